This design comes from an exercise in tuning for small area, a short achievable clock period and few clock cycles on the open sky130 flow, not from production work. In this exercise RTL edits were held to simulation tests only and were not proved equivalent to the original. Order is by start time. A run may have started before the one above it ended, and the first run may already hold edits. The series may have gaps, and a smaller design here may also do less where the tests do not look.

[design/flow/design.v]
`timescale 1ns / 1ps
module xxh32_mul(
input  wire        clk,
input  wire        sclr,
input  wire [31:0] a,
input  wire [31:0] b,
output reg  [63:0] p
);
always @(posedge clk)
begin
	if(sclr)
		p <= 64'b0;
	else
		p <= a * b;
end
endmodule
module fifo_16x32b(
input  wire        clk,
input  wire        rst,
input  wire [31:0] din,
input  wire        wr_en,
input  wire        rd_en,
output wire [31:0] dout,
output wire        full,
output wire        empty,
output wire        valid,
output wire [3:0]  data_count
);
reg [31:0] mem [0:15];
reg [3:0]  wp, rp;
reg [4:0]  cnt;
wire do_rd = rd_en && (cnt != 5'd0);
wire do_wr = wr_en && (cnt != 5'd16);
always @(posedge clk)
begin
	if(rst)
	begin
		wp  <= 4'd0;
		rp  <= 4'd0;
		cnt <= 5'd0;
	end
	else
	begin
		if(do_wr) wp <= wp + 4'd1;
		if(do_rd) rp <= rp + 4'd1;
		cnt <= cnt + {4'd0,do_wr} - {4'd0,do_rd};
	end
end
always @(posedge clk)
	if(do_wr) mem[wp] <= din;
assign dout       = mem[rp];
assign empty      = (cnt == 5'd0);
assign full       = (cnt == 5'd16);
assign valid      = !empty;
assign data_count = cnt[3:0];
endmodule
`timescale 1ns / 1ps
module xxh32_calc_v2(
input	wire				clk,
input wire				rstN,
input wire				compress_start,
input wire				compress_done,
input wire	[31:0]	length,
input wire				length_valid,
input wire	[31:0]	data,
input wire				data_valid,
output reg	[31:0]	digest,
output reg				digest_valid
);
parameter		PRIME32_1  = 32'd2654435761;
parameter		PRIME32_2  = 32'd2246822519;
parameter		PRIME32_3  = 32'd3266489917;
parameter		PRIME32_4  = 32'd668265263;
parameter		PRIME32_5  = 32'd374761393;
parameter		IDLE					=	4'h0	;
parameter		XXH32_RESET			=	4'h1	;
parameter		XXH32_UPDATE_WAIT	=	4'h2	;
parameter		XXH32_UPDATE		=	4'h3	;
parameter		XXH32_UPDATE_END	=	4'h4	;
parameter		XXH32_DIGEST_WAIT	=	4'h5	;
parameter		XXH32_DIGEST_INIT	=	4'h6	;
parameter		XXH32_DIGEST_DW	=	4'h7	;
parameter		XXH32_DIGEST_BYTE	=	4'h8	;
parameter		XXH32_DIGEST_END1	=	4'h9	;
parameter		XXH32_DIGEST_END2	=	4'hA	;
parameter		XXH32_DONE			=	4'hB	;
parameter		XXH32_DIGEST_LAST	=	4'hC	;
reg	[3:0]		current_state,next_state;
reg	[31:0]	state_v1,state_v2,state_v3,state_v4;
reg	[31:0]	temp_v1,temp_v2,temp_v3,temp_v4;
reg				v1_valid,v2_valid,v3_valid,v4_valid;
wire	[31:0]	mul_vi;
reg	[31:0]	digest_temp;
wire	[63:0]	mul_vi_temp,mul_digest,update_vi_temp;
reg	[31:0]	update_coe1;
wire	[31:0]	update_coe2;
reg	[31:0]	digest_coe;
reg	[31:0]	update_temp;
wire	[31:0]	update_vi;
reg	[31:0]	mul_data;
reg				update_wait;
reg	[31:0]	data_reg;
reg				compress_start_d1;
reg	[31:0]	proc_cnt;
reg	[1:0]		vi_cnt,vi_cnt_d1;
reg				vi_updating;
reg	[31:0]	h32,h32_reg;
reg				h32_valid;
reg	[31:0]	length_reg;
reg	[3:0]		remain;
reg	[3:0]		remain_next;
reg	[1:0]		byte_idx;
reg				s2_valid,s2_byte;
reg				issue_valid,issue_byte;
reg				h_first,h_first_next;
wire	[31:0]	h_cur;
reg	[31:0]	data_d1;
reg				data_valid_d1,data_valid_d2;
wire				fifo_valid,fifo_empty;
reg				fifo_wr,fifo_rd;
wire	[31:0]	fifo_data;
wire	[3:0]		data_count;
function	[31:0] ROTL32_13;
	input	[31:0] data_in;
	ROTL32_13	=	(data_in << 13) | (data_in >> 19);
endfunction
function	[31:0] ROTL32_1;
	input	[31:0] data_in;
	ROTL32_1	=	(data_in << 1) | (data_in >> 31);
endfunction
function	[31:0] ROTL32_7;
	input	[31:0] data_in;
	ROTL32_7	=	(data_in << 7) | (data_in >> 25);
endfunction
function	[31:0] ROTL32_12;
	input	[31:0] data_in;
	ROTL32_12	=	(data_in << 12) | (data_in >> 20);
endfunction
function	[31:0] ROTL32_18;
	input	[31:0] data_in;
	ROTL32_18	=	(data_in << 18) | (data_in >> 14);
endfunction
function	[31:0] ROTL32_17;
	input	[31:0] data_in;
	ROTL32_17	=	(data_in << 17) | (data_in >> 15);
endfunction
function	[31:0] ROTL32_11;
	input	[31:0] data_in;
	ROTL32_11	=	(data_in << 11) | (data_in >> 21);
endfunction
function	[31:0] COMPLEMENT32;
	input	[31:0] data_in;
	COMPLEMENT32	=	(~data_in) + 32'h1;
endfunction
assign		update_coe2	=	(vi_updating || update_wait) ? PRIME32_1 : 32'b0;
assign		mul_vi	=	mul_vi_temp[31:0];
assign		update_vi=	update_vi_temp[31:0];
assign		h_cur		=	h_first ? h32_reg : mul_digest[31:0];
assign		fifo_empty	=	(data_count>4'b0) ? 1'b0 : 1'b1;
always @ (posedge clk or negedge rstN)
begin
	if(!rstN)
	begin
		current_state	<=	IDLE;
	end
	else
	begin
		current_state	<=	next_state;
	end
end
always @ (posedge clk or negedge rstN)
begin
	if(!rstN)
	begin
		compress_start_d1	<=	1'b0;
	end
	else
	begin
		compress_start_d1	<=	compress_start;
	end
end
always @ (posedge clk or negedge rstN)
begin
	if(!rstN)
	begin
		state_v1	<=	32'b0;
		state_v2	<=	32'b0;
		state_v3	<=	32'b0;
		state_v4	<=	32'b0;
	end
	else
	begin
		if(v1_valid)
			state_v1	<=	temp_v1;
		if(v2_valid)
			state_v2	<=	temp_v2;
		if(v3_valid)
			state_v3	<=	temp_v3;
		if(v4_valid)
			state_v4	<=	temp_v4;
	end
end
always @ (posedge clk or negedge rstN)
begin
	if(!rstN)
	begin
		proc_cnt		<=	32'b0;
		length_reg	<=	32'b0;
	end
	else
	begin
		if(length_valid)
		begin
			proc_cnt		<=	32'b0;
			length_reg	<=	length;
		end
		else if(vi_updating)
		begin
			proc_cnt		<=	proc_cnt + 32'd4;
		end
	end
end
always @ (posedge clk or negedge rstN)
begin
	if(!rstN)
	begin
		vi_cnt	<=	2'b0;
		vi_cnt_d1<=	2'b0;
	end
	else
	begin
		if(vi_updating)
		begin
			vi_cnt_d1	<=	vi_cnt;
			vi_cnt		<=	vi_cnt + 1'b1;
		end
	end
end
always @ (posedge clk or negedge rstN)
begin
	if(!rstN)
	begin
		h32_reg	<=	32'b0;
	end
	else
	begin
		if(h32_valid)
			h32_reg	<=	h32;
	end
end
always @ (posedge clk or negedge rstN)
begin
	if(!rstN)
	begin
		data_d1			<=	32'b0;
		data_valid_d2	<=	1'b0;
		data_valid_d1	<=	1'b0;
	end
	else
	begin
		data_valid_d2	<=	data_valid_d1;
		data_valid_d1	<=	data_valid;
		if(data_valid)
			data_d1	<=	data;
	end
end
always @ (posedge clk or negedge rstN)
begin
	if(!rstN)
	begin
		data_reg	<=	32'b0;
	end
	else
	begin
		if(data_valid)
			data_reg	<=	data;
	end
end
always @ (posedge clk or negedge rstN)
begin
	if(!rstN)
	begin
		remain	<=	4'b0;
		byte_idx	<=	2'b0;
		s2_valid	<=	1'b0;
		s2_byte	<=	1'b0;
		h_first	<=	1'b1;
	end
	else
	begin
		remain	<=	remain_next;
		s2_valid	<=	issue_valid;
		s2_byte	<=	issue_byte;
		h_first	<=	h_first_next;
		if(current_state == XXH32_DIGEST_BYTE)
			byte_idx	<=	byte_idx + 1'b1;
		else
			byte_idx	<=	2'b0;
	end
end
always@ (*)
begin
	case(current_state)
	IDLE					:	begin
									if({compress_start_d1,compress_start}==2'b01)
										next_state	=	XXH32_RESET;
									else
										next_state	=	IDLE;
								end
	XXH32_RESET			:	begin
									if(data_valid)
										next_state	=	XXH32_UPDATE;
									else
										next_state	=	XXH32_UPDATE_WAIT;
								end
	XXH32_UPDATE_WAIT	:	begin
									if(data_valid)
										next_state	=	XXH32_UPDATE;
									else
										next_state	=	XXH32_UPDATE_WAIT;
								end
	XXH32_UPDATE		:	begin
									if(((proc_cnt + 32'd20) > length_reg)&&(vi_cnt==2'b11))
										next_state	=	XXH32_UPDATE_END;
									else if(data_valid)
										next_state	=	XXH32_UPDATE;
									else
										next_state	=	XXH32_UPDATE_WAIT;
								end
	XXH32_UPDATE_END	:	begin
									next_state	=	XXH32_DIGEST_WAIT;
								end
	XXH32_DIGEST_WAIT	:	begin
									if((proc_cnt+{26'b0,data_count,2'b0}) < length_reg)
										next_state	=	XXH32_DIGEST_WAIT;
									else
										next_state	=	XXH32_DIGEST_INIT;
								end
	XXH32_DIGEST_INIT	:	begin
									if(remain >= 4'h4)
										next_state	=	XXH32_DIGEST_DW;
									else if(remain != 4'h0)
										next_state	=	XXH32_DIGEST_BYTE;
									else
										next_state	=	XXH32_DIGEST_END1;
								end
	XXH32_DIGEST_DW	:	begin
									if(remain >= 4'h8)
										next_state	=	XXH32_DIGEST_DW;
									else if(remain != 4'h4)
										next_state	=	XXH32_DIGEST_BYTE;
									else
										next_state	=	XXH32_DIGEST_LAST;
								end
	XXH32_DIGEST_BYTE	:	begin
									if(remain != 4'h1)
										next_state	=	XXH32_DIGEST_BYTE;
									else
										next_state	=	XXH32_DIGEST_LAST;
								end
	XXH32_DIGEST_LAST	:	begin
									next_state	=	XXH32_DIGEST_END1;
								end
	XXH32_DIGEST_END1	:	begin
									next_state	=	XXH32_DIGEST_END2;
								end
	XXH32_DIGEST_END2	:	begin
									next_state	=	XXH32_DONE;
								end
	XXH32_DONE			:	begin
									next_state	=	IDLE;
								end
	default				:	begin
									next_state	=	IDLE;
								end
	endcase
end
always@ (*)
begin
	case(vi_cnt)
	2'b00		:	update_temp	=	ROTL32_13(mul_vi + state_v1);
	2'b01		:	update_temp	=	ROTL32_13(mul_vi + state_v2);
	2'b10		:	update_temp	=	ROTL32_13(mul_vi + state_v3);
	default	:	update_temp	=	ROTL32_13(mul_vi + state_v4);
	endcase
end
always@ (*)
begin
	fifo_wr		=	1'b0;
	fifo_rd		=	1'b0;
	temp_v1		=	32'b0;
	temp_v2		=	32'b0;
	temp_v3		=	32'b0;
	temp_v4		=	32'b0;
	v1_valid		=	1'b0;
	v2_valid		=	1'b0;
	v3_valid		=	1'b0;
	v4_valid		=	1'b0;
	vi_updating	=	1'b0;
	update_wait	=	1'b0;
	h32			=	32'b0;
	h32_valid	=	1'b0;
	digest_temp	=	32'b0;
	digest_coe	=	PRIME32_4;
	update_coe1	=	PRIME32_2;
	mul_data		=	data_valid ? data : data_reg;
	digest		=	32'b0;
	digest_valid=	1'b0;
	remain_next	=	remain;
	issue_valid	=	1'b0;
	issue_byte	=	1'b0;
	h_first_next=	h_first;
	if(((current_state == XXH32_UPDATE_WAIT) || (current_state == XXH32_UPDATE)) ? data_valid_d2 : (current_state == XXH32_UPDATE_END))
	begin
		case(vi_cnt_d1)
		2'b00		:	begin
							temp_v1	=	update_vi;
							v1_valid	=	1'b1;
						end
		2'b01		:	begin
							temp_v2	=	update_vi;
							v2_valid	=	1'b1;
						end
		2'b10		:	begin
							temp_v3	=	update_vi;
							v3_valid	=	1'b1;
						end
		default	:	begin
							temp_v4	=	update_vi;
							v4_valid	=	1'b1;
						end
		endcase
	end
	if(s2_valid)
	begin
		if(s2_byte)
		begin
			digest_temp	=	ROTL32_11(h_cur + mul_vi);
			digest_coe	=	PRIME32_1;
		end
		else
		begin
			digest_temp	=	ROTL32_17(h_cur + mul_vi);
			digest_coe	=	PRIME32_4;
		end
		h_first_next	=	1'b0;
	end
	case(current_state)
	XXH32_RESET			:	begin
									temp_v1		=	PRIME32_1 + PRIME32_2;
									temp_v2		=	PRIME32_2;
									temp_v3		=	32'b0;
									temp_v4		=	COMPLEMENT32(PRIME32_1);
									v1_valid		=	1'b1;
									v2_valid		=	1'b1;
									v3_valid		=	1'b1;
									v4_valid		=	1'b1;
								end
	XXH32_UPDATE_WAIT	:	begin
									update_wait	=	1'b1;
								end
	XXH32_UPDATE		:	begin
									vi_updating	=	1'b1;
									if(!data_valid)
										update_wait	=	1'b1;
								end
	XXH32_UPDATE_END	:	begin
									if(data_valid_d1)
										fifo_wr		=	1'b1;
								end
	XXH32_DIGEST_WAIT	:	begin
									if(data_valid_d1)
										fifo_wr		=	1'b1;
									remain_next	=	length_reg[3:0] - proc_cnt[3:0];
								end
	XXH32_DIGEST_INIT	:	begin
									h32			=	ROTL32_1(state_v1) + ROTL32_7(state_v2)
													 + ROTL32_12(state_v3) + ROTL32_18(state_v4)
													 + length_reg;
									h32_valid	=	1'b1;
									h_first_next=	1'b1;
								end
	XXH32_DIGEST_DW	:	begin
									fifo_rd		=	1'b1;
									mul_data		=	fifo_data;
									update_coe1	=	PRIME32_3;
									issue_valid	=	1'b1;
									remain_next	=	remain - 4'h4;
								end
	XXH32_DIGEST_BYTE	:	begin
									case(byte_idx)
									2'b00		:	mul_data	=	{fifo_data[31:24],24'b0};
									2'b01		:	mul_data	=	{fifo_data[23:16],24'b0};
									2'b10		:	mul_data	=	{fifo_data[15:8],24'b0};
									default	:	mul_data	=	{fifo_data[7:0],24'b0};
									endcase
									if(remain == 4'h1)
										fifo_rd	=	1'b1;
									update_coe1	=	PRIME32_5;
									issue_valid	=	1'b1;
									issue_byte	=	1'b1;
									remain_next	=	remain - 4'h1;
								end
	XXH32_DIGEST_END1	:	begin
									h32			=	h_cur ^ (h_cur >> 15);
									digest_temp	=	h32;
									digest_coe	=	PRIME32_2;
								end
	XXH32_DIGEST_END2	:	begin
									h32			=	mul_digest[31:0] ^ (mul_digest[31:0]>>13);
									digest_temp	=	h32;
									digest_coe	=	PRIME32_3;
								end
	XXH32_DONE			:	begin
									digest		=	mul_digest[31:0] ^ (mul_digest[31:0]>>16);
									digest_valid=	1'b1;
								end
	default				:	begin
								end
	endcase
end
xxh32_mul vi_mul1
(
  .clk		(clk),
  .sclr		(~rstN),
  .a			(update_coe1),
  .b			({mul_data[7:0],mul_data[15:8],mul_data[23:16],mul_data[31:24]}),
  .p			(mul_vi_temp)
);
xxh32_mul vi_mul2
(
  .clk		(clk),
  .sclr		(~rstN),
  .a			(update_coe2),
  .b			(update_temp),
  .p			(update_vi_temp)
);
xxh32_mul digest_mul
(
  .clk		(clk),
  .sclr		(~rstN),
  .a			(digest_coe),
  .b			(digest_temp),
  .p			(mul_digest)
);
fifo_16x32b	U_digest_fifo
(
  .clk			(clk),
  .rst			(~rstN),
  .din			(data_d1),
  .wr_en			(fifo_wr),
  .rd_en			(fifo_rd),
  .dout			(fifo_data),
  .full			(),
  .empty			(),
  .valid			(fifo_valid),
  .data_count	(data_count)
);
endmodule
[design/flow/run.sh]
#!/bin/bash
# synth_recipe.tcl (not shown) runs the flow's synth.tcl, then flattens the netlist and writes it again
# the make line also repeats each setting of config.mk as NAME=value (left out here)
make -C /OpenROAD-flow-scripts/flow DESIGN_CONFIG=/design/flow/config.mk WORK_HOME=/design/flow/orfs CLKGATE_MAP_FILE= SYNTH_SCRIPT=/design/flow/synth_recipe.tcl finish
[design/flow/config.mk]
export PLATFORM = sky130hd
export DESIGN_NAME = xxh32_calc_v2
export DESIGN_NICKNAME = xxh32_calc_v2
export VERILOG_FILES = /design/flow/design.v
export SDC_FILE = /design/flow/constraint.sdc
export NUM_CORES = 4
export LEC_CHECK = 0
export CAP_MARGIN = 20
export CORE_MARGIN = 2
export CORE_UTILIZATION = 40
export PLACE_DENSITY = 0.6
export SLEW_MARGIN = 20
[design/flow/constraint.sdc]
create_clock -name core_clock -period 13.0 [get_ports {clk}]
set_input_delay 2.6000 -clock core_clock [delete_from_list [all_inputs] [get_ports {clk}]]
set_output_delay 2.6000 -clock core_clock [all_outputs]
set_load 0.01 [all_outputs]
==> results of run 1 <==
[metrics by stage]
| step | util [%] | instances | setup slack [ps] | instance area (sq um) |
|---|---|---|---|---|
| detailed placement | 42.81 | 10908 | 411.5 | 90880 |
| floorplan | - | 8036 | 711.3 | 85660 |
| global placement | 42.80 | 10907 | 473.2 | 90870 |
| CTS | 44.40 | 11088 | 375.2 | 94270 |
| global route | 44.44 | 11090 | 11.33 | 94340 |
| finish | 44.44 | 11090 | 608.6 | 94340 |
[worst max-delay path by stage]
stage,from,to,slack [ps],cells after the start
3_5_place_dp,h_first$_DFFE_PN1P_,digest_mul.p[31]$_SDFF_PN0_,410,42
2_1_floorplan,h_first$_DFFE_PN1P_,digest_mul.p[31]$_SDFF_PN0_,710,48
4_1_cts,h_first$_DFFE_PN1P_,digest_mul.p[31]$_SDFF_PN0_,380,42
3_3_place_gp,h_first$_DFFE_PN1P_,digest_mul.p[31]$_SDFF_PN0_,470,42
6_report,h_first$_DFFE_PN1P_,digest_mul.p[31]$_SDFF_PN0_,610,48
5_1_grt,h_first$_DFFE_PN1P_,digest_mul.p[31]$_SDFF_PN0_,10,52
[logic make-up after synthesis]
logic type               Yosys count
AO/OA/AOI/OAI                   1096
XOR/XNOR                         501
adder cells (fa/ha/maj)         1801
buffers and inverters           1771
flip-flops                       931
multiplexers                     222
other                              2
AND/OR/NAND/NOR                 1676
[worst max-delay path: cells and delay by family (launching register included)]
family	cells	cell delay, ps
AOI/OAI and AO/OA	17	3770
xor gates and xnor gates	2	690
adders and majority gates	11	4410
buffers and inverters	9	1200
DFF	1	680
muxes	1	290
and+or+nand+nor	8	1230
[layer usage]
metal,track usage (%),vias up
li1,-,26408
met1,36.17,30636
met2,42.28,2148
met3,4.072,442
met4,9.410,8
met5,0,-
[cell usage in the layout (no fill, tap or decap), types with 160 or more instances in the layout]
cell type     n
a21oi_1     387
buf_4       162
dfrtp_1     305
edfxtp_1    512
fa_1       1069
ha_1        731
inv_1      1548
mux4_2      160
nand2_1     740
nor2_1      401
o21ai_0     271
xnor2_1     328
[layout make-up]
class                   count  area, sq um
fillers                 20180       118000
multi-input cells        5334        53900
flip-flops and latches    931        25310
inverters                1553         5831
well taps                2821         3530
clock buffers             130         2653
repair buffers            271         2384
clock inverters            50        729.5
==> impl_metrics.csv, run 1 <==
group,metric,value,unit
clocking,clock_latency,750,ps
critical_path,reg2reg_from,"h_first$_DFFE_PN1P_",
sta,tns,0,ps
grt,antenna_found_initial,7,
sta,period_minus_slack,12390,ps
grt,grt_pass1_wl,419.1,mm
grt,grt_max_degree,120,
clocking,cts_resized,0,
clocking,clk_pin_slew_worst_paths,70,ps
hold_path,holdPathEnd,"data_valid_d2$_DFF_PN0_",
floorplanning,fp-row-count,169,
grt,grt_overflow_total,0,
route,dr.max_layer_used,"met5",
grt,grt_pass1_vias,61967,
floorplanning,io_pins,103,
critical_path,cp.arrival,13020,ps
sta,finalClockSkew,50.97,ps
sta,hold_viol_final,0,
critical_path,rrSetupSlack,610,ps
critical_path,crit_top_cell,"fa_1",
route,ant_nets,0,
route,totalWireLength,283.3,mm
floorplanning,coreArea,212300,sq um
sta,whs,374.0,ps
route,drt_first_pass_iters,7,
route,drt_iter0_drc,5474,
placement,finalWeightedCongestion,1.001,
logic_synthesis,synth_area_leaders,"fa_1, edfxtp_1, ha_1",
critical_path,worst-setup-path-type,"reg2reg",
clocking,holdBufCountCts,0,
run,maxCapViolCount,0,
sta,rsz0062_at_grt,"false",
logic_synthesis,synthTopCellsByCount,"inv_1, fa_1, nand2_1",
critical_path,ff2ff_path_depth,48,
layout,antenna_cells,0,
logic_synthesis,synthesis.area,85520,sq um
logic_synthesis,yosys.area.top_type,"fa_1",
floorplanning,die_h,466.4,microns
route,vias,59642,
critical_path,crit_path_max_incr_delay,680,ps
floorplanning,dieWidth,466.4,microns
critical_path,end_kind,"register",
logic_synthesis,synthMuxAreaShare,4.968,%
sta,maxSlewViolCount,0,
logic_synthesis,syn_avg_cell_area,10.69,sq um
clocking,cts_htree_levels,3,
logic_synthesis,synth_cell_type_count,93,
route,dr_wl_met2,131.0,mm
clocking,cts_setup_buffers,0,
placement,io_buffers,101,
clocking,cts_buffers,96,
clocking,cts-root-buf,"clkbuf_16",
critical_path,critPathLaunchType,"register",
logic_synthesis,synthXorXnorAreaFrac,5.318,%
route,avgRoutedWirePerCell,25.55,microns
sta,max_freq,0.08070,GHz
critical_path,r2r_end,"digest_mul.p[31]$_SDFF_PN0_",
logic_synthesis,synth-compound-area-share,7.871,%
route,drc,0,
sta,setup_viol,0,
logic_synthesis,synth_top_area_share,25.02,%
logic_synthesis,synth_cells,8000,
clocking,cts_tree,"built",
hold_path,hp-start,"data_valid_d1$_DFF_PN0_",
floorplanning,dieArea,217500,sq um
logic_synthesis,synth.most_common_cell,"inv_1",
layout,layout-drive-gt1-share,7.208,%
logic_synthesis,synthSimpleGateAreaFrac,8.706,%
layout,area_delta_synth_final,10.31,%
status,status,"finished clean",
hold_path,hp-class,"reg2reg",
critical_path,cp_data_required_time,13630,ps
logic_synthesis,ys_seq_area_share,29.58,%
clocking,cts.path.max_buffers,3,
logic_synthesis,synth_ff_type,"edfxtp_1",
logic_synthesis,yosys_warnings,3,
floorplanning,start_util,40.28,%
sta,period_share,95.32,%
route,vias_per_cell,5.378,
sta,tightestPinTransition,1155,ps
sta,relSlewSlack,23.02,%
logic_synthesis,ys_ff_latch,931,
critical_path,crit_slowest_cell,"dfstp_2",
route,wl_met3,19.45,mm
placement,dpl.hpwl,229.0,mm
hold_path,hold_depth,0,
grt,track_usage,26.33,%
logic_synthesis,synth_top_family_by_area,"adder cells",
logic_synthesis,async_reset_ff_share,32.87,%
critical_path,cp_max_fo,9,
logic_synthesis,yosys.area_share.adder,35.73,%
clocking,cts_sinks,931,
layout,top_register,"U_digest_fifo.mem",
layout,largest_reg_flops,512,
route,wl_met1,120.8,mm
logic_synthesis,synth_edf_count,512,
layout,finalNetCount,10058,
Testbench counts, summed over its fixed seeds: cycles 40,435.
Power of run 1 is not shown: default switching activity piles up to over one toggle a cycle in this logic, so the estimate is an artifact.
==> run 2: too many edits to list; what changed since run 1 <==
design/flow/design.v: 559 -> 950 lines; modules unchanged: 0
  xxh32_tp1: new, 141 lines
  xxh32_tp2: new, 147 lines, not shown
  xxh32_tp3: new, 180 lines, shown in part
  xxh32_tp4: new, 166 lines, not shown
  xxh32_tp5b: new, 64 lines
  xxh32_calc_v2: edited, 502 -> 250 lines
  removed: xxh32_mul, fifo_16x32b
==> module xxh32_tp1 as of run 2 <==
module xxh32_tp1(input wire [31:0] x, output wire [31:0] s, output wire [31:0] c);
wire n_1 = x[25] ^ ~x[21]; wire n_2 = x[25] & ~x[21];
wire n_3 = x[26] ^ ~x[22]; wire n_4 = x[26] & ~x[22];
wire n_5 = x[27] ^ ~x[23]; wire n_6 = x[27] & ~x[23];
wire n_7 = x[28] ^ ~x[24]; wire n_8 = x[28] & ~x[24];
wire n_9 = x[29] ^ ~x[25] ^ ~x[23]; wire n_10 = (x[29] & ~x[25]) | (x[29] & ~x[23]) | (~x[25] & ~x[23]);
wire n_11 = x[30] ^ ~x[26] ^ ~x[24]; wire n_12 = (x[30] & ~x[26]) | (x[30] & ~x[24]) | (~x[26] & ~x[24]);
wire n_13 = x[31] ^ ~x[27] ^ ~x[25]; wire n_14 = (x[31] & ~x[27]) | (x[31] & ~x[25]) | (~x[27] & ~x[25]);
wire n_15 = x[22] ^ ~x[20]; wire n_16 = x[22] & ~x[20];
wire n_17 = x[15] ^ ~x[11]; wire n_18 = x[15] & ~x[11];
wire n_19 = x[16] ^ ~x[12]; wire n_20 = x[16] & ~x[12];
wire n_21 = x[17] ^ ~x[13]; wire n_22 = x[17] & ~x[13];
wire n_23 = x[18] ^ ~x[14]; wire n_24 = x[18] & ~x[14];
wire n_25 = x[19] ^ ~x[15] ^ ~x[13]; wire n_26 = (x[19] & ~x[15]) | (x[19] & ~x[13]) | (~x[15] & ~x[13]);
wire n_27 = x[10] ^ ~x[8]; wire n_28 = x[10] & ~x[8];
wire n_29 = x[20] ^ ~x[16] ^ ~x[14]; wire n_30 = (x[20] & ~x[16]) | (x[20] & ~x[14]) | (~x[16] & ~x[14]);
wire n_31 = x[11] ^ ~x[9]; wire n_32 = x[11] & ~x[9];
wire n_33 = x[21] ^ ~x[17] ^ ~x[15]; wire n_34 = (x[21] & ~x[17]) | (x[21] & ~x[15]) | (~x[17] & ~x[15]);
wire n_35 = x[12] ^ ~x[10]; wire n_36 = x[12] & ~x[10];
wire n_37 = x[22] ^ ~x[18] ^ ~x[16]; wire n_38 = (x[22] & ~x[18]) | (x[22] & ~x[16]) | (~x[18] & ~x[16]);
wire n_39 = x[13] ^ ~x[11] ^ ~x[7]; wire n_40 = (x[13] & ~x[11]) | (x[13] & ~x[7]) | (~x[11] & ~x[7]);
wire n_41 = x[23] ^ ~x[19] ^ ~x[17]; wire n_42 = (x[23] & ~x[19]) | (x[23] & ~x[17]) | (~x[19] & ~x[17]);
wire n_43 = x[14] ^ ~x[12] ^ ~x[8]; wire n_44 = (x[14] & ~x[12]) | (x[14] & ~x[8]) | (~x[12] & ~x[8]);
wire n_45 = x[24] ^ ~x[20] ^ ~x[18]; wire n_46 = (x[24] & ~x[20]) | (x[24] & ~x[18]) | (~x[20] & ~x[18]);
wire n_47 = x[15] ^ ~x[13] ^ ~x[9]; wire n_48 = (x[15] & ~x[13]) | (x[15] & ~x[9]) | (~x[13] & ~x[9]);
wire n_49 = n_1 ^ ~x[19] ^ x[16]; wire n_50 = (n_1 & ~x[19]) | (n_1 & x[16]) | (~x[19] & x[16]);
wire n_51 = ~x[14] ^ ~x[10] ^ ~x[6]; wire n_52 = (~x[14] & ~x[10]) | (~x[14] & ~x[6]) | (~x[10] & ~x[6]);
wire n_53 = x[3] ^ ~x[0]; wire n_54 = x[3] & ~x[0];
wire n_55 = n_3 ^ ~x[20] ^ x[17]; wire n_56 = (n_3 & ~x[20]) | (n_3 & x[17]) | (~x[20] & x[17]);
wire n_57 = ~x[15] ^ ~x[11] ^ ~x[7]; wire n_58 = (~x[15] & ~x[11]) | (~x[15] & ~x[7]) | (~x[11] & ~x[7]);
wire n_59 = x[4] ^ ~x[1] ^ n_2; wire n_60 = (x[4] & ~x[1]) | (x[4] & n_2) | (~x[1] & n_2);
wire n_61 = n_5 ^ ~x[21] ^ x[18]; wire n_62 = (n_5 & ~x[21]) | (n_5 & x[18]) | (~x[21] & x[18]);
wire n_63 = ~x[16] ^ ~x[12] ^ ~x[8]; wire n_64 = (~x[16] & ~x[12]) | (~x[16] & ~x[8]) | (~x[12] & ~x[8]);
wire n_65 = x[5] ^ ~x[2] ^ n_4; wire n_66 = (x[5] & ~x[2]) | (x[5] & n_4) | (~x[2] & n_4);
wire n_67 = n_7 ^ ~x[22] ^ x[19]; wire n_68 = (n_7 & ~x[22]) | (n_7 & x[19]) | (~x[22] & x[19]);
wire n_69 = ~x[17] ^ ~x[13] ^ ~x[9]; wire n_70 = (~x[17] & ~x[13]) | (~x[17] & ~x[9]) | (~x[13] & ~x[9]);
wire n_71 = x[6] ^ ~x[3] ^ n_6; wire n_72 = (x[6] & ~x[3]) | (x[6] & n_6) | (~x[3] & n_6);
wire n_73 = n_9 ^ x[20] ^ ~x[18]; wire n_74 = (n_9 & x[20]) | (n_9 & ~x[18]) | (x[20] & ~x[18]);
wire n_75 = ~x[14] ^ ~x[10] ^ x[7]; wire n_76 = (~x[14] & ~x[10]) | (~x[14] & x[7]) | (~x[10] & x[7]);
wire n_77 = ~x[4] ^ x[0] ^ n_8; wire n_78 = (~x[4] & x[0]) | (~x[4] & n_8) | (x[0] & n_8);
wire n_79 = n_11 ^ x[21] ^ ~x[19]; wire n_80 = (n_11 & x[21]) | (n_11 & ~x[19]) | (x[21] & ~x[19]);
wire n_81 = ~x[15] ^ ~x[11] ^ x[8]; wire n_82 = (~x[15] & ~x[11]) | (~x[15] & x[8]) | (~x[11] & x[8]);
wire n_83 = ~x[5] ^ x[1] ^ n_10; wire n_84 = (~x[5] & x[1]) | (~x[5] & n_10) | (x[1] & n_10);
wire n_85 = n_13 ^ n_15 ^ ~x[16]; wire n_86 = (n_13 & n_15) | (n_13 & ~x[16]) | (n_15 & ~x[16]);
wire n_87 = ~x[12] ^ x[9] ^ ~x[6]; wire n_88 = (~x[12] & x[9]) | (~x[12] & ~x[6]) | (x[9] & ~x[6]);
wire n_89 = x[2] ^ x[0] ^ n_12; wire n_90 = (x[2] & x[0]) | (x[2] & n_12) | (x[0] & n_12);
wire n_91 = x[11] ^ ~x[7] ^ ~x[5]; wire n_92 = (x[11] & ~x[7]) | (x[11] & ~x[5]) | (~x[7] & ~x[5]);
wire n_93 = x[12] ^ ~x[8] ^ ~x[6]; wire n_94 = (x[12] & ~x[8]) | (x[12] & ~x[6]) | (~x[8] & ~x[6]);
wire n_95 = x[13] ^ ~x[9] ^ ~x[7]; wire n_96 = (x[13] & ~x[9]) | (x[13] & ~x[7]) | (~x[9] & ~x[7]);
wire n_97 = x[14] ^ ~x[10] ^ ~x[8]; wire n_98 = (x[14] & ~x[10]) | (x[14] & ~x[8]) | (~x[10] & ~x[8]);
wire n_99 = n_17 ^ ~x[9] ^ x[6]; wire n_100 = (n_17 & ~x[9]) | (n_17 & x[6]) | (~x[9] & x[6]);
wire n_101 = ~x[4] ^ ~x[0]; wire n_102 = ~x[4] & ~x[0];
wire n_103 = n_19 ^ ~x[10] ^ x[7]; wire n_104 = (n_19 & ~x[10]) | (n_19 & x[7]) | (~x[10] & x[7]);
wire n_105 = ~x[5] ^ ~x[1] ^ n_18; wire n_106 = (~x[5] & ~x[1]) | (~x[5] & n_18) | (~x[1] & n_18);
wire n_107 = n_21 ^ ~x[11] ^ x[8]; wire n_108 = (n_21 & ~x[11]) | (n_21 & x[8]) | (~x[11] & x[8]);
wire n_109 = ~x[6] ^ ~x[2] ^ n_20; wire n_110 = (~x[6] & ~x[2]) | (~x[6] & n_20) | (~x[2] & n_20);
wire n_111 = n_23 ^ ~x[12] ^ x[9]; wire n_112 = (n_23 & ~x[12]) | (n_23 & x[9]) | (~x[12] & x[9]);
wire n_113 = ~x[7] ^ ~x[3] ^ n_22; wire n_114 = (~x[7] & ~x[3]) | (~x[7] & n_22) | (~x[3] & n_22);
wire n_115 = n_25 ^ n_27 ^ ~x[4]; wire n_116 = (n_25 & n_27) | (n_25 & ~x[4]) | (n_27 & ~x[4]);
wire n_117 = ~(~x[0] ^ n_24); wire n_118 = ~x[0] | n_24;
wire n_119 = n_29 ^ n_31 ^ ~x[5]; wire n_120 = (n_29 & n_31) | (n_29 & ~x[5]) | (n_31 & ~x[5]);
wire n_121 = ~x[1] ^ n_26 ^ n_28; wire n_122 = (~x[1] & n_26) | (~x[1] & n_28) | (n_26 & n_28);
wire n_123 = n_33 ^ n_35 ^ ~x[6]; wire n_124 = (n_33 & n_35) | (n_33 & ~x[6]) | (n_35 & ~x[6]);
wire n_125 = ~x[2] ^ n_30 ^ n_32; wire n_126 = (~x[2] & n_30) | (~x[2] & n_32) | (n_30 & n_32);
wire n_127 = n_37 ^ n_39 ^ ~x[3]; wire n_128 = (n_37 & n_39) | (n_37 & ~x[3]) | (n_39 & ~x[3]);
wire n_129 = x[0] ^ n_34 ^ n_36; wire n_130 = (x[0] & n_34) | (x[0] & n_36) | (n_34 & n_36);
wire n_131 = n_41 ^ n_43 ^ ~x[4]; wire n_132 = (n_41 & n_43) | (n_41 & ~x[4]) | (n_43 & ~x[4]);
wire n_133 = x[1] ^ n_38 ^ n_40; wire n_134 = (x[1] & n_38) | (x[1] & n_40) | (n_38 & n_40);
wire n_135 = n_45 ^ n_47 ^ ~x[5]; wire n_136 = (n_45 & n_47) | (n_45 & ~x[5]) | (n_47 & ~x[5]);
wire n_137 = x[2] ^ n_42 ^ n_44; wire n_138 = (x[2] & n_42) | (x[2] & n_44) | (n_42 & n_44);
wire n_139 = n_49 ^ n_51 ^ n_53; wire n_140 = (n_49 & n_51) | (n_49 & n_53) | (n_51 & n_53);
wire n_141 = ~(n_46 ^ n_48); wire n_142 = n_46 | n_48;
wire n_143 = n_55 ^ n_57 ^ n_59; wire n_144 = (n_55 & n_57) | (n_55 & n_59) | (n_57 & n_59);
wire n_145 = n_50 ^ n_52 ^ n_54; wire n_146 = (n_50 & n_52) | (n_50 & n_54) | (n_52 & n_54);
wire n_147 = n_61 ^ n_63 ^ n_65; wire n_148 = (n_61 & n_63) | (n_61 & n_65) | (n_63 & n_65);
wire n_149 = n_56 ^ n_58 ^ n_60; wire n_150 = (n_56 & n_58) | (n_56 & n_60) | (n_58 & n_60);
wire n_151 = n_67 ^ n_69 ^ n_71; wire n_152 = (n_67 & n_69) | (n_67 & n_71) | (n_69 & n_71);
wire n_153 = n_62 ^ n_64 ^ n_66; wire n_154 = (n_62 & n_64) | (n_62 & n_66) | (n_64 & n_66);
wire n_155 = n_73 ^ n_75 ^ n_77; wire n_156 = (n_73 & n_75) | (n_73 & n_77) | (n_75 & n_77);
wire n_157 = n_68 ^ n_70 ^ n_72; wire n_158 = (n_68 & n_70) | (n_68 & n_72) | (n_70 & n_72);
wire n_159 = n_79 ^ n_81 ^ n_83; wire n_160 = (n_79 & n_81) | (n_79 & n_83) | (n_81 & n_83);
wire n_161 = n_74 ^ n_76 ^ n_78; wire n_162 = (n_74 & n_76) | (n_74 & n_78) | (n_76 & n_78);
wire n_163 = n_85 ^ n_87 ^ n_89; wire n_164 = (n_85 & n_87) | (n_85 & n_89) | (n_87 & n_89);
wire n_165 = n_80 ^ n_82 ^ n_84; wire n_166 = (n_80 & n_82) | (n_80 & n_84) | (n_82 & n_84);
wire n_167 = x[6] ^ ~x[2]; wire n_168 = x[6] & ~x[2];
wire n_169 = x[7] ^ ~x[3]; wire n_170 = x[7] & ~x[3];
wire n_171 = x[8] ^ ~x[4]; wire n_172 = x[8] & ~x[4];
wire n_173 = x[9] ^ ~x[5] ^ ~x[3]; wire n_174 = (x[9] & ~x[5]) | (x[9] & ~x[3]) | (~x[5] & ~x[3]);
wire n_175 = x[10] ^ ~x[6] ^ ~x[4]; wire n_176 = (x[10] & ~x[6]) | (x[10] & ~x[4]) | (~x[6] & ~x[4]);
wire n_177 = n_91 ^ x[2] ^ ~x[0]; wire n_178 = (n_91 & x[2]) | (n_91 & ~x[0]) | (x[2] & ~x[0]);
wire n_179 = n_93 ^ x[3] ^ ~x[1]; wire n_180 = (n_93 & x[3]) | (n_93 & ~x[1]) | (x[3] & ~x[1]);
wire n_181 = n_95 ^ x[4] ^ ~x[2]; wire n_182 = (n_95 & x[4]) | (n_95 & ~x[2]) | (x[4] & ~x[2]);
wire n_183 = n_97 ^ x[5] ^ ~x[3]; wire n_184 = (n_97 & x[5]) | (n_97 & ~x[3]) | (x[5] & ~x[3]);
wire n_185 = n_99 ^ n_101 ^ n_98; wire n_186 = (n_99 & n_101) | (n_99 & n_98) | (n_101 & n_98);
wire n_187 = n_103 ^ n_105 ^ n_100; wire n_188 = (n_103 & n_105) | (n_103 & n_100) | (n_105 & n_100);
wire n_189 = n_107 ^ n_109 ^ n_104; wire n_190 = (n_107 & n_109) | (n_107 & n_104) | (n_109 & n_104);
wire n_191 = n_111 ^ n_113 ^ n_108; wire n_192 = (n_111 & n_113) | (n_111 & n_108) | (n_113 & n_108);
wire n_193 = n_115 ^ n_117 ^ n_112; wire n_194 = (n_115 & n_117) | (n_115 & n_112) | (n_117 & n_112);
wire n_195 = n_119 ^ n_121 ^ n_116; wire n_196 = (n_119 & n_121) | (n_119 & n_116) | (n_121 & n_116);
wire n_197 = n_123 ^ n_125 ^ n_120; wire n_198 = (n_123 & n_125) | (n_123 & n_120) | (n_125 & n_120);
wire n_199 = n_127 ^ n_129 ^ n_124; wire n_200 = (n_127 & n_129) | (n_127 & n_124) | (n_129 & n_124);
wire n_201 = n_131 ^ n_133 ^ n_128; wire n_202 = (n_131 & n_133) | (n_131 & n_128) | (n_133 & n_128);
wire n_203 = n_135 ^ n_137 ^ n_132; wire n_204 = (n_135 & n_137) | (n_135 & n_132) | (n_137 & n_132);
wire n_205 = n_139 ^ n_141 ^ n_136; wire n_206 = (n_139 & n_141) | (n_139 & n_136) | (n_141 & n_136);
wire n_207 = n_143 ^ n_145 ^ n_140; wire n_208 = (n_143 & n_145) | (n_143 & n_140) | (n_145 & n_140);
wire n_209 = n_147 ^ n_149 ^ n_144; wire n_210 = (n_147 & n_149) | (n_147 & n_144) | (n_149 & n_144);
wire n_211 = n_151 ^ n_153 ^ n_148; wire n_212 = (n_151 & n_153) | (n_151 & n_148) | (n_153 & n_148);
wire n_213 = n_155 ^ n_157 ^ n_152; wire n_214 = (n_155 & n_157) | (n_155 & n_152) | (n_157 & n_152);
wire n_215 = n_159 ^ n_161 ^ n_156; wire n_216 = (n_159 & n_161) | (n_159 & n_156) | (n_161 & n_156);
wire n_217 = n_163 ^ n_165 ^ n_160; wire n_218 = (n_163 & n_165) | (n_163 & n_160) | (n_165 & n_160);
wire n_219 = x[4] ^ ~x[0]; wire n_220 = x[4] & ~x[0];
wire n_221 = x[5] ^ ~x[1]; wire n_222 = x[5] & ~x[1];
wire n_223 = ~(n_167 ^ ~x[0]); wire n_224 = n_167 | ~x[0];
wire n_225 = n_169 ^ ~x[1] ^ n_168; wire n_226 = (n_169 & ~x[1]) | (n_169 & n_168) | (~x[1] & n_168);
wire n_227 = n_171 ^ ~x[2] ^ n_170; wire n_228 = (n_171 & ~x[2]) | (n_171 & n_170) | (~x[2] & n_170);
wire n_229 = n_173 ^ x[0] ^ n_172; wire n_230 = (n_173 & x[0]) | (n_173 & n_172) | (x[0] & n_172);
wire n_231 = n_175 ^ x[1] ^ n_174; wire n_232 = (n_175 & x[1]) | (n_175 & n_174) | (x[1] & n_174);
wire n_233 = ~(n_177 ^ n_176); wire n_234 = n_177 | n_176;
wire n_235 = n_179 ^ n_92 ^ n_178; wire n_236 = (n_179 & n_92) | (n_179 & n_178) | (n_92 & n_178);
wire n_237 = n_181 ^ n_94 ^ n_180; wire n_238 = (n_181 & n_94) | (n_181 & n_180) | (n_94 & n_180);
wire n_239 = n_183 ^ n_96 ^ n_182; wire n_240 = (n_183 & n_96) | (n_183 & n_182) | (n_96 & n_182);
wire n_241 = ~(n_185 ^ n_184); wire n_242 = n_185 | n_184;
wire n_243 = n_187 ^ n_102 ^ n_186; wire n_244 = (n_187 & n_102) | (n_187 & n_186) | (n_102 & n_186);
wire n_245 = n_189 ^ n_106 ^ n_188; wire n_246 = (n_189 & n_106) | (n_189 & n_188) | (n_106 & n_188);
wire n_247 = n_191 ^ n_110 ^ n_190; wire n_248 = (n_191 & n_110) | (n_191 & n_190) | (n_110 & n_190);
wire n_249 = n_193 ^ n_114 ^ n_192; wire n_250 = (n_193 & n_114) | (n_193 & n_192) | (n_114 & n_192);
wire n_251 = n_195 ^ n_118 ^ n_194; wire n_252 = (n_195 & n_118) | (n_195 & n_194) | (n_118 & n_194);
wire n_253 = n_197 ^ n_122 ^ n_196; wire n_254 = (n_197 & n_122) | (n_197 & n_196) | (n_122 & n_196);
wire n_255 = n_199 ^ n_126 ^ n_198; wire n_256 = (n_199 & n_126) | (n_199 & n_198) | (n_126 & n_198);
wire n_257 = n_201 ^ n_130 ^ n_200; wire n_258 = (n_201 & n_130) | (n_201 & n_200) | (n_130 & n_200);
wire n_259 = n_203 ^ n_134 ^ n_202; wire n_260 = (n_203 & n_134) | (n_203 & n_202) | (n_134 & n_202);
wire n_261 = n_205 ^ n_138 ^ n_204; wire n_262 = (n_205 & n_138) | (n_205 & n_204) | (n_138 & n_204);
wire n_263 = n_207 ^ n_142 ^ n_206; wire n_264 = (n_207 & n_142) | (n_207 & n_206) | (n_142 & n_206);
wire n_265 = n_209 ^ n_146 ^ n_208; wire n_266 = (n_209 & n_146) | (n_209 & n_208) | (n_146 & n_208);
wire n_267 = n_211 ^ n_150 ^ n_210; wire n_268 = (n_211 & n_150) | (n_211 & n_210) | (n_150 & n_210);
wire n_269 = n_213 ^ n_154 ^ n_212; wire n_270 = (n_213 & n_154) | (n_213 & n_212) | (n_154 & n_212);
wire n_271 = n_215 ^ n_158 ^ n_214; wire n_272 = (n_215 & n_158) | (n_215 & n_214) | (n_158 & n_214);
wire n_273 = n_217 ^ n_162 ^ n_216; wire n_274 = (n_217 & n_162) | (n_217 & n_216) | (n_162 & n_216);
assign s = {n_273, n_271, n_269, n_267, n_265, n_263, n_261, n_259, n_257, n_255, n_253, n_251, n_249, n_247, n_245, n_243, n_241, n_239, n_237, n_235, n_233, n_231, n_229, n_227, n_225, n_223, n_221, n_219, x[3], x[2], x[1], x[0]};
assign c = {n_272, n_270, n_268, n_266, n_264, n_262, n_260, n_258, n_256, n_254, n_252, n_250, n_248, n_246, n_244, n_242, n_240, n_238, n_236, n_234, n_232, n_230, n_228, n_226, n_224, n_222, n_220, 1'b1, 1'b0, 1'b0, 1'b0, 1'b0};
endmodule
==> module xxh32_tp3 as of run 2, first 21 of 180 lines <==
module xxh32_tp3(input wire [31:0] x, output wire [31:0] s, output wire [31:0] c);
wire n_1 = x[30] ^ ~x[28]; wire n_2 = x[30] & ~x[28];
wire n_3 = x[31] ^ ~x[29]; wire n_4 = x[31] & ~x[29];
wire n_5 = x[20] ^ ~x[18]; wire n_6 = x[20] & ~x[18];
wire n_7 = x[21] ^ ~x[19]; wire n_8 = x[21] & ~x[19];
wire n_9 = x[22] ^ ~x[20] ^ x[16]; wire n_10 = (x[22] & ~x[20]) | (x[22] & x[16]) | (~x[20] & x[16]);
wire n_11 = ~x[13] ^ ~x[10]; wire n_12 = ~x[13] & ~x[10];
wire n_13 = x[23] ^ ~x[21] ^ x[17]; wire n_14 = (x[23] & ~x[21]) | (x[23] & x[17]) | (~x[21] & x[17]);
wire n_15 = ~x[14] ^ ~x[11]; wire n_16 = ~x[14] & ~x[11];
wire n_17 = x[24] ^ ~x[22] ^ x[18]; wire n_18 = (x[24] & ~x[22]) | (x[24] & x[18]) | (~x[22] & x[18]);
wire n_19 = ~x[15] ^ ~x[12] ^ ~x[10]; wire n_20 = (~x[15] & ~x[12]) | (~x[15] & ~x[10]) | (~x[12] & ~x[10]);
wire n_21 = ~x[8] ^ x[6]; wire n_22 = ~x[8] & x[6];
wire n_23 = x[25] ^ ~x[23] ^ x[19]; wire n_24 = (x[25] & ~x[23]) | (x[25] & x[19]) | (~x[23] & x[19]);
wire n_25 = ~x[16] ^ ~x[13] ^ ~x[11]; wire n_26 = (~x[16] & ~x[13]) | (~x[16] & ~x[11]) | (~x[13] & ~x[11]);
wire n_27 = ~x[9] ^ x[7]; wire n_28 = ~x[9] & x[7];
wire n_29 = x[26] ^ ~x[24] ^ x[20]; wire n_30 = (x[26] & ~x[24]) | (x[26] & x[20]) | (~x[24] & x[20]);
wire n_31 = ~x[17] ^ ~x[14] ^ ~x[12]; wire n_32 = (~x[17] & ~x[14]) | (~x[17] & ~x[12]) | (~x[14] & ~x[12]);
wire n_33 = ~x[10] ^ x[8] ^ ~x[6]; wire n_34 = (~x[10] & x[8]) | (~x[10] & ~x[6]) | (x[8] & ~x[6]);
wire n_35 = x[27] ^ ~x[25] ^ x[21]; wire n_36 = (x[27] & ~x[25]) | (x[27] & x[21]) | (~x[25] & x[21]);
wire n_37 = ~x[18] ^ ~x[15] ^ ~x[13]; wire n_38 = (~x[18] & ~x[15]) | (~x[18] & ~x[13]) | (~x[15] & ~x[13]);
wire n_39 = ~x[11] ^ x[9] ^ ~x[7]; wire n_40 = (~x[11] & x[9]) | (~x[11] & ~x[7]) | (x[9] & ~x[7]);
==> module xxh32_tp5b as of run 2 <==
module xxh32_tp5b(input wire [7:0] x, output wire [31:0] s, output wire [31:0] c);
wire n_1 = ~x[6] ^ x[4]; wire n_2 = ~x[6] & x[4];
wire n_3 = ~x[7] ^ x[5]; wire n_4 = ~x[7] & x[5];
wire n_5 = x[6] ^ ~x[4]; wire n_6 = x[6] & ~x[4];
wire n_7 = x[7] ^ ~x[5]; wire n_8 = x[7] & ~x[5];
wire n_9 = ~x[6] ^ ~x[4]; wire n_10 = ~x[6] & ~x[4];
wire n_11 = ~x[7] ^ ~x[5]; wire n_12 = ~x[7] & ~x[5];
wire n_13 = ~x[6] ^ ~x[4]; wire n_14 = ~x[6] & ~x[4];
wire n_15 = ~x[7] ^ ~x[5]; wire n_16 = ~x[7] & ~x[5];
wire n_17 = ~x[6] ^ x[4]; wire n_18 = ~x[6] & x[4];
wire n_19 = ~x[7] ^ x[5]; wire n_20 = ~x[7] & x[5];
wire n_21 = x[6] ^ ~x[4] ^ ~x[2]; wire n_22 = (x[6] & ~x[4]) | (x[6] & ~x[2]) | (~x[4] & ~x[2]);
wire n_23 = x[7] ^ ~x[5] ^ ~x[3]; wire n_24 = (x[7] & ~x[5]) | (x[7] & ~x[3]) | (~x[5] & ~x[3]);
wire n_25 = ~x[6] ^ ~x[4]; wire n_26 = ~x[6] & ~x[4];
wire n_27 = x[6] ^ ~x[2]; wire n_28 = x[6] & ~x[2];
wire n_29 = x[7] ^ ~x[3]; wire n_30 = x[7] & ~x[3];
wire n_31 = x[4] ^ ~x[2]; wire n_32 = x[4] & ~x[2];
wire n_33 = x[5] ^ ~x[3] ^ x[1]; wire n_34 = (x[5] & ~x[3]) | (x[5] & x[1]) | (~x[3] & x[1]);
wire n_35 = x[6] ^ ~x[4] ^ x[2]; wire n_36 = (x[6] & ~x[4]) | (x[6] & x[2]) | (~x[4] & x[2]);
wire n_37 = x[7] ^ ~x[5] ^ x[3]; wire n_38 = (x[7] & ~x[5]) | (x[7] & x[3]) | (~x[5] & x[3]);
wire n_39 = n_1 ^ ~x[2] ^ ~x[0]; wire n_40 = (n_1 & ~x[2]) | (n_1 & ~x[0]) | (~x[2] & ~x[0]);
wire n_41 = n_3 ^ ~x[3] ^ ~x[1]; wire n_42 = (n_3 & ~x[3]) | (n_3 & ~x[1]) | (~x[3] & ~x[1]);
wire n_43 = n_5 ^ ~x[2] ^ ~x[0]; wire n_44 = (n_5 & ~x[2]) | (n_5 & ~x[0]) | (~x[2] & ~x[0]);
wire n_45 = n_7 ^ ~x[3] ^ ~x[1]; wire n_46 = (n_7 & ~x[3]) | (n_7 & ~x[1]) | (~x[3] & ~x[1]);
wire n_47 = n_9 ^ ~x[2] ^ x[0]; wire n_48 = (n_9 & ~x[2]) | (n_9 & x[0]) | (~x[2] & x[0]);
wire n_49 = n_11 ^ ~x[3] ^ x[1]; wire n_50 = (n_11 & ~x[3]) | (n_11 & x[1]) | (~x[3] & x[1]);
wire n_51 = n_13 ^ x[2] ^ ~x[0]; wire n_52 = (n_13 & x[2]) | (n_13 & ~x[0]) | (x[2] & ~x[0]);
wire n_53 = n_15 ^ x[3] ^ ~x[1]; wire n_54 = (n_15 & x[3]) | (n_15 & ~x[1]) | (x[3] & ~x[1]);
wire n_55 = n_17 ^ ~x[2] ^ ~x[0]; wire n_56 = (n_17 & ~x[2]) | (n_17 & ~x[0]) | (~x[2] & ~x[0]);
wire n_57 = n_19 ^ ~x[3] ^ ~x[1]; wire n_58 = (n_19 & ~x[3]) | (n_19 & ~x[1]) | (~x[3] & ~x[1]);
wire n_59 = n_21 ^ x[0] ^ n_20; wire n_60 = (n_21 & x[0]) | (n_21 & n_20) | (x[0] & n_20);
wire n_61 = n_23 ^ x[1] ^ n_22; wire n_62 = (n_23 & x[1]) | (n_23 & n_22) | (x[1] & n_22);
wire n_63 = n_25 ^ x[2] ^ n_24; wire n_64 = (n_25 & x[2]) | (n_25 & n_24) | (x[2] & n_24);
wire n_65 = x[4] ^ ~x[0]; wire n_66 = x[4] & ~x[0];
wire n_67 = x[5] ^ ~x[1]; wire n_68 = x[5] & ~x[1];
wire n_69 = ~(n_27 ^ ~x[0]); wire n_70 = n_27 | ~x[0];
wire n_71 = n_29 ^ ~x[1] ^ n_28; wire n_72 = (n_29 & ~x[1]) | (n_29 & n_28) | (~x[1] & n_28);
wire n_73 = ~x[4] ^ ~x[2] ^ n_30; wire n_74 = (~x[4] & ~x[2]) | (~x[4] & n_30) | (~x[2] & n_30);
wire n_75 = ~x[5] ^ ~x[3]; wire n_76 = ~x[5] & ~x[3];
wire n_77 = ~x[6] ^ ~x[4]; wire n_78 = ~x[6] & ~x[4];
wire n_79 = ~x[7] ^ ~x[5] ^ x[0]; wire n_80 = (~x[7] & ~x[5]) | (~x[7] & x[0]) | (~x[5] & x[0]);
wire n_81 = ~(~x[6] ^ x[1]); wire n_82 = ~x[6] | x[1];
wire n_83 = ~x[7] ^ x[2] ^ ~x[0]; wire n_84 = (~x[7] & x[2]) | (~x[7] & ~x[0]) | (x[2] & ~x[0]);
wire n_85 = ~(x[3] ^ ~x[1]); wire n_86 = x[3] | ~x[1];
wire n_87 = ~(n_31 ^ x[0]); wire n_88 = n_31 | x[0];
wire n_89 = ~(n_33 ^ n_32); wire n_90 = n_33 | n_32;
wire n_91 = n_35 ^ ~x[0] ^ n_34; wire n_92 = (n_35 & ~x[0]) | (n_35 & n_34) | (~x[0] & n_34);
wire n_93 = n_37 ^ ~x[1] ^ n_36; wire n_94 = (n_37 & ~x[1]) | (n_37 & n_36) | (~x[1] & n_36);
wire n_95 = ~(n_39 ^ n_38); wire n_96 = n_39 | n_38;
wire n_97 = n_41 ^ n_2 ^ n_40; wire n_98 = (n_41 & n_2) | (n_41 & n_40) | (n_2 & n_40);
wire n_99 = n_43 ^ n_4 ^ n_42; wire n_100 = (n_43 & n_4) | (n_43 & n_42) | (n_4 & n_42);
wire n_101 = n_45 ^ n_6 ^ n_44; wire n_102 = (n_45 & n_6) | (n_45 & n_44) | (n_6 & n_44);
wire n_103 = n_47 ^ n_8 ^ n_46; wire n_104 = (n_47 & n_8) | (n_47 & n_46) | (n_8 & n_46);
wire n_105 = n_49 ^ n_10 ^ n_48; wire n_106 = (n_49 & n_10) | (n_49 & n_48) | (n_10 & n_48);
wire n_107 = n_51 ^ n_12 ^ n_50; wire n_108 = (n_51 & n_12) | (n_51 & n_50) | (n_12 & n_50);
wire n_109 = n_53 ^ n_14 ^ n_52; wire n_110 = (n_53 & n_14) | (n_53 & n_52) | (n_14 & n_52);
wire n_111 = n_55 ^ n_16 ^ n_54; wire n_112 = (n_55 & n_16) | (n_55 & n_54) | (n_16 & n_54);
wire n_113 = n_57 ^ n_18 ^ n_56; wire n_114 = (n_57 & n_18) | (n_57 & n_56) | (n_18 & n_56);
wire n_115 = ~(n_59 ^ n_58); wire n_116 = n_59 | n_58;
wire n_117 = ~(n_61 ^ n_60); wire n_118 = n_61 | n_60;
wire n_119 = ~(n_63 ^ n_62); wire n_120 = n_63 | n_62;
assign s = {n_119, n_117, n_115, n_113, n_111, n_109, n_107, n_105, n_103, n_101, n_99, n_97, n_95, n_93, n_91, n_89, n_87, n_85, n_83, n_81, n_79, n_77, n_75, n_73, n_71, n_69, n_67, n_65, x[3], x[2], x[1], x[0]};
assign c = {n_118, n_116, n_114, n_112, n_110, n_108, n_106, n_104, n_102, n_100, n_98, n_96, n_94, n_92, n_90, n_88, n_86, n_84, n_82, n_80, n_78, n_76, n_74, n_72, n_70, n_68, n_66, 1'b1, 1'b0, 1'b0, 1'b0, 1'b0};
endmodule
==> module xxh32_calc_v2 as of run 2 <==
module xxh32_calc_v2(
input	wire				clk,
input wire				rstN,
input wire				compress_start,
input wire				compress_done,
input wire	[31:0]	length,
input wire				length_valid,
input wire	[31:0]	data,
input wire				data_valid,
output wire	[31:0]	digest,
output reg				digest_valid
);
localparam	[31:0]	PRIME32_1 = 32'd2654435761;
localparam	[31:0]	PRIME32_2 = 32'd2246822519;
localparam	[1:0]	XF_R13 = 2'd0, XF_R17 = 2'd1, XF_R11 = 2'd2, XF_ID = 2'd3;
localparam	[1:0]	KA_P2 = 2'd0, KA_P3 = 2'd1, KA_P5 = 2'd2;
localparam	[1:0]	VS_D = 2'd0, VS_INIT = 2'd1, VS_H = 2'd2, VS_0 = 2'd3;
localparam	[1:0]	TS_NONE = 2'd0, TS_ISSUE = 2'd1, TS_BUSY = 2'd2, TS_AV = 2'd3;
reg	[31:0]	d_r;		 
reg				dv_r;
reg	[15:0]	len_q;
reg	[11:0]	ns;		 
reg	[1:0]		lane;
reg				first;
reg	[2:0]		tcnt;		 
reg	[2:0]		fcnt;		 
reg	[1:0]		tst;
reg	[2:0]		opn;		 
reg	[1:0]		ph;
reg				avc;
reg				av3;
reg	[31:0]	as, ac, xb, cs, cc, vd;
reg	[1:0]		xf_a;
reg				kc_a, kc_b;
reg	[31:0]	hacc;
reg	[31:0]	tb0, tb1, tb2;
reg	[23:0]	tb3;
reg	[31:0]	digest_r;
assign digest = digest_r;
wire	[1:0]		k = len_q[3:2];
wire	[1:0]		b = len_q[1:0];
wire	[2:0]		nops = {1'b0, k} + {1'b0, b};
wire				is_stripe = dv_r && (ns != 12'd0);
wire				is_tail   = dv_r && (ns == 12'd0);
wire				last_stripe = is_stripe && (lane == 2'd3) && (ns == 12'd1);
wire				op_w     = (opn < {1'b0, k});
wire				op_more  = (opn < nops);
wire				op_ready = op_w ? (tcnt > opn) : (tcnt > {1'b0, k});
wire				issue_op = (tst == TS_ISSUE) && op_more && op_ready;
wire				issue_av1 = (tst == TS_ISSUE) && !op_more;
wire				issue_av2 = (tst == TS_AV) && avc;
reg				adv;
reg	[1:0]		ka, vs, xf;
reg				kc;
always @(*)
begin
	adv	= 1'b0;
	ka		= KA_P2;
	vs		= VS_D;
	xf		= XF_R13;
	kc		= 1'b0;
	if(is_stripe)
	begin
		adv	= 1'b1;
		vs		= first ? VS_INIT : VS_D;
	end
	else if((fcnt != 3'd0) && (fcnt != 3'd4))
		adv	= 1'b1;
	else if(issue_op)
	begin
		adv	= 1'b1;
		ka		= op_w ? KA_P3 : KA_P5;
		vs		= (opn == 3'd0) ? VS_H : VS_D;
		xf		= op_w ? XF_R17 : XF_R11;
		kc		= op_w;
	end
	else if(issue_av1)
	begin
		adv	= 1'b1;
		vs		= VS_0;
		xf		= XF_ID;
	end
	else if(tst == TS_BUSY || tst == TS_AV)
	begin
		adv	= 1'b1;
		ka		= KA_P3;
		vs		= VS_0;
		xf		= XF_ID;
	end
end
reg	[31:0]	init_v;
always @(*)
begin
	case(lane)
	2'd0		:	init_v	=	PRIME32_1 + PRIME32_2;
	2'd1		:	init_v	=	PRIME32_2;
	2'd2		:	init_v	=	32'd0;
	default	:	init_v	=	32'd0 - PRIME32_1;
	endcase
end
wire	[31:0]	hsrc = (nops == 3'd0) ? hacc : vd;
wire	[31:0]	in2 = (tst == TS_ISSUE) ? (hsrc ^ (hsrc >> 15)) : d_r;
wire	[31:0]	tword = (opn[1:0] == 2'd0) ? tb0 : (opn[1:0] == 2'd1) ? tb1 : tb2;
wire	[31:0]	in3 = (tst == TS_AV) ? (xb ^ (xb >> 13)) : tword;
wire	[1:0]		bidx = opn[1:0] - k;
wire	[31:0]	pword = (k == 2'd0) ? tb0 : (k == 2'd1) ? tb1 : (k == 2'd2) ? tb2 : {8'd0, tb3};
wire	[7:0]		in5 = (bidx == 2'd0) ? pword[7:0] : (bidx == 2'd1) ? pword[15:8] : pword[23:16];
wire	[31:0]	s2, c2, s3, c3, s5, c5;
xxh32_tp2 u_tp2 (.x(in2), .s(s2), .c(c2));
xxh32_tp3 u_tp3 (.x(in3), .s(s3), .c(c3));
xxh32_tp5b u_tp5 (.x(in5), .s(s5), .c(c5));
wire	[31:0]	ms = (ka == KA_P3) ? s3 : (ka == KA_P5) ? s5 : s2;
wire	[31:0]	mc = (ka == KA_P3) ? c3 : (ka == KA_P5) ? c5 : c2;
wire	[31:0]	vrow = (vs == VS_D) ? vd : (vs == VS_INIT) ? init_v : (vs == VS_H) ? hacc : 32'd0;
wire	[31:0]	as_n = ms ^ mc ^ vrow;
wire	[31:0]	ac_n = {((ms[30:0] & mc[30:0]) | (ms[30:0] & vrow[30:0]) | (mc[30:0] & vrow[30:0])), 1'b0};
wire	[31:0]	sb = as + ac;
reg	[31:0]	xb_n;
always @(*)
begin
	case(xf_a)
	XF_R13	:	xb_n	=	{sb[18:0], sb[31:19]};
	XF_R17	:	xb_n	=	{sb[14:0], sb[31:15]};
	XF_R11	:	xb_n	=	{sb[20:0], sb[31:21]};
	default	:	xb_n	=	sb;
	endcase
end
wire	[31:0]	s1, c1, s4, c4;
xxh32_tp1 u_tp1 (.x(xb), .s(s1), .c(c1));
xxh32_tp4 u_tp4 (.x(xb), .s(s4), .c(c4));
wire	[31:0]	sd = cs + cc;
reg	[31:0]	vrot;
always @(*)
begin
	case(fcnt[1:0])
	2'd1		:	vrot	=	{vd[30:0], vd[31]};
	2'd2		:	vrot	=	{vd[24:0], vd[31:25]};
	2'd3		:	vrot	=	{vd[19:0], vd[31:20]};
	default	:	vrot	=	{vd[13:0], vd[31:14]};
	endcase
end
wire	[31:0]	hsum = ((fcnt == 3'd1) ? {16'd0, len_q} : hacc) + vrot;
always @(posedge clk)
begin
	d_r	<=	{data[7:0], data[15:8], data[23:16], data[31:24]};
	if(length_valid)
		len_q	<=	length[15:0];
	if(adv)
	begin
		as		<=	as_n;
		ac		<=	ac_n;
		xf_a	<=	xf;
		xb		<=	xb_n;
		kc_a	<=	kc;
		kc_b	<=	kc_a;
		cs		<=	kc_b ? s4 : s1;
		cc		<=	kc_b ? c4 : c1;
		vd		<=	sd;
	end
	if(fcnt != 3'd0)
		hacc	<=	hsum;
	if(is_tail && tcnt == 3'd0) tb0 <= d_r;
	if(is_tail && tcnt == 3'd1) tb1 <= d_r;
	if(is_tail && tcnt == 3'd2) tb2 <= d_r;
	if(is_tail && tcnt == 3'd3) tb3 <= d_r[23:0];
	digest_r	<=	sb ^ (sb >> 16);
end
always @(posedge clk or negedge rstN)
begin
	if(!rstN)
	begin
		dv_r		<=	1'b0;
		ns			<=	12'd0;
		lane		<=	2'd0;
		first		<=	1'b1;
		tcnt		<=	3'd0;
		fcnt		<=	3'd0;
		tst		<=	TS_NONE;
		opn		<=	3'd0;
		ph			<=	2'd0;
		avc		<=	1'b0;
		av3		<=	1'b0;
		digest_valid	<=	1'b0;
	end
	else
	begin
		dv_r		<=	data_valid;
		av3		<=	issue_av2;
		digest_valid	<=	av3;
		if(length_valid)
			ns		<=	length[15:4];
		else if(is_stripe && lane == 2'd3)
			ns		<=	ns - 12'd1;
		if(compress_start)
		begin
			lane	<=	2'd0;
			first	<=	1'b1;
			tcnt	<=	3'd0;
			fcnt	<=	3'd0;
			tst	<=	TS_NONE;
			opn	<=	3'd0;
			ph		<=	2'd0;
			avc	<=	1'b0;
		end
		else
		begin
			if(is_stripe)
			begin
				lane	<=	lane + 2'd1;
				if(lane == 2'd3)
					first	<=	1'b0;
			end
			if(is_tail)
				tcnt	<=	tcnt + 3'd1;
			if(last_stripe)
				fcnt	<=	3'd1;
			else if(fcnt == 3'd4)
				fcnt	<=	3'd0;
			else if(fcnt != 3'd0)
				fcnt	<=	fcnt + 3'd1;
			case(tst)
			TS_NONE	:	if(fcnt == 3'd4) tst <= TS_ISSUE;
			TS_ISSUE	:	begin
								if(issue_op)
								begin
									opn	<=	opn + 3'd1;
									ph		<=	2'd0;
									tst	<=	TS_BUSY;
								end
								else if(issue_av1)
								begin
									avc	<=	1'b0;
									tst	<=	TS_AV;
								end
							end
			TS_BUSY	:	begin
								ph		<=	ph + 2'd1;
								if(ph == 2'd2)
									tst	<=	TS_ISSUE;
							end
			default	:	begin
								avc	<=	1'b1;
								if(avc)
									tst	<=	TS_NONE;
							end
			endcase
		end
	end
end
endmodule
==> run 2 against run 1 <==
Sequential share of layout area up 1.1 points. Cell count down 53%. Maximum frequency up 63%. Flip-flop and latch count down 476. Register-to-register slack better by 4800 ps. Still clean. Highest routed layer is now met4. First-iteration DRC count down 45%. Die area down 51%. Clock skew down 15 ps. Final area down 51%.
==> impl_metrics.csv, run 2 <==
group,metric,value,unit
grt,grt_pass1_wl,192.2,mm
sta,hold_viol_final,0,
logic_synthesis,synthesis.area,41450,sq um
sta,rsz0062_at_grt,"false",
hold_path,hp-class,"reg2reg",
critical_path,crit_top_cell,"xnor2_1",
sta,whs,357.4,ps
floorplanning,coreArea,103200,sq um
sta,tightestPinTransition,1102,ps
critical_path,crit_path_max_incr_delay,680,ps
logic_synthesis,async_reset_ff_share,7.033,%
clocking,clk_pin_slew_worst_paths,60,ps
layout,mostFrequentLayoutCell,"inv_1",
critical_path,crit_family,"adder cells",
logic_synthesis,synth_cells,3710,
layout,area_delta_synth_final,11.11,%
clocking,cts.path.max_buffers,3,
logic_synthesis,ys_seq_area_share,31.04,%
floorplanning,dieWidth,325.9,microns
critical_path,cp_max_fo,49,
logic_synthesis,ys_ff_latch,455,
clocking,cts_resized,0,
critical_path,critPathLaunch,"len_q[2]$_DFFE_PP_",
grt,grt_max_degree,83,
logic_synthesis,synthTopCellsByCount,"inv_1, fa_1, edfxtp_1",
critical_path,worst-setup-path-type,"reg2reg",
run,maxCapViolCount,0,
floorplanning,io_pins,103,
logic_synthesis,syn_avg_cell_area,11.17,sq um
layout,finalNetCount,4642,
status,status,"finished clean",
logic_synthesis,synth_area_leaders,"edfxtp_1, fa_1, ha_1",
route,drc,0,
critical_path,path_cells,"buf_4 > ha_1 > fa_1 > nor3_4 > buf_4 > o21ai_0 > mux2i_2 > inv_1 > maj3_1 > fa_1 > inv_1 > fa_1 > inv_1 > fa_1 > xnor2_1 > xnor2_1 > xnor2_1 > xnor2_1 > xnor3_1 > xor3_1 > o21ai_1 > o21ai_1 > xnor2_1",
route,drt_first_pass_iters,10,
grt,grt_overflow_total,0,
critical_path,crit_buf_inv,5,
floorplanning,dieArea,106200,sq um
clocking,cts-root-buf,"clkbuf_16",
route,vias_per_cell,5.384,
floorplanning,start_util,40.16,%
sta,relSlewSlack,26.01,%
logic_synthesis,synth_edf_count,359,
critical_path,end_kind,"register",
placement,io_buffers,85,
route,ant_nets,0,
clocking,cts_tree,"built",
layout,fin_cells,5219,
clocking,holdBufCountCts,0,
route,avgRoutedWirePerCell,24.99,microns
placement,dp_slack,5421,ps
critical_path,critPathLaunchType,"register",
critical_path,crit_slowest_cell,"mux2i_2",
logic_synthesis,synth.most_common_cell,"inv_1",
sta,period_minus_slack,7619,ps
logic_synthesis,yosys.area.top_type,"edfxtp_1",
logic_synthesis,synth_top_area_share,26.01,%
sta,max_freq,0.1313,GHz
sta,finalClockSkew,35.78,ps
critical_path,cp.arrival,8080,ps
clocking,cts_setup_buffers,0,
route,vias,28100,
clocking,clock_latency,660,ps
layout,layout_common_cells,"inv_1, fa_1, edfxtp_1",
logic_synthesis,synth_ff_type,"edfxtp_1",
route,drt_iter0_drc,3021,
placement,finalWeightedCongestion,0.9749,
logic_synthesis,yosys_warnings,1,
floorplanning,fp-row-count,118,
clocking,cts_htree_levels,2,
clocking,cts_sinks,455,
critical_path,reg2reg_from,"len_q[2]$_DFFE_PP_",
route,totalWireLength,130.4,mm
sta,setup_ws,5381,ps
grt,grt_pass1_vias,28245,
critical_path,rrSetupSlack,5380,ps
placement,placedCellCount,5120,
clocking,cts_buffers,53,
sta,maxSlewViolCount,0,
logic_synthesis,synth_cell_type_count,92,
sta,tns,0,ps
grt,track_usage,24.81,%
critical_path,cp_data_required_time,13460,ps
sta,setup_viol,0,
placement,dpl.hpwl,101.3,mm
floorplanning,die_h,325.9,microns
grt,antenna_found_initial,2,
layout,layout-drive-gt1-share,8.286,%
hold_path,hp-start,"av3$_DFF_PN0_",
sta,period_share,58.60,%
run 2: changes by cell type after synthesis, moves of 81 or more:
cell / change
edfxtp_1: -153
nand2_1: -589
xnor2_1: -117
a21oi_1: -167
mux2i_1: +119
ha_1: -449
dfrtp_1: -274
mux4_2: -129
a21o_1: -81
fa_1: -575
nor2_1: -185
o21ai_0: -131
inv_1: -969
run 2: area by class of cell:
class | instances | area (sq um)
antenna | 1 | 2.502
clock buffer | 73 | 1593
clock inverter | 25 | 315.3
fill | 9688 | 57150
inverter | 584 | 2192
multi-input combinational | 2539 | 25930
sequential | 455 | 12860
tap | 1380 | 1727
timing repair buffer | 162 | 1428
run 2: worst register-to-register path: stages (launching register included):
cell and delay, ps:
edfxtp_1 360, buf_4 240, ha_1 240, fa_1 540, nor3_4 190, buf_4 490, o21ai_0 350, mux2i_2 680
inv_1 340, maj3_1 440, fa_1 510, inv_1 50, fa_1 500, inv_1 60, fa_1 440, xnor2_1 190
xnor2_1 110, xnor2_1 210, xnor2_1 140, xnor3_1 430, xor3_1 430, o21ai_1 150, o21ai_1 90, xnor2_1 270
run 2: kinds of logic (layout without fill, tap and decap cells):
group / after synthesis / in the layout / synth area share (%)
buffers and inverters: 716 / 844 / 6.593
AND/OR/NAND/NOR: 569 / 569 / 6.210
AO/OA/AOI/OAI: 619 / 619 / 9.452
adder cells (fa/ha/maj): 783 / 783 / 32.55
multiplexers: 273 / 273 / 7.804
flip-flops: 455 / 455 / 31.04
other: 0 / 1 / 0
XOR/XNOR: 295 / 295 / 6.358
run 2: per-layer routing:
metal  part of all wire, %  vias up  global-route usage, %
met4                   4.7        0                  10.11
met3                   9.3      249                  6.138
met1                    44    14062                  35.43
li1                      -    12623                      -
met2                    42     1166                  36.06
met5                     0        -                      0
run 2: per-stage QoR:
step	area [sq um]	util [%]
2_1_floorplan	41450	-
3_3_place_gp	44140	42.77
3_5_place_dp	44140	42.77
4_1_cts	46050	44.62
5_1_grt	46050	44.62
6_report	46050	44.62
run 2: path summary, 6_finish.rpt:
| path | cells after the start | end |
|---|---|---|
| min in group asynchronous | 1 | ns[2]$_DFFE_PN0P_ |
| min | 0 | digest_valid$_DFF_PN0_ |
| max reg2reg | 23 | as[31]$_DFFE_PP_ |
| max | 23 | as[31]$_DFFE_PP_ |
| min reg2reg | 0 | digest_valid$_DFF_PN0_ |
| max in group asynchronous | 1 | ph[0]$_DFFE_PN0P_ |
Testbench counts for the RTL of run 2, summed over its fixed seeds: cycles 45,476.
Power of run 2 is left out for the same reason.
==> run 3: changes to the inputs <==
--- a/design/flow/design.v
+++ b/design/flow/design.v
@@ -712,81 +712,93 @@
 );
 localparam	[31:0]	PRIME32_1 = 32'd2654435761;
 localparam	[31:0]	PRIME32_2 = 32'd2246822519;
-localparam	[1:0]	XF_R13 = 2'd0, XF_R17 = 2'd1, XF_R11 = 2'd2, XF_ID = 2'd3;
-localparam	[1:0]	KA_P2 = 2'd0, KA_P3 = 2'd1, KA_P5 = 2'd2;
-localparam	[1:0]	VS_D = 2'd0, VS_INIT = 2'd1, VS_H = 2'd2, VS_0 = 2'd3;
-localparam	[1:0]	TS_NONE = 2'd0, TS_ISSUE = 2'd1, TS_BUSY = 2'd2, TS_AV = 2'd3;
+localparam	[2:0]	XF_R13 = 3'd0, XF_R17 = 3'd1, XF_R11 = 3'd2, XF_ID = 3'd3, XF_X13 = 3'd4;
+localparam	[1:0]	KA_P2 = 2'd0, KA_P3 = 2'd1, KA_P5 = 2'd2, KA_0 = 2'd3;
+localparam	[2:0]	VS_D = 3'd0, VS_INIT = 3'd1, VS_H = 3'd2, VS_0 = 3'd3, VS_IN = 3'd4;
+localparam	[1:0]	KC_P1 = 2'd0, KC_P4 = 2'd1, KC_1 = 2'd2;
 reg	[31:0]	d_r;		 
 reg				dv_r;
 reg	[15:0]	len_q;
 reg	[11:0]	ns;		 
+reg				ns_nz;	 
+reg				ns1;		 
 reg	[1:0]		lane;
 reg				first;
 reg	[2:0]		tcnt;		 
-reg	[2:0]		fcnt;		 
-reg	[1:0]		tst;
-reg	[2:0]		opn;		 
+reg				st_fl, st_is, st_bz, st_av;	 
+reg	[2:0]		acnt;		 
 reg	[1:0]		ph;
-reg				avc;
 reg				av3;
+reg				fw;		 
+reg				om;		 
+reg				pa;		 
+reg				nz;		 
+reg	[31:0]	o_r;		 
+reg				o_ok;		 
 reg	[31:0]	as, ac, xb, cs, cc, vd;
-reg	[1:0]		xf_a;
-reg				kc_a, kc_b;
+reg	[2:0]		xf_a;
+reg	[1:0]		kc_a, kc_b;
 reg	[31:0]	hacc;
-reg	[31:0]	tb0, tb1, tb2;
-reg	[23:0]	tb3;
+reg	[23:0]	preg;
 reg	[31:0]	digest_r;
 assign digest = digest_r;
 wire	[1:0]		k = len_q[3:2];
 wire	[1:0]		b = len_q[1:0];
 wire	[2:0]		nops = {1'b0, k} + {1'b0, b};
-wire				is_stripe = dv_r && (ns != 12'd0);
-wire				is_tail   = dv_r && (ns == 12'd0);
-wire				last_stripe = is_stripe && (lane == 2'd3) && (ns == 12'd1);
-wire				op_w     = (opn < {1'b0, k});
-wire				op_more  = (opn < nops);
-wire				op_ready = op_w ? (tcnt > opn) : (tcnt > {1'b0, k});
-wire				issue_op = (tst == TS_ISSUE) && op_more && op_ready;
-wire				issue_av1 = (tst == TS_ISSUE) && !op_more;
-wire				issue_av2 = (tst == TS_AV) && avc;
+wire				is_stripe = dv_r && ns_nz;
+wire				is_tail   = dv_r && !ns_nz;
+wire				last_stripe = is_stripe && (lane == 2'd3) && ns1;
+wire				fl_adv   = st_fl && (!fw || is_tail);
+wire				issue_op = st_is && om && o_ok;
+wire				issue_av1 = st_is && !om;
+wire				issue_av2 = st_av && ph[0];
 reg				adv;
-reg	[1:0]		ka, vs, xf;
-reg				kc;
+reg	[1:0]		ka, kc;
+reg	[2:0]		xf;
+reg	[2:0]		vs;
 always @(*)
 begin
 	adv	= 1'b0;
-	ka		= KA_P2;
+	ka		= KA_0;
 	vs		= VS_D;
-	xf		= XF_R13;
-	kc		= 1'b0;
+	xf		= XF_ID;
+	kc		= KC_1;
 	if(is_stripe)
 	begin
 		adv	= 1'b1;
+		ka		= KA_P2;
 		vs		= first ? VS_INIT : VS_D;
+		xf		= XF_R13;
+		kc		= KC_P1;
 	end
-	else if((fcnt != 3'd0) && (fcnt != 3'd4))
+	else if(fl_adv)
+	begin
 		adv	= 1'b1;
+		vs		= fw ? VS_IN : VS_D;
+	end
 	else if(issue_op)
 	begin
 		adv	= 1'b1;
-		ka		= op_w ? KA_P3 : KA_P5;
-		vs		= (opn == 3'd0) ? VS_H : VS_D;
-		xf		= op_w ? XF_R17 : XF_R11;
-		kc		= op_w;
+		ka		= fw ? KA_P3 : KA_P5;
+		vs		= (acnt == 3'd0) ? VS_H : VS_D;
+		xf		= fw ? XF_R17 : XF_R11;
+		kc		= fw ? KC_P4 : KC_P1;
 	end
 	else if(issue_av1)
 	begin
 		adv	= 1'b1;
+		ka		= KA_P2;
 		vs		= VS_0;
-		xf		= XF_ID;
+		xf		= XF_X13;
 	end
-	else if(tst == TS_BUSY || tst == TS_AV)
+	else if(issue_av2)
 	begin
 		adv	= 1'b1;
 		ka		= KA_P3;
 		vs		= VS_0;
-		xf		= XF_ID;
 	end
+	else if(st_bz || st_av)
+		adv	= 1'b1;
 end
 reg	[31:0]	init_v;
 always @(*)
@@ -798,20 +810,30 @@
 	default	:	init_v	=	32'd0 - PRIME32_1;
 	endcase
 end
-wire	[31:0]	hsrc = (nops == 3'd0) ? hacc : vd;
-wire	[31:0]	in2 = (tst == TS_ISSUE) ? (hsrc ^ (hsrc >> 15)) : d_r;
-wire	[31:0]	tword = (opn[1:0] == 2'd0) ? tb0 : (opn[1:0] == 2'd1) ? tb1 : tb2;
-wire	[31:0]	in3 = (tst == TS_AV) ? (xb ^ (xb >> 13)) : tword;
-wire	[1:0]		bidx = opn[1:0] - k;
-wire	[31:0]	pword = (k == 2'd0) ? tb0 : (k == 2'd1) ? tb1 : (k == 2'd2) ? tb2 : {8'd0, tb3};
-wire	[7:0]		in5 = (bidx == 2'd0) ? pword[7:0] : (bidx == 2'd1) ? pword[15:8] : pword[23:16];
+wire	[31:0]	in2 = d_r;
+wire	[31:0]	in3 = o_r;
+wire	[7:0]		in5 = o_r[7:0];
 wire	[31:0]	s2, c2, s3, c3, s5, c5;
 xxh32_tp2 u_tp2 (.x(in2), .s(s2), .c(c2));
 xxh32_tp3 u_tp3 (.x(in3), .s(s3), .c(c3));
 xxh32_tp5b u_tp5 (.x(in5), .s(s5), .c(c5));
-wire	[31:0]	ms = (ka == KA_P3) ? s3 : (ka == KA_P5) ? s5 : s2;
-wire	[31:0]	mc = (ka == KA_P3) ? c3 : (ka == KA_P5) ? c5 : c2;
-wire	[31:0]	vrow = (vs == VS_D) ? vd : (vs == VS_INIT) ? init_v : (vs == VS_H) ? hacc : 32'd0;
+reg	[31:0]	ms, mc, vrow;
+always @(*)
+begin
+	case(ka)
+	KA_P2		:	begin ms = s2; mc = c2; end
+	KA_P3		:	begin ms = s3; mc = c3; end
+	KA_P5		:	begin ms = s5; mc = c5; end
+	default	:	begin ms = 32'd0; mc = 32'd0; end
+	endcase
+	case(vs)
+	VS_D		:	vrow	=	vd;
+	VS_INIT	:	vrow	=	init_v;
+	VS_H		:	vrow	=	hacc;
+	VS_IN		:	vrow	=	d_r;
+	default	:	vrow	=	32'd0;
+	endcase
+end
 wire	[31:0]	as_n = ms ^ mc ^ vrow;
 wire	[31:0]	ac_n = {((ms[30:0] & mc[30:0]) | (ms[30:0] & vrow[30:0]) | (mc[30:0] & vrow[30:0])), 1'b0};
 wire	[31:0]	sb = as + ac;
@@ -822,27 +844,42 @@
 	XF_R13	:	xb_n	=	{sb[18:0], sb[31:19]};
 	XF_R17	:	xb_n	=	{sb[14:0], sb[31:15]};
 	XF_R11	:	xb_n	=	{sb[20:0], sb[31:21]};
+	XF_X13	:	xb_n	=	sb ^ (sb >> 13);
 	default	:	xb_n	=	sb;
 	endcase
 end
 wire	[31:0]	s1, c1, s4, c4;
 xxh32_tp1 u_tp1 (.x(xb), .s(s1), .c(c1));
 xxh32_tp4 u_tp4 (.x(xb), .s(s4), .c(c4));
+reg	[31:0]	cs_n, cc_n;
+always @(*)
+begin
+	case(kc_b)
+	KC_P1		:	begin cs_n = s1; cc_n = c1; end
+	KC_P4		:	begin cs_n = s4; cc_n = c4; end
+	default	:	begin cs_n = xb; cc_n = 32'd0; end
+	endcase
+end
 wire	[31:0]	sd = cs + cc;
 reg	[31:0]	vrot;
 always @(*)
 begin
-	case(fcnt[1:0])
-	2'd1		:	vrot	=	{vd[30:0], vd[31]};
-	2'd2		:	vrot	=	{vd[24:0], vd[31:25]};
-	2'd3		:	vrot	=	{vd[19:0], vd[31:20]};
+	case(acnt[1:0])
+	2'd0		:	vrot	=	{vd[30:0], vd[31]};
+	2'd1		:	vrot	=	{vd[24:0], vd[31:25]};
+	2'd2		:	vrot	=	{vd[19:0], vd[31:20]};
 	default	:	vrot	=	{vd[13:0], vd[31:14]};
 	endcase
 end
-wire	[31:0]	hsum = ((fcnt == 3'd1) ? {16'd0, len_q} : hacc) + vrot;
+wire	[31:0]	hsum = ((acnt[1:0] == 2'd0) ? {16'd0, len_q} : hacc) + vrot;
 always @(posedge clk)
 begin
-	d_r	<=	{data[7:0], data[15:8], data[23:16], data[31:24]};
+	if(ld_h0)
+		d_r	<=	hsum ^ (hsum >> 15);
+	else if(ld_hn)
+		d_r	<=	sd ^ (sd >> 15);
+	else
+		d_r	<=	{data[7:0], data[15:8], data[23:16], data[31:24]};
 	if(length_valid)
 		len_q	<=	length[15:0];
 	if(adv)
@@ -850,36 +887,69 @@
 		as		<=	as_n;
 		ac		<=	ac_n;
 		xf_a	<=	xf;
-		xb		<=	xb_n;
 		kc_a	<=	kc;
+		xb		<=	xb_n;
 		kc_b	<=	kc_a;
-		cs		<=	kc_b ? s4 : s1;
-		cc		<=	kc_b ? c4 : c1;
+		cs		<=	cs_n;
+		cc		<=	cc_n;
 		vd		<=	sd;
 	end
-	if(fcnt != 3'd0)
+	if(fl_adv)
 		hacc	<=	hsum;
-	if(is_tail && tcnt == 3'd0) tb0 <= d_r;
-	if(is_tail && tcnt == 3'd1) tb1 <= d_r;
-	if(is_tail && tcnt == 3'd2) tb2 <= d_r;
-	if(is_tail && tcnt == 3'd3) tb3 <= d_r[23:0];
+	if(is_tail && tcnt == {1'b0, k})
+		preg	<=	d_r[23:0];
 	digest_r	<=	sb ^ (sb >> 16);
 end
+wire				ld_h0 = st_fl && fl_adv && (acnt == 3'd3) && !nz;
+wire				ld_hn = st_bz && (ph == 2'd2) && !om;
+wire				pre = (st_fl && fl_adv && (acnt == 3'd3)) || (st_bz && (ph == 2'd2));
+wire	[1:0]		bsel = acnt_n[1:0] - k;
+wire	[7:0]		pbyte = (bsel == 2'd0) ? preg[7:0] : (bsel == 2'd1) ? preg[15:8] : preg[23:16];
+wire	[31:0]	pword = (acnt_n[1:0] == 2'd0) ? cs : (acnt_n[1:0] == 2'd1) ? xb : as;
+wire				nxt_w = (acnt_n < {1'b0, k});
+always @(posedge clk)
+begin
+	if(pre && nxt_w)
+		o_r	<=	pword;
+	else if((pre || (st_is && !o_ok)) && pa)
+		o_r	<=	{24'd0, pbyte};
+	else if(st_av && !ph[0])
+		o_r	<=	xb_n;
+end
+reg	[2:0]		acnt_n;
+always @(*)
+begin
+	acnt_n	=	acnt;
+	if(compress_start)
+		acnt_n	=	3'd0;
+	else if(st_fl && fl_adv)
+		acnt_n	=	(acnt == 3'd3) ? 3'd0 : acnt + 3'd1;
+	else if(issue_op)
+		acnt_n	=	acnt + 3'd1;
+end
 always @(posedge clk or negedge rstN)
 begin
 	if(!rstN)
 	begin
 		dv_r		<=	1'b0;
 		ns			<=	12'd0;
+		ns_nz		<=	1'b0;
+		ns1		<=	1'b0;
 		lane		<=	2'd0;
 		first		<=	1'b1;
 		tcnt		<=	3'd0;
-		fcnt		<=	3'd0;
-		tst		<=	TS_NONE;
-		opn		<=	3'd0;
+		st_fl		<=	1'b0;
+		st_is		<=	1'b0;
+		st_bz		<=	1'b0;
+		st_av		<=	1'b0;
+		acnt		<=	3'd0;
 		ph			<=	2'd0;
-		avc		<=	1'b0;
 		av3		<=	1'b0;
+		fw			<=	1'b0;
+		om			<=	1'b0;
+		pa			<=	1'b0;
+		nz			<=	1'b0;
+		o_ok		<=	1'b0;
 		digest_valid	<=	1'b0;
 	end
 	else
@@ -887,20 +957,39 @@
 		dv_r		<=	data_valid;
 		av3		<=	issue_av2;
 		digest_valid	<=	av3;
+		acnt		<=	acnt_n;
+		fw			<=	(acnt_n < {1'b0, k});
+		om			<=	(acnt_n < nops);
+		nz			<=	(nops != 3'd0);
+		if(pre)
+			o_ok	<=	nxt_w || pa;
+		else if(issue_op)
+			o_ok	<=	1'b0;
+		else if(st_is && pa)
+			o_ok	<=	1'b1;
 		if(length_valid)
+		begin
 			ns		<=	length[15:4];
+			ns_nz	<=	1'b1;
+			ns1	<=	(length[15:4] == 12'd1);
+		end
 		else if(is_stripe && lane == 2'd3)
+		begin
 			ns		<=	ns - 12'd1;
+			ns_nz	<=	!ns1;
+			ns1	<=	(ns == 12'd2);
+		end
 		if(compress_start)
 		begin
 			lane	<=	2'd0;
 			first	<=	1'b1;
 			tcnt	<=	3'd0;
-			fcnt	<=	3'd0;
-			tst	<=	TS_NONE;
-			opn	<=	3'd0;
+			st_fl	<=	1'b0;
+			st_is	<=	1'b0;
+			st_bz	<=	1'b0;
+			st_av	<=	1'b0;
 			ph		<=	2'd0;
-			avc	<=	1'b0;
+			pa		<=	1'b0;
 		end
 		else
 		begin
@@ -911,39 +1000,47 @@
 					first	<=	1'b0;
 			end
 			if(is_tail)
+			begin
 				tcnt	<=	tcnt + 3'd1;
+				if(tcnt == {1'b0, k})
+					pa	<=	1'b1;
+			end
 			if(last_stripe)
-				fcnt	<=	3'd1;
-			else if(fcnt == 3'd4)
-				fcnt	<=	3'd0;
-			else if(fcnt != 3'd0)
-				fcnt	<=	fcnt + 3'd1;
-			case(tst)
-			TS_NONE	:	if(fcnt == 3'd4) tst <= TS_ISSUE;
-			TS_ISSUE	:	begin
-								if(issue_op)
-								begin
-									opn	<=	opn + 3'd1;
-									ph		<=	2'd0;
-									tst	<=	TS_BUSY;
-								end
-								else if(issue_av1)
-								begin
-									avc	<=	1'b0;
-									tst	<=	TS_AV;
-								end
-							end
-			TS_BUSY	:	begin
-								ph		<=	ph + 2'd1;
-								if(ph == 2'd2)
-									tst	<=	TS_ISSUE;
-							end
-			default	:	begin
-								avc	<=	1'b1;
-								if(avc)
-									tst	<=	TS_NONE;
-							end
-			endcase
+				st_fl	<=	1'b1;
+			if(st_fl && fl_adv && acnt == 3'd3)
+			begin
+				st_fl	<=	1'b0;
+				st_is	<=	1'b1;
+			end
+			if(st_is)
+			begin
+				ph		<=	2'd0;
+				if(issue_op)
+				begin
+					st_is	<=	1'b0;
+					st_bz	<=	1'b1;
+				end
+				else if(issue_av1)
+				begin
+					st_is	<=	1'b0;
+					st_av	<=	1'b1;
+				end
+			end
+			if(st_bz)
+			begin
+				ph		<=	ph + 2'd1;
+				if(ph == 2'd2)
+				begin
+					st_bz	<=	1'b0;
+					st_is	<=	1'b1;
+				end
+			end
+			if(st_av)
+			begin
+				ph		<=	ph + 2'd1;
+				if(ph[0])
+					st_av	<=	1'b0;
+			end
 		end
 	end
 end
==> design/flow/flow/run.sh (new file) <==
#!/bin/bash
# The standard layout (standard.sh, unchanged synthesis and steps), with ORFS's
# timing repair asked to leave a setup margin, so that it speeds up the paths that
# set the achieved period even though they already meet the 13 ns clock.
set -o pipefail
export SETUP_SLACK_MARGIN=9
echo "export SETUP_SLACK_MARGIN = 9" >> config.mk
bash standard.sh > standard.log 2>&1
==> design/flow/standard.sh (new file) <==
#!/bin/bash
# synth_recipe.tcl (not shown) runs the flow's synth.tcl, then flattens the netlist and writes it again
# the make line also repeats each setting of config.mk as NAME=value (left out here)
make -C /OpenROAD-flow-scripts/flow DESIGN_CONFIG=/design/flow/config.mk WORK_HOME=/design/flow/orfs CLKGATE_MAP_FILE= SYNTH_SCRIPT=/design/flow/synth_recipe.tcl "${@:-finish}"
--- a/design/flow/config.mk
+++ b/design/flow/config.mk
@@ -10,3 +10,4 @@
 export CORE_UTILIZATION = 40
 export PLACE_DENSITY = 0.6
 export SLEW_MARGIN = 20
+export SETUP_SLACK_MARGIN = 9
removed: design/flow/run.sh
==> run 3 against run 2 <==
Global-route usage rose by 3.7 points. Clock skew rose by 49 ps. Flip-flop and latch count fell by 55. Maximum frequency rose by 75%. Critical path depth is 13 lower. Die area shrank 2.9%. Core utilization grew 3.7 points. Count of clock-buffer cells in the layout shrank 6. Largest cell class unchanged. Via count up 14%. Synthesized cell count rose by 4.9%. Sequential share of layout area fell by 4.6 points. Non-clock buffer count grew 239.
==> impl_metrics.csv, run 3 <==
group,metric,value,unit
logic_synthesis,async_reset_ff_share,9.250,%
route,vias_per_cell,5.771,
sta,rsz0062_at_grt,"true",
sta,setup_viol,0,
route,vias,31944,
grt,track_usage,28.47,%
logic_synthesis,synth_cells,3892,
floorplanning,die_h,321.1,microns
logic_synthesis,synthTopCellsByCount,"inv_1, fa_1, edfxtp_1",
logic_synthesis,synth.most_common_cell,"inv_1",
logic_synthesis,synth_cell_type_count,109,
critical_path,rrSetupSlack,8650,ps
sta,setup_ws,8648,ps
route,wl_met1,59.33,mm
logic_synthesis,syn_avg_cell_area,10.33,sq um
sta,maxSlewViolCount,0,
floorplanning,coreArea,99860,sq um
clocking,cts-root-buf,"clkbuf_16",
clocking,clock_latency,640,ps
logic_synthesis,synthSimpleGateAreaFrac,8.791,%
floorplanning,io_pins,103,
logic_synthesis,synth_top_family_by_area,"adder cells",
sta,relSlewSlack,22.72,%
logic_synthesis,synth_area_leaders,"fa_1, edfxtp_1, ha_1",
floorplanning,dieWidth,321.1,microns
clocking,cts_buffers,47,
hold_path,hp-class,"reg2reg",
layout,nFillCells,9126,
logic_synthesis,synth_ff_type,"edfxtp_1",
placement,dpl_cell_area,42920,sq um
logic_synthesis,synth_edf_count,299,
clocking,cts.path.max_buffers,3,
critical_path,end_kind,"register",
layout,finalNetCount,5055,
logic_synthesis,synthXorXnorAreaFrac,4.856,%
route,dr.max_layer_used,"met5",
route,dr_wl_met2,65.26,mm
clocking,cts_htree_levels,2,
floorplanning,dieArea,103100,sq um
critical_path,cp.arrival,4650,ps
floorplanning,start_util,40.28,%
placement,finalWeightedCongestion,0.9602,
sta,period_share,33.47,%
layout,area_delta_synth_final,19.89,%
clocking,clk_pin_slew_worst_paths,70,ps
logic_synthesis,synthMuxAreaShare,2.874,%
route,avgRoutedWirePerCell,26.66,microns
route,wl_met3,15.08,mm
grt,grt_max_degree,166,
logic_synthesis,synthesis.area,40220,sq um
logic_synthesis,yosys.area_share.adder,34.52,%
sta,max_freq,0.2298,GHz
placement,dpl.hpwl,108.7,mm
route,ant_nets,0,
floorplanning,fp-row-count,116,
logic_synthesis,yosys.area.top_type,"fa_1",
layout,final_area,48220,sq um
logic_synthesis,ys_seq_area_share,27.81,%
sta,period_minus_slack,4352,ps
grt,grt_overflow_total,0,
route,drt_iter0_drc,3954,
sta,tightestPinTransition,1151,ps
logic_synthesis,synth-compound-area-share,13.81,%
logic_synthesis,ys_ff_latch,400,
critical_path,cp_max_fo,3,
logic_synthesis,synth_top_area_share,26.53,%
route,drc,0,
clocking,cts_tree,"built",
status,status,"finished clean",
grt,grt_pass1_wl,214.7,mm
placement,io_buffers,85,
logic_synthesis,yosys_warnings,1,
grt,antenna_found_initial,2,
critical_path,worst-setup-path-type,"reg2reg",
sta,finalClockSkew,84.54,ps
grt,grt_pass1_vias,31476,
critical_path,critPathLaunchType,"register",
clocking,holdBufCountCts,0,
route,drt_first_pass_iters,12,
sta,tns,0,ps
sta,hold_viol_final,0,
critical_path,cp_data_required_time,13300,ps
run,maxCapViolCount,0,
placement,dp_slack,6908,ps
layout,layout-drive-gt1-share,19.01,%
clocking,cts_sinks,400,
layout,layout_common_cells,"inv_1, fa_1, edfxtp_1",
layout,mostFrequentLayoutCell,"inv_1",
route,totalWireLength,147.6,mm
run 3: cell count changes in the layout (fill, tap and decap cells not counted), sizes merged, moves of 43 or more:
cell and change:
clkinvlp +43, mux2 -56, edfxtp -60, buf +234
xnor2 -59, nand2 +127, mux2i -73
run 3: cell families after synthesis:
group / count (synthesis)
flip-flops: 400
XOR/XNOR: 214
AND/OR/NAND/NOR: 778
AO/OA/AOI/OAI: 829
adder cells (fa/ha/maj): 790
multiplexers: 113
buffers and inverters: 768
run 3: worst paths after layout:
| path | from | endpoint | cells past startpoint |
|---|---|---|---|
| hold reg to reg | av3$_DFF_PN0_ | digest_valid$_DFF_PN0_ | 0 |
| hold / removal | av3$_DFF_PN0_ | digest_valid$_DFF_PN0_ | 0 |
| setup / recovery | o_r[8]$_DFFE_PP_ | as[30]$_DFFE_PP_ | 10 |
| max in group asynchronous | rstN | acnt[0]$_DFF_PN0_ | 1 |
| min in group asynchronous | rstN | ns[4]$_DFFE_PN0P_ | 1 |
| setup reg to reg | o_r[8]$_DFFE_PP_ | as[30]$_DFFE_PP_ | 10 |
run 3: per-layer routing:
| metal | up-vias | GRT usage, % |
|---|---|---|
| li1 | 13749 | - |
| met1 | 15939 | 39.15 |
| met2 | 1850 | 44.10 |
| met3 | 404 | 5.698 |
| met4 | 2 | 11.48 |
| met5 | - | 0 |
run 3: critical path: stages (launching register included):
cell,delay [ps]
edfxtp_1,510
clkinv_4,160
fa_2,470
buf_6,140
fa_1,510
inv_2,40
fa_1,470
fa_1,590
fa_1,450
o21ai_2,200
fa_2,470
run 3: repair_timing:
item                                    in CTS  in global routing
gates cloned                                11                  3
resized for setup                          290                163
endpoints found under the setup margin     229                141
setup buffers                              171                 76
pin swaps                                   94                149
run 3: through the flow:
step / instances / utilization, % / hold slack, ps
after floorplan: 3892 / - / 331.2
after global placement: 5183 / 42.98 / 335.4
after detailed placement: 5183 / 42.98 / 339.5
after CTS: 5453 / 46.95 / 403.1
after global routing: 5532 / 48.28 / 414.1
final: 5535 / 48.29 / 395.9
run 3: area by class of cell:
| class | instances | area [sq um] | area share [%] |
|---|---|---|---|
| timing repair buffer | 401 | 3822 | 7.927 |
| clock buffer | 67 | 1331 | 2.761 |
| tap | 1298 | 1624 | 3.368 |
| multi-input combinational | 2729 | 27450 | 56.92 |
| clock inverter | 21 | 230.2 | 0.4774 |
| antenna | 3 | 7.507 | 0.01557 |
| inverter | 614 | 2501 | 5.187 |
| timing repair inverter | 2 | 17.52 | 0.03632 |
| sequential | 400 | 11240 | 23.31 |
Testbench counts for the RTL of run 3, summed over its fixed seeds: cycles 45,476.
Power of run 3 is not shown: the default activity estimate is doubtful for this run.
==> run 4: changes to the inputs <==
==> design/flow/design.v (replaced) <==
`timescale 1ns / 1ps
module xxh32_tp14(input wire [31:0] x, input wire sel, output wire [31:0] s, output wire [31:0] c);
wire n_1 = sel ? ~x[0] : x[0];
wire n_2 = sel ? ~x[1] : x[1];
wire n_3 = sel ? ~x[2] : x[2];
wire n_4 = sel ? ~x[3] : x[3];
wire n_5 = sel ? ~x[4] : x[4];
wire n_6 = sel ? ~x[5] : x[5];
wire n_7 = sel ? ~x[6] : x[6];
wire n_8 = sel ? ~x[7] : x[7];
wire n_9 = sel ? ~x[8] : x[8];
wire n_10 = sel ? ~x[9] : x[9];
wire n_11 = sel ? ~x[10] : x[10];
wire n_12 = sel ? ~x[11] : x[11];
wire n_13 = sel ? ~x[12] : x[12];
wire n_14 = sel ? ~x[13] : x[13];
wire n_15 = sel ? ~x[14] : x[14];
wire n_16 = sel ? ~x[15] : x[15];
wire n_17 = sel ? ~x[16] : x[16];
wire n_18 = sel ? ~x[17] : x[17];
wire n_19 = sel ? ~x[18] : x[18];
wire n_20 = sel ? ~x[19] : x[19];
wire n_21 = sel ? ~x[20] : x[20];
wire n_22 = sel ? ~x[21] : x[21];
wire n_23 = sel ? ~x[22] : x[22];
wire n_24 = sel ? ~x[23] : x[23];
wire n_25 = sel ? ~x[24] : x[24];
wire n_26 = sel ? ~x[25] : x[25];
wire n_27 = sel ? ~x[26] : x[26];
wire n_28 = sel ? ~x[27] : x[27];
wire n_29 = sel ? ~x[28] : x[28];
wire n_30 = sel ? ~x[29] : x[29];
wire n_31 = sel ? ~x[30] : x[30];
wire n_32 = sel ? ~x[31] : x[31];
wire n_33 = sel ? x[0] : ~x[0];
wire n_34 = sel ? x[1] : ~x[1];
wire n_35 = sel ? x[2] : ~x[2];
wire n_36 = sel ? x[3] : ~x[3];
wire n_37 = sel ? x[4] : ~x[4];
wire n_38 = sel ? x[5] : ~x[5];
wire n_39 = sel ? x[6] : ~x[6];
wire n_40 = sel ? x[7] : ~x[7];
wire n_41 = sel ? x[8] : ~x[8];
wire n_42 = sel ? x[9] : ~x[9];
wire n_43 = sel ? x[10] : ~x[10];
wire n_44 = sel ? x[11] : ~x[11];
wire n_45 = sel ? x[12] : ~x[12];
wire n_46 = sel ? x[13] : ~x[13];
wire n_47 = sel ? x[14] : ~x[14];
wire n_48 = sel ? x[15] : ~x[15];
wire n_49 = sel ? x[16] : ~x[16];
wire n_50 = sel ? x[17] : ~x[17];
wire n_51 = sel ? x[18] : ~x[18];
wire n_52 = sel ? x[19] : ~x[19];
wire n_53 = sel ? x[20] : ~x[20];
wire n_54 = sel ? x[21] : ~x[21];
wire n_55 = sel ? x[22] : ~x[22];
wire n_56 = sel ? x[23] : ~x[23];
wire n_57 = sel ? x[24] : ~x[24];
wire n_58 = sel ? x[25] : ~x[25];
wire n_59 = sel & ~x[0];
wire n_60 = sel ? ~x[1] : x[0];
wire n_61 = sel ? ~x[2] : x[1];
wire n_62 = sel ? ~x[3] : x[2];
wire n_63 = sel ? ~x[4] : x[3];
wire n_64 = sel ? ~x[5] : x[4];
wire n_65 = sel ? ~x[6] : x[5];
wire n_66 = sel ? ~x[7] : x[6];
wire n_67 = sel ? ~x[8] : x[7];
wire n_68 = sel ? ~x[9] : x[8];
wire n_69 = sel ? ~x[10] : x[9];
wire n_70 = sel ? ~x[11] : x[10];
wire n_71 = sel ? ~x[12] : x[11];
wire n_72 = sel ? ~x[13] : x[12];
wire n_73 = sel ? ~x[14] : x[13];
wire n_74 = sel ? ~x[15] : x[14];
wire n_75 = sel ? ~x[16] : x[15];
wire n_76 = sel ? ~x[17] : x[16];
wire n_77 = sel ? ~x[18] : x[17];
wire n_78 = sel ? ~x[19] : x[18];
wire n_79 = sel ? ~x[20] : x[19];
wire n_80 = sel ? ~x[21] : x[20];
wire n_81 = sel ? ~x[22] : x[21];
wire n_82 = sel ? ~x[23] : x[22];
wire n_83 = sel & ~x[0];
wire n_84 = sel ? ~x[1] : ~x[0];
wire n_85 = sel ? ~x[2] : ~x[1];
wire n_86 = sel ? ~x[3] : ~x[2];
wire n_87 = sel ? ~x[4] : ~x[3];
wire n_88 = sel ? ~x[5] : ~x[4];
wire n_89 = sel ? ~x[6] : ~x[5];
wire n_90 = sel ? ~x[7] : ~x[6];
wire n_91 = sel ? ~x[8] : ~x[7];
wire n_92 = sel ? ~x[9] : ~x[8];
wire n_93 = sel ? ~x[10] : ~x[9];
wire n_94 = sel ? ~x[11] : ~x[10];
wire n_95 = sel ? ~x[12] : ~x[11];
wire n_96 = sel ? ~x[13] : ~x[12];
wire n_97 = sel ? ~x[14] : ~x[13];
wire n_98 = sel ? ~x[15] : ~x[14];
wire n_99 = sel ? ~x[16] : ~x[15];
wire n_100 = sel ? ~x[17] : ~x[16];
wire n_101 = sel ? ~x[18] : ~x[17];
wire n_102 = sel ? ~x[19] : ~x[18];
wire n_103 = sel ? ~x[20] : ~x[19];
wire n_104 = sel ? ~x[21] : ~x[20];
wire n_105 = sel & ~x[0];
wire n_106 = sel & ~x[1];
wire n_107 = sel & ~x[2];
wire n_108 = sel ? ~x[3] : ~x[0];
wire n_109 = sel ? ~x[4] : ~x[1];
wire n_110 = sel ? ~x[5] : ~x[2];
wire n_111 = sel ? ~x[6] : ~x[3];
wire n_112 = sel ? ~x[7] : ~x[4];
wire n_113 = sel ? ~x[8] : ~x[5];
wire n_114 = sel ? ~x[9] : ~x[6];
wire n_115 = sel ? ~x[10] : ~x[7];
wire n_116 = sel ? ~x[11] : ~x[8];
wire n_117 = sel ? ~x[12] : ~x[9];
wire n_118 = sel ? ~x[13] : ~x[10];
wire n_119 = sel ? ~x[14] : ~x[11];
wire n_120 = sel ? ~x[15] : ~x[12];
wire n_121 = sel ? ~x[16] : ~x[13];
wire n_122 = sel ? ~x[17] : ~x[14];
wire n_123 = sel ? ~x[18] : ~x[15];
wire n_124 = sel ? ~x[19] : ~x[16];
wire n_125 = sel & x[0];
wire n_126 = sel & x[1];
wire n_127 = sel & x[2];
wire n_128 = sel ? x[3] : ~x[0];
wire n_129 = sel ? x[4] : ~x[1];
wire n_130 = sel ? x[5] : ~x[2];
wire n_131 = sel ? x[6] : ~x[3];
wire n_132 = sel ? x[7] : ~x[4];
wire n_133 = sel ? x[8] : ~x[5];
wire n_134 = sel ? x[9] : ~x[6];
wire n_135 = sel ? x[10] : ~x[7];
wire n_136 = sel ? x[11] : ~x[8];
wire n_137 = sel ? x[12] : ~x[9];
wire n_138 = sel ? x[13] : ~x[10];
wire n_139 = sel ? x[14] : ~x[11];
wire n_140 = sel ? x[15] : ~x[12];
wire n_141 = sel & x[0];
wire n_142 = sel & x[1];
wire n_143 = sel & x[2];
wire n_144 = sel & x[3];
wire n_145 = sel ? x[4] : x[0];
wire n_146 = sel ? x[5] : x[1];
wire n_147 = sel ? x[6] : x[2];
wire n_148 = sel ? x[7] : x[3];
wire n_149 = sel ? x[8] : x[4];
wire n_150 = sel ? x[9] : x[5];
wire n_151 = sel ? x[10] : x[6];
wire n_152 = sel ? x[11] : x[7];
wire n_153 = sel ? x[12] : x[8];
wire n_154 = sel ? x[13] : x[9];
wire n_155 = sel & x[0];
wire n_156 = sel & x[1];
wire n_157 = sel & x[2];
wire n_158 = sel & x[3];
wire n_159 = sel & x[4];
wire n_160 = sel ? x[5] : ~x[0];
wire n_161 = sel ? x[6] : ~x[1];
wire n_162 = sel ? x[7] : ~x[2];
wire n_163 = sel ? x[8] : ~x[3];
wire n_164 = sel ? x[9] : ~x[4];
wire n_165 = sel ? x[10] : ~x[5];
wire n_166 = sel ? x[11] : ~x[6];
wire n_167 = sel & ~x[0];
wire n_168 = sel & ~x[1];
wire n_169 = sel & ~x[2];
wire n_170 = sel & ~x[3];
wire n_171 = sel & ~x[4];
wire n_172 = sel & ~x[5];
wire n_173 = sel & ~x[6];
wire n_174 = sel & ~x[7];
wire n_175 = sel & ~x[8];
wire n_176 = sel ? ~x[9] : x[0];
wire n_177 = sel & x[0];
wire n_178 = sel & x[1];
wire n_179 = sel & x[2];
wire n_180 = sel & x[3];
wire n_181 = sel & x[4];
wire n_182 = n_23 ^ n_49 ^ n_73;
wire n_183 = (n_23 & n_49) | (n_23 & n_73) | (n_49 & n_73);
wire n_184 = n_24 ^ n_50 ^ n_74;
wire n_185 = (n_24 & n_50) | (n_24 & n_74) | (n_50 & n_74);
wire n_186 = n_25 ^ n_51 ^ n_75;
wire n_187 = (n_25 & n_51) | (n_25 & n_75) | (n_51 & n_75);
wire n_188 = n_26 ^ n_52 ^ n_76;
wire n_189 = (n_26 & n_52) | (n_26 & n_76) | (n_52 & n_76);
wire n_190 = n_98 ^ n_118;
wire n_191 = n_98 & n_118;
wire n_192 = n_27 ^ n_53 ^ n_77;
wire n_193 = (n_27 & n_53) | (n_27 & n_77) | (n_53 & n_77);
wire n_194 = n_99 ^ n_119;
wire n_195 = n_99 & n_119;
wire n_196 = n_28 ^ n_54 ^ n_78;
wire n_197 = (n_28 & n_54) | (n_28 & n_78) | (n_54 & n_78);
wire n_198 = n_100 ^ n_120 ^ n_136;
wire n_199 = (n_100 & n_120) | (n_100 & n_136) | (n_120 & n_136);
wire n_200 = n_29 ^ n_55 ^ n_79;
wire n_201 = (n_29 & n_55) | (n_29 & n_79) | (n_55 & n_79);
wire n_202 = n_101 ^ n_121 ^ n_137;
wire n_203 = (n_101 & n_121) | (n_101 & n_137) | (n_121 & n_137);
wire n_204 = x[0] ^ n_30 ^ n_56;
wire n_205 = (x[0] & n_30) | (x[0] & n_56) | (n_30 & n_56);
wire n_206 = n_80 ^ n_102 ^ n_122;
wire n_207 = (n_80 & n_102) | (n_80 & n_122) | (n_102 & n_122);
wire n_208 = n_138 ^ n_152;
wire n_209 = n_138 & n_152;
wire n_210 = x[1] ^ n_31 ^ n_57;
wire n_211 = (x[1] & n_31) | (x[1] & n_57) | (n_31 & n_57);
wire n_212 = n_81 ^ n_103 ^ n_123;
wire n_213 = (n_81 & n_103) | (n_81 & n_123) | (n_103 & n_123);
wire n_214 = n_139 ^ n_153 ^ n_165;
wire n_215 = (n_139 & n_153) | (n_139 & n_165) | (n_153 & n_165);
wire n_216 = x[2] ^ n_32 ^ n_58;
wire n_217 = (x[2] & n_32) | (x[2] & n_58) | (n_32 & n_58);
wire n_218 = n_82 ^ n_104 ^ n_124;
wire n_219 = (n_82 & n_104) | (n_82 & n_124) | (n_104 & n_124);
wire n_220 = n_140 ^ n_154 ^ n_166;
wire n_221 = (n_140 & n_154) | (n_140 & n_166) | (n_154 & n_166);
wire n_222 = n_13 ^ n_39;
wire n_223 = n_13 & n_39;
wire n_224 = n_14 ^ n_40;
wire n_225 = n_14 & n_40;
wire n_226 = n_15 ^ n_41;
wire n_227 = n_15 & n_41;
wire n_228 = n_16 ^ n_42 ^ n_66;
wire n_229 = (n_16 & n_42) | (n_16 & n_66) | (n_42 & n_66);
wire n_230 = n_17 ^ n_43 ^ n_67;
wire n_231 = (n_17 & n_43) | (n_17 & n_67) | (n_43 & n_67);
wire n_232 = n_18 ^ n_44 ^ n_68;
wire n_233 = (n_18 & n_44) | (n_18 & n_68) | (n_44 & n_68);
wire n_234 = n_19 ^ n_45 ^ n_69;
wire n_235 = (n_19 & n_45) | (n_19 & n_69) | (n_45 & n_69);
wire n_236 = n_91 ^ n_111;
wire n_237 = n_91 & n_111;
wire n_238 = n_20 ^ n_46 ^ n_70;
wire n_239 = (n_20 & n_46) | (n_20 & n_70) | (n_46 & n_70);
wire n_240 = n_92 ^ n_112 ^ n_128;
wire n_241 = (n_92 & n_112) | (n_92 & n_128) | (n_112 & n_128);
wire n_242 = x[15] ^ sel;
wire n_243 = x[15] | sel;
wire n_244 = n_21 ^ n_47 ^ n_71;
wire n_245 = (n_21 & n_47) | (n_21 & n_71) | (n_47 & n_71);
wire n_246 = n_93 ^ n_113 ^ n_129;
wire n_247 = (n_93 & n_113) | (n_93 & n_129) | (n_113 & n_129);
wire n_248 = ~x[16];
wire n_249 = n_248 ^ n_143 ^ n_155;
wire n_250 = (n_248 & n_143) | (n_248 & n_155) | (n_143 & n_155);
wire n_251 = n_22 ^ n_48 ^ n_72;
wire n_252 = (n_22 & n_48) | (n_22 & n_72) | (n_48 & n_72);
wire n_253 = n_94 ^ n_114 ^ n_130;
wire n_254 = (n_94 & n_114) | (n_94 & n_130) | (n_114 & n_130);
wire n_255 = ~x[17];
wire n_256 = n_255 ^ n_144 ^ n_156;
wire n_257 = (n_255 & n_144) | (n_255 & n_156) | (n_144 & n_156);
wire n_258 = n_182 ^ n_95 ^ n_115;
wire n_259 = (n_182 & n_95) | (n_182 & n_115) | (n_95 & n_115);
wire n_260 = n_131 ^ n_145 ^ n_157;
wire n_261 = (n_131 & n_145) | (n_131 & n_157) | (n_145 & n_157);
wire n_262 = ~x[18];
wire n_263 = n_262 ^ n_167 ^ sel;
wire n_264 = (n_262 & n_167) | (n_262 & sel) | (n_167 & sel);
wire n_265 = n_184 ^ n_96 ^ n_116;
wire n_266 = (n_184 & n_96) | (n_184 & n_116) | (n_96 & n_116);
wire n_267 = n_132 ^ n_146 ^ n_158;
wire n_268 = (n_132 & n_146) | (n_132 & n_158) | (n_146 & n_158);
wire n_269 = ~x[19];
wire n_270 = n_269 ^ n_168 ^ n_183;
wire n_271 = (n_269 & n_168) | (n_269 & n_183) | (n_168 & n_183);
wire n_272 = n_186 ^ n_97 ^ n_117;
wire n_273 = (n_186 & n_97) | (n_186 & n_117) | (n_97 & n_117);
wire n_274 = n_133 ^ n_147 ^ n_159;
wire n_275 = (n_133 & n_147) | (n_133 & n_159) | (n_147 & n_159);
wire n_276 = ~x[20];
wire n_277 = n_276 ^ n_169 ^ n_185;
wire n_278 = (n_276 & n_169) | (n_276 & n_185) | (n_169 & n_185);
wire n_279 = n_188 ^ n_190 ^ n_134;
wire n_280 = (n_188 & n_190) | (n_188 & n_134) | (n_190 & n_134);
wire n_281 = n_148 ^ n_160 ^ n_170;
wire n_282 = (n_148 & n_160) | (n_148 & n_170) | (n_160 & n_170);
wire n_283 = ~n_187;
wire n_284 = x[21] ^ sel ^ n_283;
wire n_285 = (x[21] & sel) | (x[21] & n_283) | (sel & n_283);
wire n_286 = n_192 ^ n_194 ^ n_135;
wire n_287 = (n_192 & n_194) | (n_192 & n_135) | (n_194 & n_135);
wire n_288 = n_149 ^ n_161 ^ n_171;
wire n_289 = (n_149 & n_161) | (n_149 & n_171) | (n_161 & n_171);
wire n_290 = ~x[22];
wire n_291 = n_290 ^ n_189 ^ n_191;
wire n_292 = (n_290 & n_189) | (n_290 & n_191) | (n_189 & n_191);
wire n_293 = n_196 ^ n_198 ^ n_150;
wire n_294 = (n_196 & n_198) | (n_196 & n_150) | (n_198 & n_150);
wire n_295 = n_162 ^ n_172 ^ n_177;
wire n_296 = (n_162 & n_172) | (n_162 & n_177) | (n_172 & n_177);
wire n_297 = ~x[23];
wire n_298 = n_297 ^ n_193 ^ n_195;
wire n_299 = (n_297 & n_193) | (n_297 & n_195) | (n_193 & n_195);
wire n_300 = n_200 ^ n_202 ^ n_151;
wire n_301 = (n_200 & n_202) | (n_200 & n_151) | (n_202 & n_151);
wire n_302 = n_163 ^ n_173 ^ n_178;
wire n_303 = (n_163 & n_173) | (n_163 & n_178) | (n_173 & n_178);
wire n_304 = ~x[24];
wire n_305 = n_304 ^ n_197 ^ n_199;
wire n_306 = (n_304 & n_197) | (n_304 & n_199) | (n_197 & n_199);
wire n_307 = n_204 ^ n_206 ^ n_208;
wire n_308 = (n_204 & n_206) | (n_204 & n_208) | (n_206 & n_208);
wire n_309 = n_164 ^ n_174 ^ n_179;
wire n_310 = (n_164 & n_174) | (n_164 & n_179) | (n_174 & n_179);
wire n_311 = ~x[25];
wire n_312 = n_311 ^ n_201 ^ n_203;
wire n_313 = (n_311 & n_201) | (n_311 & n_203) | (n_201 & n_203);
wire n_314 = n_210 ^ n_212 ^ n_214;
wire n_315 = (n_210 & n_212) | (n_210 & n_214) | (n_212 & n_214);
wire n_316 = n_175 ^ n_180 ^ n_205;
wire n_317 = (n_175 & n_180) | (n_175 & n_205) | (n_180 & n_205);
wire n_318 = ~x[26];
wire n_319 = n_318 ^ n_207 ^ n_209;
wire n_320 = (n_318 & n_207) | (n_318 & n_209) | (n_207 & n_209);
wire n_321 = n_216 ^ n_218 ^ n_220;
wire n_322 = (n_216 & n_218) | (n_216 & n_220) | (n_218 & n_220);
wire n_323 = n_176 ^ n_181 ^ n_211;
wire n_324 = (n_176 & n_181) | (n_176 & n_211) | (n_181 & n_211);
wire n_325 = ~x[27];
wire n_326 = n_325 ^ n_213 ^ n_215;
wire n_327 = (n_325 & n_213) | (n_325 & n_215) | (n_213 & n_215);
wire n_328 = n_9 ^ n_35;
wire n_329 = n_9 & n_35;
wire n_330 = n_10 ^ n_36;
wire n_331 = n_10 & n_36;
wire n_332 = n_11 ^ n_37 ^ n_61;
wire n_333 = (n_11 & n_37) | (n_11 & n_61) | (n_37 & n_61);
wire n_334 = n_83 ^ sel;
wire n_335 = n_83 & sel;
wire n_336 = n_12 ^ n_38 ^ n_62;
wire n_337 = (n_12 & n_38) | (n_12 & n_62) | (n_38 & n_62);
wire n_338 = ~n_84;
wire n_339 = x[7] ^ n_338 ^ sel;
wire n_340 = (x[7] & n_338) | (x[7] & sel) | (n_338 & sel);
wire n_341 = n_222 ^ n_63 ^ n_85;
wire n_342 = (n_222 & n_63) | (n_222 & n_85) | (n_63 & n_85);
wire n_343 = ~x[8];
wire n_344 = n_343 ^ n_105 ^ sel;
wire n_345 = (n_343 & n_105) | (n_343 & sel) | (n_105 & sel);
wire n_346 = n_224 ^ n_64 ^ n_86;
wire n_347 = (n_224 & n_64) | (n_224 & n_86) | (n_64 & n_86);
wire n_348 = ~x[9];
wire n_349 = n_348 ^ n_106 ^ n_223;
wire n_350 = (n_348 & n_106) | (n_348 & n_223) | (n_106 & n_223);
wire n_351 = n_226 ^ n_65 ^ n_87;
wire n_352 = (n_226 & n_65) | (n_226 & n_87) | (n_65 & n_87);
wire n_353 = ~x[10];
wire n_354 = n_353 ^ n_107 ^ n_225;
wire n_355 = (n_353 & n_107) | (n_353 & n_225) | (n_107 & n_225);
wire n_356 = n_228 ^ n_88 ^ n_108;
wire n_357 = (n_228 & n_88) | (n_228 & n_108) | (n_88 & n_108);
wire n_358 = ~n_227;
wire n_359 = x[11] ^ sel ^ n_358;
wire n_360 = (x[11] & sel) | (x[11] & n_358) | (sel & n_358);
wire n_361 = n_230 ^ n_89 ^ n_109;
wire n_362 = (n_230 & n_89) | (n_230 & n_109) | (n_89 & n_109);
wire n_363 = ~x[12];
wire n_364 = n_363 ^ n_125 ^ n_229;
wire n_365 = (n_363 & n_125) | (n_363 & n_229) | (n_125 & n_229);
wire n_366 = n_232 ^ n_90 ^ n_110;
wire n_367 = (n_232 & n_90) | (n_232 & n_110) | (n_90 & n_110);
wire n_368 = ~x[13];
wire n_369 = n_368 ^ n_126 ^ n_231;
wire n_370 = (n_368 & n_126) | (n_368 & n_231) | (n_126 & n_231);
wire n_371 = n_234 ^ n_236 ^ n_127;
wire n_372 = (n_234 & n_236) | (n_234 & n_127) | (n_236 & n_127);
wire n_373 = ~x[14];
wire n_374 = n_373 ^ n_141 ^ n_233;
wire n_375 = (n_373 & n_141) | (n_373 & n_233) | (n_141 & n_233);
wire n_376 = n_238 ^ n_240 ^ n_242;
wire n_377 = (n_238 & n_240) | (n_238 & n_242) | (n_240 & n_242);
wire n_378 = n_142 ^ n_235 ^ n_237;
wire n_379 = (n_142 & n_235) | (n_142 & n_237) | (n_235 & n_237);
wire n_380 = n_244 ^ n_246 ^ n_249;
wire n_381 = (n_244 & n_246) | (n_244 & n_249) | (n_246 & n_249);
wire n_382 = ~n_243;
wire n_383 = n_239 ^ n_241 ^ n_382;
wire n_384 = (n_239 & n_241) | (n_239 & n_382) | (n_241 & n_382);
wire n_385 = n_251 ^ n_253 ^ n_256;
wire n_386 = (n_251 & n_253) | (n_251 & n_256) | (n_253 & n_256);
wire n_387 = n_245 ^ n_247 ^ n_250;
wire n_388 = (n_245 & n_247) | (n_245 & n_250) | (n_247 & n_250);
wire n_389 = n_258 ^ n_260 ^ n_263;
wire n_390 = (n_258 & n_260) | (n_258 & n_263) | (n_260 & n_263);
wire n_391 = n_252 ^ n_254 ^ n_257;
wire n_392 = (n_252 & n_254) | (n_252 & n_257) | (n_254 & n_257);
wire n_393 = n_265 ^ n_267 ^ n_270;
wire n_394 = (n_265 & n_267) | (n_265 & n_270) | (n_267 & n_270);
wire n_395 = n_259 ^ n_261 ^ n_264;
wire n_396 = (n_259 & n_261) | (n_259 & n_264) | (n_261 & n_264);
wire n_397 = n_272 ^ n_274 ^ n_277;
wire n_398 = (n_272 & n_274) | (n_272 & n_277) | (n_274 & n_277);
wire n_399 = n_266 ^ n_268 ^ n_271;
wire n_400 = (n_266 & n_268) | (n_266 & n_271) | (n_268 & n_271);
wire n_401 = n_279 ^ n_281 ^ n_273;
wire n_402 = (n_279 & n_281) | (n_279 & n_273) | (n_281 & n_273);
wire n_403 = ~n_284;
wire n_404 = n_403 ^ n_275 ^ n_278;
wire n_405 = (n_403 & n_275) | (n_403 & n_278) | (n_275 & n_278);
wire n_406 = n_286 ^ n_288 ^ n_291;
wire n_407 = (n_286 & n_288) | (n_286 & n_291) | (n_288 & n_291);
wire n_408 = ~n_285;
wire n_409 = n_280 ^ n_282 ^ n_408;
wire n_410 = (n_280 & n_282) | (n_280 & n_408) | (n_282 & n_408);
wire n_411 = n_293 ^ n_295 ^ n_298;
wire n_412 = (n_293 & n_295) | (n_293 & n_298) | (n_295 & n_298);
wire n_413 = n_287 ^ n_289 ^ n_292;
wire n_414 = (n_287 & n_289) | (n_287 & n_292) | (n_289 & n_292);
wire n_415 = n_300 ^ n_302 ^ n_305;
wire n_416 = (n_300 & n_302) | (n_300 & n_305) | (n_302 & n_305);
wire n_417 = n_294 ^ n_296 ^ n_299;
wire n_418 = (n_294 & n_296) | (n_294 & n_299) | (n_296 & n_299);
wire n_419 = n_307 ^ n_309 ^ n_312;
wire n_420 = (n_307 & n_309) | (n_307 & n_312) | (n_309 & n_312);
wire n_421 = n_301 ^ n_303 ^ n_306;
wire n_422 = (n_301 & n_303) | (n_301 & n_306) | (n_303 & n_306);
wire n_423 = n_314 ^ n_316 ^ n_319;
wire n_424 = (n_314 & n_316) | (n_314 & n_319) | (n_316 & n_319);
wire n_425 = n_308 ^ n_310 ^ n_313;
wire n_426 = (n_308 & n_310) | (n_308 & n_313) | (n_310 & n_313);
wire n_427 = n_321 ^ n_323 ^ n_326;
wire n_428 = (n_321 & n_323) | (n_321 & n_326) | (n_323 & n_326);
wire n_429 = n_315 ^ n_317 ^ n_320;
wire n_430 = (n_315 & n_317) | (n_315 & n_320) | (n_317 & n_320);
wire n_431 = n_7 ^ n_33;
wire n_432 = n_7 & n_33;
wire n_433 = n_8 ^ n_34;
wire n_434 = n_8 & n_34;
wire n_435 = n_328 ^ n_59 ^ sel;
wire n_436 = (n_328 & n_59) | (n_328 & sel) | (n_59 & sel);
wire n_437 = n_330 ^ n_60 ^ n_329;
wire n_438 = (n_330 & n_60) | (n_330 & n_329) | (n_60 & n_329);
wire n_439 = n_332 ^ n_334 ^ n_331;
wire n_440 = (n_332 & n_334) | (n_332 & n_331) | (n_334 & n_331);
wire n_441 = n_336 ^ n_333 ^ n_335;
wire n_442 = (n_336 & n_333) | (n_336 & n_335) | (n_333 & n_335);
wire n_443 = n_341 ^ n_344 ^ n_337;
wire n_444 = (n_341 & n_344) | (n_341 & n_337) | (n_344 & n_337);
wire n_445 = n_346 ^ n_349 ^ n_342;
wire n_446 = (n_346 & n_349) | (n_346 & n_342) | (n_349 & n_342);
wire n_447 = n_351 ^ n_354 ^ n_347;
wire n_448 = (n_351 & n_354) | (n_351 & n_347) | (n_354 & n_347);
wire n_449 = n_356 ^ n_352 ^ n_355;
wire n_450 = (n_356 & n_352) | (n_356 & n_355) | (n_352 & n_355);
wire n_451 = n_361 ^ n_364 ^ n_357;
wire n_452 = (n_361 & n_364) | (n_361 & n_357) | (n_364 & n_357);
wire n_453 = n_366 ^ n_369 ^ n_362;
wire n_454 = (n_366 & n_369) | (n_366 & n_362) | (n_369 & n_362);
wire n_455 = n_371 ^ n_374 ^ n_367;
wire n_456 = (n_371 & n_374) | (n_371 & n_367) | (n_374 & n_367);
wire n_457 = n_376 ^ n_378 ^ n_372;
wire n_458 = (n_376 & n_378) | (n_376 & n_372) | (n_378 & n_372);
wire n_459 = n_380 ^ n_383 ^ n_377;
wire n_460 = (n_380 & n_383) | (n_380 & n_377) | (n_383 & n_377);
wire n_461 = n_385 ^ n_387 ^ n_381;
wire n_462 = (n_385 & n_387) | (n_385 & n_381) | (n_387 & n_381);
wire n_463 = n_389 ^ n_391 ^ n_386;
wire n_464 = (n_389 & n_391) | (n_389 & n_386) | (n_391 & n_386);
wire n_465 = n_393 ^ n_395 ^ n_390;
wire n_466 = (n_393 & n_395) | (n_393 & n_390) | (n_395 & n_390);
wire n_467 = n_397 ^ n_399 ^ n_394;
wire n_468 = (n_397 & n_399) | (n_397 & n_394) | (n_399 & n_394);
wire n_469 = n_401 ^ n_404 ^ n_398;
wire n_470 = (n_401 & n_404) | (n_401 & n_398) | (n_404 & n_398);
wire n_471 = n_406 ^ n_409 ^ n_402;
wire n_472 = (n_406 & n_409) | (n_406 & n_402) | (n_409 & n_402);
wire n_473 = n_411 ^ n_413 ^ n_407;
wire n_474 = (n_411 & n_413) | (n_411 & n_407) | (n_413 & n_407);
wire n_475 = n_415 ^ n_417 ^ n_412;
wire n_476 = (n_415 & n_417) | (n_415 & n_412) | (n_417 & n_412);
wire n_477 = n_419 ^ n_421 ^ n_416;
wire n_478 = (n_419 & n_421) | (n_419 & n_416) | (n_421 & n_416);
wire n_479 = n_423 ^ n_425 ^ n_420;
wire n_480 = (n_423 & n_425) | (n_423 & n_420) | (n_425 & n_420);
wire n_481 = n_427 ^ n_429 ^ n_424;
wire n_482 = (n_427 & n_429) | (n_427 & n_424) | (n_429 & n_424);
wire n_483 = x[1] ^ n_6;
wire n_484 = ~x[1] & n_6;
wire n_485 = ~n_431;
wire n_486 = n_485 ^ x[2] ^ sel;
wire n_487 = (n_485 & x[2]) | (n_485 & sel) | (x[2] & sel);
wire n_488 = ~x[3];
wire n_489 = n_433 ^ n_488 ^ n_432;
wire n_490 = (n_433 & n_488) | (n_433 & n_432) | (n_488 & n_432);
wire n_491 = ~x[4];
wire n_492 = n_435 ^ n_491 ^ n_434;
wire n_493 = (n_435 & n_491) | (n_435 & n_434) | (n_491 & n_434);
wire n_494 = ~x[5];
wire n_495 = n_437 ^ n_494 ^ n_436;
wire n_496 = (n_437 & n_494) | (n_437 & n_436) | (n_494 & n_436);
wire n_497 = ~x[6];
wire n_498 = n_439 ^ n_497 ^ n_438;
wire n_499 = (n_439 & n_497) | (n_439 & n_438) | (n_497 & n_438);
wire n_500 = ~n_339;
wire n_501 = n_441 ^ n_500 ^ n_440;
wire n_502 = (n_441 & n_500) | (n_441 & n_440) | (n_500 & n_440);
wire n_503 = ~n_340;
wire n_504 = n_443 ^ n_503 ^ n_442;
wire n_505 = (n_443 & n_503) | (n_443 & n_442) | (n_503 & n_442);
wire n_506 = n_445 ^ n_345 ^ n_444;
wire n_507 = (n_445 & n_345) | (n_445 & n_444) | (n_345 & n_444);
wire n_508 = n_447 ^ n_350 ^ n_446;
wire n_509 = (n_447 & n_350) | (n_447 & n_446) | (n_350 & n_446);
wire n_510 = ~n_359;
wire n_511 = n_449 ^ n_510 ^ n_448;
wire n_512 = (n_449 & n_510) | (n_449 & n_448) | (n_510 & n_448);
wire n_513 = ~n_360;
wire n_514 = n_451 ^ n_513 ^ n_450;
wire n_515 = (n_451 & n_513) | (n_451 & n_450) | (n_513 & n_450);
wire n_516 = n_453 ^ n_365 ^ n_452;
wire n_517 = (n_453 & n_365) | (n_453 & n_452) | (n_365 & n_452);
wire n_518 = n_455 ^ n_370 ^ n_454;
wire n_519 = (n_455 & n_370) | (n_455 & n_454) | (n_370 & n_454);
wire n_520 = n_457 ^ n_375 ^ n_456;
wire n_521 = (n_457 & n_375) | (n_457 & n_456) | (n_375 & n_456);
wire n_522 = n_459 ^ n_379 ^ n_458;
wire n_523 = (n_459 & n_379) | (n_459 & n_458) | (n_379 & n_458);
wire n_524 = n_461 ^ n_384 ^ n_460;
wire n_525 = (n_461 & n_384) | (n_461 & n_460) | (n_384 & n_460);
wire n_526 = n_463 ^ n_388 ^ n_462;
wire n_527 = (n_463 & n_388) | (n_463 & n_462) | (n_388 & n_462);
wire n_528 = n_465 ^ n_392 ^ n_464;
wire n_529 = (n_465 & n_392) | (n_465 & n_464) | (n_392 & n_464);
wire n_530 = n_467 ^ n_396 ^ n_466;
wire n_531 = (n_467 & n_396) | (n_467 & n_466) | (n_396 & n_466);
wire n_532 = n_469 ^ n_400 ^ n_468;
wire n_533 = (n_469 & n_400) | (n_469 & n_468) | (n_400 & n_468);
wire n_534 = n_471 ^ n_405 ^ n_470;
wire n_535 = (n_471 & n_405) | (n_471 & n_470) | (n_405 & n_470);
wire n_536 = n_473 ^ n_410 ^ n_472;
wire n_537 = (n_473 & n_410) | (n_473 & n_472) | (n_410 & n_472);
wire n_538 = n_475 ^ n_414 ^ n_474;
wire n_539 = (n_475 & n_414) | (n_475 & n_474) | (n_414 & n_474);
wire n_540 = n_477 ^ n_418 ^ n_476;
wire n_541 = (n_477 & n_418) | (n_477 & n_476) | (n_418 & n_476);
wire n_542 = n_479 ^ n_422 ^ n_478;
wire n_543 = (n_479 & n_422) | (n_479 & n_478) | (n_422 & n_478);
wire n_544 = n_481 ^ n_426 ^ n_480;
wire n_545 = (n_481 & n_426) | (n_481 & n_480) | (n_426 & n_480);
assign s = {n_544, n_542, n_540, n_538, n_536, n_534, n_532, n_530, n_528, n_526, n_524, n_522, n_520, n_518, n_516, n_514, n_511, n_508, n_506, n_504, n_501, n_498, n_495, n_492, n_489, ~n_486, ~n_483, x[0], n_4, n_3, n_2, n_1};
assign c = {n_543, n_541, n_539, n_537, n_535, n_533, n_531, n_529, n_527, n_525, n_523, n_521, n_519, n_517, n_515, n_512, n_509, n_507, n_505, n_502, n_499, n_496, n_493, n_490, ~n_487, n_484, ~x[0], n_5, 1'b0, 1'b0, 1'b0, sel};
endmodule
module xxh32_tp2(input wire [31:0] x, output wire [31:0] s, output wire [31:0] c);
wire n_1 = x[19] ^ x[17];
wire n_2 = x[19] & x[17];
wire n_3 = x[20] ^ x[18] ^ x[16];
wire n_4 = (x[20] & x[18]) | (x[20] & x[16]) | (x[18] & x[16]);
wire n_5 = x[21] ^ x[19] ^ x[17];
wire n_6 = (x[21] & x[19]) | (x[21] & x[17]) | (x[19] & x[17]);
wire n_7 = x[22] ^ x[20] ^ x[18];
wire n_8 = (x[22] & x[20]) | (x[22] & x[18]) | (x[20] & x[18]);
wire n_9 = x[23] ^ x[21] ^ x[19];
wire n_10 = (x[23] & x[21]) | (x[23] & x[19]) | (x[21] & x[19]);
wire n_11 = x[24] ^ x[22] ^ x[20];
wire n_12 = (x[24] & x[22]) | (x[24] & x[20]) | (x[22] & x[20]);
wire n_13 = x[4] ^ x[0];
wire n_14 = x[4] & x[0];
wire n_15 = x[8] ^ x[6];
wire n_16 = x[8] & x[6];
wire n_17 = x[9] ^ x[7];
wire n_18 = x[9] & x[7];
wire n_19 = x[10] ^ x[8];
wire n_20 = x[10] & x[8];
wire n_21 = x[11] ^ x[9];
wire n_22 = x[11] | x[9];
wire n_23 = x[18] ^ x[15];
wire n_24 = x[18] | x[15];
wire n_25 = x[12] ^ x[10] ^ x[8];
wire n_26 = (x[12] & x[10]) | (x[12] & x[8]) | (x[10] & x[8]);
wire n_27 = x[19] ^ x[16];
wire n_28 = x[19] | x[16];
wire n_29 = x[13] ^ x[11];
wire n_30 = x[13] | x[11];
wire n_31 = x[20] ^ x[17] ^ x[6];
wire n_32 = (x[20] & x[17]) | (x[20] & x[6]) | (x[17] & x[6]);
wire n_33 = x[2] ^ x[0];
wire n_34 = x[2] | x[0];
wire n_35 = x[14] ^ x[12] ^ x[10];
wire n_36 = (x[14] & x[12]) | (x[14] & x[10]) | (x[12] & x[10]);
wire n_37 = x[21] ^ x[18] ^ x[7];
wire n_38 = (x[21] & x[18]) | (x[21] & x[7]) | (x[18] & x[7]);
wire n_39 = x[3] ^ x[1];
wire n_40 = x[3] | x[1];
wire n_41 = x[15] ^ x[13] ^ x[11];
wire n_42 = (x[15] & x[13]) | (x[15] & x[11]) | (x[13] & x[11]);
wire n_43 = x[22] ^ x[19] ^ x[8];
wire n_44 = (x[22] & x[19]) | (x[22] & x[8]) | (x[19] & x[8]);
wire n_45 = x[4] ^ x[2];
wire n_46 = x[4] | x[2];
wire n_47 = x[16] ^ x[14] ^ x[12];
wire n_48 = (x[16] & x[14]) | (x[16] & x[12]) | (x[14] & x[12]);
wire n_49 = x[23] ^ x[20] ^ x[9];
wire n_50 = (x[23] & x[20]) | (x[23] & x[9]) | (x[20] & x[9]);
wire n_51 = x[5] ^ x[3];
wire n_52 = x[5] | x[3];
wire n_53 = x[17] ^ x[15] ^ x[13];
wire n_54 = (x[17] & x[15]) | (x[17] & x[13]) | (x[15] & x[13]);
wire n_55 = x[24] ^ x[21] ^ x[10];
wire n_56 = (x[24] & x[21]) | (x[24] & x[10]) | (x[21] & x[10]);
wire n_57 = x[6] ^ x[4];
wire n_58 = x[6] | x[4];
wire n_59 = x[25] ^ x[18] ^ x[16];
wire n_60 = (x[25] & x[18]) | (x[25] & x[16]) | (x[18] & x[16]);
wire n_61 = x[22] ^ x[11] ^ x[7];
wire n_62 = (x[22] & x[11]) | (x[22] & x[7]) | (x[11] & x[7]);
wire n_63 = ~x[14];
wire n_64 = n_63 ^ x[5] ^ x[0];
wire n_65 = (n_63 & x[5]) | (n_63 & x[0]) | (x[5] & x[0]);
wire n_66 = x[26] ^ x[23] ^ x[12];
wire n_67 = (x[26] & x[23]) | (x[26] & x[12]) | (x[23] & x[12]);
wire n_68 = x[8] ^ x[6] ^ x[1];
wire n_69 = (x[8] & x[6]) | (x[8] & x[1]) | (x[6] & x[1]);
wire n_70 = ~x[25];
wire n_71 = n_1 ^ x[15] ^ n_70;
wire n_72 = (n_1 & x[15]) | (n_1 & n_70) | (x[15] & n_70);
wire n_73 = n_3 ^ x[0] ^ n_2;
wire n_74 = (n_3 & x[0]) | (n_3 & n_2) | (x[0] & n_2);
wire n_75 = x[27] ^ x[24] ^ x[13];
wire n_76 = (x[27] & x[24]) | (x[27] & x[13]) | (x[24] & x[13]);
wire n_77 = x[9] ^ x[7] ^ x[2];
wire n_78 = (x[9] & x[7]) | (x[9] & x[2]) | (x[7] & x[2]);
wire n_79 = n_5 ^ x[1] ^ n_4;
wire n_80 = (n_5 & x[1]) | (n_5 & n_4) | (x[1] & n_4);
wire n_81 = x[28] ^ x[25] ^ x[14];
wire n_82 = (x[28] & x[25]) | (x[28] & x[14]) | (x[25] & x[14]);
wire n_83 = x[10] ^ x[8] ^ x[3];
wire n_84 = (x[10] & x[8]) | (x[10] & x[3]) | (x[8] & x[3]);
wire n_85 = n_7 ^ x[2] ^ n_6;
wire n_86 = (n_7 & x[2]) | (n_7 & n_6) | (x[2] & n_6);
wire n_87 = x[29] ^ x[26] ^ x[15];
wire n_88 = (x[29] & x[26]) | (x[29] & x[15]) | (x[26] & x[15]);
wire n_89 = x[11] ^ x[9] ^ x[4];
wire n_90 = (x[11] & x[9]) | (x[11] & x[4]) | (x[9] & x[4]);
wire n_91 = n_9 ^ x[3] ^ n_8;
wire n_92 = (n_9 & x[3]) | (n_9 & n_8) | (x[3] & n_8);
wire n_93 = x[30] ^ x[27] ^ x[16];
wire n_94 = (x[30] & x[27]) | (x[30] & x[16]) | (x[27] & x[16]);
wire n_95 = x[12] ^ x[10] ^ x[5];
wire n_96 = (x[12] & x[10]) | (x[12] & x[5]) | (x[10] & x[5]);
wire n_97 = n_11 ^ n_13 ^ n_10;
wire n_98 = (n_11 & n_13) | (n_11 & n_10) | (n_13 & n_10);
wire n_99 = x[31] ^ x[28] ^ x[17];
wire n_100 = (x[31] & x[28]) | (x[31] & x[17]) | (x[28] & x[17]);
wire n_101 = x[13] ^ x[11] ^ x[6];
wire n_102 = (x[13] & x[11]) | (x[13] & x[6]) | (x[11] & x[6]);
wire n_103 = x[4] ^ x[2];
wire n_104 = x[4] & x[2];
wire n_105 = x[5] ^ x[3] ^ x[1];
wire n_106 = (x[5] & x[3]) | (x[5] & x[1]) | (x[3] & x[1]);
wire n_107 = x[6] ^ x[4] ^ x[2];
wire n_108 = (x[6] & x[4]) | (x[6] & x[2]) | (x[4] & x[2]);
wire n_109 = x[14] ^ x[7] ^ x[5];
wire n_110 = (x[14] & x[7]) | (x[14] & x[5]) | (x[7] & x[5]);
wire n_111 = x[11] ^ x[0];
wire n_112 = x[11] | x[0];
wire n_113 = x[15] ^ x[12] ^ x[1];
wire n_114 = (x[15] & x[12]) | (x[15] & x[1]) | (x[12] & x[1]);
wire n_115 = ~x[14];
wire n_116 = n_15 ^ x[4] ^ n_115;
wire n_117 = (n_15 & x[4]) | (n_15 & n_115) | (x[4] & n_115);
wire n_118 = n_17 ^ x[5] ^ n_16;
wire n_119 = (n_17 & x[5]) | (n_17 & n_16) | (x[5] & n_16);
wire n_120 = x[16] ^ x[13] ^ x[2];
wire n_121 = (x[16] & x[13]) | (x[16] & x[2]) | (x[13] & x[2]);
wire n_122 = n_19 ^ x[6] ^ n_18;
wire n_123 = (n_19 & x[6]) | (n_19 & n_18) | (x[6] & n_18);
wire n_124 = x[17] ^ x[14] ^ x[3];
wire n_125 = (x[17] & x[14]) | (x[17] & x[3]) | (x[14] & x[3]);
wire n_126 = n_23 ^ x[7] ^ n_20;
wire n_127 = (n_23 & x[7]) | (n_23 & n_20) | (x[7] & n_20);
wire n_128 = n_21 ^ x[4] ^ x[0];
wire n_129 = (n_21 & x[4]) | (n_21 & x[0]) | (x[4] & x[0]);
wire n_130 = n_25 ^ n_27 ^ n_22;
wire n_131 = (n_25 & n_27) | (n_25 & n_22) | (n_27 & n_22);
wire n_132 = x[5] ^ x[1] ^ n_24;
wire n_133 = (x[5] & x[1]) | (x[5] & n_24) | (x[1] & n_24);
wire n_134 = n_33 ^ x[9] ^ n_26;
wire n_135 = (n_33 & x[9]) | (n_33 & n_26) | (x[9] & n_26);
wire n_136 = n_29 ^ n_31 ^ n_28;
wire n_137 = (n_29 & n_31) | (n_29 & n_28) | (n_31 & n_28);
wire n_138 = n_35 ^ n_39 ^ n_30;
wire n_139 = (n_35 & n_39) | (n_35 & n_30) | (n_39 & n_30);
wire n_140 = n_37 ^ n_32 ^ n_34;
wire n_141 = (n_37 & n_32) | (n_37 & n_34) | (n_32 & n_34);
wire n_142 = n_41 ^ n_45 ^ n_36;
wire n_143 = (n_41 & n_45) | (n_41 & n_36) | (n_45 & n_36);
wire n_144 = n_43 ^ n_38 ^ n_40;
wire n_145 = (n_43 & n_38) | (n_43 & n_40) | (n_38 & n_40);
wire n_146 = n_47 ^ n_51 ^ n_42;
wire n_147 = (n_47 & n_51) | (n_47 & n_42) | (n_51 & n_42);
wire n_148 = n_49 ^ n_44 ^ n_46;
wire n_149 = (n_49 & n_44) | (n_49 & n_46) | (n_44 & n_46);
wire n_150 = n_53 ^ n_57 ^ n_48;
wire n_151 = (n_53 & n_57) | (n_53 & n_48) | (n_57 & n_48);
wire n_152 = n_55 ^ n_50 ^ n_52;
wire n_153 = (n_55 & n_50) | (n_55 & n_52) | (n_50 & n_52);
wire n_154 = n_61 ^ n_64 ^ n_56;
wire n_155 = (n_61 & n_64) | (n_61 & n_56) | (n_64 & n_56);
wire n_156 = ~n_58;
wire n_157 = n_59 ^ n_54 ^ n_156;
wire n_158 = (n_59 & n_54) | (n_59 & n_156) | (n_54 & n_156);
wire n_159 = n_66 ^ n_68 ^ n_62;
wire n_160 = (n_66 & n_68) | (n_66 & n_62) | (n_68 & n_62);
wire n_161 = ~n_65;
wire n_162 = n_71 ^ n_60 ^ n_161;
wire n_163 = (n_71 & n_60) | (n_71 & n_161) | (n_60 & n_161);
wire n_164 = n_75 ^ n_77 ^ n_67;
wire n_165 = (n_75 & n_77) | (n_75 & n_67) | (n_77 & n_67);
wire n_166 = ~n_69;
wire n_167 = n_73 ^ n_166 ^ n_72;
wire n_168 = (n_73 & n_166) | (n_73 & n_72) | (n_166 & n_72);
wire n_169 = n_81 ^ n_83 ^ n_76;
wire n_170 = (n_81 & n_83) | (n_81 & n_76) | (n_83 & n_76);
wire n_171 = ~n_78;
wire n_172 = n_79 ^ n_74 ^ n_171;
wire n_173 = (n_79 & n_74) | (n_79 & n_171) | (n_74 & n_171);
wire n_174 = n_87 ^ n_89 ^ n_82;
wire n_175 = (n_87 & n_89) | (n_87 & n_82) | (n_89 & n_82);
wire n_176 = ~n_84;
wire n_177 = n_85 ^ n_80 ^ n_176;
wire n_178 = (n_85 & n_80) | (n_85 & n_176) | (n_80 & n_176);
wire n_179 = n_93 ^ n_95 ^ n_88;
wire n_180 = (n_93 & n_95) | (n_93 & n_88) | (n_95 & n_88);
wire n_181 = ~n_90;
wire n_182 = n_91 ^ n_86 ^ n_181;
wire n_183 = (n_91 & n_86) | (n_91 & n_181) | (n_86 & n_181);
wire n_184 = n_99 ^ n_101 ^ n_94;
wire n_185 = (n_99 & n_101) | (n_99 & n_94) | (n_101 & n_94);
wire n_186 = ~n_96;
wire n_187 = n_97 ^ n_92 ^ n_186;
wire n_188 = (n_97 & n_92) | (n_97 & n_186) | (n_92 & n_186);
wire n_189 = x[2] ^ x[0];
wire n_190 = x[2] & x[0];
wire n_191 = ~x[3];
wire n_192 = x[10] ^ x[7] ^ n_191;
wire n_193 = (x[10] & x[7]) | (x[10] & n_191) | (x[7] & n_191);
wire n_194 = ~n_103;
wire n_195 = n_194 ^ x[11] ^ x[8];
wire n_196 = (n_194 & x[11]) | (n_194 & x[8]) | (x[11] & x[8]);
wire n_197 = ~n_105;
wire n_198 = n_197 ^ x[12] ^ x[9];
wire n_199 = (n_197 & x[12]) | (n_197 & x[9]) | (x[12] & x[9]);
wire n_200 = ~n_107;
wire n_201 = n_200 ^ x[13] ^ x[10];
wire n_202 = (n_200 & x[13]) | (n_200 & x[10]) | (x[13] & x[10]);
wire n_203 = n_109 ^ n_111 ^ x[3];
wire n_204 = (n_109 & n_111) | (n_109 & x[3]) | (n_111 & x[3]);
wire n_205 = ~n_113;
wire n_206 = n_205 ^ n_116 ^ n_110;
wire n_207 = (n_205 & n_116) | (n_205 & n_110) | (n_116 & n_110);
wire n_208 = ~n_118;
wire n_209 = n_208 ^ n_120 ^ n_114;
wire n_210 = (n_208 & n_120) | (n_208 & n_114) | (n_120 & n_114);
wire n_211 = ~n_124;
wire n_212 = n_122 ^ n_211 ^ n_119;
wire n_213 = (n_122 & n_211) | (n_122 & n_119) | (n_211 & n_119);
wire n_214 = ~n_128;
wire n_215 = n_126 ^ n_214 ^ n_123;
wire n_216 = (n_126 & n_214) | (n_126 & n_123) | (n_214 & n_123);
wire n_217 = ~n_132;
wire n_218 = n_130 ^ n_217 ^ n_127;
wire n_219 = (n_130 & n_217) | (n_130 & n_127) | (n_217 & n_127);
wire n_220 = ~n_136;
wire n_221 = n_134 ^ n_220 ^ n_131;
wire n_222 = (n_134 & n_220) | (n_134 & n_131) | (n_220 & n_131);
wire n_223 = ~n_140;
wire n_224 = n_138 ^ n_223 ^ n_135;
wire n_225 = (n_138 & n_223) | (n_138 & n_135) | (n_223 & n_135);
wire n_226 = ~n_144;
wire n_227 = n_142 ^ n_226 ^ n_139;
wire n_228 = (n_142 & n_226) | (n_142 & n_139) | (n_226 & n_139);
wire n_229 = ~n_148;
wire n_230 = n_146 ^ n_229 ^ n_143;
wire n_231 = (n_146 & n_229) | (n_146 & n_143) | (n_229 & n_143);
wire n_232 = ~n_152;
wire n_233 = n_150 ^ n_232 ^ n_147;
wire n_234 = (n_150 & n_232) | (n_150 & n_147) | (n_232 & n_147);
wire n_235 = ~n_154;
wire n_236 = n_235 ^ n_157 ^ n_151;
wire n_237 = (n_235 & n_157) | (n_235 & n_151) | (n_157 & n_151);
wire n_238 = ~n_162;
wire n_239 = n_159 ^ n_238 ^ n_155;
wire n_240 = (n_159 & n_238) | (n_159 & n_155) | (n_238 & n_155);
wire n_241 = ~n_167;
wire n_242 = n_164 ^ n_241 ^ n_160;
wire n_243 = (n_164 & n_241) | (n_164 & n_160) | (n_241 & n_160);
wire n_244 = ~n_172;
wire n_245 = n_169 ^ n_244 ^ n_165;
wire n_246 = (n_169 & n_244) | (n_169 & n_165) | (n_244 & n_165);
wire n_247 = ~n_177;
wire n_248 = n_174 ^ n_247 ^ n_170;
wire n_249 = (n_174 & n_247) | (n_174 & n_170) | (n_247 & n_170);
wire n_250 = ~n_182;
wire n_251 = n_179 ^ n_250 ^ n_175;
wire n_252 = (n_179 & n_250) | (n_179 & n_175) | (n_250 & n_175);
wire n_253 = ~n_187;
wire n_254 = n_184 ^ n_253 ^ n_180;
wire n_255 = (n_184 & n_253) | (n_184 & n_180) | (n_253 & n_180);
wire n_256 = x[4] ^ x[1];
wire n_257 = x[4] | x[1];
wire n_258 = x[5] ^ x[2];
wire n_259 = x[5] | x[2];
wire n_260 = x[6] ^ x[3];
wire n_261 = x[6] | x[3];
wire n_262 = ~x[0];
wire n_263 = x[7] ^ x[4] ^ n_262;
wire n_264 = (x[7] & x[4]) | (x[7] & n_262) | (x[4] & n_262);
wire n_265 = ~x[1];
wire n_266 = x[8] ^ x[5] ^ n_265;
wire n_267 = (x[8] & x[5]) | (x[8] & n_265) | (x[5] & n_265);
wire n_268 = ~n_189;
wire n_269 = n_268 ^ x[9] ^ x[6];
wire n_270 = (n_268 & x[9]) | (n_268 & x[6]) | (x[9] & x[6]);
wire n_271 = ~n_192;
wire n_272 = n_271 ^ x[1] ^ n_190;
wire n_273 = (n_271 & x[1]) | (n_271 & n_190) | (x[1] & n_190);
wire n_274 = ~x[0];
wire n_275 = n_195 ^ n_274 ^ n_193;
wire n_276 = (n_195 & n_274) | (n_195 & n_193) | (n_274 & n_193);
wire n_277 = ~n_104;
wire n_278 = n_198 ^ n_277 ^ n_196;
wire n_279 = (n_198 & n_277) | (n_198 & n_196) | (n_277 & n_196);
wire n_280 = ~n_106;
wire n_281 = n_201 ^ n_280 ^ n_199;
wire n_282 = (n_201 & n_280) | (n_201 & n_199) | (n_280 & n_199);
wire n_283 = ~n_202;
wire n_284 = n_203 ^ n_108 ^ n_283;
wire n_285 = (n_203 & n_108) | (n_203 & n_283) | (n_108 & n_283);
wire n_286 = ~n_112;
wire n_287 = n_206 ^ n_286 ^ n_204;
wire n_288 = (n_206 & n_286) | (n_206 & n_204) | (n_286 & n_204);
wire n_289 = ~n_209;
wire n_290 = n_289 ^ n_117 ^ n_207;
wire n_291 = (n_289 & n_117) | (n_289 & n_207) | (n_117 & n_207);
wire n_292 = ~n_212;
wire n_293 = n_292 ^ n_121 ^ n_210;
wire n_294 = (n_292 & n_121) | (n_292 & n_210) | (n_121 & n_210);
wire n_295 = ~n_125;
wire n_296 = n_215 ^ n_295 ^ n_213;
wire n_297 = (n_215 & n_295) | (n_215 & n_213) | (n_295 & n_213);
wire n_298 = ~n_129;
wire n_299 = n_218 ^ n_298 ^ n_216;
wire n_300 = (n_218 & n_298) | (n_218 & n_216) | (n_298 & n_216);
wire n_301 = ~n_133;
wire n_302 = n_221 ^ n_301 ^ n_219;
wire n_303 = (n_221 & n_301) | (n_221 & n_219) | (n_301 & n_219);
wire n_304 = ~n_137;
wire n_305 = n_224 ^ n_304 ^ n_222;
wire n_306 = (n_224 & n_304) | (n_224 & n_222) | (n_304 & n_222);
wire n_307 = ~n_141;
wire n_308 = n_227 ^ n_307 ^ n_225;
wire n_309 = (n_227 & n_307) | (n_227 & n_225) | (n_307 & n_225);
wire n_310 = ~n_145;
wire n_311 = n_230 ^ n_310 ^ n_228;
wire n_312 = (n_230 & n_310) | (n_230 & n_228) | (n_310 & n_228);
wire n_313 = ~n_149;
wire n_314 = n_233 ^ n_313 ^ n_231;
wire n_315 = (n_233 & n_313) | (n_233 & n_231) | (n_313 & n_231);
wire n_316 = ~n_153;
wire n_317 = n_236 ^ n_316 ^ n_234;
wire n_318 = (n_236 & n_316) | (n_236 & n_234) | (n_316 & n_234);
wire n_319 = ~n_239;
wire n_320 = n_319 ^ n_158 ^ n_237;
wire n_321 = (n_319 & n_158) | (n_319 & n_237) | (n_158 & n_237);
wire n_322 = ~n_163;
wire n_323 = n_242 ^ n_322 ^ n_240;
wire n_324 = (n_242 & n_322) | (n_242 & n_240) | (n_322 & n_240);
wire n_325 = ~n_168;
wire n_326 = n_245 ^ n_325 ^ n_243;
wire n_327 = (n_245 & n_325) | (n_245 & n_243) | (n_325 & n_243);
wire n_328 = ~n_173;
wire n_329 = n_248 ^ n_328 ^ n_246;
wire n_330 = (n_248 & n_328) | (n_248 & n_246) | (n_328 & n_246);
wire n_331 = ~n_178;
wire n_332 = n_251 ^ n_331 ^ n_249;
wire n_333 = (n_251 & n_331) | (n_251 & n_249) | (n_331 & n_249);
wire n_334 = ~n_183;
wire n_335 = n_254 ^ n_334 ^ n_252;
wire n_336 = (n_254 & n_334) | (n_254 & n_252) | (n_334 & n_252);
assign s = {~n_335, ~n_332, ~n_329, ~n_326, ~n_323, n_320, n_317, n_314, n_311, n_308, n_305, n_302, n_299, n_296, ~n_293, n_290, n_287, n_284, ~n_281, ~n_278, ~n_275, n_272, ~n_269, ~n_266, ~n_263, n_260, n_258, n_256, x[3], ~x[2], ~x[1], ~x[0]};
assign c = {~n_333, ~n_330, ~n_327, ~n_324, n_321, n_318, n_315, n_312, n_309, n_306, n_303, n_300, n_297, ~n_294, n_291, n_288, n_285, ~n_282, ~n_279, ~n_276, n_273, ~n_270, ~n_267, ~n_264, ~n_261, ~n_259, ~n_257, ~x[3], ~x[0], 1'b0, 1'b0, 1'b1};
endmodule
module xxh32_tp3(input wire [31:0] x, output wire [31:0] s, output wire [31:0] c);
wire n_1 = x[31] ^ x[25];
wire n_2 = x[31] & x[25];
wire n_3 = x[21] ^ x[15];
wire n_4 = x[21] & x[15];
wire n_5 = x[22] ^ x[16];
wire n_6 = x[22] | x[16];
wire n_7 = x[20] ^ x[13];
wire n_8 = x[20] | x[13];
wire n_9 = x[23] ^ x[17] ^ x[5];
wire n_10 = (x[23] & x[17]) | (x[23] & x[5]) | (x[17] & x[5]);
wire n_11 = x[21] ^ x[14];
wire n_12 = x[21] | x[14];
wire n_13 = x[24] ^ x[18];
wire n_14 = x[24] | x[18];
wire n_15 = x[22] ^ x[15] ^ x[12];
wire n_16 = (x[22] & x[15]) | (x[22] & x[12]) | (x[15] & x[12]);
wire n_17 = x[10] ^ x[8];
wire n_18 = x[10] | x[8];
wire n_19 = x[25] ^ x[19] ^ x[7];
wire n_20 = (x[25] & x[19]) | (x[25] & x[7]) | (x[19] & x[7]);
wire n_21 = x[23] ^ x[16] ^ x[13];
wire n_22 = (x[23] & x[16]) | (x[23] & x[13]) | (x[16] & x[13]);
wire n_23 = x[11] ^ x[9];
wire n_24 = x[11] | x[9];
wire n_25 = x[26] ^ x[20] ^ x[8];
wire n_26 = (x[26] & x[20]) | (x[26] & x[8]) | (x[20] & x[8]);
wire n_27 = x[24] ^ x[17] ^ x[14];
wire n_28 = (x[24] & x[17]) | (x[24] & x[14]) | (x[17] & x[14]);
wire n_29 = x[12] ^ x[10] ^ x[6];
wire n_30 = (x[12] & x[10]) | (x[12] & x[6]) | (x[10] & x[6]);
wire n_31 = x[27] ^ x[21] ^ x[9];
wire n_32 = (x[27] & x[21]) | (x[27] & x[9]) | (x[21] & x[9]);
wire n_33 = x[25] ^ x[18] ^ x[15];
wire n_34 = (x[25] & x[18]) | (x[25] & x[15]) | (x[18] & x[15]);
wire n_35 = x[13] ^ x[11] ^ x[7];
wire n_36 = (x[13] & x[11]) | (x[13] & x[7]) | (x[11] & x[7]);
wire n_37 = x[28] ^ x[22] ^ x[10];
wire n_38 = (x[28] & x[22]) | (x[28] & x[10]) | (x[22] & x[10]);
wire n_39 = x[26] ^ x[19] ^ x[16];
wire n_40 = (x[26] & x[19]) | (x[26] & x[16]) | (x[19] & x[16]);
wire n_41 = x[14] ^ x[12] ^ x[8];
wire n_42 = (x[14] & x[12]) | (x[14] & x[8]) | (x[12] & x[8]);
wire n_43 = x[29] ^ x[23] ^ x[11];
wire n_44 = (x[29] & x[23]) | (x[29] & x[11]) | (x[23] & x[11]);
wire n_45 = x[27] ^ x[20] ^ x[17];
wire n_46 = (x[27] & x[20]) | (x[27] & x[17]) | (x[20] & x[17]);
wire n_47 = x[15] ^ x[13] ^ x[9];
wire n_48 = (x[15] & x[13]) | (x[15] & x[9]) | (x[13] & x[9]);
wire n_49 = x[24] ^ x[12] ^ x[4];
wire n_50 = (x[24] & x[12]) | (x[24] & x[4]) | (x[12] & x[4]);
wire n_51 = x[30] ^ x[28] ^ x[21];
wire n_52 = (x[30] & x[28]) | (x[30] & x[21]) | (x[28] & x[21]);
wire n_53 = x[18] ^ x[16] ^ x[14];
wire n_54 = (x[18] & x[16]) | (x[18] & x[14]) | (x[16] & x[14]);
wire n_55 = x[10] ^ x[8];
wire n_56 = x[10] | x[8];
wire n_57 = n_1 ^ x[13] ^ x[5];
wire n_58 = (n_1 & x[13]) | (n_1 & x[5]) | (x[13] & x[5]);
wire n_59 = x[29] ^ x[22] ^ x[19];
wire n_60 = (x[29] & x[22]) | (x[29] & x[19]) | (x[22] & x[19]);
wire n_61 = x[17] ^ x[15] ^ x[11];
wire n_62 = (x[17] & x[15]) | (x[17] & x[11]) | (x[15] & x[11]);
wire n_63 = x[9] ^ x[7] ^ x[1];
wire n_64 = (x[9] & x[7]) | (x[9] & x[1]) | (x[7] & x[1]);
wire n_65 = x[15] ^ x[9];
wire n_66 = x[15] & x[9];
wire n_67 = x[16] ^ x[10];
wire n_68 = x[16] | x[10];
wire n_69 = x[14] ^ x[7];
wire n_70 = x[14] | x[7];
wire n_71 = x[15] ^ x[8] ^ x[5];
wire n_72 = (x[15] & x[8]) | (x[15] & x[5]) | (x[8] & x[5]);
wire n_73 = x[17] ^ x[11];
wire n_74 = x[17] & x[11];
wire n_75 = x[18] ^ x[12] ^ x[0];
wire n_76 = (x[18] & x[12]) | (x[18] & x[0]) | (x[12] & x[0]);
wire n_77 = x[16] ^ x[9] ^ x[6];
wire n_78 = (x[16] & x[9]) | (x[16] & x[6]) | (x[9] & x[6]);
wire n_79 = x[19] ^ x[13] ^ x[1];
wire n_80 = (x[19] & x[13]) | (x[19] & x[1]) | (x[13] & x[1]);
wire n_81 = x[17] ^ x[10] ^ x[7];
wire n_82 = (x[17] & x[10]) | (x[17] & x[7]) | (x[10] & x[7]);
wire n_83 = x[20] ^ x[18] ^ x[11];
wire n_84 = (x[20] & x[18]) | (x[20] & x[11]) | (x[18] & x[11]);
wire n_85 = x[8] ^ x[6] ^ x[4];
wire n_86 = (x[8] & x[6]) | (x[8] & x[4]) | (x[6] & x[4]);
wire n_87 = x[14] ^ x[2];
wire n_88 = x[14] & x[2];
wire n_89 = n_3 ^ x[3] ^ x[20];
wire n_90 = (n_3 & x[3]) | (n_3 & x[20]) | (x[3] & x[20]);
wire n_91 = x[19] ^ x[12] ^ x[9];
wire n_92 = (x[19] & x[12]) | (x[19] & x[9]) | (x[12] & x[9]);
wire n_93 = x[7] ^ x[5] ^ x[1];
wire n_94 = (x[7] & x[5]) | (x[7] & x[1]) | (x[5] & x[1]);
wire n_95 = n_7 ^ x[4] ^ n_4;
wire n_96 = (n_7 & x[4]) | (n_7 & n_4) | (x[4] & n_4);
wire n_97 = n_5 ^ x[10] ^ x[8];
wire n_98 = (n_5 & x[10]) | (n_5 & x[8]) | (x[10] & x[8]);
wire n_99 = x[6] ^ x[2] ^ x[0];
wire n_100 = (x[6] & x[2]) | (x[6] & x[0]) | (x[2] & x[0]);
wire n_101 = n_9 ^ n_11 ^ n_6;
wire n_102 = (n_9 & n_11) | (n_9 & n_6) | (n_11 & n_6);
wire n_103 = x[11] ^ x[9] ^ x[7];
wire n_104 = (x[11] & x[9]) | (x[11] & x[7]) | (x[9] & x[7]);
wire n_105 = x[3] ^ x[1] ^ n_8;
wire n_106 = (x[3] & x[1]) | (x[3] & n_8) | (x[1] & n_8);
wire n_107 = n_17 ^ x[6] ^ n_10;
wire n_108 = (n_17 & x[6]) | (n_17 & n_10) | (x[6] & n_10);
wire n_109 = n_13 ^ n_15 ^ x[4];
wire n_110 = (n_13 & n_15) | (n_13 & x[4]) | (n_15 & x[4]);
wire n_111 = x[2] ^ x[0] ^ n_12;
wire n_112 = (x[2] & x[0]) | (x[2] & n_12) | (x[0] & n_12);
wire n_113 = n_19 ^ n_23 ^ n_14;
wire n_114 = (n_19 & n_23) | (n_19 & n_14) | (n_23 & n_14);
wire n_115 = n_21 ^ x[5] ^ x[3];
wire n_116 = (n_21 & x[5]) | (n_21 & x[3]) | (x[5] & x[3]);
wire n_117 = x[1] ^ n_16 ^ n_18;
wire n_118 = (x[1] & n_16) | (x[1] & n_18) | (n_16 & n_18);
wire n_119 = n_25 ^ x[0] ^ n_20;
wire n_120 = (n_25 & x[0]) | (n_25 & n_20) | (x[0] & n_20);
wire n_121 = n_27 ^ n_29 ^ x[4];
wire n_122 = (n_27 & n_29) | (n_27 & x[4]) | (n_29 & x[4]);
wire n_123 = x[2] ^ n_22 ^ n_24;
wire n_124 = (x[2] & n_22) | (x[2] & n_24) | (n_22 & n_24);
wire n_125 = n_31 ^ x[1] ^ n_26;
wire n_126 = (n_31 & x[1]) | (n_31 & n_26) | (x[1] & n_26);
wire n_127 = n_33 ^ n_35 ^ x[5];
wire n_128 = (n_33 & n_35) | (n_33 & x[5]) | (n_35 & x[5]);
wire n_129 = x[3] ^ n_28 ^ n_30;
wire n_130 = (x[3] & n_28) | (x[3] & n_30) | (n_28 & n_30);
wire n_131 = n_37 ^ x[2] ^ n_32;
wire n_132 = (n_37 & x[2]) | (n_37 & n_32) | (x[2] & n_32);
wire n_133 = n_39 ^ n_41 ^ x[6];
wire n_134 = (n_39 & n_41) | (n_39 & x[6]) | (n_41 & x[6]);
wire n_135 = x[4] ^ n_34 ^ n_36;
wire n_136 = (x[4] & n_34) | (x[4] & n_36) | (n_34 & n_36);
wire n_137 = n_43 ^ x[3] ^ n_38;
wire n_138 = (n_43 & x[3]) | (n_43 & n_38) | (x[3] & n_38);
wire n_139 = n_45 ^ n_47 ^ x[7];
wire n_140 = (n_45 & n_47) | (n_45 & x[7]) | (n_47 & x[7]);
wire n_141 = x[5] ^ n_40 ^ n_42;
wire n_142 = (x[5] & n_40) | (x[5] & n_42) | (n_40 & n_42);
wire n_143 = n_49 ^ n_55 ^ n_44;
wire n_144 = (n_49 & n_55) | (n_49 & n_44) | (n_55 & n_44);
wire n_145 = n_51 ^ n_53 ^ x[6];
wire n_146 = (n_51 & n_53) | (n_51 & x[6]) | (n_53 & x[6]);
wire n_147 = x[0] ^ n_46 ^ n_48;
wire n_148 = (x[0] & n_46) | (x[0] & n_48) | (n_46 & n_48);
wire n_149 = n_57 ^ x[30] ^ n_50;
wire n_150 = (n_57 & x[30]) | (n_57 & n_50) | (x[30] & n_50);
wire n_151 = n_59 ^ n_61 ^ n_63;
wire n_152 = (n_59 & n_61) | (n_59 & n_63) | (n_61 & n_63);
wire n_153 = n_52 ^ n_54 ^ n_56;
wire n_154 = (n_52 & n_54) | (n_52 & n_56) | (n_54 & n_56);
wire n_155 = x[10] ^ x[4];
wire n_156 = x[10] & x[4];
wire n_157 = x[11] ^ x[5];
wire n_158 = x[11] & x[5];
wire n_159 = x[12] ^ x[6];
wire n_160 = x[12] | x[6];
wire n_161 = x[10] ^ x[3];
wire n_162 = x[10] | x[3];
wire n_163 = x[11] ^ x[4] ^ x[1];
wire n_164 = (x[11] & x[4]) | (x[11] & x[1]) | (x[4] & x[1]);
wire n_165 = x[13] ^ x[7];
wire n_166 = x[13] & x[7];
wire n_167 = x[14] ^ x[12] ^ x[5];
wire n_168 = (x[14] & x[12]) | (x[14] & x[5]) | (x[12] & x[5]);
wire n_169 = ~x[8];
wire n_170 = n_169 ^ x[2] ^ x[0];
wire n_171 = (n_169 & x[2]) | (n_169 & x[0]) | (x[2] & x[0]);
wire n_172 = x[13] ^ x[6] ^ x[3];
wire n_173 = (x[13] & x[6]) | (x[13] & x[3]) | (x[6] & x[3]);
wire n_174 = ~x[1];
wire n_175 = n_65 ^ n_174 ^ x[14];
wire n_176 = (n_65 & n_174) | (n_65 & x[14]) | (n_174 & x[14]);
wire n_177 = n_67 ^ x[4] ^ x[2];
wire n_178 = (n_67 & x[4]) | (n_67 & x[2]) | (x[4] & x[2]);
wire n_179 = ~x[0];
wire n_180 = n_69 ^ n_179 ^ n_66;
wire n_181 = (n_69 & n_179) | (n_69 & n_66) | (n_179 & n_66);
wire n_182 = n_71 ^ x[3] ^ x[1];
wire n_183 = (n_71 & x[3]) | (n_71 & x[1]) | (x[3] & x[1]);
wire n_184 = ~n_70;
wire n_185 = n_73 ^ n_68 ^ n_184;
wire n_186 = (n_73 & n_68) | (n_73 & n_184) | (n_68 & n_184);
wire n_187 = n_77 ^ x[4] ^ x[2];
wire n_188 = (n_77 & x[4]) | (n_77 & x[2]) | (x[4] & x[2]);
wire n_189 = ~n_72;
wire n_190 = n_75 ^ n_189 ^ n_74;
wire n_191 = (n_75 & n_189) | (n_75 & n_74) | (n_189 & n_74);
wire n_192 = n_81 ^ x[5] ^ x[3];
wire n_193 = (n_81 & x[5]) | (n_81 & x[3]) | (x[5] & x[3]);
wire n_194 = ~n_78;
wire n_195 = n_79 ^ n_76 ^ n_194;
wire n_196 = (n_79 & n_76) | (n_79 & n_194) | (n_76 & n_194);
wire n_197 = n_83 ^ n_85 ^ x[0];
wire n_198 = (n_83 & n_85) | (n_83 & x[0]) | (n_85 & x[0]);
wire n_199 = ~n_82;
wire n_200 = n_87 ^ n_80 ^ n_199;
wire n_201 = (n_87 & n_80) | (n_87 & n_199) | (n_80 & n_199);
wire n_202 = n_91 ^ n_93 ^ n_84;
wire n_203 = (n_91 & n_93) | (n_91 & n_84) | (n_93 & n_84);
wire n_204 = ~n_86;
wire n_205 = n_89 ^ n_204 ^ n_88;
wire n_206 = (n_89 & n_204) | (n_89 & n_88) | (n_204 & n_88);
wire n_207 = n_97 ^ n_99 ^ n_92;
wire n_208 = (n_97 & n_99) | (n_97 & n_92) | (n_99 & n_92);
wire n_209 = ~n_94;
wire n_210 = n_95 ^ n_90 ^ n_209;
wire n_211 = (n_95 & n_90) | (n_95 & n_209) | (n_90 & n_209);
wire n_212 = n_103 ^ n_105 ^ n_98;
wire n_213 = (n_103 & n_105) | (n_103 & n_98) | (n_105 & n_98);
wire n_214 = ~n_100;
wire n_215 = n_101 ^ n_96 ^ n_214;
wire n_216 = (n_101 & n_96) | (n_101 & n_214) | (n_96 & n_214);
wire n_217 = n_109 ^ n_111 ^ n_104;
wire n_218 = (n_109 & n_111) | (n_109 & n_104) | (n_111 & n_104);
wire n_219 = ~n_106;
wire n_220 = n_107 ^ n_102 ^ n_219;
wire n_221 = (n_107 & n_102) | (n_107 & n_219) | (n_102 & n_219);
wire n_222 = n_115 ^ n_117 ^ n_110;
wire n_223 = (n_115 & n_117) | (n_115 & n_110) | (n_117 & n_110);
wire n_224 = ~n_112;
wire n_225 = n_113 ^ n_108 ^ n_224;
wire n_226 = (n_113 & n_108) | (n_113 & n_224) | (n_108 & n_224);
wire n_227 = n_121 ^ n_123 ^ n_116;
wire n_228 = (n_121 & n_123) | (n_121 & n_116) | (n_123 & n_116);
wire n_229 = ~n_118;
wire n_230 = n_119 ^ n_114 ^ n_229;
wire n_231 = (n_119 & n_114) | (n_119 & n_229) | (n_114 & n_229);
wire n_232 = n_127 ^ n_129 ^ n_122;
wire n_233 = (n_127 & n_129) | (n_127 & n_122) | (n_129 & n_122);
wire n_234 = ~n_124;
wire n_235 = n_125 ^ n_120 ^ n_234;
wire n_236 = (n_125 & n_120) | (n_125 & n_234) | (n_120 & n_234);
wire n_237 = n_133 ^ n_135 ^ n_128;
wire n_238 = (n_133 & n_135) | (n_133 & n_128) | (n_135 & n_128);
wire n_239 = ~n_130;
wire n_240 = n_131 ^ n_126 ^ n_239;
wire n_241 = (n_131 & n_126) | (n_131 & n_239) | (n_126 & n_239);
wire n_242 = n_139 ^ n_141 ^ n_134;
wire n_243 = (n_139 & n_141) | (n_139 & n_134) | (n_141 & n_134);
wire n_244 = ~n_136;
wire n_245 = n_137 ^ n_132 ^ n_244;
wire n_246 = (n_137 & n_132) | (n_137 & n_244) | (n_132 & n_244);
wire n_247 = n_145 ^ n_147 ^ n_140;
wire n_248 = (n_145 & n_147) | (n_145 & n_140) | (n_147 & n_140);
wire n_249 = ~n_142;
wire n_250 = n_143 ^ n_138 ^ n_249;
wire n_251 = (n_143 & n_138) | (n_143 & n_249) | (n_138 & n_249);
wire n_252 = n_151 ^ n_153 ^ n_146;
wire n_253 = (n_151 & n_153) | (n_151 & n_146) | (n_153 & n_146);
wire n_254 = ~n_148;
wire n_255 = n_149 ^ n_144 ^ n_254;
wire n_256 = (n_149 & n_144) | (n_149 & n_254) | (n_144 & n_254);
wire n_257 = x[9] ^ x[7];
wire n_258 = x[9] | x[7];
wire n_259 = ~n_155;
wire n_260 = n_259 ^ x[8] ^ x[1];
wire n_261 = (n_259 & x[8]) | (n_259 & x[1]) | (x[8] & x[1]);
wire n_262 = ~n_157;
wire n_263 = n_262 ^ x[9] ^ x[2];
wire n_264 = (n_262 & x[9]) | (n_262 & x[2]) | (x[9] & x[2]);
wire n_265 = ~n_161;
wire n_266 = n_159 ^ n_265 ^ x[0];
wire n_267 = (n_159 & n_265) | (n_159 & x[0]) | (n_265 & x[0]);
wire n_268 = ~n_163;
wire n_269 = n_268 ^ n_165 ^ n_160;
wire n_270 = (n_268 & n_165) | (n_268 & n_160) | (n_165 & n_160);
wire n_271 = n_167 ^ n_170 ^ n_164;
wire n_272 = (n_167 & n_170) | (n_167 & n_164) | (n_170 & n_164);
wire n_273 = n_172 ^ n_168 ^ n_171;
wire n_274 = (n_172 & n_168) | (n_172 & n_171) | (n_168 & n_171);
wire n_275 = ~n_180;
wire n_276 = n_177 ^ n_275 ^ n_173;
wire n_277 = (n_177 & n_275) | (n_177 & n_173) | (n_275 & n_173);
wire n_278 = ~n_185;
wire n_279 = n_182 ^ n_278 ^ n_178;
wire n_280 = (n_182 & n_278) | (n_182 & n_178) | (n_278 & n_178);
wire n_281 = ~n_190;
wire n_282 = n_187 ^ n_281 ^ n_183;
wire n_283 = (n_187 & n_281) | (n_187 & n_183) | (n_281 & n_183);
wire n_284 = ~n_195;
wire n_285 = n_192 ^ n_284 ^ n_188;
wire n_286 = (n_192 & n_284) | (n_192 & n_188) | (n_284 & n_188);
wire n_287 = ~n_200;
wire n_288 = n_197 ^ n_287 ^ n_193;
wire n_289 = (n_197 & n_287) | (n_197 & n_193) | (n_287 & n_193);
wire n_290 = ~n_205;
wire n_291 = n_202 ^ n_290 ^ n_198;
wire n_292 = (n_202 & n_290) | (n_202 & n_198) | (n_290 & n_198);
wire n_293 = ~n_210;
wire n_294 = n_207 ^ n_293 ^ n_203;
wire n_295 = (n_207 & n_293) | (n_207 & n_203) | (n_293 & n_203);
wire n_296 = ~n_215;
wire n_297 = n_212 ^ n_296 ^ n_208;
wire n_298 = (n_212 & n_296) | (n_212 & n_208) | (n_296 & n_208);
wire n_299 = ~n_220;
wire n_300 = n_217 ^ n_299 ^ n_213;
wire n_301 = (n_217 & n_299) | (n_217 & n_213) | (n_299 & n_213);
wire n_302 = ~n_225;
wire n_303 = n_222 ^ n_302 ^ n_218;
wire n_304 = (n_222 & n_302) | (n_222 & n_218) | (n_302 & n_218);
wire n_305 = ~n_230;
wire n_306 = n_227 ^ n_305 ^ n_223;
wire n_307 = (n_227 & n_305) | (n_227 & n_223) | (n_305 & n_223);
wire n_308 = ~n_235;
wire n_309 = n_232 ^ n_308 ^ n_228;
wire n_310 = (n_232 & n_308) | (n_232 & n_228) | (n_308 & n_228);
wire n_311 = ~n_240;
wire n_312 = n_237 ^ n_311 ^ n_233;
wire n_313 = (n_237 & n_311) | (n_237 & n_233) | (n_311 & n_233);
wire n_314 = ~n_245;
wire n_315 = n_242 ^ n_314 ^ n_238;
wire n_316 = (n_242 & n_314) | (n_242 & n_238) | (n_314 & n_238);
wire n_317 = ~n_250;
wire n_318 = n_247 ^ n_317 ^ n_243;
wire n_319 = (n_247 & n_317) | (n_247 & n_243) | (n_317 & n_243);
wire n_320 = ~n_255;
wire n_321 = n_252 ^ n_320 ^ n_248;
wire n_322 = (n_252 & n_320) | (n_252 & n_248) | (n_320 & n_248);
wire n_323 = x[3] ^ x[1];
wire n_324 = x[3] & ~x[1];
wire n_325 = x[4] ^ x[2];
wire n_326 = x[4] & ~x[2];
wire n_327 = x[5] ^ x[3];
wire n_328 = x[5] & ~x[3];
wire n_329 = ~x[4];
wire n_330 = x[6] ^ n_329 ^ x[0];
wire n_331 = (x[6] & n_329) | (x[6] & x[0]) | (n_329 & x[0]);
wire n_332 = ~x[5];
wire n_333 = x[7] ^ n_332 ^ x[1];
wire n_334 = (x[7] & n_332) | (x[7] & x[1]) | (n_332 & x[1]);
wire n_335 = ~x[6];
wire n_336 = x[8] ^ n_335 ^ x[2];
wire n_337 = (x[8] & n_335) | (x[8] & x[2]) | (n_335 & x[2]);
wire n_338 = ~x[0];
wire n_339 = n_257 ^ x[3] ^ n_338;
wire n_340 = (n_257 & x[3]) | (n_257 & n_338) | (x[3] & n_338);
wire n_341 = ~x[9];
wire n_342 = n_260 ^ n_341 ^ n_258;
wire n_343 = (n_260 & n_341) | (n_260 & n_258) | (n_341 & n_258);
wire n_344 = ~n_156;
wire n_345 = n_263 ^ n_344 ^ n_261;
wire n_346 = (n_263 & n_344) | (n_263 & n_261) | (n_344 & n_261);
wire n_347 = ~n_158;
wire n_348 = n_266 ^ n_347 ^ n_264;
wire n_349 = (n_266 & n_347) | (n_266 & n_264) | (n_347 & n_264);
wire n_350 = ~n_269;
wire n_351 = n_350 ^ n_162 ^ n_267;
wire n_352 = (n_350 & n_162) | (n_350 & n_267) | (n_162 & n_267);
wire n_353 = ~n_271;
wire n_354 = n_353 ^ n_166 ^ n_270;
wire n_355 = (n_353 & n_166) | (n_353 & n_270) | (n_166 & n_270);
wire n_356 = ~n_175;
wire n_357 = n_273 ^ n_356 ^ n_272;
wire n_358 = (n_273 & n_356) | (n_273 & n_272) | (n_356 & n_272);
wire n_359 = ~n_176;
wire n_360 = n_276 ^ n_359 ^ n_274;
wire n_361 = (n_276 & n_359) | (n_276 & n_274) | (n_359 & n_274);
wire n_362 = ~n_181;
wire n_363 = n_279 ^ n_362 ^ n_277;
wire n_364 = (n_279 & n_362) | (n_279 & n_277) | (n_362 & n_277);
wire n_365 = ~n_186;
wire n_366 = n_282 ^ n_365 ^ n_280;
wire n_367 = (n_282 & n_365) | (n_282 & n_280) | (n_365 & n_280);
wire n_368 = ~n_191;
wire n_369 = n_285 ^ n_368 ^ n_283;
wire n_370 = (n_285 & n_368) | (n_285 & n_283) | (n_368 & n_283);
wire n_371 = ~n_196;
wire n_372 = n_288 ^ n_371 ^ n_286;
wire n_373 = (n_288 & n_371) | (n_288 & n_286) | (n_371 & n_286);
wire n_374 = ~n_201;
wire n_375 = n_291 ^ n_374 ^ n_289;
wire n_376 = (n_291 & n_374) | (n_291 & n_289) | (n_374 & n_289);
wire n_377 = ~n_206;
wire n_378 = n_294 ^ n_377 ^ n_292;
wire n_379 = (n_294 & n_377) | (n_294 & n_292) | (n_377 & n_292);
wire n_380 = ~n_211;
wire n_381 = n_297 ^ n_380 ^ n_295;
wire n_382 = (n_297 & n_380) | (n_297 & n_295) | (n_380 & n_295);
wire n_383 = ~n_216;
wire n_384 = n_300 ^ n_383 ^ n_298;
wire n_385 = (n_300 & n_383) | (n_300 & n_298) | (n_383 & n_298);
wire n_386 = ~n_221;
wire n_387 = n_303 ^ n_386 ^ n_301;
wire n_388 = (n_303 & n_386) | (n_303 & n_301) | (n_386 & n_301);
wire n_389 = ~n_226;
wire n_390 = n_306 ^ n_389 ^ n_304;
wire n_391 = (n_306 & n_389) | (n_306 & n_304) | (n_389 & n_304);
wire n_392 = ~n_231;
wire n_393 = n_309 ^ n_392 ^ n_307;
wire n_394 = (n_309 & n_392) | (n_309 & n_307) | (n_392 & n_307);
wire n_395 = ~n_236;
wire n_396 = n_312 ^ n_395 ^ n_310;
wire n_397 = (n_312 & n_395) | (n_312 & n_310) | (n_395 & n_310);
wire n_398 = ~n_241;
wire n_399 = n_315 ^ n_398 ^ n_313;
wire n_400 = (n_315 & n_398) | (n_315 & n_313) | (n_398 & n_313);
wire n_401 = ~n_246;
wire n_402 = n_318 ^ n_401 ^ n_316;
wire n_403 = (n_318 & n_401) | (n_318 & n_316) | (n_401 & n_316);
wire n_404 = ~n_251;
wire n_405 = n_321 ^ n_404 ^ n_319;
wire n_406 = (n_321 & n_404) | (n_321 & n_319) | (n_404 & n_319);
assign s = {~n_405, ~n_402, ~n_399, ~n_396, ~n_393, ~n_390, ~n_387, ~n_384, ~n_381, ~n_378, ~n_375, ~n_372, ~n_369, ~n_366, ~n_363, ~n_360, ~n_357, n_354, ~n_351, ~n_348, ~n_345, ~n_342, n_339, n_336, n_333, n_330, ~n_327, ~n_325, ~n_323, ~x[2], x[1], x[0]};
assign c = {~n_403, ~n_400, ~n_397, ~n_394, ~n_391, ~n_388, ~n_385, ~n_382, ~n_379, ~n_376, ~n_373, ~n_370, ~n_367, ~n_364, ~n_361, ~n_358, n_355, ~n_352, ~n_349, ~n_346, ~n_343, n_340, n_337, n_334, n_331, n_328, n_326, n_324, x[2], ~x[0], 1'b0, 1'b0};
endmodule
module xxh32_tp5b(input wire [7:0] x, output wire [31:0] s, output wire [31:0] c);
wire n_1 = x[7] ^ x[3];
wire n_2 = x[7] | x[3];
wire n_3 = x[4] ^ x[2];
wire n_4 = x[4] | x[2];
wire n_5 = x[5] ^ x[3];
wire n_6 = x[5] | x[3];
wire n_7 = x[6] ^ x[4];
wire n_8 = x[6] | x[4];
wire n_9 = x[7] ^ x[5];
wire n_10 = x[7] | x[5];
wire n_11 = x[6] ^ x[4];
wire n_12 = x[6] | x[4];
wire n_13 = x[7] ^ x[5];
wire n_14 = x[7] | x[5];
wire n_15 = x[6] ^ x[2];
wire n_16 = x[6] | x[2];
wire n_17 = x[7] ^ x[3];
wire n_18 = x[7] | x[3];
wire n_19 = x[6] ^ x[0];
wire n_20 = x[6] | x[0];
wire n_21 = x[7] ^ x[1];
wire n_22 = x[7] | x[1];
wire n_23 = x[3] ^ x[1];
wire n_24 = x[3] | x[1];
wire n_25 = x[5] ^ x[1];
wire n_26 = x[5] | x[1];
wire n_27 = ~x[4];
wire n_28 = x[6] ^ n_27 ^ x[2];
wire n_29 = (x[6] & n_27) | (x[6] & x[2]) | (n_27 & x[2]);
wire n_30 = ~x[5];
wire n_31 = x[7] ^ n_30 ^ x[3];
wire n_32 = (x[7] & n_30) | (x[7] & x[3]) | (n_30 & x[3]);
wire n_33 = ~x[2];
wire n_34 = x[6] ^ x[4] ^ n_33;
wire n_35 = (x[6] & x[4]) | (x[6] & n_33) | (x[4] & n_33);
wire n_36 = ~x[1];
wire n_37 = n_1 ^ x[5] ^ n_36;
wire n_38 = (n_1 & x[5]) | (n_1 & n_36) | (x[5] & n_36);
wire n_39 = ~x[0];
wire n_40 = n_3 ^ x[6] ^ n_39;
wire n_41 = (n_3 & x[6]) | (n_3 & n_39) | (x[6] & n_39);
wire n_42 = ~x[1];
wire n_43 = n_5 ^ x[7] ^ n_42;
wire n_44 = (n_5 & x[7]) | (n_5 & n_42) | (x[7] & n_42);
wire n_45 = ~x[2];
wire n_46 = n_7 ^ n_45 ^ x[0];
wire n_47 = (n_7 & n_45) | (n_7 & x[0]) | (n_45 & x[0]);
wire n_48 = ~x[3];
wire n_49 = n_9 ^ n_48 ^ x[1];
wire n_50 = (n_9 & n_48) | (n_9 & x[1]) | (n_48 & x[1]);
wire n_51 = ~x[0];
wire n_52 = n_11 ^ x[2] ^ n_51;
wire n_53 = (n_11 & x[2]) | (n_11 & n_51) | (x[2] & n_51);
wire n_54 = ~x[1];
wire n_55 = n_13 ^ x[3] ^ n_54;
wire n_56 = (n_13 & x[3]) | (n_13 & n_54) | (x[3] & n_54);
wire n_57 = ~x[0];
wire n_58 = n_15 ^ x[4] ^ n_57;
wire n_59 = (n_15 & x[4]) | (n_15 & n_57) | (x[4] & n_57);
wire n_60 = ~x[1];
wire n_61 = n_17 ^ x[5] ^ n_60;
wire n_62 = (n_17 & x[5]) | (n_17 & n_60) | (x[5] & n_60);
wire n_63 = n_19 ^ x[4] ^ x[2];
wire n_64 = (n_19 & x[4]) | (n_19 & x[2]) | (x[4] & x[2]);
wire n_65 = n_21 ^ x[5] ^ x[3];
wire n_66 = (n_21 & x[5]) | (n_21 & x[3]) | (x[5] & x[3]);
wire n_67 = x[6] ^ x[2] ^ n_22;
wire n_68 = (x[6] & x[2]) | (x[6] & n_22) | (x[2] & n_22);
wire n_69 = x[5] ^ x[1];
wire n_70 = x[5] & ~x[1];
wire n_71 = x[6] ^ x[2] ^ x[0];
wire n_72 = (x[6] & x[2]) | (x[6] & x[0]) | (x[2] & x[0]);
wire n_73 = n_23 ^ x[7] ^ x[6];
wire n_74 = (n_23 & x[7]) | (n_23 & x[6]) | (x[7] & x[6]);
wire n_75 = x[4] ^ x[2] ^ n_24;
wire n_76 = (x[4] & x[2]) | (x[4] & n_24) | (x[2] & n_24);
wire n_77 = x[5] ^ x[3];
wire n_78 = x[5] | x[3];
wire n_79 = x[6] ^ x[4];
wire n_80 = x[6] | x[4];
wire n_81 = ~x[0];
wire n_82 = x[7] ^ x[5] ^ n_81;
wire n_83 = (x[7] & x[5]) | (x[7] & n_81) | (x[5] & n_81);
wire n_84 = x[6] ^ x[1];
wire n_85 = ~x[6] | x[1];
wire n_86 = ~x[2];
wire n_87 = x[7] ^ n_86 ^ x[0];
wire n_88 = (x[7] & n_86) | (x[7] & x[0]) | (n_86 & x[0]);
wire n_89 = x[3] ^ x[1];
wire n_90 = x[3] | ~x[1];
wire n_91 = ~x[0];
wire n_92 = x[4] ^ x[2] ^ n_91;
wire n_93 = (x[4] & x[2]) | (x[4] & n_91) | (x[2] & n_91);
wire n_94 = ~x[4];
wire n_95 = n_25 ^ x[3] ^ n_94;
wire n_96 = (n_25 & x[3]) | (n_25 & n_94) | (x[3] & n_94);
wire n_97 = ~x[0];
wire n_98 = n_28 ^ n_97 ^ n_26;
wire n_99 = (n_28 & n_97) | (n_28 & n_26) | (n_97 & n_26);
wire n_100 = ~x[1];
wire n_101 = n_31 ^ n_100 ^ n_29;
wire n_102 = (n_31 & n_100) | (n_31 & n_29) | (n_100 & n_29);
wire n_103 = ~x[0];
wire n_104 = n_34 ^ n_103 ^ n_32;
wire n_105 = (n_34 & n_103) | (n_34 & n_32) | (n_103 & n_32);
wire n_106 = ~x[6];
wire n_107 = n_37 ^ n_106 ^ n_35;
wire n_108 = (n_37 & n_106) | (n_37 & n_35) | (n_106 & n_35);
wire n_109 = ~n_2;
wire n_110 = n_40 ^ n_109 ^ n_38;
wire n_111 = (n_40 & n_109) | (n_40 & n_38) | (n_109 & n_38);
wire n_112 = ~n_4;
wire n_113 = n_43 ^ n_112 ^ n_41;
wire n_114 = (n_43 & n_112) | (n_43 & n_41) | (n_112 & n_41);
wire n_115 = ~n_6;
wire n_116 = n_46 ^ n_115 ^ n_44;
wire n_117 = (n_46 & n_115) | (n_46 & n_44) | (n_115 & n_44);
wire n_118 = ~n_8;
wire n_119 = n_49 ^ n_118 ^ n_47;
wire n_120 = (n_49 & n_118) | (n_49 & n_47) | (n_118 & n_47);
wire n_121 = ~n_10;
wire n_122 = n_52 ^ n_121 ^ n_50;
wire n_123 = (n_52 & n_121) | (n_52 & n_50) | (n_121 & n_50);
wire n_124 = ~n_12;
wire n_125 = n_55 ^ n_124 ^ n_53;
wire n_126 = (n_55 & n_124) | (n_55 & n_53) | (n_124 & n_53);
wire n_127 = ~n_14;
wire n_128 = n_58 ^ n_127 ^ n_56;
wire n_129 = (n_58 & n_127) | (n_58 & n_56) | (n_127 & n_56);
wire n_130 = ~n_16;
wire n_131 = n_61 ^ n_130 ^ n_59;
wire n_132 = (n_61 & n_130) | (n_61 & n_59) | (n_130 & n_59);
wire n_133 = ~n_62;
wire n_134 = n_63 ^ n_18 ^ n_133;
wire n_135 = (n_63 & n_18) | (n_63 & n_133) | (n_18 & n_133);
wire n_136 = ~n_20;
wire n_137 = n_65 ^ n_136 ^ n_64;
wire n_138 = (n_65 & n_136) | (n_65 & n_64) | (n_136 & n_64);
wire n_139 = ~n_67;
wire n_140 = n_139 ^ x[4] ^ n_66;
wire n_141 = (n_139 & x[4]) | (n_139 & n_66) | (x[4] & n_66);
assign s = {~n_140, ~n_137, ~n_134, n_131, n_128, n_125, n_122, n_119, n_116, n_113, n_110, n_107, n_104, n_101, n_98, ~n_95, ~n_92, n_89, ~n_87, n_84, ~n_82, n_79, n_77, ~n_75, n_73, ~n_71, ~n_69, ~x[4], x[3], x[2], x[1], x[0]};
assign c = {~n_138, ~n_135, n_132, n_129, n_126, n_123, n_120, n_117, n_114, n_111, n_108, n_105, n_102, n_99, ~n_96, ~n_93, n_90, ~n_88, n_85, ~n_83, ~n_80, ~n_78, ~n_76, n_74, ~n_72, n_70, x[4], ~x[0], 1'b0, 1'b0, 1'b0, 1'b0};
endmodule
`timescale 1ns / 1ps
module xxh32_calc_v2(
input	wire				clk,
input wire				rstN,
input wire				compress_start,
input wire				compress_done,
input wire	[31:0]	length,
input wire				length_valid,
input wire	[31:0]	data,
input wire				data_valid,
output wire	[31:0]	digest,
output reg				digest_valid
);
localparam	[31:0]	PRIME32_1 = 32'd2654435761;
localparam	[31:0]	PRIME32_2 = 32'd2246822519;
localparam	[2:0]	XF_R13 = 3'd0, XF_R17 = 3'd1, XF_R11 = 3'd2, XF_ID = 3'd3, XF_X13 = 3'd4, XF_X16 = 3'd5;
localparam	[1:0]	KA_P2 = 2'd0, KA_P3 = 2'd1, KA_P5 = 2'd2, KA_0 = 2'd3;
localparam	[2:0]	VS_D = 3'd0, VS_INIT = 3'd1, VS_H = 3'd2, VS_0 = 3'd3, VS_IN = 3'd4;
localparam	[1:0]	KC_P1 = 2'd0, KC_P4 = 2'd1, KC_1 = 2'd2;
reg	[31:0]	d_r;		 
reg				dv_r;
reg	[3:0]		len_q;
reg	[11:0]	ns;		 
reg				ns_nz;	 
reg				ns1;		 
reg	[1:0]		lane;
reg				first;
reg	[2:0]		tcnt;		 
reg				st_fl, st_is, st_bz, st_av;	 
reg	[2:0]		acnt;		 
reg	[1:0]		ph;
reg				av3;
reg				fw;		 
reg				om;		 
reg				pa;		 
reg				nz;		 
reg	[31:0]	o_r;		 
reg				o_ok;		 
reg	[31:0]	as, ac, xb, cs, cc, vd;
reg	[2:0]		xf_a;
reg	[1:0]		kc_a, kc_b;
reg	[31:0]	hacc;
reg	[23:0]	preg;
assign digest = xb;
wire	[1:0]		k = len_q[3:2];
wire	[1:0]		b = len_q[1:0];
wire	[2:0]		nops = {1'b0, k} + {1'b0, b};
wire				is_stripe = dv_r && ns_nz;
wire				is_tail   = dv_r && !ns_nz;
wire				last_stripe = is_stripe && (lane == 2'd3) && ns1;
wire				fl_adv   = st_fl && (!fw || is_tail);
wire				issue_op = st_is && om && o_ok;
wire				issue_av1 = st_is && !om;
wire				issue_av2 = st_av && ph[0];
reg				adv;
reg	[1:0]		ka, kc;
reg	[2:0]		xf;
reg	[2:0]		vs;
always @(*)
begin
	adv	= 1'b0;
	ka		= KA_0;
	vs		= VS_D;
	xf		= XF_ID;
	kc		= KC_1;
	if(is_stripe)
	begin
		adv	= 1'b1;
		ka		= KA_P2;
		vs		= first ? VS_INIT : VS_D;
		xf		= XF_R13;
		kc		= KC_P1;
	end
	else if(fl_adv)
	begin
		adv	= 1'b1;
		vs		= fw ? VS_IN : VS_D;
	end
	else if(issue_op)
	begin
		adv	= 1'b1;
		ka		= fw ? KA_P3 : KA_P5;
		vs		= (acnt == 3'd0) ? VS_H : VS_D;
		xf		= fw ? XF_R17 : XF_R11;
		kc		= fw ? KC_P4 : KC_P1;
	end
	else if(issue_av1)
	begin
		adv	= 1'b1;
		ka		= KA_P2;
		vs		= VS_0;
		xf		= XF_X13;
	end
	else if(issue_av2)
	begin
		adv	= 1'b1;
		ka		= KA_P3;
		vs		= VS_0;
		xf		= XF_X16;
	end
	else if(st_bz || st_av || av3)
		adv	= 1'b1;
end
reg	[31:0]	init_v;
always @(*)
begin
	case(lane)
	2'd0		:	init_v	=	PRIME32_1 + PRIME32_2;
	2'd1		:	init_v	=	PRIME32_2;
	2'd2		:	init_v	=	32'd0;
	default	:	init_v	=	32'd0 - PRIME32_1;
	endcase
end
wire	[31:0]	in2 = d_r;
wire	[31:0]	in3 = o_r;
wire	[7:0]		in5 = o_r[7:0];
wire	[31:0]	s2, c2, s3, c3, s5, c5;
xxh32_tp2 u_tp2 (.x(in2), .s(s2), .c(c2));
xxh32_tp3 u_tp3 (.x(in3), .s(s3), .c(c3));
xxh32_tp5b u_tp5 (.x(in5), .s(s5), .c(c5));
reg	[31:0]	ms, mc, vrow;
always @(*)
begin
	case(ka)
	KA_P2		:	begin ms = s2; mc = c2; end
	KA_P3		:	begin ms = s3; mc = c3; end
	KA_P5		:	begin ms = s5; mc = c5; end
	default	:	begin ms = 32'd0; mc = 32'd0; end
	endcase
	case(vs)
	VS_D		:	vrow	=	vd;
	VS_INIT	:	vrow	=	init_v;
	VS_H		:	vrow	=	hacc;
	VS_IN		:	vrow	=	d_r;
	default	:	vrow	=	32'd0;
	endcase
end
wire	[31:0]	as_n = ms ^ mc ^ vrow;
wire	[31:0]	ac_n = {((ms[30:0] & mc[30:0]) | (ms[30:0] & vrow[30:0]) | (mc[30:0] & vrow[30:0])), 1'b0};
wire	[31:0]	sb = as + ac;
reg	[31:0]	xb_n;
always @(*)
begin
	case(xf_a)
	XF_R13	:	xb_n	=	{sb[18:0], sb[31:19]};
	XF_R17	:	xb_n	=	{sb[14:0], sb[31:15]};
	XF_R11	:	xb_n	=	{sb[20:0], sb[31:21]};
	XF_X13	:	xb_n	=	sb ^ (sb >> 13);
	XF_X16	:	xb_n	=	sb ^ (sb >> 16);
	default	:	xb_n	=	sb;
	endcase
end
wire	[31:0]	s14, c14;
xxh32_tp14 u_tp14 (.x(xb), .sel(kc_b == KC_P4), .s(s14), .c(c14));
reg	[31:0]	cs_n, cc_n;
always @(*)
begin
	if(kc_b == KC_1)
	begin
		cs_n	=	xb;
		cc_n	=	32'd0;
	end
	else
	begin
		cs_n	=	s14;
		cc_n	=	c14;
	end
end
wire	[31:0]	sd = cs + cc;
reg	[31:0]	vrot;
always @(*)
begin
	case(acnt[1:0])
	2'd0		:	vrot	=	{vd[30:0], vd[31]};
	2'd1		:	vrot	=	{vd[24:0], vd[31:25]};
	2'd2		:	vrot	=	{vd[19:0], vd[31:20]};
	default	:	vrot	=	{vd[13:0], vd[31:14]};
	endcase
end
wire	[31:0]	hsum = hacc + vrot;
always @(posedge clk)
begin
	if(ld_h0)
		d_r	<=	hsum ^ (hsum >> 15);
	else if(ld_hn)
		d_r	<=	sd ^ (sd >> 15);
	else
		d_r	<=	{data[7:0], data[15:8], data[23:16], data[31:24]};
	if(length_valid)
		len_q	<=	length[3:0];
	if(adv)
	begin
		as		<=	as_n;
		ac		<=	ac_n;
		xf_a	<=	xf;
		kc_a	<=	kc;
		xb		<=	xb_n;
		kc_b	<=	kc_a;
		cs		<=	cs_n;
		cc		<=	cc_n;
		vd		<=	sd;
	end
	if(length_valid)
		hacc	<=	{16'd0, length[15:0]};
	else if(fl_adv)
		hacc	<=	hsum;
	if(is_tail && tcnt == {1'b0, k})
		preg	<=	d_r[23:0];
end
wire				ld_h0 = st_fl && fl_adv && (acnt == 3'd3) && !nz;
wire				ld_hn = st_bz && (ph == 2'd2) && !om;
wire				pre = (st_fl && fl_adv && (acnt == 3'd3)) || (st_bz && (ph == 2'd2));
wire	[1:0]		bsel = acnt_n[1:0] - k;
wire	[7:0]		pbyte = (bsel == 2'd0) ? preg[7:0] : (bsel == 2'd1) ? preg[15:8] : preg[23:16];
wire	[31:0]	pword = (acnt_n[1:0] == 2'd0) ? cs : (acnt_n[1:0] == 2'd1) ? xb : as;
wire				nxt_w = (acnt_n < {1'b0, k});
always @(posedge clk)
begin
	if(pre && nxt_w)
		o_r	<=	pword;
	else if((pre || (st_is && !o_ok)) && pa)
		o_r	<=	{24'd0, pbyte};
	else if(st_av && !ph[0])
		o_r	<=	xb_n;
end
reg	[2:0]		acnt_n;
always @(*)
begin
	acnt_n	=	acnt;
	if(compress_start)
		acnt_n	=	3'd0;
	else if(st_fl && fl_adv)
		acnt_n	=	(acnt == 3'd3) ? 3'd0 : acnt + 3'd1;
	else if(issue_op)
		acnt_n	=	acnt + 3'd1;
end
always @(posedge clk or negedge rstN)
begin
	if(!rstN)
	begin
		dv_r		<=	1'b0;
		ns			<=	12'd0;
		ns_nz		<=	1'b0;
		ns1		<=	1'b0;
		lane		<=	2'd0;
		first		<=	1'b1;
		tcnt		<=	3'd0;
		st_fl		<=	1'b0;
		st_is		<=	1'b0;
		st_bz		<=	1'b0;
		st_av		<=	1'b0;
		acnt		<=	3'd0;
		ph			<=	2'd0;
		av3		<=	1'b0;
		fw			<=	1'b0;
		om			<=	1'b0;
		pa			<=	1'b0;
		nz			<=	1'b0;
		o_ok		<=	1'b0;
		digest_valid	<=	1'b0;
	end
	else
	begin
		dv_r		<=	data_valid;
		av3		<=	issue_av2;
		digest_valid	<=	av3;
		acnt		<=	acnt_n;
		fw			<=	(acnt_n < {1'b0, k});
		om			<=	(acnt_n < nops);
		nz			<=	(nops != 3'd0);
		if(pre)
			o_ok	<=	nxt_w || pa;
		else if(issue_op)
			o_ok	<=	1'b0;
		else if(st_is && pa)
			o_ok	<=	1'b1;
		if(length_valid)
		begin
			ns		<=	length[15:4];
			ns_nz	<=	1'b1;
			ns1	<=	(length[15:4] == 12'd1);
		end
		else if(is_stripe && lane == 2'd3)
		begin
			ns		<=	ns - 12'd1;
			ns_nz	<=	!ns1;
			ns1	<=	(ns == 12'd2);
		end
		if(compress_start)
		begin
			lane	<=	2'd0;
			first	<=	1'b1;
			tcnt	<=	3'd0;
			st_fl	<=	1'b0;
			st_is	<=	1'b0;
			st_bz	<=	1'b0;
			st_av	<=	1'b0;
			ph		<=	2'd0;
			pa		<=	1'b0;
		end
		else
		begin
			if(is_stripe)
			begin
				lane	<=	lane + 2'd1;
				if(lane == 2'd3)
					first	<=	1'b0;
			end
			if(is_tail)
			begin
				tcnt	<=	tcnt + 3'd1;
				if(tcnt == {1'b0, k})
					pa	<=	1'b1;
			end
			if(last_stripe)
				st_fl	<=	1'b1;
			if(st_fl && fl_adv && acnt == 3'd3)
			begin
				st_fl	<=	1'b0;
				st_is	<=	1'b1;
			end
			if(st_is)
			begin
				ph		<=	2'd0;
				if(issue_op)
				begin
					st_is	<=	1'b0;
					st_bz	<=	1'b1;
				end
				else if(issue_av1)
				begin
					st_is	<=	1'b0;
					st_av	<=	1'b1;
				end
			end
			if(st_bz)
			begin
				ph		<=	ph + 2'd1;
				if(ph == 2'd2)
				begin
					st_bz	<=	1'b0;
					st_is	<=	1'b1;
				end
			end
			if(st_av)
			begin
				ph		<=	ph + 2'd1;
				if(ph[0])
					st_av	<=	1'b0;
			end
		end
	end
end
endmodule
--- a/design/flow/config.mk
+++ b/design/flow/config.mk
@@ -7,7 +7,7 @@
 export LEC_CHECK = 0
 export CAP_MARGIN = 20
 export CORE_MARGIN = 2
-export CORE_UTILIZATION = 40
-export PLACE_DENSITY = 0.6
+export CORE_UTILIZATION = 60
+export PLACE_DENSITY = 0.75
 export SLEW_MARGIN = 20
 export SETUP_SLACK_MARGIN = 9
==> run 4 against run 3 <==
Still clean on timing, DRC and antenna. Worst setup slack improved by 29 ps. Global-route usage increased by 16 points. Via count increased by 3.8%. Worst hold slack improved by 31 ps. Flip-flop and latch count decreased by 44. Synthesized cell count decreased by 0.69%. Count of clock-buffer cells in the layout decreased by 16. Critical path type unchanged. Critical endpoint is now cs[31]$_DFFE_PP_. Largest cell class unchanged.
==> impl_metrics.csv, run 4 <==
group,metric,value,unit
status,status,"finished clean",
layout,layout-drive-gt1-share,18.77,%
layout,finalNetCount,4812,
critical_path,cp.arrival,4620,ps
route,ant_nets,0,
logic_synthesis,synth_edf_count,271,
sta,relSlewSlack,29.24,%
sta,maxSlewViolCount,0,
critical_path,worst-setup-path-type,"reg2reg",
placement,finalWeightedCongestion,1.008,
route,drt_iter0_drc,5555,
layout,nFillCells,4334,
route,drc,0,
sta,setup_viol,0,
sta,tns,0,ps
hold_path,hp-class,"reg2reg",
logic_synthesis,synthTopCellsByCount,"inv_1, fa_1, nand2_1",
hold_path,hold_depth,0,
route,drt_first_pass_iters,14,
logic_synthesis,synth.most_common_cell,"inv_1",
logic_synthesis,yosys.area.top_type,"fa_1",
logic_synthesis,ys_seq_area_share,27.07,%
critical_path,end_kind,"register",
clocking,cts_htree_levels,2,
critical_path,critPathLaunchType,"register",
route,vias,33153,
layout,postLayoutCoreUtil,72.76,%
route,totalWireLength,144.1,mm
critical_path,reg2reg_from,"kc_b[1]$_DFFE_PP_",
clocking,cts_sinks,356,
route,vias_per_cell,6.710,
grt,grt_overflow_total,0,
logic_synthesis,synth_cell_type_count,96,
layout,mostFrequentLayoutCell,"inv_1",
critical_path,cp_data_required_time,13300,ps
placement,dpl_cell_area,39020,sq um
logic_synthesis,syn_avg_cell_area,9.581,sq um
logic_synthesis,yosys_warnings,1,
layout,multi_input_area,26380,sq um
logic_synthesis,synthesis.area,37030,sq um
critical_path,ff2ff_path_depth,16,
sta,hold_viol_final,0,
clocking,clk_pin_slew_worst_paths,80,ps
layout,final_area,44650,sq um
sta,period_share,33.25,%
sta,finalClockSkew,24.39,ps
floorplanning,dieWidth,252.4,microns
floorplanning,fp-row-count,91,
grt,antenna_found_initial,6,
logic_synthesis,synth_top_area_share,23.62,%
logic_synthesis,ys_ff_latch,356,
layout,area_delta_synth_final,20.58,%
floorplanning,start_util,60.34,%
floorplanning,coreArea,61370,sq um
grt,track_usage,44.41,%
route,avgRoutedWirePerCell,29.16,microns
clocking,cts_tree,"built",
sta,max_freq,0.2313,GHz
floorplanning,io_pins,103,
critical_path,cp_max_fo,6,
clocking,cts.path.max_buffers,3,
placement,dpl.hpwl,100.7,mm
sta,period_minus_slack,4323,ps
sta,tightestPinTransition,1059,ps
clocking,cts-root-buf,"clkbuf_16",
grt,grt_pass1_wl,204.8,mm
clocking,clock_latency,590,ps
critical_path,critPathLaunch,"kc_b[1]$_DFFE_PP_",
run,maxCapViolCount,0,
sta,rsz0062_at_grt,"true",
floorplanning,die_h,252.4,microns
logic_synthesis,synth_cells,3865,
hold_path,hp-start,"av3$_DFF_PN0_",
logic_synthesis,synth_ff_type,"edfxtp_1",
grt,grt_max_degree,170,
clocking,cts_buffers,43,
logic_synthesis,async_reset_ff_share,10.39,%
floorplanning,dieArea,63720,sq um
layout,layout_common_cells,"inv_1, fa_1, nand2_1",
layout,seqCellArea,10090,sq um
placement,io_buffers,85,
grt,grt_pass1_vias,31357,
logic_synthesis,synth_area_leaders,"fa_1, edfxtp_1, ha_1",
==> run 4: cell types whose count changed after synthesis, moves of 27 or more <==
cell,delta
a21oi_1,+43
and2_1,+38
clkbuf_1,+51
edfxtp_1,-28
fa_1,-96
ha_1,-64
inv_1,-133
nand2_1,+111
nor2b_1,-28
o21ai_0,+63
xnor2_1,+29
xor2_1,+27
==> run 4: critical path, cell delays in order (launching register included) <==
cell and delay [ps]:
edfxtp_1 400, nand2b_4 270, inv_12 130, buf_16 140, nand2_4 60, a21boi_4 140
fa_1 580, fa_1 460, fa_1 490, inv_1 50, fa_2 360, xor2_2 170
xnor2_1 130, xnor2_1 200, xnor2_1 180, xnor2_1 170, a21oi_1 90
==> run 4: area by class of cell <==
class                           count  share of cell area [%]
Multi-Input combinational cell   2845                   59.07
Antenna cell                        7                 0.03923
Timing Repair Buffer              387                   8.681
Clock inverter                     26                  0.6193
Sequential cell                   356                   22.60
Timing Repair inverter              1                 0.01961
Tap cell                          790                   2.214
Clock buffer                       51                   2.547
Inverter                          478                   4.217
==> run 4: what timing repair did <==
| action | in CTS | in global routing |
|---|---|---|
| endpoints found under the setup margin | 221 | 198 |
| hold buffers | 0 | 0 |
| gates resized for setup | 330 | 214 |
| pin swaps | 123 | 123 |
| buffers inserted | 163 | 63 |
| gates cloned | 12 | 8 |
==> run 4: path summary, 6_finish.rpt <==
path | to | slack (ps)
max in group asynchronous | acnt[1]$_DFF_PN0_ | 10230
min in group asynchronous | ns[4]$_DFFE_PN0P_ | 2130
worst max-delay path | cs[31]$_DFFE_PP_ | 8680
worst max register to register | cs[31]$_DFFE_PP_ | 8680
worst min-delay path | digest_valid$_DFF_PN0_ | 430
worst min register to register | digest_valid$_DFF_PN0_ | 430
==> run 4: logic make-up after synthesis <==
kind of cell | after synthesis | synth area share (%)
XOR/XNOR | 265 | 6.366
AO/OA/AOI/OAI | 916 | 15.86
AND/OR/NAND/NOR | 937 | 11.18
adder cells (fa/ha/maj) | 638 | 30.36
buffers and inverters | 669 | 6.866
multiplexers | 84 | 2.291
flip-flops | 356 | 27.07
==> run 4: routing by layer <==
metal / vias to the layer above / track usage, % / part of all wire [%]
met3: 768 / 14.29 / 15
met4: 4 / 28.52 / 8.5
met2: 2765 / 64.64 / 42
met5: - / 0 / 0.021
met1: 15875 / 57.31 / 35
li1: 13741 / - / -
==> run 4: per-stage QoR <==
step	std cells	setup WS (ps)	hold slack, ps
after floorplan	3865	4391	345.4
after global placement	4611	6781	383.8
after global routing	4934	8604	431.1
after CTS	4863	8766	418.3
after detailed placement	4611	6736	398.9
final	4941	8677	427.1
Testbench counts for the RTL of run 4, summed over its fixed seeds: cycles 45,476.
Power of run 4 is not shown: the default activity estimate is doubtful for this run.
==> run 5: changes to the inputs <==
--- a/design/flow/config.mk
+++ b/design/flow/config.mk
@@ -10,4 +10,5 @@
 export CORE_UTILIZATION = 60
 export PLACE_DENSITY = 0.75
 export SLEW_MARGIN = 20
+export TNS_END_PERCENT = 5
 export SETUP_SLACK_MARGIN = 9
==> run 5 against run 4 <==
Clock skew up 4.1 ps. Synthesized cell count is the same. Non-clock buffer count is 85 lower. Register-to-register slack got worse by 20 ps. Cell count fell by 1.9%. Die area unchanged. Critical path type unchanged. Worst setup slack got worse by 25 ps. Largest cell class unchanged. Worst hold slack worse by 23 ps. Maximum frequency decreased by 0.57%.
==> impl_metrics.csv, run 5 <==
group,metric,value,unit
route,drt_iter0_drc,5272,
critical_path,end_kind,"register",
sta,rsz0062_at_grt,"true",
clocking,cts_tree,"built",
grt,grt_util_met3,12.35,%
logic_synthesis,synth_ff_type,"edfxtp_1",
logic_synthesis,synth.most_common_cell,"inv_1",
logic_synthesis,synthSimpleGateAreaFrac,11.18,%
grt,grt_overflow_total,0,
layout,layout_common_cells,"inv_1, fa_1, nand2_1",
logic_synthesis,ys_seq_area_share,27.07,%
floorplanning,start_util,60.34,%
logic_synthesis,synth_area_leaders,"fa_1, edfxtp_1, ha_1",
critical_path,cp_max_fo,5,
logic_synthesis,synthXorXnorAreaFrac,6.366,%
sta,relSlewSlack,21.28,%
critical_path,crit_slowest_cell,"a311oi_1",
logic_synthesis,synth_cells,3865,
hold_path,hp-class,"reg2reg",
clocking,cts_sinks,356,
placement,io_buffers,85,
sta,tightestPinTransition,1181,ps
logic_synthesis,synthTopCellsByCount,"inv_1, fa_1, nand2_1",
logic_synthesis,synth_edf_count,271,
floorplanning,fp-row-count,91,
critical_path,crit_top_cell,"a21oi_1",
route,drt_first_pass_iters,17,
grt,grt_pass1_vias,31041,
floorplanning,die_h,252.4,microns
sta,tns,0,ps
layout,finalNetCount,4722,
route,vias,32248,
clocking,clock_latency,610,ps
clocking,cts.path.max_buffers,3,
sta,period_share,33.44,%
route,drc,0,
logic_synthesis,synthMuxAreaShare,2.291,%
sta,maxSlewViolCount,0,
logic_synthesis,synth_top_area_share,23.62,%
grt,grt_util_met1,57.63,%
critical_path,crit_path_max_incr_delay,580,ps
logic_synthesis,synth_top_family_by_area,"adder cells",
logic_synthesis,yosys.area_share.adder,30.36,%
critical_path,path_cells,"ha_1 > a21o_1 > or3_1 > o211ai_1 > a21oi_1 > o31ai_1 > xor2_1 > o32a_1 > a22o_1 > a311oi_1 > a21oi_1",
route,vias_per_cell,6.653,
sta,hold_viol_final,0,
clocking,cts_buffers,41,
sta,setup_ws,8652,ps
sta,period_minus_slack,4348,ps
logic_synthesis,synth-compound-area-share,15.86,%
logic_synthesis,async_reset_ff_share,10.39,%
floorplanning,io_pins,103,
critical_path,rrSetupSlack,8650,ps
route,totalWireLength,138.7,mm
floorplanning,coreArea,61370,sq um
clocking,cts_htree_levels,2,
run,maxCapViolCount,0,
layout,mostFrequentLayoutCell,"inv_1",
logic_synthesis,yosys.area.top_type,"fa_1",
logic_synthesis,ys_ff_latch,356,
logic_synthesis,syn_avg_cell_area,9.581,sq um
route,avgRoutedWirePerCell,28.61,microns
layout,layout-drive-gt1-share,12.03,%
grt,grt_pass1_wl,199.2,mm
sta,finalClockSkew,28.49,ps
placement,dp_slack,6357,ps
critical_path,cp_data_required_time,13270,ps
grt,grt_max_degree,174,
sta,max_freq,0.2300,GHz
critical_path,cp.arrival,4620,ps
floorplanning,dieArea,63720,sq um
route,ant_nets,0,
sta,setup_viol,0,
floorplanning,dieWidth,252.4,microns
layout,area_delta_synth_final,14.72,%
logic_synthesis,synth_cell_type_count,96,
grt,grtUsageMet2,62.10,%
logic_synthesis,yosys_warnings,1,
critical_path,worst-setup-path-type,"reg2reg",
clocking,clk_pin_slew_worst_paths,70,ps
grt,busiest_layer,"met2",
grt,antenna_found_initial,0,
placement,dpl.hpwl,99.93,mm
status,status,"finished clean",
critical_path,critPathLaunchType,"register",
grt,track_usage,43.03,%
clocking,cts-root-buf,"clkbuf_16",
placement,finalWeightedCongestion,1.009,
clocking,holdBufCountCts,0,
logic_synthesis,synthesis.area,37030,sq um
[run 5: cell counts after synthesis]
No cell type changed its count.
[run 5: kinds of logic after synthesis]
family                     count (synthesis)
AOI/OAI and AO/OA                        916
and+or+nand+nor                          937
muxes                                     84
buffers and inverters                    669
DFF                                      356
adders and majority gates                638
xor gates and xnor gates                 265
[run 5: final cells by class]
cell class              count  area, sq um
multi-input cells        2842        25310
fillers                  4648        18890
flip-flops and latches    356        10070
repair buffers            302         2940
inverters                 478         1834
clock buffers              56         1145
well taps                 790        988.4
clock inverters            20        176.4
repair inverters            1        7.507
diodes                      2        5.005
[run 5: final timing paths]
kind	depth (start not counted)	start	endpoint
worst max-delay path	11	as[6]$_DFFE_PP_	xb[9]$_DFFE_PP_
worst min-delay path	0	av3$_DFF_PN0_	digest_valid$_DFF_PN0_
worst max register to register	11	as[6]$_DFFE_PP_	xb[9]$_DFFE_PP_
worst min register to register	0	av3$_DFF_PN0_	digest_valid$_DFF_PN0_
max in group asynchronous	1	rstN	st_bz$_DFF_PN0_
min in group asynchronous	1	rstN	ns[4]$_DFFE_PN0P_
[run 5: through the flow]
step | hold WS (ps) | instance area, sq um | cells | utilization (%)
after floorplan | 345.4 | 37070 | 3865 | -
after detailed placement | 375.5 | 38710 | 4616 | 63.07
after global routing | 416.2 | 42480 | 4845 | 69.21
after global placement | 387.8 | 38710 | 4616 | 63.07
final | 403.6 | 42480 | 4847 | 69.22
after CTS | 403.1 | 41700 | 4813 | 67.95
[run 5: worst max-delay path, delay by kind of cell (launching register included)]
family | cells | cell delay (ps)
compound gates | 8 | 2480
flops | 1 | 430
simple gates | 1 | 420
fa+ha+maj | 1 | 400
xor+xnor | 1 | 280
[run 5: per-layer routing]
metal  vias to the layer above  part of all wire (%)
li1                      13558                     -
met4                         0                   7.6
met3                       616                    14
met5                         -                     0
met2                      2453                    42
met1                     15621                    36
[run 5: repair_timing]
| item | CTS | global route |
|---|---|---|
| pin swaps | 61 | 65 |
| cloned | 8 | 5 |
| gates resized for setup | 189 | 93 |
| setup endpoints to repair | 230 | 246 |
| buffers inserted | 113 | 27 |
| endpoints found under the hold margin | 0 | 0 |
Power of run 5 is not shown: the default activity estimate is doubtful for this run.
==> run 6: changes to the inputs <==
--- a/design/flow/design.v
+++ b/design/flow/design.v
@@ -889,70 +889,70 @@
 assign c = {~n_333, ~n_330, ~n_327, ~n_324, n_321, n_318, n_315, n_312, n_309, n_306, n_303, n_300, n_297, ~n_294, n_291, n_288, n_285, ~n_282, ~n_279, ~n_276, n_273, ~n_270, ~n_267, ~n_264, ~n_261, ~n_259, ~n_257, ~x[3], ~x[0], 1'b0, 1'b0, 1'b1};
 endmodule
 module xxh32_tp3(input wire [31:0] x, output wire [31:0] s, output wire [31:0] c);
-wire n_1 = x[31] ^ x[25];
-wire n_2 = x[31] & x[25];
-wire n_3 = x[21] ^ x[15];
-wire n_4 = x[21] & x[15];
-wire n_5 = x[22] ^ x[16];
-wire n_6 = x[22] | x[16];
-wire n_7 = x[20] ^ x[13];
-wire n_8 = x[20] | x[13];
-wire n_9 = x[23] ^ x[17] ^ x[5];
-wire n_10 = (x[23] & x[17]) | (x[23] & x[5]) | (x[17] & x[5]);
-wire n_11 = x[21] ^ x[14];
-wire n_12 = x[21] | x[14];
-wire n_13 = x[24] ^ x[18];
-wire n_14 = x[24] | x[18];
-wire n_15 = x[22] ^ x[15] ^ x[12];
-wire n_16 = (x[22] & x[15]) | (x[22] & x[12]) | (x[15] & x[12]);
-wire n_17 = x[10] ^ x[8];
-wire n_18 = x[10] | x[8];
-wire n_19 = x[25] ^ x[19] ^ x[7];
-wire n_20 = (x[25] & x[19]) | (x[25] & x[7]) | (x[19] & x[7]);
-wire n_21 = x[23] ^ x[16] ^ x[13];
-wire n_22 = (x[23] & x[16]) | (x[23] & x[13]) | (x[16] & x[13]);
-wire n_23 = x[11] ^ x[9];
-wire n_24 = x[11] | x[9];
-wire n_25 = x[26] ^ x[20] ^ x[8];
-wire n_26 = (x[26] & x[20]) | (x[26] & x[8]) | (x[20] & x[8]);
-wire n_27 = x[24] ^ x[17] ^ x[14];
-wire n_28 = (x[24] & x[17]) | (x[24] & x[14]) | (x[17] & x[14]);
-wire n_29 = x[12] ^ x[10] ^ x[6];
-wire n_30 = (x[12] & x[10]) | (x[12] & x[6]) | (x[10] & x[6]);
-wire n_31 = x[27] ^ x[21] ^ x[9];
-wire n_32 = (x[27] & x[21]) | (x[27] & x[9]) | (x[21] & x[9]);
-wire n_33 = x[25] ^ x[18] ^ x[15];
-wire n_34 = (x[25] & x[18]) | (x[25] & x[15]) | (x[18] & x[15]);
-wire n_35 = x[13] ^ x[11] ^ x[7];
-wire n_36 = (x[13] & x[11]) | (x[13] & x[7]) | (x[11] & x[7]);
-wire n_37 = x[28] ^ x[22] ^ x[10];
-wire n_38 = (x[28] & x[22]) | (x[28] & x[10]) | (x[22] & x[10]);
-wire n_39 = x[26] ^ x[19] ^ x[16];
-wire n_40 = (x[26] & x[19]) | (x[26] & x[16]) | (x[19] & x[16]);
-wire n_41 = x[14] ^ x[12] ^ x[8];
-wire n_42 = (x[14] & x[12]) | (x[14] & x[8]) | (x[12] & x[8]);
-wire n_43 = x[29] ^ x[23] ^ x[11];
-wire n_44 = (x[29] & x[23]) | (x[29] & x[11]) | (x[23] & x[11]);
-wire n_45 = x[27] ^ x[20] ^ x[17];
-wire n_46 = (x[27] & x[20]) | (x[27] & x[17]) | (x[20] & x[17]);
-wire n_47 = x[15] ^ x[13] ^ x[9];
-wire n_48 = (x[15] & x[13]) | (x[15] & x[9]) | (x[13] & x[9]);
-wire n_49 = x[24] ^ x[12] ^ x[4];
-wire n_50 = (x[24] & x[12]) | (x[24] & x[4]) | (x[12] & x[4]);
-wire n_51 = x[30] ^ x[28] ^ x[21];
-wire n_52 = (x[30] & x[28]) | (x[30] & x[21]) | (x[28] & x[21]);
-wire n_53 = x[18] ^ x[16] ^ x[14];
-wire n_54 = (x[18] & x[16]) | (x[18] & x[14]) | (x[16] & x[14]);
-wire n_55 = x[10] ^ x[8];
-wire n_56 = x[10] | x[8];
-wire n_57 = n_1 ^ x[13] ^ x[5];
-wire n_58 = (n_1 & x[13]) | (n_1 & x[5]) | (x[13] & x[5]);
+wire n_1 = x[21] ^ x[15];
+wire n_2 = x[21] & x[15];
+wire n_3 = x[22] ^ x[16];
+wire n_4 = x[22] | x[16];
+wire n_5 = x[20] ^ x[13];
+wire n_6 = x[20] | x[13];
+wire n_7 = x[23] ^ x[17] ^ x[5];
+wire n_8 = (x[23] & x[17]) | (x[23] & x[5]) | (x[17] & x[5]);
+wire n_9 = x[21] ^ x[14];
+wire n_10 = x[21] | x[14];
+wire n_11 = x[24] ^ x[18];
+wire n_12 = x[24] | x[18];
+wire n_13 = x[22] ^ x[15] ^ x[12];
+wire n_14 = (x[22] & x[15]) | (x[22] & x[12]) | (x[15] & x[12]);
+wire n_15 = x[10] ^ x[8];
+wire n_16 = x[10] | x[8];
+wire n_17 = x[25] ^ x[19] ^ x[7];
+wire n_18 = (x[25] & x[19]) | (x[25] & x[7]) | (x[19] & x[7]);
+wire n_19 = x[23] ^ x[16] ^ x[13];
+wire n_20 = (x[23] & x[16]) | (x[23] & x[13]) | (x[16] & x[13]);
+wire n_21 = x[11] ^ x[9];
+wire n_22 = x[11] | x[9];
+wire n_23 = x[26] ^ x[20] ^ x[8];
+wire n_24 = (x[26] & x[20]) | (x[26] & x[8]) | (x[20] & x[8]);
+wire n_25 = x[24] ^ x[17] ^ x[14];
+wire n_26 = (x[24] & x[17]) | (x[24] & x[14]) | (x[17] & x[14]);
+wire n_27 = x[12] ^ x[10] ^ x[6];
+wire n_28 = (x[12] & x[10]) | (x[12] & x[6]) | (x[10] & x[6]);
+wire n_29 = x[27] ^ x[21] ^ x[9];
+wire n_30 = (x[27] & x[21]) | (x[27] & x[9]) | (x[21] & x[9]);
+wire n_31 = x[25] ^ x[18] ^ x[15];
+wire n_32 = (x[25] & x[18]) | (x[25] & x[15]) | (x[18] & x[15]);
+wire n_33 = x[13] ^ x[11] ^ x[7];
+wire n_34 = (x[13] & x[11]) | (x[13] & x[7]) | (x[11] & x[7]);
+wire n_35 = x[28] ^ x[22] ^ x[10];
+wire n_36 = (x[28] & x[22]) | (x[28] & x[10]) | (x[22] & x[10]);
+wire n_37 = x[26] ^ x[19] ^ x[16];
+wire n_38 = (x[26] & x[19]) | (x[26] & x[16]) | (x[19] & x[16]);
+wire n_39 = x[14] ^ x[12] ^ x[8];
+wire n_40 = (x[14] & x[12]) | (x[14] & x[8]) | (x[12] & x[8]);
+wire n_41 = x[29] ^ x[23] ^ x[11];
+wire n_42 = (x[29] & x[23]) | (x[29] & x[11]) | (x[23] & x[11]);
+wire n_43 = x[27] ^ x[20] ^ x[17];
+wire n_44 = (x[27] & x[20]) | (x[27] & x[17]) | (x[20] & x[17]);
+wire n_45 = x[15] ^ x[13] ^ x[9];
+wire n_46 = (x[15] & x[13]) | (x[15] & x[9]) | (x[13] & x[9]);
+wire n_47 = x[30] ^ x[24] ^ x[12];
+wire n_48 = (x[30] & x[24]) | (x[30] & x[12]) | (x[24] & x[12]);
+wire n_49 = x[28] ^ x[21] ^ x[18];
+wire n_50 = (x[28] & x[21]) | (x[28] & x[18]) | (x[21] & x[18]);
+wire n_51 = x[16] ^ x[14] ^ x[10];
+wire n_52 = (x[16] & x[14]) | (x[16] & x[10]) | (x[14] & x[10]);
+wire n_53 = x[4] ^ x[0];
+wire n_54 = x[4] & x[0];
+wire n_55 = x[31] ^ x[25] ^ x[13];
+wire n_56 = (x[31] & x[25]) | (x[31] & x[13]) | (x[25] & x[13]);
+wire n_57 = x[5] ^ x[1] ^ x[0];
+wire n_58 = (x[5] & x[1]) | (x[5] & x[0]) | (x[1] & x[0]);
 wire n_59 = x[29] ^ x[22] ^ x[19];
 wire n_60 = (x[29] & x[22]) | (x[29] & x[19]) | (x[22] & x[19]);
 wire n_61 = x[17] ^ x[15] ^ x[11];
 wire n_62 = (x[17] & x[15]) | (x[17] & x[11]) | (x[15] & x[11]);
-wire n_63 = x[9] ^ x[7] ^ x[1];
-wire n_64 = (x[9] & x[7]) | (x[9] & x[1]) | (x[7] & x[1]);
+wire n_63 = x[9] ^ x[7];
+wire n_64 = x[9] | x[7];
 wire n_65 = x[15] ^ x[9];
 wire n_66 = x[15] & x[9];
 wire n_67 = x[16] ^ x[10];
@@ -977,240 +977,240 @@
 wire n_86 = (x[8] & x[6]) | (x[8] & x[4]) | (x[6] & x[4]);
 wire n_87 = x[14] ^ x[2];
 wire n_88 = x[14] & x[2];
-wire n_89 = n_3 ^ x[3] ^ x[20];
-wire n_90 = (n_3 & x[3]) | (n_3 & x[20]) | (x[3] & x[20]);
+wire n_89 = n_1 ^ x[3] ^ x[20];
+wire n_90 = (n_1 & x[3]) | (n_1 & x[20]) | (x[3] & x[20]);
 wire n_91 = x[19] ^ x[12] ^ x[9];
 wire n_92 = (x[19] & x[12]) | (x[19] & x[9]) | (x[12] & x[9]);
 wire n_93 = x[7] ^ x[5] ^ x[1];
 wire n_94 = (x[7] & x[5]) | (x[7] & x[1]) | (x[5] & x[1]);
-wire n_95 = n_7 ^ x[4] ^ n_4;
-wire n_96 = (n_7 & x[4]) | (n_7 & n_4) | (x[4] & n_4);
-wire n_97 = n_5 ^ x[10] ^ x[8];
-wire n_98 = (n_5 & x[10]) | (n_5 & x[8]) | (x[10] & x[8]);
+wire n_95 = n_5 ^ x[4] ^ n_2;
+wire n_96 = (n_5 & x[4]) | (n_5 & n_2) | (x[4] & n_2);
+wire n_97 = n_3 ^ x[10] ^ x[8];
+wire n_98 = (n_3 & x[10]) | (n_3 & x[8]) | (x[10] & x[8]);
 wire n_99 = x[6] ^ x[2] ^ x[0];
 wire n_100 = (x[6] & x[2]) | (x[6] & x[0]) | (x[2] & x[0]);
-wire n_101 = n_9 ^ n_11 ^ n_6;
-wire n_102 = (n_9 & n_11) | (n_9 & n_6) | (n_11 & n_6);
+wire n_101 = n_7 ^ n_9 ^ n_4;
+wire n_102 = (n_7 & n_9) | (n_7 & n_4) | (n_9 & n_4);
 wire n_103 = x[11] ^ x[9] ^ x[7];
 wire n_104 = (x[11] & x[9]) | (x[11] & x[7]) | (x[9] & x[7]);
-wire n_105 = x[3] ^ x[1] ^ n_8;
-wire n_106 = (x[3] & x[1]) | (x[3] & n_8) | (x[1] & n_8);
-wire n_107 = n_17 ^ x[6] ^ n_10;
-wire n_108 = (n_17 & x[6]) | (n_17 & n_10) | (x[6] & n_10);
-wire n_109 = n_13 ^ n_15 ^ x[4];
-wire n_110 = (n_13 & n_15) | (n_13 & x[4]) | (n_15 & x[4]);
-wire n_111 = x[2] ^ x[0] ^ n_12;
-wire n_112 = (x[2] & x[0]) | (x[2] & n_12) | (x[0] & n_12);
-wire n_113 = n_19 ^ n_23 ^ n_14;
-wire n_114 = (n_19 & n_23) | (n_19 & n_14) | (n_23 & n_14);
-wire n_115 = n_21 ^ x[5] ^ x[3];
-wire n_116 = (n_21 & x[5]) | (n_21 & x[3]) | (x[5] & x[3]);
-wire n_117 = x[1] ^ n_16 ^ n_18;
-wire n_118 = (x[1] & n_16) | (x[1] & n_18) | (n_16 & n_18);
-wire n_119 = n_25 ^ x[0] ^ n_20;
-wire n_120 = (n_25 & x[0]) | (n_25 & n_20) | (x[0] & n_20);
-wire n_121 = n_27 ^ n_29 ^ x[4];
-wire n_122 = (n_27 & n_29) | (n_27 & x[4]) | (n_29 & x[4]);
-wire n_123 = x[2] ^ n_22 ^ n_24;
-wire n_124 = (x[2] & n_22) | (x[2] & n_24) | (n_22 & n_24);
-wire n_125 = n_31 ^ x[1] ^ n_26;
-wire n_126 = (n_31 & x[1]) | (n_31 & n_26) | (x[1] & n_26);
-wire n_127 = n_33 ^ n_35 ^ x[5];
-wire n_128 = (n_33 & n_35) | (n_33 & x[5]) | (n_35 & x[5]);
-wire n_129 = x[3] ^ n_28 ^ n_30;
-wire n_130 = (x[3] & n_28) | (x[3] & n_30) | (n_28 & n_30);
-wire n_131 = n_37 ^ x[2] ^ n_32;
-wire n_132 = (n_37 & x[2]) | (n_37 & n_32) | (x[2] & n_32);
-wire n_133 = n_39 ^ n_41 ^ x[6];
-wire n_134 = (n_39 & n_41) | (n_39 & x[6]) | (n_41 & x[6]);
-wire n_135 = x[4] ^ n_34 ^ n_36;
-wire n_136 = (x[4] & n_34) | (x[4] & n_36) | (n_34 & n_36);
-wire n_137 = n_43 ^ x[3] ^ n_38;
-wire n_138 = (n_43 & x[3]) | (n_43 & n_38) | (x[3] & n_38);
-wire n_139 = n_45 ^ n_47 ^ x[7];
-wire n_140 = (n_45 & n_47) | (n_45 & x[7]) | (n_47 & x[7]);
-wire n_141 = x[5] ^ n_40 ^ n_42;
-wire n_142 = (x[5] & n_40) | (x[5] & n_42) | (n_40 & n_42);
-wire n_143 = n_49 ^ n_55 ^ n_44;
-wire n_144 = (n_49 & n_55) | (n_49 & n_44) | (n_55 & n_44);
-wire n_145 = n_51 ^ n_53 ^ x[6];
-wire n_146 = (n_51 & n_53) | (n_51 & x[6]) | (n_53 & x[6]);
-wire n_147 = x[0] ^ n_46 ^ n_48;
-wire n_148 = (x[0] & n_46) | (x[0] & n_48) | (n_46 & n_48);
-wire n_149 = n_57 ^ x[30] ^ n_50;
-wire n_150 = (n_57 & x[30]) | (n_57 & n_50) | (x[30] & n_50);
-wire n_151 = n_59 ^ n_61 ^ n_63;
-wire n_152 = (n_59 & n_61) | (n_59 & n_63) | (n_61 & n_63);
-wire n_153 = n_52 ^ n_54 ^ n_56;
-wire n_154 = (n_52 & n_54) | (n_52 & n_56) | (n_54 & n_56);
-wire n_155 = x[10] ^ x[4];
-wire n_156 = x[10] & x[4];
-wire n_157 = x[11] ^ x[5];
-wire n_158 = x[11] & x[5];
-wire n_159 = x[12] ^ x[6];
-wire n_160 = x[12] | x[6];
-wire n_161 = x[10] ^ x[3];
-wire n_162 = x[10] | x[3];
-wire n_163 = x[11] ^ x[4] ^ x[1];
-wire n_164 = (x[11] & x[4]) | (x[11] & x[1]) | (x[4] & x[1]);
-wire n_165 = x[13] ^ x[7];
-wire n_166 = x[13] & x[7];
-wire n_167 = x[14] ^ x[12] ^ x[5];
-wire n_168 = (x[14] & x[12]) | (x[14] & x[5]) | (x[12] & x[5]);
-wire n_169 = ~x[8];
-wire n_170 = n_169 ^ x[2] ^ x[0];
-wire n_171 = (n_169 & x[2]) | (n_169 & x[0]) | (x[2] & x[0]);
-wire n_172 = x[13] ^ x[6] ^ x[3];
-wire n_173 = (x[13] & x[6]) | (x[13] & x[3]) | (x[6] & x[3]);
-wire n_174 = ~x[1];
-wire n_175 = n_65 ^ n_174 ^ x[14];
-wire n_176 = (n_65 & n_174) | (n_65 & x[14]) | (n_174 & x[14]);
-wire n_177 = n_67 ^ x[4] ^ x[2];
-wire n_178 = (n_67 & x[4]) | (n_67 & x[2]) | (x[4] & x[2]);
-wire n_179 = ~x[0];
-wire n_180 = n_69 ^ n_179 ^ n_66;
-wire n_181 = (n_69 & n_179) | (n_69 & n_66) | (n_179 & n_66);
-wire n_182 = n_71 ^ x[3] ^ x[1];
-wire n_183 = (n_71 & x[3]) | (n_71 & x[1]) | (x[3] & x[1]);
-wire n_184 = ~n_70;
-wire n_185 = n_73 ^ n_68 ^ n_184;
-wire n_186 = (n_73 & n_68) | (n_73 & n_184) | (n_68 & n_184);
-wire n_187 = n_77 ^ x[4] ^ x[2];
-wire n_188 = (n_77 & x[4]) | (n_77 & x[2]) | (x[4] & x[2]);
-wire n_189 = ~n_72;
-wire n_190 = n_75 ^ n_189 ^ n_74;
-wire n_191 = (n_75 & n_189) | (n_75 & n_74) | (n_189 & n_74);
-wire n_192 = n_81 ^ x[5] ^ x[3];
-wire n_193 = (n_81 & x[5]) | (n_81 & x[3]) | (x[5] & x[3]);
-wire n_194 = ~n_78;
-wire n_195 = n_79 ^ n_76 ^ n_194;
-wire n_196 = (n_79 & n_76) | (n_79 & n_194) | (n_76 & n_194);
-wire n_197 = n_83 ^ n_85 ^ x[0];
-wire n_198 = (n_83 & n_85) | (n_83 & x[0]) | (n_85 & x[0]);
-wire n_199 = ~n_82;
-wire n_200 = n_87 ^ n_80 ^ n_199;
-wire n_201 = (n_87 & n_80) | (n_87 & n_199) | (n_80 & n_199);
-wire n_202 = n_91 ^ n_93 ^ n_84;
-wire n_203 = (n_91 & n_93) | (n_91 & n_84) | (n_93 & n_84);
-wire n_204 = ~n_86;
-wire n_205 = n_89 ^ n_204 ^ n_88;
-wire n_206 = (n_89 & n_204) | (n_89 & n_88) | (n_204 & n_88);
-wire n_207 = n_97 ^ n_99 ^ n_92;
-wire n_208 = (n_97 & n_99) | (n_97 & n_92) | (n_99 & n_92);
-wire n_209 = ~n_94;
-wire n_210 = n_95 ^ n_90 ^ n_209;
-wire n_211 = (n_95 & n_90) | (n_95 & n_209) | (n_90 & n_209);
-wire n_212 = n_103 ^ n_105 ^ n_98;
-wire n_213 = (n_103 & n_105) | (n_103 & n_98) | (n_105 & n_98);
-wire n_214 = ~n_100;
-wire n_215 = n_101 ^ n_96 ^ n_214;
-wire n_216 = (n_101 & n_96) | (n_101 & n_214) | (n_96 & n_214);
-wire n_217 = n_109 ^ n_111 ^ n_104;
-wire n_218 = (n_109 & n_111) | (n_109 & n_104) | (n_111 & n_104);
-wire n_219 = ~n_106;
-wire n_220 = n_107 ^ n_102 ^ n_219;
-wire n_221 = (n_107 & n_102) | (n_107 & n_219) | (n_102 & n_219);
-wire n_222 = n_115 ^ n_117 ^ n_110;
-wire n_223 = (n_115 & n_117) | (n_115 & n_110) | (n_117 & n_110);
-wire n_224 = ~n_112;
-wire n_225 = n_113 ^ n_108 ^ n_224;
-wire n_226 = (n_113 & n_108) | (n_113 & n_224) | (n_108 & n_224);
-wire n_227 = n_121 ^ n_123 ^ n_116;
-wire n_228 = (n_121 & n_123) | (n_121 & n_116) | (n_123 & n_116);
-wire n_229 = ~n_118;
-wire n_230 = n_119 ^ n_114 ^ n_229;
-wire n_231 = (n_119 & n_114) | (n_119 & n_229) | (n_114 & n_229);
-wire n_232 = n_127 ^ n_129 ^ n_122;
-wire n_233 = (n_127 & n_129) | (n_127 & n_122) | (n_129 & n_122);
-wire n_234 = ~n_124;
-wire n_235 = n_125 ^ n_120 ^ n_234;
-wire n_236 = (n_125 & n_120) | (n_125 & n_234) | (n_120 & n_234);
-wire n_237 = n_133 ^ n_135 ^ n_128;
-wire n_238 = (n_133 & n_135) | (n_133 & n_128) | (n_135 & n_128);
-wire n_239 = ~n_130;
-wire n_240 = n_131 ^ n_126 ^ n_239;
-wire n_241 = (n_131 & n_126) | (n_131 & n_239) | (n_126 & n_239);
-wire n_242 = n_139 ^ n_141 ^ n_134;
-wire n_243 = (n_139 & n_141) | (n_139 & n_134) | (n_141 & n_134);
-wire n_244 = ~n_136;
-wire n_245 = n_137 ^ n_132 ^ n_244;
-wire n_246 = (n_137 & n_132) | (n_137 & n_244) | (n_132 & n_244);
-wire n_247 = n_145 ^ n_147 ^ n_140;
-wire n_248 = (n_145 & n_147) | (n_145 & n_140) | (n_147 & n_140);
-wire n_249 = ~n_142;
-wire n_250 = n_143 ^ n_138 ^ n_249;
-wire n_251 = (n_143 & n_138) | (n_143 & n_249) | (n_138 & n_249);
-wire n_252 = n_151 ^ n_153 ^ n_146;
-wire n_253 = (n_151 & n_153) | (n_151 & n_146) | (n_153 & n_146);
-wire n_254 = ~n_148;
-wire n_255 = n_149 ^ n_144 ^ n_254;
-wire n_256 = (n_149 & n_144) | (n_149 & n_254) | (n_144 & n_254);
+wire n_105 = x[3] ^ x[1] ^ n_6;
+wire n_106 = (x[3] & x[1]) | (x[3] & n_6) | (x[1] & n_6);
+wire n_107 = n_15 ^ x[6] ^ n_8;
+wire n_108 = (n_15 & x[6]) | (n_15 & n_8) | (x[6] & n_8);
+wire n_109 = n_11 ^ n_13 ^ x[4];
+wire n_110 = (n_11 & n_13) | (n_11 & x[4]) | (n_13 & x[4]);
+wire n_111 = x[2] ^ x[0] ^ n_10;
+wire n_112 = (x[2] & x[0]) | (x[2] & n_10) | (x[0] & n_10);
+wire n_113 = n_17 ^ n_21 ^ n_12;
+wire n_114 = (n_17 & n_21) | (n_17 & n_12) | (n_21 & n_12);
+wire n_115 = n_19 ^ x[5] ^ x[3];
+wire n_116 = (n_19 & x[5]) | (n_19 & x[3]) | (x[5] & x[3]);
+wire n_117 = x[1] ^ n_14 ^ n_16;
+wire n_118 = (x[1] & n_14) | (x[1] & n_16) | (n_14 & n_16);
+wire n_119 = n_23 ^ x[0] ^ n_18;
+wire n_120 = (n_23 & x[0]) | (n_23 & n_18) | (x[0] & n_18);
+wire n_121 = n_25 ^ n_27 ^ x[4];
+wire n_122 = (n_25 & n_27) | (n_25 & x[4]) | (n_27 & x[4]);
+wire n_123 = x[2] ^ n_20 ^ n_22;
+wire n_124 = (x[2] & n_20) | (x[2] & n_22) | (n_20 & n_22);
+wire n_125 = n_29 ^ x[1] ^ n_24;
+wire n_126 = (n_29 & x[1]) | (n_29 & n_24) | (x[1] & n_24);
+wire n_127 = n_31 ^ n_33 ^ x[5];
+wire n_128 = (n_31 & n_33) | (n_31 & x[5]) | (n_33 & x[5]);
+wire n_129 = x[3] ^ n_26 ^ n_28;
+wire n_130 = (x[3] & n_26) | (x[3] & n_28) | (n_26 & n_28);
+wire n_131 = n_35 ^ x[2] ^ n_30;
+wire n_132 = (n_35 & x[2]) | (n_35 & n_30) | (x[2] & n_30);
+wire n_133 = n_37 ^ n_39 ^ x[6];
+wire n_134 = (n_37 & n_39) | (n_37 & x[6]) | (n_39 & x[6]);
+wire n_135 = x[4] ^ n_32 ^ n_34;
+wire n_136 = (x[4] & n_32) | (x[4] & n_34) | (n_32 & n_34);
+wire n_137 = n_41 ^ x[3] ^ n_36;
+wire n_138 = (n_41 & x[3]) | (n_41 & n_36) | (x[3] & n_36);
+wire n_139 = n_43 ^ n_45 ^ x[7];
+wire n_140 = (n_43 & n_45) | (n_43 & x[7]) | (n_45 & x[7]);
+wire n_141 = x[5] ^ n_38 ^ n_40;
+wire n_142 = (x[5] & n_38) | (x[5] & n_40) | (n_38 & n_40);
+wire n_143 = n_47 ^ n_53 ^ n_42;
+wire n_144 = (n_47 & n_53) | (n_47 & n_42) | (n_53 & n_42);
+wire n_145 = n_49 ^ n_51 ^ x[8];
+wire n_146 = (n_49 & n_51) | (n_49 & x[8]) | (n_51 & x[8]);
+wire n_147 = x[6] ^ n_44 ^ n_46;
+wire n_148 = (x[6] & n_44) | (x[6] & n_46) | (n_44 & n_46);
+wire n_149 = n_55 ^ n_57 ^ n_63;
+wire n_150 = (n_55 & n_57) | (n_55 & n_63) | (n_57 & n_63);
+wire n_151 = n_59 ^ n_61 ^ n_50;
+wire n_152 = (n_59 & n_61) | (n_59 & n_50) | (n_61 & n_50);
+wire n_153 = ~n_52;
+wire n_154 = n_48 ^ n_153 ^ n_54;
+wire n_155 = (n_48 & n_153) | (n_48 & n_54) | (n_153 & n_54);
+wire n_156 = x[10] ^ x[4];
+wire n_157 = x[10] & x[4];
+wire n_158 = x[11] ^ x[5];
+wire n_159 = x[11] & x[5];
+wire n_160 = x[12] ^ x[6];
+wire n_161 = x[12] | x[6];
+wire n_162 = x[10] ^ x[3];
+wire n_163 = x[10] | x[3];
+wire n_164 = x[11] ^ x[4] ^ x[1];
+wire n_165 = (x[11] & x[4]) | (x[11] & x[1]) | (x[4] & x[1]);
+wire n_166 = x[13] ^ x[7];
+wire n_167 = x[13] & x[7];
+wire n_168 = x[14] ^ x[12] ^ x[5];
+wire n_169 = (x[14] & x[12]) | (x[14] & x[5]) | (x[12] & x[5]);
+wire n_170 = ~x[8];
+wire n_171 = n_170 ^ x[2] ^ x[0];
+wire n_172 = (n_170 & x[2]) | (n_170 & x[0]) | (x[2] & x[0]);
+wire n_173 = x[13] ^ x[6] ^ x[3];
+wire n_174 = (x[13] & x[6]) | (x[13] & x[3]) | (x[6] & x[3]);
+wire n_175 = ~x[1];
+wire n_176 = n_65 ^ n_175 ^ x[14];
+wire n_177 = (n_65 & n_175) | (n_65 & x[14]) | (n_175 & x[14]);
+wire n_178 = n_67 ^ x[4] ^ x[2];
+wire n_179 = (n_67 & x[4]) | (n_67 & x[2]) | (x[4] & x[2]);
+wire n_180 = ~x[0];
+wire n_181 = n_69 ^ n_180 ^ n_66;
+wire n_182 = (n_69 & n_180) | (n_69 & n_66) | (n_180 & n_66);
+wire n_183 = n_71 ^ x[3] ^ x[1];
+wire n_184 = (n_71 & x[3]) | (n_71 & x[1]) | (x[3] & x[1]);
+wire n_185 = ~n_70;
+wire n_186 = n_73 ^ n_68 ^ n_185;
+wire n_187 = (n_73 & n_68) | (n_73 & n_185) | (n_68 & n_185);
+wire n_188 = n_77 ^ x[4] ^ x[2];
+wire n_189 = (n_77 & x[4]) | (n_77 & x[2]) | (x[4] & x[2]);
+wire n_190 = ~n_72;
+wire n_191 = n_75 ^ n_190 ^ n_74;
+wire n_192 = (n_75 & n_190) | (n_75 & n_74) | (n_190 & n_74);
+wire n_193 = n_81 ^ x[5] ^ x[3];
+wire n_194 = (n_81 & x[5]) | (n_81 & x[3]) | (x[5] & x[3]);
+wire n_195 = ~n_78;
+wire n_196 = n_79 ^ n_76 ^ n_195;
+wire n_197 = (n_79 & n_76) | (n_79 & n_195) | (n_76 & n_195);
+wire n_198 = n_83 ^ n_85 ^ x[0];
+wire n_199 = (n_83 & n_85) | (n_83 & x[0]) | (n_85 & x[0]);
+wire n_200 = ~n_82;
+wire n_201 = n_87 ^ n_80 ^ n_200;
+wire n_202 = (n_87 & n_80) | (n_87 & n_200) | (n_80 & n_200);
+wire n_203 = n_91 ^ n_93 ^ n_84;
+wire n_204 = (n_91 & n_93) | (n_91 & n_84) | (n_93 & n_84);
+wire n_205 = ~n_86;
+wire n_206 = n_89 ^ n_205 ^ n_88;
+wire n_207 = (n_89 & n_205) | (n_89 & n_88) | (n_205 & n_88);
+wire n_208 = n_97 ^ n_99 ^ n_92;
+wire n_209 = (n_97 & n_99) | (n_97 & n_92) | (n_99 & n_92);
+wire n_210 = ~n_94;
+wire n_211 = n_95 ^ n_90 ^ n_210;
+wire n_212 = (n_95 & n_90) | (n_95 & n_210) | (n_90 & n_210);
+wire n_213 = n_103 ^ n_105 ^ n_98;
+wire n_214 = (n_103 & n_105) | (n_103 & n_98) | (n_105 & n_98);
+wire n_215 = ~n_100;
+wire n_216 = n_101 ^ n_96 ^ n_215;
+wire n_217 = (n_101 & n_96) | (n_101 & n_215) | (n_96 & n_215);
+wire n_218 = n_109 ^ n_111 ^ n_104;
+wire n_219 = (n_109 & n_111) | (n_109 & n_104) | (n_111 & n_104);
+wire n_220 = ~n_106;
+wire n_221 = n_107 ^ n_102 ^ n_220;
+wire n_222 = (n_107 & n_102) | (n_107 & n_220) | (n_102 & n_220);
+wire n_223 = n_115 ^ n_117 ^ n_110;
+wire n_224 = (n_115 & n_117) | (n_115 & n_110) | (n_117 & n_110);
+wire n_225 = ~n_112;
+wire n_226 = n_113 ^ n_108 ^ n_225;
+wire n_227 = (n_113 & n_108) | (n_113 & n_225) | (n_108 & n_225);
+wire n_228 = n_121 ^ n_123 ^ n_116;
+wire n_229 = (n_121 & n_123) | (n_121 & n_116) | (n_123 & n_116);
+wire n_230 = ~n_118;
+wire n_231 = n_119 ^ n_114 ^ n_230;
+wire n_232 = (n_119 & n_114) | (n_119 & n_230) | (n_114 & n_230);
+wire n_233 = n_127 ^ n_129 ^ n_122;
+wire n_234 = (n_127 & n_129) | (n_127 & n_122) | (n_129 & n_122);
+wire n_235 = ~n_124;
+wire n_236 = n_125 ^ n_120 ^ n_235;
+wire n_237 = (n_125 & n_120) | (n_125 & n_235) | (n_120 & n_235);
+wire n_238 = n_133 ^ n_135 ^ n_128;
+wire n_239 = (n_133 & n_135) | (n_133 & n_128) | (n_135 & n_128);
+wire n_240 = ~n_130;
+wire n_241 = n_131 ^ n_126 ^ n_240;
+wire n_242 = (n_131 & n_126) | (n_131 & n_240) | (n_126 & n_240);
+wire n_243 = n_139 ^ n_141 ^ n_134;
+wire n_244 = (n_139 & n_141) | (n_139 & n_134) | (n_141 & n_134);
+wire n_245 = ~n_136;
+wire n_246 = n_137 ^ n_132 ^ n_245;
+wire n_247 = (n_137 & n_132) | (n_137 & n_245) | (n_132 & n_245);
+wire n_248 = n_145 ^ n_147 ^ n_140;
+wire n_249 = (n_145 & n_147) | (n_145 & n_140) | (n_147 & n_140);
+wire n_250 = ~n_142;
+wire n_251 = n_143 ^ n_138 ^ n_250;
+wire n_252 = (n_143 & n_138) | (n_143 & n_250) | (n_138 & n_250);
+wire n_253 = n_149 ^ n_154 ^ n_144;
+wire n_254 = (n_149 & n_154) | (n_149 & n_144) | (n_154 & n_144);
+wire n_255 = n_151 ^ n_146 ^ n_148;
+wire n_256 = (n_151 & n_146) | (n_151 & n_148) | (n_146 & n_148);
 wire n_257 = x[9] ^ x[7];
 wire n_258 = x[9] | x[7];
-wire n_259 = ~n_155;
+wire n_259 = ~n_156;
 wire n_260 = n_259 ^ x[8] ^ x[1];
 wire n_261 = (n_259 & x[8]) | (n_259 & x[1]) | (x[8] & x[1]);
-wire n_262 = ~n_157;
+wire n_262 = ~n_158;
 wire n_263 = n_262 ^ x[9] ^ x[2];
 wire n_264 = (n_262 & x[9]) | (n_262 & x[2]) | (x[9] & x[2]);
-wire n_265 = ~n_161;
-wire n_266 = n_159 ^ n_265 ^ x[0];
-wire n_267 = (n_159 & n_265) | (n_159 & x[0]) | (n_265 & x[0]);
-wire n_268 = ~n_163;
-wire n_269 = n_268 ^ n_165 ^ n_160;
-wire n_270 = (n_268 & n_165) | (n_268 & n_160) | (n_165 & n_160);
-wire n_271 = n_167 ^ n_170 ^ n_164;
-wire n_272 = (n_167 & n_170) | (n_167 & n_164) | (n_170 & n_164);
-wire n_273 = n_172 ^ n_168 ^ n_171;
-wire n_274 = (n_172 & n_168) | (n_172 & n_171) | (n_168 & n_171);
-wire n_275 = ~n_180;
-wire n_276 = n_177 ^ n_275 ^ n_173;
-wire n_277 = (n_177 & n_275) | (n_177 & n_173) | (n_275 & n_173);
-wire n_278 = ~n_185;
-wire n_279 = n_182 ^ n_278 ^ n_178;
-wire n_280 = (n_182 & n_278) | (n_182 & n_178) | (n_278 & n_178);
-wire n_281 = ~n_190;
-wire n_282 = n_187 ^ n_281 ^ n_183;
-wire n_283 = (n_187 & n_281) | (n_187 & n_183) | (n_281 & n_183);
-wire n_284 = ~n_195;
-wire n_285 = n_192 ^ n_284 ^ n_188;
-wire n_286 = (n_192 & n_284) | (n_192 & n_188) | (n_284 & n_188);
-wire n_287 = ~n_200;
-wire n_288 = n_197 ^ n_287 ^ n_193;
-wire n_289 = (n_197 & n_287) | (n_197 & n_193) | (n_287 & n_193);
-wire n_290 = ~n_205;
-wire n_291 = n_202 ^ n_290 ^ n_198;
-wire n_292 = (n_202 & n_290) | (n_202 & n_198) | (n_290 & n_198);
-wire n_293 = ~n_210;
-wire n_294 = n_207 ^ n_293 ^ n_203;
-wire n_295 = (n_207 & n_293) | (n_207 & n_203) | (n_293 & n_203);
-wire n_296 = ~n_215;
-wire n_297 = n_212 ^ n_296 ^ n_208;
-wire n_298 = (n_212 & n_296) | (n_212 & n_208) | (n_296 & n_208);
-wire n_299 = ~n_220;
-wire n_300 = n_217 ^ n_299 ^ n_213;
-wire n_301 = (n_217 & n_299) | (n_217 & n_213) | (n_299 & n_213);
-wire n_302 = ~n_225;
-wire n_303 = n_222 ^ n_302 ^ n_218;
-wire n_304 = (n_222 & n_302) | (n_222 & n_218) | (n_302 & n_218);
-wire n_305 = ~n_230;
-wire n_306 = n_227 ^ n_305 ^ n_223;
-wire n_307 = (n_227 & n_305) | (n_227 & n_223) | (n_305 & n_223);
-wire n_308 = ~n_235;
-wire n_309 = n_232 ^ n_308 ^ n_228;
-wire n_310 = (n_232 & n_308) | (n_232 & n_228) | (n_308 & n_228);
-wire n_311 = ~n_240;
-wire n_312 = n_237 ^ n_311 ^ n_233;
-wire n_313 = (n_237 & n_311) | (n_237 & n_233) | (n_311 & n_233);
-wire n_314 = ~n_245;
-wire n_315 = n_242 ^ n_314 ^ n_238;
-wire n_316 = (n_242 & n_314) | (n_242 & n_238) | (n_314 & n_238);
-wire n_317 = ~n_250;
-wire n_318 = n_247 ^ n_317 ^ n_243;
-wire n_319 = (n_247 & n_317) | (n_247 & n_243) | (n_317 & n_243);
-wire n_320 = ~n_255;
-wire n_321 = n_252 ^ n_320 ^ n_248;
-wire n_322 = (n_252 & n_320) | (n_252 & n_248) | (n_320 & n_248);
+wire n_265 = ~n_162;
+wire n_266 = n_160 ^ n_265 ^ x[0];
+wire n_267 = (n_160 & n_265) | (n_160 & x[0]) | (n_265 & x[0]);
+wire n_268 = ~n_164;
+wire n_269 = n_268 ^ n_166 ^ n_161;
+wire n_270 = (n_268 & n_166) | (n_268 & n_161) | (n_166 & n_161);
+wire n_271 = n_168 ^ n_171 ^ n_165;
+wire n_272 = (n_168 & n_171) | (n_168 & n_165) | (n_171 & n_165);
+wire n_273 = n_173 ^ n_169 ^ n_172;
+wire n_274 = (n_173 & n_169) | (n_173 & n_172) | (n_169 & n_172);
+wire n_275 = ~n_181;
+wire n_276 = n_178 ^ n_275 ^ n_174;
+wire n_277 = (n_178 & n_275) | (n_178 & n_174) | (n_275 & n_174);
+wire n_278 = ~n_186;
+wire n_279 = n_183 ^ n_278 ^ n_179;
+wire n_280 = (n_183 & n_278) | (n_183 & n_179) | (n_278 & n_179);
+wire n_281 = ~n_191;
+wire n_282 = n_188 ^ n_281 ^ n_184;
+wire n_283 = (n_188 & n_281) | (n_188 & n_184) | (n_281 & n_184);
+wire n_284 = ~n_196;
+wire n_285 = n_193 ^ n_284 ^ n_189;
+wire n_286 = (n_193 & n_284) | (n_193 & n_189) | (n_284 & n_189);
+wire n_287 = ~n_201;
+wire n_288 = n_198 ^ n_287 ^ n_194;
+wire n_289 = (n_198 & n_287) | (n_198 & n_194) | (n_287 & n_194);
+wire n_290 = ~n_206;
+wire n_291 = n_203 ^ n_290 ^ n_199;
+wire n_292 = (n_203 & n_290) | (n_203 & n_199) | (n_290 & n_199);
+wire n_293 = ~n_211;
+wire n_294 = n_208 ^ n_293 ^ n_204;
+wire n_295 = (n_208 & n_293) | (n_208 & n_204) | (n_293 & n_204);
+wire n_296 = ~n_216;
+wire n_297 = n_213 ^ n_296 ^ n_209;
+wire n_298 = (n_213 & n_296) | (n_213 & n_209) | (n_296 & n_209);
+wire n_299 = ~n_221;
+wire n_300 = n_218 ^ n_299 ^ n_214;
+wire n_301 = (n_218 & n_299) | (n_218 & n_214) | (n_299 & n_214);
+wire n_302 = ~n_226;
+wire n_303 = n_223 ^ n_302 ^ n_219;
+wire n_304 = (n_223 & n_302) | (n_223 & n_219) | (n_302 & n_219);
+wire n_305 = ~n_231;
+wire n_306 = n_228 ^ n_305 ^ n_224;
+wire n_307 = (n_228 & n_305) | (n_228 & n_224) | (n_305 & n_224);
+wire n_308 = ~n_236;
+wire n_309 = n_233 ^ n_308 ^ n_229;
+wire n_310 = (n_233 & n_308) | (n_233 & n_229) | (n_308 & n_229);
+wire n_311 = ~n_241;
+wire n_312 = n_238 ^ n_311 ^ n_234;
+wire n_313 = (n_238 & n_311) | (n_238 & n_234) | (n_311 & n_234);
+wire n_314 = ~n_246;
+wire n_315 = n_243 ^ n_314 ^ n_239;
+wire n_316 = (n_243 & n_314) | (n_243 & n_239) | (n_314 & n_239);
+wire n_317 = ~n_251;
+wire n_318 = n_248 ^ n_317 ^ n_244;
+wire n_319 = (n_248 & n_317) | (n_248 & n_244) | (n_317 & n_244);
+wire n_320 = ~n_253;
+wire n_321 = n_320 ^ n_255 ^ n_249;
+wire n_322 = (n_320 & n_255) | (n_320 & n_249) | (n_255 & n_249);
 wire n_323 = x[3] ^ x[1];
 wire n_324 = x[3] & ~x[1];
 wire n_325 = x[4] ^ x[2];
@@ -1232,67 +1232,67 @@
 wire n_341 = ~x[9];
 wire n_342 = n_260 ^ n_341 ^ n_258;
 wire n_343 = (n_260 & n_341) | (n_260 & n_258) | (n_341 & n_258);
-wire n_344 = ~n_156;
+wire n_344 = ~n_157;
 wire n_345 = n_263 ^ n_344 ^ n_261;
 wire n_346 = (n_263 & n_344) | (n_263 & n_261) | (n_344 & n_261);
-wire n_347 = ~n_158;
+wire n_347 = ~n_159;
 wire n_348 = n_266 ^ n_347 ^ n_264;
 wire n_349 = (n_266 & n_347) | (n_266 & n_264) | (n_347 & n_264);
 wire n_350 = ~n_269;
-wire n_351 = n_350 ^ n_162 ^ n_267;
-wire n_352 = (n_350 & n_162) | (n_350 & n_267) | (n_162 & n_267);
+wire n_351 = n_350 ^ n_163 ^ n_267;
+wire n_352 = (n_350 & n_163) | (n_350 & n_267) | (n_163 & n_267);
 wire n_353 = ~n_271;
-wire n_354 = n_353 ^ n_166 ^ n_270;
-wire n_355 = (n_353 & n_166) | (n_353 & n_270) | (n_166 & n_270);
-wire n_356 = ~n_175;
+wire n_354 = n_353 ^ n_167 ^ n_270;
+wire n_355 = (n_353 & n_167) | (n_353 & n_270) | (n_167 & n_270);
+wire n_356 = ~n_176;
 wire n_357 = n_273 ^ n_356 ^ n_272;
 wire n_358 = (n_273 & n_356) | (n_273 & n_272) | (n_356 & n_272);
-wire n_359 = ~n_176;
+wire n_359 = ~n_177;
 wire n_360 = n_276 ^ n_359 ^ n_274;
 wire n_361 = (n_276 & n_359) | (n_276 & n_274) | (n_359 & n_274);
-wire n_362 = ~n_181;
+wire n_362 = ~n_182;
 wire n_363 = n_279 ^ n_362 ^ n_277;
 wire n_364 = (n_279 & n_362) | (n_279 & n_277) | (n_362 & n_277);
-wire n_365 = ~n_186;
+wire n_365 = ~n_187;
 wire n_366 = n_282 ^ n_365 ^ n_280;
 wire n_367 = (n_282 & n_365) | (n_282 & n_280) | (n_365 & n_280);
-wire n_368 = ~n_191;
+wire n_368 = ~n_192;
 wire n_369 = n_285 ^ n_368 ^ n_283;
 wire n_370 = (n_285 & n_368) | (n_285 & n_283) | (n_368 & n_283);
-wire n_371 = ~n_196;
+wire n_371 = ~n_197;
 wire n_372 = n_288 ^ n_371 ^ n_286;
 wire n_373 = (n_288 & n_371) | (n_288 & n_286) | (n_371 & n_286);
-wire n_374 = ~n_201;
+wire n_374 = ~n_202;
 wire n_375 = n_291 ^ n_374 ^ n_289;
 wire n_376 = (n_291 & n_374) | (n_291 & n_289) | (n_374 & n_289);
-wire n_377 = ~n_206;
+wire n_377 = ~n_207;
 wire n_378 = n_294 ^ n_377 ^ n_292;
 wire n_379 = (n_294 & n_377) | (n_294 & n_292) | (n_377 & n_292);
-wire n_380 = ~n_211;
+wire n_380 = ~n_212;
 wire n_381 = n_297 ^ n_380 ^ n_295;
 wire n_382 = (n_297 & n_380) | (n_297 & n_295) | (n_380 & n_295);
-wire n_383 = ~n_216;
+wire n_383 = ~n_217;
 wire n_384 = n_300 ^ n_383 ^ n_298;
 wire n_385 = (n_300 & n_383) | (n_300 & n_298) | (n_383 & n_298);
-wire n_386 = ~n_221;
+wire n_386 = ~n_222;
 wire n_387 = n_303 ^ n_386 ^ n_301;
 wire n_388 = (n_303 & n_386) | (n_303 & n_301) | (n_386 & n_301);
-wire n_389 = ~n_226;
+wire n_389 = ~n_227;
 wire n_390 = n_306 ^ n_389 ^ n_304;
 wire n_391 = (n_306 & n_389) | (n_306 & n_304) | (n_389 & n_304);
-wire n_392 = ~n_231;
+wire n_392 = ~n_232;
 wire n_393 = n_309 ^ n_392 ^ n_307;
 wire n_394 = (n_309 & n_392) | (n_309 & n_307) | (n_392 & n_307);
-wire n_395 = ~n_236;
+wire n_395 = ~n_237;
 wire n_396 = n_312 ^ n_395 ^ n_310;
 wire n_397 = (n_312 & n_395) | (n_312 & n_310) | (n_395 & n_310);
-wire n_398 = ~n_241;
+wire n_398 = ~n_242;
 wire n_399 = n_315 ^ n_398 ^ n_313;
 wire n_400 = (n_315 & n_398) | (n_315 & n_313) | (n_398 & n_313);
-wire n_401 = ~n_246;
+wire n_401 = ~n_247;
 wire n_402 = n_318 ^ n_401 ^ n_316;
 wire n_403 = (n_318 & n_401) | (n_318 & n_316) | (n_401 & n_316);
-wire n_404 = ~n_251;
+wire n_404 = ~n_252;
 wire n_405 = n_321 ^ n_404 ^ n_319;
 wire n_406 = (n_321 & n_404) | (n_321 & n_319) | (n_404 & n_319);
 assign s = {~n_405, ~n_402, ~n_399, ~n_396, ~n_393, ~n_390, ~n_387, ~n_384, ~n_381, ~n_378, ~n_375, ~n_372, ~n_369, ~n_366, ~n_363, ~n_360, ~n_357, n_354, ~n_351, ~n_348, ~n_345, ~n_342, n_339, n_336, n_333, n_330, ~n_327, ~n_325, ~n_323, ~x[2], x[1], x[0]};
==> run 6 against run 5 <==
Critical path type unchanged. Worst setup slack worse by 17 ps. Clock skew down 9.9 ps. Final area down 1.4%. Still clean on timing, DRC and antenna. Highest routed layer is now met5. Core utilization up 0.46 points. Critical endpoint is now as[26]$_DFFE_PP_. Non-clock buffer count down 1.
==> impl_metrics.csv, run 6 <==
group,metric,value,unit
clocking,cts.path.max_buffers,3,
layout,layout_common_cells,"inv_1, fa_1, nand2_1",
logic_synthesis,synth_ff_type,"edfxtp_1",
critical_path,critPathLaunchType,"register",
logic_synthesis,ys_seq_area_share,27.56,%
grt,grt_pass1_vias,30090,
placement,dpl.hpwl,97.54,mm
layout,area_delta_synth_final,15.18,%
route,vias,31293,
logic_synthesis,yosys.area.top_type,"fa_1",
critical_path,cp_max_fo,3,
sta,finalClockSkew,18.64,ps
sta,rsz0062_at_grt,"true",
placement,finalWeightedCongestion,1.042,
layout,postLayoutCoreUtil,69.68,%
sta,maxSlewViolCount,0,
route,totalWireLength,134.5,mm
logic_synthesis,synth_cells,3759,
logic_synthesis,async_reset_ff_share,10.39,%
critical_path,r2r_end,"as[26]$_DFFE_PP_",
logic_synthesis,synthesis.area,36380,sq um
grt,track_usage,42.47,%
grt,grt_pass1_wl,194.5,mm
placement,io_buffers,85,
sta,setup_viol,0,
route,drc,0,
clocking,cts_tree,"built",
floorplanning,io_pins,103,
logic_synthesis,synth_top_area_share,24.05,%
route,drt_first_pass_iters,14,
floorplanning,die_h,250.2,microns
critical_path,rrSetupSlack,8630,ps
clocking,clock_latency,580,ps
logic_synthesis,synth.most_common_cell,"inv_1",
hold_path,hp-class,"reg2reg",
logic_synthesis,yosys_warnings,1,
critical_path,reg2reg_from,"o_r[8]$_DFFE_PP_",
clocking,cts_sinks,356,
status,status,"finished clean",
sta,relSlewSlack,29.64,%
clocking,cts_buffers,41,
layout,finalNetCount,4633,
sta,hold_viol_final,0,
critical_path,ff2ff_path_depth,11,
floorplanning,start_util,60.50,%
sta,period_share,33.58,%
logic_synthesis,syn_avg_cell_area,9.678,sq um
critical_path,critPathLaunch,"o_r[8]$_DFFE_PP_",
layout,final_area,41900,sq um
sta,max_freq,0.2291,GHz
critical_path,crit_end,"as[26]$_DFFE_PP_",
floorplanning,dieWidth,250.2,microns
layout,fin_cells,4747,
logic_synthesis,ys_ff_latch,356,
logic_synthesis,synth_area_leaders,"fa_1, edfxtp_1, ha_1",
critical_path,worst-setup-path-type,"reg2reg",
route,drt_iter0_drc,4799,
layout,layout-drive-gt1-share,12.16,%
floorplanning,coreArea,60130,sq um
clocking,cts_htree_levels,2,
critical_path,cp_data_required_time,13290,ps
grt,antenna_found_initial,1,
logic_synthesis,synthTopCellsByCount,"inv_1, fa_1, nand2_1",
grt,grt_max_degree,78,
route,vias_per_cell,6.592,
sta,period_minus_slack,4365,ps
logic_synthesis,synth_cell_type_count,93,
logic_synthesis,synth_edf_count,271,
clocking,clk_pin_slew_worst_paths,60,ps
critical_path,cp.arrival,4660,ps
floorplanning,dieArea,62620,sq um
floorplanning,fp-row-count,90,
route,avgRoutedWirePerCell,28.33,microns
grt,grt_overflow_total,0,
clocking,cts-root-buf,"clkbuf_16",
sta,tightestPinTransition,1055,ps
sta,tns,0,ps
route,ant_nets,0,
critical_path,end_kind,"register",
run,maxCapViolCount,0,
placement,placedCellCount,4512,
layout,mostFrequentLayoutCell,"inv_1",
placement,dpl_cell_area,38120,sq um
[run 6: per-layer routing]
metal | up-vias | share of wire [%] | wire, microns | GRT usage (%)
met3 | 631 | 14 | 19330 | 12.54
met1 | 15020 | 35 | 47530 | 55.97
met5 | - | 0.034 | 46 | 0
met2 | 2475 | 42 | 56940 | 62.56
met4 | 2 | 7.9 | 10630 | 24.89
li1 | 13165 | - | - | -
[run 6: metrics by stage]
stage	hold slack, ps	setup slack (ps)
final	392.8	8635
after global placement	384.3	5802
after global routing	391.1	8609
after CTS	390.9	8744
after floorplan	346.5	8432
after detailed placement	367.7	5792
[run 6: worst min-delay path by stage]
| stage | startpoint | to | slack [ps] | cells past startpoint |
|---|---|---|---|---|
| 6_report | av3$_DFF_PN0_ | digest_valid$_DFF_PN0_ | 390 | 0 |
| 5_1_grt | av3$_DFF_PN0_ | digest_valid$_DFF_PN0_ | 390 | 0 |
| 4_1_cts | av3$_DFF_PN0_ | digest_valid$_DFF_PN0_ | 390 | 0 |
| 3_5_place_dp | av3$_DFF_PN0_ | digest_valid$_DFF_PN0_ | 370 | 0 |
| 3_3_place_gp | av3$_DFF_PN0_ | digest_valid$_DFF_PN0_ | 380 | 0 |
| 2_1_floorplan | av3$_DFF_PN0_ | digest_valid$_DFF_PN0_ | 350 | 0 |
[run 6: repair_timing]
item	4_1_cts	5_1_grt
resized for setup	147	110
hold buffers	0	0
endpoints found under the setup margin	224	248
setup buffers	112	30
pin swaps	51	83
cloned	11	5
[run 6: logic make-up after synthesis]
logic type,count (synthesis),share of synthesized area (%)
AO/OA/AOI/OAI,898,15.64
XOR/XNOR,265,6.452
adder cells (fa/ha/maj),641,31.00
AND/OR/NAND/NOR,880,10.43
buffers and inverters,634,6.555
flip-flops,356,27.56
multiplexers,85,2.359
[run 6: worst max-delay path, cell delays in order, from the launching register on]
cell and delay, ps:
edfxtp_1 550, buf_6 200, fa_1 470, inv_1 50, fa_1 470, inv_1 50, fa_1 500, inv_1 70
fa_1 480, fa_1 570, o22ai_2 100, fa_1 570
[run 6: final cells by class]
type | instances | area [sq um]
tap | 782 | 978.4
sequential | 356 | 10070
clock inverter | 21 | 175.2
clock buffer | 55 | 1161
timing repair inverter | 1 | 8.758
multi-input combinational | 2775 | 24800
inverter | 455 | 1774
timing repair buffer | 301 | 2927
antenna | 1 | 2.502
fill | 4515 | 18230
Testbench counts for the RTL of run 6, summed over its fixed seeds: cycles 45,476.
Power of run 6 is not shown: the default activity estimate is doubtful for this run.

[static timing again, ports no longer ideal]
The results above use ideal ports. As a check the final layouts listed here were re-extracted and re-timed, cells and wires unchanged.
Step 1: set_driving_cell puts a clkbuf_16 on clk and a buf_2 on each other input, an assumption about the parent block.
Step 2 also shifts input and output timing later by t, the mid clock arrival at the registers, as if the neighbouring blocks saw the same clock.
Three values: ideal ports, drivers, drivers and shift; two values: the first two.
run	t (ns)	slack for setup (ns)	pins driven straight from the clock port
run 1	0.815	0.609 / 0.609 / 0.609	1
run 2	0.711	5.381 / 5.381 / 5.381	1
run 3	0.673	8.648 / 8.648 / 8.238	1
run 4	0.645	8.677 / 8.677 / 8.372	1
run 5	0.659	8.652 / 8.652 / 8.217	1
run 6	0.633	8.635 / 8.628 / 8.282	1
After both steps setup and hold are still met in every run listed. The setup slack of run 5, which loses most, moves by 0.000 ns with the drivers and by -0.435 ns with both steps.
